Context: an optimization exercise on an open-source flow, tuned for small area. The choices shown serve that exercise and are no tape-out recipe. Function was checked by simulation only, so behaviour that the tests miss may differ from the original. Order is by start time. A run may have started before the one above it ended, and the first run may already hold edits. The series may have gaps, and a smaller design here may also do less where the tests do not look. Power and IR drop assume default switching activity.

### flow/run.sh
#!/bin/bash
# synth_recipe.tcl (not shown) runs the flow's synth.tcl, then flattens the netlist and writes it again
# the make line also repeats each setting of config.mk as NAME=value (left out here)
make -C /OpenROAD-flow-scripts/flow DESIGN_CONFIG=/design/flow/config.mk WORK_HOME=/design/flow/orfs CLKGATE_MAP_FILE= SYNTH_SCRIPT=/design/flow/synth_recipe.tcl finish
### flow/config.mk
export PLATFORM = sky130hd
export DESIGN_NAME = mc6809i
export DESIGN_NICKNAME = mc6809i
export VERILOG_FILES = /design/flow/design.v
export SDC_FILE = /design/flow/constraint.sdc
export NUM_CORES = 8
export LEC_CHECK = 0
export CAP_MARGIN = 20
export CORE_MARGIN = 2
export CORE_UTILIZATION = 25
export SLEW_MARGIN = 20
### flow/constraint.sdc
create_clock -name core_clock -period 10.0 [get_ports {CLK_ROOT}]
set_input_delay 2.0000 -clock core_clock [delete_from_list [all_inputs] [get_ports {CLK_ROOT}]]
set_output_delay 2.0000 -clock core_clock [all_outputs]
set_load 0.01 [all_outputs]
### flow/design.v
`timescale 1ns / 1ns
module mc6809i
#(
    parameter ILLEGAL_INSTRUCTIONS="GHOST"
) 
(
    input   [7:0]  D,
    output  [7:0]  DOut,
    output  [15:0] ADDR,
    output  RnW,
    input   CLK_ROOT,
    input   CE_E_FALL,
    input   CE_Q_FALL,
    output  BS,
    output  BA,
    input   nIRQ,
    input   nFIRQ,
    input   nNMI,
    output  AVMA,
    output  BUSY,
    output  LIC,
    input   nHALT,
    input   nRESET,
    input   nDMABREQ,
    output  [111:0] RegData
);
reg     [7:0]  DOutput;
assign DOut = DOutput;
reg     RnWOut;          
reg     rLIC;
assign LIC = rLIC;
reg     rAVMA;
assign AVMA = rAVMA;
reg     rBUSY;
assign BUSY = rBUSY;
assign RnW = RnWOut;
reg     [7:0]           a;
reg     [7:0]           b;
reg     [15:0]          x;
reg     [15:0]          y;
reg     [15:0]          u;
reg     [15:0]          s;
reg     [15:0]          pc;
reg     [7:0]           dp;
reg     [7:0]           cc;
reg     [15:0]          tmp;
reg     [15:0]          addr;
reg     [15:0]          ea;
assign  RegData[7:0] = a;
assign  RegData[15:8] = b;
assign  RegData[31:16] = x;
assign  RegData[47:32] = y;
assign  RegData[63:48] = s;
assign  RegData[79:64] = u;
assign  RegData[87:80] = cc;
assign  RegData[95:88] = dp;
assign  RegData[111:96] = pc;
reg     [7:0]           a_nxt;
reg     [7:0]           b_nxt;
reg     [15:0]          x_nxt;
reg     [15:0]          y_nxt;
reg     [15:0]          u_nxt;
reg     [15:0]          s_nxt;
reg     [15:0]          pc_nxt;
reg     [7:0]           dp_nxt;
reg     [7:0]           cc_nxt;
reg     [15:0]          addr_nxt;
reg     [15:0]          ea_nxt;
reg     [15:0]          tmp_nxt;
reg                     BS_nxt;
reg                     BA_nxt;
assign BS = BS_nxt;
assign BA = BA_nxt;
assign ADDR=addr_nxt;
localparam CC_E=  8'H80;
localparam CC_F=  8'H40;
localparam CC_H=  8'H20;
localparam CC_I=  8'H10;
localparam CC_N=  8'H08;
localparam CC_Z=  8'H04;
localparam CC_V=  8'H02;
localparam CC_C=  8'H01;
localparam CC_E_BIT=  3'd7;
localparam CC_F_BIT=  3'd6;
localparam CC_H_BIT=  3'd5;
localparam CC_I_BIT=  3'd4;
localparam CC_N_BIT=  3'd3;
localparam CC_Z_BIT=  3'd2;
localparam CC_V_BIT=  3'd1;
localparam CC_C_BIT=  3'd0;
reg     [15:0] pc_p1;
reg     [15:0] pc_p2;
reg     [15:0] pc_p3;
reg     [15:0] s_p1;
reg     [15:0] s_m1;
reg     [15:0] u_p1;
reg     [15:0] u_m1;
reg     [15:0] addr_p1;
reg     [15:0] ea_p1;
reg     NMIMask;
reg     NMILatched;
reg     NMISample;
reg     NMISample2;
reg     NMIClear;
reg     NMIClear_nxt;
reg     IRQLatched;
reg     IRQSample;
reg     IRQSample2;
reg     FIRQLatched;
reg     FIRQSample;
reg     FIRQSample2;
reg     HALTLatched;
reg     HALTSample;
reg     HALTSample2;
reg     DMABREQLatched;
reg     DMABREQSample;
reg     DMABREQSample2;
localparam INTTYPE_NMI      = 3'H0 ;
localparam INTTYPE_IRQ      = 3'H1 ;
localparam INTTYPE_FIRQ     = 3'H2 ;
localparam INTTYPE_SWI      = 3'H3 ;
localparam INTTYPE_SWI2     = 3'H4 ;
localparam INTTYPE_SWI3     = 3'H5 ;
reg [2:0] IntType;
reg [2:0] IntType_nxt;
reg     InstPage2;
reg     InstPage3;
reg     InstPage2_nxt;
reg     InstPage3_nxt;
reg     [7:0]        Inst1;
reg     [7:0]        Inst2;
reg     [7:0]        Inst3;
reg     [7:0]        Inst1_nxt;
reg     [7:0]        Inst2_nxt;
reg     [7:0]        Inst3_nxt;
localparam CPUSTATE_RESET      =  7'd0;
localparam CPUSTATE_RESET0     =  7'd1;
localparam CPUSTATE_RESET2     =  7'd3;
localparam CPUSTATE_FETCH_I1   =  7'd4;
localparam CPUSTATE_FETCH_I1V2 =  7'd5;     
localparam CPUSTATE_FETCH_I2   =  7'd8;
localparam CPUSTATE_LBRA_OFFSETLOW =  7'd17;
localparam CPUSTATE_LBRA_DONTCARE  =  7'd18;
localparam CPUSTATE_LBRA_DONTCARE2 =  7'd19;
localparam CPUSTATE_BRA_DONTCARE   =  7'd20;
localparam CPUSTATE_BSR_DONTCARE1  =  7'd21;
localparam CPUSTATE_BSR_DONTCARE2  =  7'd22;
localparam CPUSTATE_BSR_RETURNLOW  =  7'd23;
localparam CPUSTATE_BSR_RETURNHIGH =  7'd24;
localparam CPUSTATE_TFR_DONTCARE1  =  7'd26;
localparam CPUSTATE_TFR_DONTCARE2  =  7'd27;
localparam CPUSTATE_TFR_DONTCARE3  =  7'd28;
localparam CPUSTATE_TFR_DONTCARE4  =  7'd29;
localparam CPUSTATE_EXG_DONTCARE1      =    7'd30;
localparam CPUSTATE_EXG_DONTCARE2      =    7'd31;
localparam CPUSTATE_EXG_DONTCARE3      =    7'd32;
localparam CPUSTATE_EXG_DONTCARE4      =    7'd33;
localparam CPUSTATE_EXG_DONTCARE5      =    7'd34;
localparam CPUSTATE_EXG_DONTCARE6      =    7'd35;
localparam CPUSTATE_ABX_DONTCARE       =    7'd36;
localparam  CPUSTATE_RTS_HI            =    7'd38;
localparam  CPUSTATE_RTS_LO            =    7'd39;     
localparam  CPUSTATE_RTS_DONTCARE2     =    7'd40;          
localparam  CPUSTATE_16IMM_LO          =    7'd41;
localparam CPUSTATE_ALU16_DONTCARE     =    7'd42;
localparam CPUSTATE_DIRECT_DONTCARE    =    7'd43;
localparam CPUSTATE_ALU_EA             =    7'd44;
localparam CPUSTATE_ALU_DONTCARE       =    7'd46;
localparam CPUSTATE_ALU_WRITEBACK      =    7'd47;
localparam CPUSTATE_LD16_LO            =    7'd48;
localparam CPUSTATE_ST16_LO            =    7'd49;
localparam CPUSTATE_ALU16_LO           =    7'd50;
localparam CPUSTATE_JSR_DONTCARE       =    7'd53;
localparam CPUSTATE_JSR_RETLO          =    7'd54;
localparam CPUSTATE_JSR_RETHI          =    7'd55;      
localparam CPUSTATE_EXTENDED_ADDRLO    =    7'd56;
localparam CPUSTATE_EXTENDED_DONTCARE  =    7'd57;      
localparam CPUSTATE_INDEXED_BASE       =    7'd58;                
localparam CPUSTATE_IDX_DONTCARE3      =    7'd60;
localparam CPUSTATE_IDX_OFFSET_LO      =    7'd61;
localparam CPUSTATE_IDX_16OFFSET_LO    =    7'd62;
localparam CPUSTATE_IDX_16OFF_DONTCARE0=    7'd63;
localparam CPUSTATE_IDX_16OFF_DONTCARE1=    7'd64;
localparam CPUSTATE_IDX_16OFF_DONTCARE2=    7'd65;
localparam CPUSTATE_IDX_16OFF_DONTCARE3=    7'd66;
localparam CPUSTATE_IDX_DOFF_DONTCARE1 =    7'd68;
localparam CPUSTATE_IDX_DOFF_DONTCARE2 =    7'd69;
localparam CPUSTATE_IDX_DOFF_DONTCARE3 =    7'd70;
localparam CPUSTATE_IDX_PC16OFF_DONTCARE =  7'd71;
localparam CPUSTATE_IDX_EXTIND_LO =         7'd72;
localparam CPUSTATE_IDX_EXTIND_DONTCARE =   7'd73;
localparam CPUSTATE_INDIRECT_HI         =   7'd74;
localparam CPUSTATE_INDIRECT_LO         =   7'd75;
localparam CPUSTATE_INDIRECT_DONTCARE   =   7'd76;
localparam CPUSTATE_MUL_ACTION          =   7'd77;
localparam CPUSTATE_PSH_DONTCARE1       =   7'd80;
localparam CPUSTATE_PSH_DONTCARE2       =   7'd81;
localparam CPUSTATE_PSH_DONTCARE3       =   7'd82;
localparam CPUSTATE_PSH_ACTION          =   7'd83;
localparam CPUSTATE_PUL_DONTCARE1       =   7'd84;
localparam CPUSTATE_PUL_DONTCARE2       =   7'd85;
localparam CPUSTATE_PUL_ACTION          =   7'd86;
localparam CPUSTATE_NMI_START           =   7'd87;
localparam CPUSTATE_IRQ_DONTCARE        =   7'd88;
localparam CPUSTATE_IRQ_START           =   7'd89;
localparam CPUSTATE_IRQ_DONTCARE2       =   7'd90;
localparam CPUSTATE_IRQ_VECTOR_HI       =   7'd91;
localparam CPUSTATE_IRQ_VECTOR_LO       =   7'd92;
localparam CPUSTATE_FIRQ_START          =   7'd93;
localparam CPUSTATE_CC_DONTCARE         =   7'd94;
localparam CPUSTATE_SWI_START           =   7'd95;
localparam CPUSTATE_TST_DONTCARE1       =   7'd96;
localparam CPUSTATE_TST_DONTCARE2       =   7'd97;
localparam CPUSTATE_DEBUG               =   7'd98;
localparam CPUSTATE_16IMM_DONTCARE      =   7'd99;
localparam CPUSTATE_HALTED              =  7'd100;
localparam CPUSTATE_HALT_EXIT2          =  7'd102;
localparam CPUSTATE_STOP                =  7'd105;
localparam CPUSTATE_STOP2               =  7'd106;
localparam CPUSTATE_STOP3               =  7'd107;
localparam CPUSTATE_CWAI                =  7'd108;
localparam CPUSTATE_CWAI_DONTCARE1      =  7'd109;
localparam CPUSTATE_CWAI_POST           =  7'd110;
localparam CPUSTATE_DMABREQ             =  7'd111;
localparam CPUSTATE_DMABREQ_EXIT        =  7'd112;
localparam CPUSTATE_SYNC                =  7'd113;
localparam CPUSTATE_SYNC_EXIT           =  7'd114;
localparam CPUSTATE_INT_DONTCARE        =  7'd115;
reg     [6:0]    CpuState;
reg     [6:0]    CpuState_nxt;
reg     [6:0]    NextState;
reg     [6:0]    NextState_nxt;
wire    [6:0]    PostIllegalState;
generate
if (ILLEGAL_INSTRUCTIONS=="STOP")
begin : postillegal
    assign PostIllegalState = CPUSTATE_STOP; 
end
else
begin
    assign PostIllegalState = CPUSTATE_FETCH_I1;
end
endgenerate
function [7:0] MapInstruction(input [7:0] i);
reg [3:0] topnyb;
reg [3:0] btmnyb;
reg [7:0] newinst;
begin
    newinst = i;
    topnyb = i[7:4];
    btmnyb = i[3:0];
    if ( (topnyb == 4'H0) || 
         (topnyb == 4'H4) || 
         (topnyb == 4'H5) || 
         (topnyb == 4'H6) ||
         (topnyb == 4'H7) 
        )
    begin
        if (btmnyb == 4'H1)
            newinst = {topnyb, 4'H0};
        if (btmnyb == 4'H2)
            newinst = {topnyb, 4'H3};
        if (btmnyb == 4'H5)
            newinst = {topnyb, 4'H4};
        if (btmnyb == 4'HB)
            newinst = {topnyb, 4'HA};
    end
    MapInstruction = newinst;
end
endfunction
wire [7:0] MappedInstruction;
generate
if (ILLEGAL_INSTRUCTIONS=="GHOST")
begin : ghost
    assign MappedInstruction = MapInstruction(D);  
end
else
begin
    assign MappedInstruction = D;
end
endgenerate
function IllegalInstruction(input [7:0] i);
reg [3:0] hi;
reg [3:0] lo;
reg       illegal;
begin
    illegal = 1'b0;
    hi = i[7:4];
    lo = i[3:0];
    if ( (hi == 4'H0) || (hi == 4'H4) || (hi == 4'H5) || (hi == 4'H6) || (hi == 4'H7) )
    begin
        if ( (lo == 4'H1) || (lo == 4'H2) || (lo == 4'H5) || (lo == 4'HB) )
            illegal = 1'b1;
        if (lo == 4'HE)
            if ( (hi == 4'H4) || (hi == 4'H5) )
                illegal = 1'b1;
    end
    if (hi == 4'H3)
    begin
        if ( (lo == 4'H8) || (lo == 4'HE) )
            illegal = 1'b1;
    end
    if (hi == 4'H1)
    begin
        if ( (lo == 4'H4) || (lo == 4'H5) || (lo == 4'H8) || (lo == 4'HB) )
            illegal = 1'b1;
    end
    if ( (hi == 4'H8) || (hi == 4'HC) )
    begin
        if ( (lo == 4'H7) || (lo == 4'HF) )
            illegal = 1'b1;
        if ( lo == 4'HD )
            if (hi == 4'HC)
                illegal = 1'b1;
    end
    IllegalInstruction = illegal;
end
endfunction
wire IsIllegalInstruction;
generate
if (ILLEGAL_INSTRUCTIONS=="GHOST")
begin : never_illegal
    assign IsIllegalInstruction = 1'b0; 
end
else
begin
    assign IsIllegalInstruction = IllegalInstruction(Inst1);
end
endgenerate
wire [6:0] IllegalInstructionState;
generate
if (ILLEGAL_INSTRUCTIONS=="IGNORE")
begin : illegal_state
    assign IllegalInstructionState = CPUSTATE_FETCH_I1;
end
else if (ILLEGAL_INSTRUCTIONS=="STOP")
begin
    assign IllegalInstructionState = CPUSTATE_STOP;
end
else
begin
    assign IllegalInstructionState = 7'd0;
end
endgenerate
always @(posedge CLK_ROOT)
begin
    if (CE_E_FALL) begin
        if ((rnRESET == 1'b0) || ((rnRESET == 1'b1) && (NMIClear_nxt == 1'b1)))
            NMILatched <= 1'b1;
        else if ((NMISample2 == 1'b1) && (NMISample == 1'b0))
            NMILatched <= NMIMask;
    end
end
always @(posedge CLK_ROOT)
begin
    if (CE_Q_FALL) begin
        NMISample <= nNMI;
        IRQSample <= nIRQ;
        FIRQSample <= nFIRQ;
        HALTSample <= nHALT;
        DMABREQSample <= nDMABREQ;
    end
end
reg rnRESET;  
always @(posedge CLK_ROOT)
begin
    if (CE_E_FALL) begin
        rnRESET <= nRESET;
        NMISample2 <= NMISample;
        IRQSample2 <= IRQSample;
        IRQLatched <= IRQSample2;
        FIRQSample2 <= FIRQSample;
        FIRQLatched <= FIRQSample2;
        HALTSample2 <= HALTSample;
        HALTLatched <= HALTSample2;
        DMABREQSample2 <= DMABREQSample;
        DMABREQLatched <= DMABREQSample2;
        if (rnRESET == 1)
        begin
            CpuState <= CpuState_nxt;
            NextState <= NextState_nxt;
            a <= a_nxt;
            b <= b_nxt;
            x <= x_nxt;
            y <= y_nxt;
            s <= s_nxt;
            u <= u_nxt;
            cc <= cc_nxt;
            dp <= dp_nxt;
            pc <= pc_nxt;
            tmp <= tmp_nxt;
            addr <= addr_nxt;
            ea <= ea_nxt;
            InstPage2 <= InstPage2_nxt;
            InstPage3 <= InstPage3_nxt;
            Inst1 <= Inst1_nxt;
            Inst2 <= Inst2_nxt;
            Inst3 <= Inst3_nxt;
            NMIClear <= NMIClear_nxt;
            IntType <= IntType_nxt;
            if ((s != s_nxt) && (CpuState != CPUSTATE_RESET))   
                NMIMask <= 1'b0;
        end
        else
        begin
            CpuState <= CPUSTATE_RESET; 
            NMIMask <= 1'b1;  
            NMIClear <= 1'b0;  
        end
    end
end
localparam IDX_REG_X   =  3'd0;
localparam IDX_REG_Y   =  3'd1;
localparam IDX_REG_U   =  3'd2;
localparam IDX_REG_S   =  3'd3;
localparam IDX_REG_PC  =  3'd4;
localparam IDX_MODE_POSTINC1   =  4'd0;
localparam IDX_MODE_POSTINC2   =  4'd1;
localparam IDX_MODE_PREDEC1    =  4'd2;
localparam IDX_MODE_PREDEC2    =  4'd3;
localparam IDX_MODE_NOOFFSET   =  4'd4;
localparam IDX_MODE_B_OFFSET   =  4'd5;
localparam IDX_MODE_A_OFFSET   =  4'd6;
localparam IDX_MODE_5BIT_OFFSET=  4'd7;     
localparam IDX_MODE_8BIT_OFFSET=  4'd8;
localparam IDX_MODE_16BIT_OFFSET   =  4'd9;
localparam IDX_MODE_D_OFFSET       =  4'd11;
localparam IDX_MODE_8BIT_OFFSET_PC =  4'd12;
localparam IDX_MODE_16BIT_OFFSET_PC=  4'd13;
localparam IDX_MODE_EXTENDED_INDIRECT  =  4'd15;
function [7:0] IndexDecode(input   [7:0] postbyte);
reg     [2:0]  regnum;
reg     indirect;
reg     [3:0]  mode;
begin
    indirect   =  0;
    mode       =  0;
    if (postbyte[7] == 0)            
    begin
        mode   =  IDX_MODE_5BIT_OFFSET;
    end
    else
    begin
        mode   =  postbyte[3:0];
        indirect   =  postbyte[4];
    end            
    if ((mode != IDX_MODE_8BIT_OFFSET_PC) && (mode != IDX_MODE_16BIT_OFFSET_PC))
        regnum[2:0]    =  postbyte[6:5];
    else
        regnum[2:0]    =  IDX_REG_PC;
    IndexDecode    =  {indirect, mode, regnum};
end
endfunction
wire    [3:0]  IndexedMode;
wire    IndexedIndirect;
wire    [2:0]  IndexedRegister;
assign  {IndexedIndirect, IndexedMode, IndexedRegister}    =  IndexDecode(Inst2);
function IsJMP(input   [7:0] inst);
reg     [3:0] hi;
reg     [3:0] lo;
begin
    hi =  inst[7:4];
    lo =  inst[3:0];
    IsJMP  =  0;
    if ((hi == 4'H0) || (hi == 4'H6) || (hi == 4'H7))
        if (lo == 4'HE)
            IsJMP  =  1;
end
endfunction
localparam ST8_REG_A   =  1'b0;
localparam ST8_REG_B   =  1'b1;
function [1:0] IsST8(input   [7:0] inst);
reg     regnum;
reg     IsStore;
begin
    IsStore        =  1'b0;
    regnum =  1'b1;
    if ( (Inst1 == 8'H97) || (Inst1 == 8'HA7) || (Inst1 == 8'HB7) )
    begin
        IsStore    =  1'b1;
        regnum     =  1'b0;
    end
    else if ( (Inst1 == 8'HD7) || (Inst1 == 8'HE7) || (Inst1 == 8'HF7) )
    begin
        IsStore    =  1'b1;
        regnum     =  1'b1;
    end
    IsST8  =  {IsStore, regnum};
end
endfunction
wire    IsStore8;
wire    Store8RegisterNum;
assign  {IsStore8, Store8RegisterNum}  =  IsST8(Inst1);        
localparam ST16_REG_X  =  3'd0;
localparam ST16_REG_Y  =  3'd1;
localparam ST16_REG_U  =  3'd2;
localparam ST16_REG_S  =  3'd3;
localparam ST16_REG_D  =  3'd4;
function [3:0] IsST16(input   [7:0] inst);
reg     [3:0] hi;
reg     [3:0] lo;
reg     [2:0] regnum;
reg     IsStore;
begin
    hi =  inst[7:4];
    lo =  inst[3:0];
    IsStore    =  1'b0;
    regnum     =  3'b111;
    if ((inst == 8'H9F) || (inst == 8'HAF) || (inst == 8'HBF))
    begin
        IsStore    =  1;
        if (~InstPage2)
            regnum =  ST16_REG_X;
        else
            regnum =  ST16_REG_Y;
    end
    else if ((inst == 8'HDF) || (inst == 8'HEF) || (inst == 8'HFF))
    begin
        IsStore        =  1;
        if (~InstPage2)
            regnum =  ST16_REG_U;
        else
            regnum =  ST16_REG_S;
    end
    else if ((inst == 8'HDD) || (inst == 8'HED) || (inst == 8'HFD))
    begin
        IsStore        =  1;
        regnum =  ST16_REG_D;
    end
    IsST16 =  {IsStore, regnum};
end
endfunction
wire    IsStore16;
wire    [2:0] StoreRegisterNum;
assign  {IsStore16, StoreRegisterNum}  =  IsST16(Inst1);
function IsSpecialImm(input   [7:0] inst);
reg     is;
reg     [3:0] hi;
reg     [3:0] lo;
begin
    hi =  inst[7:4];
    lo =  inst[3:0];
    is =  0;
    if (hi == 4'H1)
    begin
        if ( (lo == 4'HA) || (lo == 4'HC) || (lo == 4'HE) || (lo == 4'HF) )      
            is =  1;
    end
    else if (hi == 4'H3)
    begin
        if ( (lo >= 4'H3) && (lo <= 4'H7) )      
            is =  1;
    end
    else
        is =  0;
    IsSpecialImm   =  is;
end
endfunction
wire    IsSpecialImmediate =  IsSpecialImm(Inst1);
function IsOneByteInstruction(input   [7:0] inst);
reg     is;
reg     [3:0] hi;
reg     [3:0] lo;
begin
    hi =  inst[7:4];
    lo =  inst[3:0];
    is = 1'b0;
    if ( (hi == 4'H4) || (hi == 4'H5) )
        is =  1'b1;
    else if ( hi == 4'H1)
    begin
        if ( (lo == 4'H2) || (lo == 4'H3) || (lo == 4'H9) || (lo == 4'HD) )
            is =  1'b1;
    end
    else if (hi == 4'H3)
    begin
        if ( (lo >= 4'H9) && (lo != 4'HC) )
            is =  1'b1;
    end
    else
        is =  1'b0;
    IsOneByteInstruction   =  is;           
end
endfunction 
localparam ALU16_REG_X =  3'd0;
localparam ALU16_REG_Y =  3'd1;
localparam ALU16_REG_U =  3'd2;
localparam ALU16_REG_S =  3'd3;
localparam ALU16_REG_D =  3'd4;
function [2:0] ALU16RegFromInst(input   Page2, input   Page3, input   [7:0] inst);
reg     [2:0] srcreg;
begin
    srcreg =  3'b111;        
    casex ({Page2, Page3, inst})  
        10'b1010xx0011:          
            srcreg =  ALU16_REG_D;
        10'b1010xx1100:          
            srcreg =  ALU16_REG_Y;
        10'b0110xx0011:          
            srcreg =  ALU16_REG_U;
        10'b0110xx1100:          
            srcreg =  ALU16_REG_S;
        10'b0010xx1100:          
            srcreg =  ALU16_REG_X;
        10'b0011xx0011:          
            srcreg =  ALU16_REG_D;
        10'b0011xx1100:          
            srcreg =  ALU16_REG_D;            
        10'b0010xx1110:          
            srcreg =  ALU16_REG_X;
        10'b0011xx1110:          
            srcreg =  ALU16_REG_U;        
        10'b1010xx1110:          
            srcreg =  ALU16_REG_Y;
        10'b1011xx1110:          
            srcreg =  ALU16_REG_S;               
        10'b0010xx0011:          
            srcreg =  ALU16_REG_D;
        10'H03A:                 
            srcreg =  ALU16_REG_X;
        10'H030:                 
            srcreg =  ALU16_REG_X;
        10'H031:                 
            srcreg =  ALU16_REG_Y;
        10'H032:                 
            srcreg =  ALU16_REG_S;
        10'H033:                 
            srcreg =  ALU16_REG_U;
        default:
            srcreg =  3'b111;
    endcase
    ALU16RegFromInst   =  srcreg;
end
endfunction
wire    [2:0] ALU16Reg     =  ALU16RegFromInst(InstPage2, InstPage3, Inst1);
localparam  ALUOP16_SUB        =  3'H0;
localparam  ALUOP16_ADD        =  3'H1;
localparam  ALUOP16_LD         =  3'H2;
localparam  ALUOP16_CMP        =  3'H3;
localparam  ALUOP16_LEA        =  3'H4;
localparam  ALUOP16_INVALID    =  3'H7;
function [3:0] ALU16OpFromInst(input   Page2, input   Page3, input   [7:0] inst);
reg     [2:0] aluop;
reg     writeback;
begin
    aluop  =  3'b111;
    writeback  =  1'b1;
    casex ({Page2, Page3, inst})
        10'b1010xx0011:          
        begin 
            aluop  =  ALUOP16_CMP;
            writeback  =  1'b0;
        end                
        10'b1010xx1100:          
        begin 
            aluop      =  ALUOP16_CMP;
            writeback  =  1'b0;
        end                
        10'b0110xx0011:          
        begin 
            aluop      =  ALUOP16_CMP;
            writeback  =  1'b0;
        end                
        10'b0110xx1100:          
        begin 
            aluop      =  ALUOP16_CMP;
            writeback  =  1'b0;
        end                
        10'b0010xx1100:          
        begin 
            aluop      =  ALUOP16_CMP;
            writeback  =  1'b0;
        end                
        10'b0011xx0011:          
            aluop  =  ALUOP16_ADD;
        10'b0011xx1100:          
            aluop  =  ALUOP16_LD;                
        10'b001xxx1110:          
            aluop  =  ALUOP16_LD;
        10'b101xxx1110:          
            aluop  =  ALUOP16_LD;
        10'b0010xx0011:          
            aluop  =  ALUOP16_SUB;
        10'H03A:                 
            aluop  =  ALUOP16_ADD;
        10'b00001100xx:          
            aluop  =  ALUOP16_LEA;
        default:
            aluop  =  ALUOP16_INVALID;
    endcase
    ALU16OpFromInst    =  {writeback, aluop};
end
endfunction
wire    ALU16OpWriteback;
wire    [2:0]  ALU16Opcode;
assign  {ALU16OpWriteback, ALU16Opcode}    =  ALU16OpFromInst(InstPage2, InstPage3, Inst1);  
wire    IsALU16Opcode  =  (ALU16Opcode != 3'b111);          
function [23:0] ALU16Inst(input   [2:0] operation16, input   [15:0] a_arg, input   [15:0] b_arg, input   [7:0] cc_arg);
reg     [7:0]    cc_out;
reg     [15:0]   ALUFn;
reg     carry;
reg     borrow;
begin
    cc_out =  cc_arg;
    case (operation16)
        ALUOP16_ADD:
        begin
            {cc_out[CC_C_BIT], ALUFn} =  {1'b0, a_arg} + b_arg;
            cc_out[CC_V_BIT]   =  (a_arg[15] & b_arg[15] & ~ALUFn[15]) | (~a_arg[15] & ~b_arg[15] & ALUFn[15]);
        end
        ALUOP16_SUB:
        begin
            {cc_out[CC_C_BIT], ALUFn} =  {1'b0, a_arg} - {1'b0, b_arg};
            cc_out[CC_V_BIT]   =  (a_arg[15] & ~b_arg[15] & ~ALUFn[15]) | (~a_arg[15] & b_arg[15] & ALUFn[15]);
        end
        ALUOP16_LD:
        begin
            ALUFn  =  b_arg;
            cc_out[CC_V_BIT]   =  1'b0;
        end
        ALUOP16_CMP:
        begin
            {cc_out[CC_C_BIT], ALUFn} =  {1'b0, a_arg} - {1'b0, b_arg};
            cc_out[CC_V_BIT]   =  (a_arg[15] & ~b_arg[15] & ~ALUFn[15]) | (~a_arg[15] & b_arg[15] & ALUFn[15]);
        end
        ALUOP16_LEA:
        begin
            ALUFn  =  a_arg;
        end
        default:
            ALUFn = 16'H0000;
    endcase
    cc_out[CC_Z_BIT]   =  (ALUFn[15:0] == 16'H0000);
    if (operation16 != ALUOP16_LEA)
        cc_out[CC_N_BIT]   =  ALUFn[15];
    ALU16Inst  =  {cc_out, ALUFn};
end
endfunction
reg     [2:0]   ALU16_OP;
reg     [15:0]  ALU16_A;
reg     [15:0]  ALU16_B;
reg     [7:0]   ALU16_CC;     
wire    [23:0] ALU16   =  ALU16Inst(ALU16_OP, ALU16_A, ALU16_B, ALU16_CC);
localparam        ALUOP_NEG  =  5'd0;
localparam        ALUOP_COM  =  5'd3;
localparam        ALUOP_LSR  =  5'd4;
localparam        ALUOP_ROR  =  5'd6;
localparam        ALUOP_ASR  =  5'd7;
localparam        ALUOP_ASL  =  5'd8;
localparam        ALUOP_LSL  =  5'd8;
localparam        ALUOP_ROL  =  5'd9;
localparam        ALUOP_DEC  =  5'd10;
localparam        ALUOP_INC  =  5'd12;
localparam        ALUOP_TST  =  5'd13;
localparam        ALUOP_CLR  =  5'd15;
localparam        ALUOP_SUB  =  5'd16;
localparam        ALUOP_CMP  =  5'd17;
localparam        ALUOP_SBC  =  5'd18;
localparam        ALUOP_AND  =  5'd20;
localparam        ALUOP_BIT  =  5'd21;
localparam        ALUOP_LD   =  5'd22;
localparam        ALUOP_EOR  =  5'd24;
localparam        ALUOP_ADC  =  5'd25;
localparam        ALUOP_OR   =  5'd26;
localparam        ALUOP_ADD  =  5'd27;
function [5:0] ALUOpFromInst(input   [7:0] inst);
reg     [4:0] op;
reg     writeback;
begin
    op =  {inst[7], inst[3:0]};
    case (op)
        ALUOP_CMP:
            writeback  =  0;
        ALUOP_TST:
            writeback  =  0;
        ALUOP_BIT:
            writeback  =  0;
        default:
            writeback  =  1;
    endcase
    ALUOpFromInst  =  {writeback, op};                        
end
endfunction
wire    [4:0] ALU8Op;
wire    ALU8Writeback;
assign  {ALU8Writeback, ALU8Op}    =  ALUOpFromInst(Inst1);
reg     [7:0] ALU_A;
reg     [7:0] ALU_B;
reg     [7:0] ALU_CC;
reg     [4:0] ALU_OP;
function [15:0] ALUInst(input   [4:0] operation, input   [7:0] a_arg, input   [7:0] b_arg, input   [7:0] cc_arg);
reg     [7:0]    cc_out;
reg     [7:0]    ALUFn;
reg     carry;
reg     borrow;
begin
    cc_out =  cc_arg;
    case (operation)
        ALUOP_NEG:
        begin
            ALUFn[7:0]             =  ~a_arg + 1'b1;
            cc_out[CC_C_BIT]       =  (ALUFn[7:0] != 8'H00);
            cc_out[CC_V_BIT]       =  (a_arg == 8'H80);
        end
        ALUOP_LSL:
        begin
            {cc_out[CC_C_BIT], ALUFn}  =  {a_arg, 1'b0};
            cc_out[CC_V_BIT]   =  a_arg[7] ^ a_arg[6];
        end
        ALUOP_LSR:
        begin
            {ALUFn, cc_out[CC_C_BIT]}  =  {1'b0, a_arg}; 
        end
        ALUOP_ASR:
        begin
            {ALUFn, cc_out[CC_C_BIT]}  =  {a_arg[7], a_arg}; 
        end    
        ALUOP_ROL:
        begin
            {cc_out[CC_C_BIT], ALUFn}  =  {a_arg, cc_arg[CC_C_BIT]};
            cc_out[CC_V_BIT]   =  a_arg[7] ^ a_arg[6];
        end
        ALUOP_ROR:
        begin
            {ALUFn, cc_out[CC_C_BIT]}  =  {cc_arg[CC_C_BIT], a_arg}; 
        end
        ALUOP_OR:
        begin
            ALUFn[7:0] =  (a_arg | b_arg);
            cc_out[CC_V_BIT]   =  1'b0;
        end
        ALUOP_ADD:
        begin
            {cc_out[CC_C_BIT], ALUFn[7:0]} =  {1'b0, a_arg} + {1'b0, b_arg};
            cc_out[CC_V_BIT]   =  (a_arg[7] & b_arg[7] & ~ALUFn[7]) | (~a_arg[7] & ~b_arg[7] & ALUFn[7]);
            cc_out[CC_H_BIT]   =  a_arg[4] ^ b_arg[4] ^ ALUFn[4];
        end
        ALUOP_SUB:
        begin
            {cc_out[CC_C_BIT], ALUFn[7:0]} = {1'b0, a_arg} - {1'b0, b_arg};
            cc_out[CC_V_BIT]   =   (a_arg[7] & ~b_arg[7] & ~ALUFn[7]) | (~a_arg[7] & b_arg[7] & ALUFn[7]);
        end
        ALUOP_AND:
        begin
            ALUFn[7:0] =  (a_arg & b_arg);
            cc_out[CC_V_BIT]   =  1'b0;
        end
        ALUOP_BIT:
        begin
            ALUFn[7:0] =  (a_arg & b_arg);
            cc_out[CC_V_BIT]   =  1'b0;
        end
        ALUOP_EOR:
        begin
            ALUFn[7:0] =  (a_arg ^ b_arg);
            cc_out[CC_V_BIT]   =  1'b0;                
        end
        ALUOP_CMP:
        begin
            {cc_out[CC_C_BIT], ALUFn[7:0]} = {1'b0, a_arg} - {1'b0, b_arg};
            cc_out[CC_V_BIT]   =   (a_arg[7] & ~b_arg[7] & ~ALUFn[7]) | (~a_arg[7] & b_arg[7] & ALUFn[7]);
        end
        ALUOP_COM:
        begin
            ALUFn[7:0] =  ~a_arg;
            cc_out[CC_V_BIT]   =  1'b0;
            cc_out[CC_C_BIT]   =  1'b1;
        end
        ALUOP_ADC:
        begin
            {cc_out[CC_C_BIT], ALUFn[7:0]} =  {1'b0, a_arg} + {1'b0, b_arg} + cc_arg[CC_C_BIT];
            cc_out[CC_V_BIT]   =  (a_arg[7] & b_arg[7] & ~ALUFn[7]) | (~a_arg[7] & ~b_arg[7] & ALUFn[7]);
            cc_out[CC_H_BIT]   =  a_arg[4] ^ b_arg[4] ^ ALUFn[4];
        end
        ALUOP_LD:
        begin
            ALUFn[7:0] =  b_arg;
            cc_out[CC_V_BIT] = 1'b0;
        end
        ALUOP_INC:
        begin
            {carry, ALUFn} =  {1'b0, a_arg} + 1'b1;
            cc_out[CC_V_BIT]   =  (~a_arg[7] & ALUFn[7]);             
        end
        ALUOP_DEC:
        begin
            {carry, ALUFn[7:0]}    =  {1'b0, a_arg} - 1'b1;
            cc_out[CC_V_BIT]       =   (a_arg[7] & ~ALUFn[7]);
        end
        ALUOP_CLR:
        begin
            ALUFn[7:0] =  8'H00;
            cc_out[CC_V_BIT]   =  1'b0;
            cc_out[CC_C_BIT]   =  1'b0;
        end
        ALUOP_TST:
        begin
            ALUFn[7:0] =  a_arg;
            cc_out[CC_V_BIT]   =  1'b0;
        end
        ALUOP_SBC:
        begin
            {cc_out[CC_C_BIT], ALUFn[7:0]} = {1'b0, a_arg} - {1'b0, b_arg} - cc_arg[CC_C_BIT];
            cc_out[CC_V_BIT]   =   (a_arg[7] & ~b_arg[7] & ~ALUFn[7]) | (~a_arg[7] & b_arg[7] & ALUFn[7]);
        end
        default:
            ALUFn = 8'H00;
    endcase
    cc_out[CC_N_BIT]   =  ALUFn[7];
    cc_out[CC_Z_BIT]   =  (ALUFn == 8'H00);
    ALUInst    =  {cc_out[7:0], ALUFn[7:0]};
end
endfunction
wire    [15:0] ALU =  ALUInst(ALU_OP, ALU_A, ALU_B, ALU_CC);
localparam TYPE_INHERENT   =  3'd0;
localparam TYPE_IMMEDIATE  =  3'd1;
localparam TYPE_DIRECT     =  3'd2;
localparam TYPE_RELATIVE   =  3'd3;
localparam TYPE_INDEXED    =  3'd4;
localparam TYPE_EXTENDED   =  3'd5;
localparam TYPE_INVALID    =  3'd7;
function [2:0] addressing_mode_type(input   [7:0] inst);
begin
    casex (inst)
    8'b0000???? :                 addressing_mode_type   =  TYPE_DIRECT;
    8'b0001???? :
    begin
        casex (inst[3:0])
        4'b0010:
            addressing_mode_type   =  TYPE_INHERENT;
        4'b0011:
            addressing_mode_type   =  TYPE_INHERENT;
        4'b1001:
            addressing_mode_type   =  TYPE_INHERENT;
        4'b1101:
            addressing_mode_type   =  TYPE_INHERENT;
        4'b0110:
            addressing_mode_type   =  TYPE_RELATIVE;
        4'b0111:
            addressing_mode_type   =  TYPE_RELATIVE;
        4'b1010:
            addressing_mode_type   =  TYPE_IMMEDIATE;
        4'b1100:
            addressing_mode_type   =  TYPE_IMMEDIATE;
        4'b1110:
            addressing_mode_type   =  TYPE_IMMEDIATE;
        4'b1111:
            addressing_mode_type   =  TYPE_IMMEDIATE;
        default:
            addressing_mode_type   =  TYPE_INVALID;
        endcase
    end
    8'b0010????:                     addressing_mode_type   =  TYPE_RELATIVE;
    8'b0011????:
    begin
        casex(inst[3:0])
        4'b00??:
            addressing_mode_type   =  TYPE_INDEXED;
        4'b01??:
            addressing_mode_type   =  TYPE_IMMEDIATE;
        4'b1001:
            addressing_mode_type   =  TYPE_INHERENT;
        4'b101?:
            addressing_mode_type   =  TYPE_INHERENT;
        4'b1100:
            addressing_mode_type   =  TYPE_INHERENT;
        4'b1101:
            addressing_mode_type   =  TYPE_INHERENT;
        4'b1111:
            addressing_mode_type   =  TYPE_INHERENT;
        default:
            addressing_mode_type   =  TYPE_INVALID;
        endcase
    end
    8'b010?????:                addressing_mode_type   =  TYPE_INHERENT;
    8'b0110????:                addressing_mode_type   =  TYPE_INDEXED;
    8'b0111????:                addressing_mode_type   =  TYPE_EXTENDED;
    8'b1000????:
    begin
        casex (inst[3:0])
        4'b0111:                addressing_mode_type   =  TYPE_INVALID;
        4'b1111:                addressing_mode_type   =  TYPE_INVALID;
        4'b1101:                addressing_mode_type   =  TYPE_RELATIVE;
        default:                addressing_mode_type   =  TYPE_IMMEDIATE;
        endcase
    end
    8'b1001????:                addressing_mode_type   =  TYPE_DIRECT;
    8'b1010????:                addressing_mode_type   =  TYPE_INDEXED;
    8'b1011????:                addressing_mode_type   =  TYPE_EXTENDED;
    8'b1100????:                addressing_mode_type   =  TYPE_IMMEDIATE;
    8'b1101????:                addressing_mode_type   =  TYPE_DIRECT;
    8'b1110????:                addressing_mode_type   =  TYPE_INDEXED;
    8'b1111????:                addressing_mode_type   =  TYPE_EXTENDED;
    endcase
end
endfunction
wire    [2:0]    AddrModeType   =  addressing_mode_type(Inst1);
localparam OPCODE_INH_ABX           =  8'H3A;
localparam OPCODE_INH_RTS           =  8'H39;
localparam OPCODE_INH_RTI           =  8'H3B;
localparam OPCODE_INH_CWAI          =  8'H3C;
localparam OPCODE_INH_MUL           =  8'H3D;
localparam OPCODE_INH_SWI           =  8'H3F;
localparam OPCODE_INH_SEX           =  8'H1D;
localparam OPCODE_INH_NOP           =  8'H12;
localparam OPCODE_INH_SYNC          =  8'H13;
localparam OPCODE_INH_DAA           =  8'H19;
localparam OPCODE_IMM_ORCC          =  8'H1A;
localparam OPCODE_IMM_ANDCC         =  8'H1C;
localparam OPCODE_IMM_EXG           =  8'H1E;
localparam OPCODE_IMM_TFR           =  8'H1F;
localparam OPCODE_IMM_PSHS          =  8'H34;
localparam OPCODE_IMM_PULS          =  8'H35;
localparam OPCODE_IMM_PSHU          =  8'H36;
localparam OPCODE_IMM_PULU          =  8'H37;
localparam OPCODE_IMM_SUBD          =  8'H83;
localparam OPCODE_IMM_CMPX          =  8'H8C;
localparam OPCODE_IMM_LDX           =  8'H8E;
localparam OPCODE_IMM_ADDD          =  8'HC3;
localparam OPCODE_IMM_LDD           =  8'HCC;
localparam OPCODE_IMM_LDU           =  8'HCE;
localparam OPCODE_IMM_CMPD          =  8'H83;     
localparam OPCODE_IMM_CMPY          =  8'H8C;     
localparam OPCODE_IMM_LDY           =  8'H8E;     
localparam OPCODE_IMM_LDS           =  8'HCE;     
localparam OPCODE_IMM_CMPU          =  8'H83;     
localparam OPCODE_IMM_CMPS          =  8'H8C;     
localparam EXGTFR_REG_D             =  4'H0;
localparam EXGTFR_REG_X             =  4'H1;
localparam EXGTFR_REG_Y             =  4'H2;
localparam EXGTFR_REG_U             =  4'H3;
localparam EXGTFR_REG_S             =  4'H4;
localparam EXGTFR_REG_PC            =  4'H5;
localparam EXGTFR_REG_A             =  4'H8;
localparam EXGTFR_REG_B             =  4'H9;
localparam EXGTFR_REG_CC            =  4'HA;
localparam EXGTFR_REG_DP            =  4'HB;
function IsALU8Set0(input   [7:0] instr);
reg     result;
reg     [3:0] hi;
reg     [3:0] lo;
begin
    hi =  instr[7:4];
    lo =  instr[3:0];
    if ( (hi == 4'H0) || (hi == 4'H4) || (hi == 4'H5) || (hi == 4'H6) || (hi == 4'H7) )
    begin
        if ( (lo != 4'H1) && (lo != 4'H2) && (lo != 4'H5) && (lo != 4'HB) && (lo != 4'HE) )      
            result =  1;
        else
            result =  0;
    end
    else
        result =  0;
    IsALU8Set0     =  result;            
end
endfunction    
function IsALU8Set1(input   [7:0] instr);
reg     result;
reg     [3:0] hi;
reg     [3:0] lo;
begin
    hi =  instr[7:4];
    lo =  instr[3:0];
    if ( (hi >= 4'H8) )
    begin
        if ( (lo <= 4'HB) && (lo != 4'H3) && (lo != 4'H7) )      
            result =  1;
        else
            result =  0;
    end
    else
        result =  0;
    IsALU8Set1     =  result;                
end
endfunction
function ALU8BitOp(input   [7:0] instr);
begin
    ALU8BitOp      =  IsALU8Set0(instr) | IsALU8Set1(instr);
end
endfunction
wire    Is8BitInst     =  ALU8BitOp(Inst1);
function IsRegA(input   [7:0] instr);
reg     result;
reg     [3:0]    hi;
begin
    hi =  instr[7:4];
    if ((hi == 4'H4) || (hi == 4'H8) || (hi == 4'H9) || (hi == 4'HA) || (hi == 4'HB) )
        result =  1;
    else
        result =  0;
    IsRegA =  result;
end
endfunction
wire    IsTargetRegA   =  IsRegA(Inst1);
localparam INST_LBRA   =  8'H16;                 
localparam INST_LBSR   =  8'H17;                
localparam INST_BRA    =  8'H20;            
localparam INST_BRN    =  8'H21;            
localparam INST_BHI    =  8'H22;            
localparam INST_BLS    =  8'H23;            
localparam INST_BCC    =  8'H24;            
localparam INST_BHS    =  8'H24;            
localparam INST_BCS    =  8'H25;            
localparam INST_BLO    =  8'H25;            
localparam INST_BNE    =  8'H26;            
localparam INST_BEQ    =  8'H27;            
localparam INST_BVC    =  8'H28;            
localparam INST_BVS    =  8'H29;            
localparam INST_BPL    =  8'H2A;            
localparam INST_BMI    =  8'H2B;            
localparam INST_BGE    =  8'H2C;            
localparam INST_BLT    =  8'H2D;            
localparam INST_BGT    =  8'H2E;            
localparam INST_BLE    =  8'H2F;            
localparam INST_BSR    =  8'H8D;            
localparam NYB_BRA     =  4'H0;             
localparam NYB_BRN     =  4'H1;             
localparam NYB_BHI     =  4'H2;             
localparam NYB_BLS     =  4'H3;             
localparam NYB_BCC     =  4'H4;             
localparam NYB_BHS     =  4'H4;             
localparam NYB_BCS     =  4'H5;             
localparam NYB_BLO     =  4'H5;             
localparam NYB_BNE     =  4'H6;             
localparam NYB_BEQ     =  4'H7;             
localparam NYB_BVC     =  4'H8;             
localparam NYB_BVS     =  4'H9;             
localparam NYB_BPL     =  4'HA;             
localparam NYB_BMI     =  4'HB;             
localparam NYB_BGE     =  4'HC;             
localparam NYB_BLT     =  4'HD;             
localparam NYB_BGT     =  4'HE;             
localparam NYB_BLE     =  4'HF;             
function take_branch(input   [7:0] Inst1, input   [7:0] cc);
begin
    take_branch    =  0;     
    if ( (Inst1 == INST_BSR) || (Inst1 == INST_LBSR) || (Inst1 == INST_LBRA) )
        take_branch    =  1;
    else
        case (Inst1[3:0])
            NYB_BRA:
                take_branch    =  1;
            NYB_BRN:
                take_branch    =  0;
            NYB_BHI:
                if ( ( cc[CC_Z_BIT] | cc[CC_C_BIT] ) == 0)
                    take_branch    =  1;
            NYB_BLS:
                if ( cc[CC_Z_BIT] | cc[CC_C_BIT] )
                    take_branch    =  1;
            NYB_BCC:
                if ( cc[CC_C_BIT] == 0 )
                    take_branch    =  1;
            NYB_BCS:
                if ( cc[CC_C_BIT] == 1 )
                    take_branch    =  1;
            NYB_BNE:
                if ( cc[CC_Z_BIT] == 0 )
                    take_branch    =  1;
            NYB_BEQ:
                if ( cc[CC_Z_BIT] == 1 )
                    take_branch    =  1;
            NYB_BVC:
                if ( cc[CC_V_BIT] == 0)
                    take_branch    =  1;
            NYB_BVS:
                if ( cc[CC_V_BIT] == 1)
                    take_branch    =  1;
            NYB_BPL:
                if ( cc[CC_N_BIT] == 0 )
                    take_branch    =  1;
            NYB_BMI:
                if (cc[CC_N_BIT] == 1)
                    take_branch    =  1;
            NYB_BGE:
                if ((cc[CC_N_BIT] ^ cc[CC_V_BIT]) == 0)
                    take_branch    =  1;
            NYB_BLT:
                if ((cc[CC_N_BIT] ^ cc[CC_V_BIT]) == 1)
                    take_branch    =  1;
            NYB_BGT:
                if ( ((cc[CC_N_BIT] ^ cc[CC_V_BIT]) == 0) & (cc[CC_Z_BIT] == 0) )
                    take_branch    =  1;
            NYB_BLE:
                if ( ((cc[CC_N_BIT] ^ cc[CC_V_BIT]) == 1) | (cc[CC_Z_BIT] == 1) )
                    take_branch    =  1;
    endcase
end
endfunction
wire    TakeBranch =  take_branch(Inst1, cc);
function [15:0] EXGTFRRegister(input [3:0] regid);
begin
        case (regid)
            EXGTFR_REG_D:
                EXGTFRRegister   =  {a, b};
            EXGTFR_REG_X:
                EXGTFRRegister   =  x;
            EXGTFR_REG_Y:
                EXGTFRRegister   =  y;
            EXGTFR_REG_U:
                EXGTFRRegister   =  u;
            EXGTFR_REG_S:
                EXGTFRRegister   =  s;
            EXGTFR_REG_PC:
                EXGTFRRegister   =  pc_p1;  
            EXGTFR_REG_DP:
                EXGTFRRegister   =  {8'HFF, dp};
            EXGTFR_REG_A:
                EXGTFRRegister   =  {8'HFF, a};
            EXGTFR_REG_B:
                EXGTFRRegister   =  {8'HFF, b};
            EXGTFR_REG_CC:
                EXGTFRRegister   =  {8'HFF, cc};
            default:
                EXGTFRRegister   =  16'H0;                                       
        endcase
end
endfunction
wire [15:0] EXGTFRRegA = EXGTFRRegister(D[7:4]);
wire [15:0] EXGTFRRegB = EXGTFRRegister(D[3:0]);
always @(*)
begin
    rLIC       =  1'b0;
    rAVMA      =  1'b1;
    rBUSY      =  1'b0;
    addr_nxt   =  16'HFFFF;
    pc_p1      =  (pc+16'H1);
    pc_p2      =  (pc+16'H2);
    pc_p3      =  (pc+16'H3);
    s_p1       =  (s+16'H1);
    s_m1       =  (s-16'H1);
    u_p1       =  (u+16'H1);
    u_m1       =  (u-16'H1);
    addr_p1    =  (addr+16'H1);
    ea_p1      =  (ea+16'H1);
    BS_nxt     =  1'b0;
    BA_nxt     =  1'b0;
    IntType_nxt = IntType;
    NMIClear_nxt = NMIClear;
    NextState_nxt = NextState;
    a_nxt      =  a;
    b_nxt      =  b;
    x_nxt      =  x;
    y_nxt      =  y;
    s_nxt      =  s;
    u_nxt      =  u;
    cc_nxt     =  cc;
    dp_nxt     =  dp;
    pc_nxt     =  pc;
    tmp_nxt    =  tmp;
    ea_nxt     =  ea;
    ALU_A      =  8'H00;
    ALU_B      =  8'H00;
    ALU_CC     =  8'H00;
    ALU_OP     =  5'H00;
    ALU16_OP   =  3'H0;
    ALU16_A    =  16'H0000;
    ALU16_B    =  16'H0000;
    ALU16_CC   =  8'H00;
    DOutput       =  8'H00;
    RnWOut     =  1'b1;      
    Inst1_nxt  =  Inst1;
    Inst2_nxt  =  Inst2;
    Inst3_nxt  =  Inst3;
    InstPage2_nxt  =  InstPage2;
    InstPage3_nxt  =  InstPage3;
    CpuState_nxt   =  CpuState;
    case (CpuState)
    CPUSTATE_RESET:
    begin
        addr_nxt   =  16'HFFFF;
        a_nxt      =  0;
        b_nxt      =  0;
        x_nxt      =  0;
        y_nxt      =  0;
        s_nxt      =  16'HFFFD;     
        u_nxt      =  0;
        cc_nxt     =  CC_F | CC_I;  
        dp_nxt     =  0;
        ea_nxt     =  16'HFFFF;
        RnWOut     =  1;         
        rLIC       =  1'b0;      
        NMIClear_nxt= 1'b0;
        IntType_nxt = 3'b111;
        rAVMA = 1'b1;
        CpuState_nxt   =  CPUSTATE_RESET0;
    end
    CPUSTATE_RESET0:
    begin
        addr_nxt       =  16'HFFFE;
        rBUSY          =  1'b1;
        pc_nxt[15:8]   =  D[7:0];
        BS_nxt         =  1'b1;  
        rAVMA = 1'b1;
        rLIC = 1'b1;
        CpuState_nxt   =  CPUSTATE_RESET2;
    end
    CPUSTATE_RESET2:
    begin
        addr_nxt       =  addr_p1;
        BS_nxt         =  1'b1;  
        pc_nxt[7:0]    =  D[7:0];
        rAVMA = 1'b1;
        rLIC = 1'b1;
        CpuState_nxt   =  CPUSTATE_FETCH_I1;
    end
    CPUSTATE_FETCH_I1:
    begin
        if (~DMABREQLatched)
        begin
            addr_nxt      = pc;
            RnWOut        = 1'b1;
            rAVMA         = 1'b0;
            tmp_nxt       = {tmp[15:4], 4'b1111};
            BS_nxt         = 1'b1;
            BA_nxt         = 1'b1;
            rLIC           = 1'b1;
            CpuState_nxt  = CPUSTATE_DMABREQ;
        end
        else if (~HALTLatched)
        begin
            addr_nxt       = pc;
            RnWOut         = 1'b1;
            rAVMA          = 1'b0;
            BS_nxt         = 1'b1;
            BA_nxt         = 1'b1;
            rLIC           = 1'b1;            
            CpuState_nxt = CPUSTATE_HALTED;
        end
        else  
        begin
            addr_nxt       =  pc;    
            pc_nxt =  pc_p1;
            RnWOut =  1;             
            Inst1_nxt  =  MappedInstruction;
            InstPage2_nxt  =  0;
            InstPage3_nxt  =  0;
            if (NMILatched == 0)
            begin
                pc_nxt = pc;        
                rAVMA = 1'b1;
                CpuState_nxt = CPUSTATE_NMI_START;
            end
            else if ((FIRQLatched == 0) && (cc[CC_F_BIT] == 0))
            begin
                pc_nxt = pc;
                rAVMA = 1'b1;
                CpuState_nxt = CPUSTATE_FIRQ_START;
            end
            else if ((IRQLatched == 0) && (cc[CC_I_BIT] == 0))
            begin
                pc_nxt = pc; 
                rAVMA = 1'b1;                
                CpuState_nxt = CPUSTATE_IRQ_START;
            end
            else if (Inst1_nxt == 8'H10)  
            begin
                InstPage2_nxt  =  1;
                rAVMA = 1'b1;
                CpuState_nxt   =  CPUSTATE_FETCH_I1V2;
            end
            else if (Inst1_nxt == 8'H11)     
            begin
                InstPage3_nxt  =  1;
                rAVMA = 1'b1;
                CpuState_nxt   =  CPUSTATE_FETCH_I1V2;
            end
            else
            begin
                rAVMA = 1'b1;
                CpuState_nxt   =  CPUSTATE_FETCH_I2;
            end
        end  
    end
    CPUSTATE_FETCH_I1V2:
    begin
        addr_nxt   =  pc;             
        pc_nxt     =  pc_p1;
        RnWOut     =  1;             
        Inst1_nxt  =  MappedInstruction;
        if (Inst1_nxt == 8'H10)          
        begin
            if (InstPage3 == 0)              
                InstPage2_nxt  =  1;
            rAVMA = 1'b1;
            CpuState_nxt   =  CPUSTATE_FETCH_I1V2;
        end
        else if (Inst1_nxt == 8'H11)     
        begin
            if (InstPage2 == 0)              
                InstPage3_nxt  =  1;
            rAVMA = 1'b1;
            CpuState_nxt   =  CPUSTATE_FETCH_I1V2;
        end
        else
        begin
            rAVMA = 1'b1;
            CpuState_nxt   =  CPUSTATE_FETCH_I2;
        end
    end
    CPUSTATE_FETCH_I2:       
    begin
        addr_nxt   =  addr_p1;     
        pc_nxt     =  pc_p1;
        Inst2_nxt  =  D[7:0];
        rAVMA = 1'b1;
        CpuState_nxt   =  CPUSTATE_FETCH_I1;
        if (IsIllegalInstruction)            
        begin
            rAVMA = 1'b1;
            CpuState_nxt = IllegalInstructionState;
            rLIC = 1'b1;
        end
        else
        begin
            case (AddrModeType)
                TYPE_INDEXED:
                begin
                    rAVMA = 1'b1;
                    CpuState_nxt   =  CPUSTATE_INDEXED_BASE;
                end
                TYPE_EXTENDED:
                begin
                    ea_nxt[15:8]   =  Inst2_nxt;
                    rAVMA = 1'b1;
                    CpuState_nxt   =  CPUSTATE_EXTENDED_ADDRLO;
                end
                TYPE_DIRECT:
                begin
                    ea_nxt =  {dp, Inst2_nxt};
                    rAVMA = 1'b0;
                    CpuState_nxt   =  CPUSTATE_DIRECT_DONTCARE;
                end
                TYPE_INHERENT:
                begin
                    if (Inst1 == OPCODE_INH_NOP)
                    begin
                        rLIC = 1'b1;  
                        rAVMA = 1'b1;
                        CpuState_nxt = CPUSTATE_FETCH_I1;    
                    end
                    else if (Inst1 == OPCODE_INH_DAA)        
                    begin
                        if ( ((cc[CC_C_BIT]) || (a[7:4] > 4'H9)) ||
                             ((a[7:4] > 4'H8) && (a[3:0] > 4'H9)) )
                            tmp_nxt[7:4] = 4'H6;
                        else
                            tmp_nxt[7:4] = 4'H0;
                        if ((cc[CC_H_BIT]) || (a[3:0] > 4'H9))
                            tmp_nxt[3:0] = 4'H6;
                        else
                            tmp_nxt[3:0] = 4'H0;
                        {tmp_nxt[8], a_nxt} = {1'b0, a} + tmp_nxt[7:0];
                        cc_nxt[CC_C_BIT] = cc_nxt[CC_C_BIT] | tmp_nxt[8];
                        cc_nxt[CC_N_BIT] = a_nxt[7];
                        cc_nxt[CC_Z_BIT] = (a_nxt == 8'H00);
                        rLIC = 1'b1;  
                        rAVMA = 1'b1;
                        CpuState_nxt = CPUSTATE_FETCH_I1;    
                    end
                    else if (Inst1 == OPCODE_INH_SYNC)
                    begin
                        CpuState_nxt = CPUSTATE_SYNC;
                        rLIC = 1'b1;
                        rAVMA = 1'b0;
                    end
                    else if (Inst1 == OPCODE_INH_MUL)
                    begin
                        tmp_nxt = 16'H0000;
                        ea_nxt[15:8] = 8'H00;
                        ea_nxt[7:0] = a;
                        a_nxt = 8;
                        rAVMA = 1'b0;
                        CpuState_nxt = CPUSTATE_MUL_ACTION;
                    end
                    else if (Inst1 == OPCODE_INH_RTS)
                    begin
                        rAVMA = 1'b1;
                        CpuState_nxt   =  CPUSTATE_RTS_HI;
                    end
                    else if (Inst1 == OPCODE_INH_RTI)
                    begin
                        rAVMA = 1'b1;
                        tmp_nxt = 16'H1001;  
                        CpuState_nxt = CPUSTATE_PUL_ACTION;
                        NextState_nxt = CPUSTATE_FETCH_I1;
                    end
                    else if (Inst1 == OPCODE_INH_SWI)
                    begin
                        rAVMA = 1'b1;
                        CpuState_nxt = CPUSTATE_SWI_START;
                    end
                    else if (Inst1 == OPCODE_INH_CWAI)
                    begin
                        rAVMA = 1'b1;
                        CpuState_nxt = CPUSTATE_CWAI;
                    end
                    else if (Inst1 == OPCODE_INH_SEX)
                    begin
                        a_nxt = {8{b[7]}};
                        rLIC = 1'b1;  
                        rAVMA = 1'b1;
                        CpuState_nxt = CPUSTATE_FETCH_I1;
                        end
                    else if (Inst1 == OPCODE_INH_ABX)
                    begin
                        x_nxt  =  x + b;
                        rAVMA = 1'b0;
                        CpuState_nxt   =  CPUSTATE_ABX_DONTCARE;
                    end                                                                        
                    else
                    begin
                        ALU_OP =  ALU8Op; 
                        if (IsTargetRegA)
                            ALU_A  =  a;
                        else
                            ALU_A  =  b;
                        ALU_B  =  0;
                        ALU_CC =  cc;
                        cc_nxt =  ALU[15:8];
                        if (ALU8Writeback)
                        begin
                            if (IsTargetRegA)
                                a_nxt  =  ALU[7:0];
                            else
                                b_nxt  =  ALU[7:0];
                        end
                        rLIC = 1'b1;  
                        rAVMA = 1'b1;
                        CpuState_nxt = CPUSTATE_FETCH_I1;  
                    end
                    if (IsOneByteInstruction(Inst1))         
                        pc_nxt =  pc;                        
                 end
                TYPE_IMMEDIATE:
                begin
                    if (IsSpecialImmediate)
                    begin
                        if (Inst1 == OPCODE_IMM_ANDCC)
                        begin
                            pc_nxt = pc_p1;
                            cc_nxt = cc & D;  
                            rAVMA = 1'b1;
                            CpuState_nxt = CPUSTATE_CC_DONTCARE;
                        end
                        else if (Inst1 == OPCODE_IMM_ORCC)
                        begin
                            pc_nxt = pc_p1;
                            cc_nxt = cc | D;  
                            rAVMA = 1'b1;
                            CpuState_nxt = CPUSTATE_CC_DONTCARE;
                        end
                        else if ( (Inst1 == OPCODE_IMM_PSHS) | (Inst1 == OPCODE_IMM_PSHU) )
                        begin
                            pc_nxt = pc_p1;
                            tmp_nxt[15] = 1'b0;
                            tmp_nxt[14] = Inst1[1];  
                            tmp_nxt[13] = 1'b0;  
                            tmp_nxt[13:8] = 6'H00;
                            tmp_nxt[7:0] = Inst2_nxt;
                            rAVMA = 1'b0;
                            CpuState_nxt = CPUSTATE_PSH_DONTCARE1;
                            NextState_nxt = CPUSTATE_FETCH_I1;
                        end
                        else if ( (Inst1 == OPCODE_IMM_PULS) | (Inst1 == OPCODE_IMM_PULU) )
                        begin
                            pc_nxt = pc_p1;
                            tmp_nxt[15] = 1'b0;
                            tmp_nxt[14] = Inst1[1];  
                            tmp_nxt[13:8] = 6'H00;
                            tmp_nxt[7:0] = Inst2_nxt;
                            rAVMA = 1'b0;
                            CpuState_nxt = CPUSTATE_PUL_DONTCARE1;
                            NextState_nxt = CPUSTATE_FETCH_I1;
                        end
                        else if (Inst1 == OPCODE_IMM_TFR)
                        begin
                            case (Inst2_nxt[3:0])
                                EXGTFR_REG_D:
                                    {a_nxt,b_nxt}  =  EXGTFRRegA;
                                EXGTFR_REG_X:
                                    x_nxt  =  EXGTFRRegA;
                                EXGTFR_REG_Y:
                                    y_nxt  =  EXGTFRRegA;
                                EXGTFR_REG_U:
                                    u_nxt  =  EXGTFRRegA;
                                EXGTFR_REG_S:
                                    s_nxt  =  EXGTFRRegA;
                                EXGTFR_REG_PC:
                                    pc_nxt =  EXGTFRRegA;
                                EXGTFR_REG_DP:
                                    dp_nxt =  EXGTFRRegA[7:0];
                                EXGTFR_REG_A:
                                    a_nxt  =  EXGTFRRegA[7:0];
                                EXGTFR_REG_B:
                                    b_nxt  =  EXGTFRRegA[7:0];
                                EXGTFR_REG_CC:
                                    cc_nxt =  EXGTFRRegA[7:0];
                                default:
                                begin
                                end
                            endcase                          
                            rAVMA = 1'b0;
                            CpuState_nxt   =  CPUSTATE_TFR_DONTCARE1;
                        end
                        else if (Inst1 == OPCODE_IMM_EXG)
                        begin
                            case (Inst2_nxt[7:4])
                                EXGTFR_REG_D:
                                    {a_nxt,b_nxt}  =  EXGTFRRegB;
                                EXGTFR_REG_X:
                                    x_nxt  =  EXGTFRRegB;
                                EXGTFR_REG_Y:
                                    y_nxt  =  EXGTFRRegB;
                                EXGTFR_REG_U:
                                    u_nxt  =  EXGTFRRegB;
                                EXGTFR_REG_S:
                                    s_nxt  =  EXGTFRRegB;
                                EXGTFR_REG_PC:
                                    pc_nxt =  EXGTFRRegB;
                                EXGTFR_REG_DP:
                                    dp_nxt =  EXGTFRRegB[7:0];
                                EXGTFR_REG_A:
                                    a_nxt  =  EXGTFRRegB[7:0];
                                EXGTFR_REG_B:
                                    b_nxt  =  EXGTFRRegB[7:0];
                                EXGTFR_REG_CC:
                                    cc_nxt =  EXGTFRRegB[7:0];
                                default:
                                begin
                                end
                            endcase
                            case (Inst2_nxt[3:0])
                                EXGTFR_REG_D:
                                    {a_nxt,b_nxt}  =  EXGTFRRegA;
                                EXGTFR_REG_X:
                                    x_nxt  =  EXGTFRRegA;
                                EXGTFR_REG_Y:
                                    y_nxt  =  EXGTFRRegA;
                                EXGTFR_REG_U:
                                    u_nxt  =  EXGTFRRegA;
                                EXGTFR_REG_S:
                                    s_nxt  =  EXGTFRRegA;
                                EXGTFR_REG_PC:
                                    pc_nxt =  EXGTFRRegA;
                                EXGTFR_REG_DP:
                                    dp_nxt =  EXGTFRRegA[7:0];
                                EXGTFR_REG_A:
                                    a_nxt  =  EXGTFRRegA[7:0];
                                EXGTFR_REG_B:
                                    b_nxt  =  EXGTFRRegA[7:0];
                                EXGTFR_REG_CC:
                                    cc_nxt =  EXGTFRRegA[7:0];
                                default:
                                begin
                                end
                            endcase                               
                            rAVMA = 1'b0;
                            CpuState_nxt   =  CPUSTATE_EXG_DONTCARE1;  
                        end
                    end
                    else if (Is8BitInst)
                    begin
                        ALU_OP =  ALU8Op;     
                        if (IsTargetRegA)
                            ALU_A  =  a;
                        else
                            ALU_A  =  b;
                        ALU_B  =  Inst2_nxt;
                        ALU_CC =  cc;
                        cc_nxt =  ALU[15:8];
                        if (ALU8Writeback)
                        begin
                            if (IsTargetRegA)
                                a_nxt  =  ALU[7:0];
                            else
                                b_nxt  =  ALU[7:0];
                        end
                        rLIC = 1'b1;  
                        rAVMA = 1'b1;
                        CpuState_nxt   =  CPUSTATE_FETCH_I1;
                    end
                    else             
                    begin
                        if (IsALU16Opcode)
                        begin
                            rAVMA = 1'b1;
                            CpuState_nxt   =  CPUSTATE_16IMM_LO;
                        end
                    end
                end
                TYPE_RELATIVE:
                begin
                    if ( (InstPage2) || (Inst1 == INST_LBRA) || (Inst1 == INST_LBSR) )
                    begin
                        rAVMA = 1'b1;
                        CpuState_nxt   =  CPUSTATE_LBRA_OFFSETLOW;
                    end
                    else
                    begin
                        rAVMA = 1'b0;
                        CpuState_nxt   =  CPUSTATE_BRA_DONTCARE;
                    end
                end
                default:
                begin
                    CpuState_nxt = CPUSTATE_FETCH_I1;
                end
            endcase
        end
    end
    CPUSTATE_LBRA_OFFSETLOW:
    begin
        addr_nxt   =  pc;
        pc_nxt     =  pc_p1;
        Inst3_nxt  =  D[7:0];
        rAVMA = 1'b0;
        CpuState_nxt   =  CPUSTATE_LBRA_DONTCARE;
    end
    CPUSTATE_LBRA_DONTCARE:
    begin
        addr_nxt       =  16'HFFFF;
        if ( TakeBranch )
        begin
            rAVMA = 1'b0;
            CpuState_nxt   =  CPUSTATE_LBRA_DONTCARE2;
        end
        else
        begin
            rLIC = 1'b1;  
            rAVMA = 1'b1;            
            CpuState_nxt   =  CPUSTATE_FETCH_I1;
        end            
    end
    CPUSTATE_BRA_DONTCARE:
    begin
        addr_nxt   =  16'HFFFF;
        tmp_nxt    =  pc;
        if (TakeBranch)
        begin
            pc_nxt =  pc + { {8{Inst2[7]}}, Inst2[7:0]};  
            if (Inst1 == INST_BSR)
            begin
                rAVMA = 1'b1;
                CpuState_nxt   =  CPUSTATE_BSR_DONTCARE1;
            end
            else
            begin
                rLIC = 1'b1;  
                rAVMA = 1'b1;                
                CpuState_nxt   =  CPUSTATE_FETCH_I1;
            end
        end
        else
        begin
            rLIC = 1'b1;
            rAVMA = 1'b1;
            CpuState_nxt   =  CPUSTATE_FETCH_I1;
        end
    end
    CPUSTATE_LBRA_DONTCARE2:
    begin
        tmp_nxt=  pc;
        addr_nxt   =  16'HFFFF;
        pc_nxt     =  pc + {Inst2[7:0], Inst3[7:0]};
        if (Inst1 == INST_LBSR)
        begin
            rAVMA = 1'b1;
            CpuState_nxt   =  CPUSTATE_BSR_DONTCARE1;
        end
        else
        begin
            rLIC = 1'b1;  
            rAVMA = 1'b1;
            CpuState_nxt   =  CPUSTATE_FETCH_I1;
        end
    end
    CPUSTATE_BSR_DONTCARE1:
    begin
        addr_nxt   =  pc;
        rAVMA = 1'b0;
        CpuState_nxt   =  CPUSTATE_BSR_DONTCARE2;
    end
    CPUSTATE_BSR_DONTCARE2:
    begin
        addr_nxt       =  16'HFFFF;
        rAVMA = 1'b1;
        CpuState_nxt   =  CPUSTATE_BSR_RETURNLOW;
    end
    CPUSTATE_BSR_RETURNLOW:
    begin
        addr_nxt       =  s_m1;
        s_nxt  =  s_m1;
        DOutput[7:0]  =  tmp[7:0];
        RnWOut     =  0;
        rAVMA = 1'b1;
        CpuState_nxt   =  CPUSTATE_BSR_RETURNHIGH;
    end
    CPUSTATE_BSR_RETURNHIGH:
    begin
        addr_nxt       =  s_m1;
        s_nxt  =  s_m1;
        DOutput[7:0]  =  tmp[15:8];
        RnWOut     =  0;
        rLIC = 1'b1;  
        rAVMA = 1'b1;
        CpuState_nxt   =  CPUSTATE_FETCH_I1;     
    end
    CPUSTATE_TFR_DONTCARE1:
    begin
        addr_nxt       =  16'HFFFF;
        rAVMA = 1'b0;
        CpuState_nxt   =  CPUSTATE_TFR_DONTCARE2;
    end            
    CPUSTATE_TFR_DONTCARE2:
    begin
        addr_nxt       =  16'HFFFF;
        rAVMA = 1'b0;
        CpuState_nxt   =  CPUSTATE_TFR_DONTCARE3;
    end            
    CPUSTATE_TFR_DONTCARE3:
    begin
        addr_nxt       =  16'HFFFF;
        rAVMA = 1'b0;
        CpuState_nxt   =  CPUSTATE_TFR_DONTCARE4;
    end            
    CPUSTATE_TFR_DONTCARE4:
    begin
        addr_nxt       =  16'HFFFF;
        rAVMA = 1'b1;
        rLIC = 1'b1;  
        CpuState_nxt   =  CPUSTATE_FETCH_I1;
    end            
    CPUSTATE_EXG_DONTCARE1:
    begin
        addr_nxt       =  16'HFFFF;
        rAVMA = 1'b0;
        CpuState_nxt   =  CPUSTATE_EXG_DONTCARE2;
    end            
    CPUSTATE_EXG_DONTCARE2:
    begin
        addr_nxt       =  16'HFFFF;
        rAVMA = 1'b0;
        CpuState_nxt   =  CPUSTATE_EXG_DONTCARE3;
    end            
    CPUSTATE_EXG_DONTCARE3:
    begin
        addr_nxt       =  16'HFFFF;
        rAVMA = 1'b0;
        CpuState_nxt   =  CPUSTATE_EXG_DONTCARE4;
    end            
    CPUSTATE_EXG_DONTCARE4:
    begin
        addr_nxt       =  16'HFFFF;
        rAVMA = 1'b0;
        CpuState_nxt   =  CPUSTATE_EXG_DONTCARE5;
    end    
    CPUSTATE_EXG_DONTCARE5:
    begin
        rAVMA = 1'b0;
        addr_nxt       =  16'HFFFF;
        CpuState_nxt   =  CPUSTATE_EXG_DONTCARE6;
    end    
    CPUSTATE_EXG_DONTCARE6:
    begin
        addr_nxt       =  16'HFFFF;
        rAVMA = 1'b1;
        rLIC = 1'b1;  
        CpuState_nxt   =  CPUSTATE_FETCH_I1;
    end            
    CPUSTATE_ABX_DONTCARE:
    begin
        addr_nxt       =  16'HFFFF;
        rAVMA = 1'b1;
        rLIC = 1'b1;  
        CpuState_nxt   =  CPUSTATE_FETCH_I1;
    end            
    CPUSTATE_RTS_HI:
    begin
        addr_nxt       =  s;
        s_nxt  =  s_p1;
        pc_nxt[15:8]   =  D[7:0];
        rAVMA = 1'b1;
        CpuState_nxt   =  CPUSTATE_RTS_LO;
    end
    CPUSTATE_RTS_LO:
    begin
        addr_nxt       =  s;
        s_nxt  =  s_p1;
        pc_nxt[7:0]    =  D[7:0];
        rAVMA = 1'b0;
        CpuState_nxt   =  CPUSTATE_RTS_DONTCARE2;
    end
    CPUSTATE_RTS_DONTCARE2:
    begin
        addr_nxt       =  16'HFFFF;
        rLIC = 1'b1;  
        rAVMA = 1'b1;
        CpuState_nxt   =  CPUSTATE_FETCH_I1;
    end
    CPUSTATE_16IMM_LO:
    begin
        addr_nxt       =  pc;
        pc_nxt =  pc_p1;
        ALU16_OP   =  ALU16Opcode;
        ALU16_CC   =  cc;
        ALU16_B    =  {Inst2, D[7:0]};
        case (ALU16Reg)
            ALU16_REG_X:
                ALU16_A    =  x;
            ALU16_REG_D:
                ALU16_A    =  {a, b};
            ALU16_REG_Y:
                ALU16_A    =  y;
            ALU16_REG_U:
                ALU16_A    =  u;
            ALU16_REG_S:
                ALU16_A    =  s;
            default:
                ALU16_A    =  16'H0;
        endcase
        if (ALU16OpWriteback)
        begin
            case (ALU16Reg)
                ALU16_REG_X:
                    {cc_nxt, x_nxt}        =  ALU16; 
                ALU16_REG_D:
                    {cc_nxt, a_nxt, b_nxt} =  ALU16;
                ALU16_REG_Y:
                    {cc_nxt, y_nxt}        =  ALU16;
                ALU16_REG_U:
                    {cc_nxt, u_nxt}        =  ALU16;
                ALU16_REG_S:
                    {cc_nxt, s_nxt}        =  ALU16;
                default:
                begin
                end
            endcase
        end
        else
            cc_nxt = ALU16[23:16];
        if (ALU16_OP == ALUOP16_LD)
        begin
            rLIC = 1'b1;  
            rAVMA = 1'b1;
            CpuState_nxt   =  CPUSTATE_FETCH_I1;
        end
        else
        begin
            rAVMA = 1'b0;
            CpuState_nxt   =  CPUSTATE_16IMM_DONTCARE;
        end
    end   
    CPUSTATE_DIRECT_DONTCARE:
    begin
        addr_nxt       =  16'HFFFF;
        if (IsJMP(Inst1))
        begin
            pc_nxt =  ea;
            rLIC = 1'b1;  
            rAVMA = 1'b1;
            CpuState_nxt   =  CPUSTATE_FETCH_I1;
        end
        else
        begin
            rAVMA = 1'b1;
            CpuState_nxt   =  CPUSTATE_ALU_EA;
        end
    end
    CPUSTATE_ALU_EA:
    begin
        if (IsALU8Set1(Inst1))
        begin
            addr_nxt   =  ea;
            ALU_OP     =  ALU8Op;
            ALU_B      =  D[7:0];
            ALU_CC     =  cc;
            if (IsTargetRegA)
                ALU_A  =  a;
            else
                ALU_A  =  b;
            cc_nxt =  ALU[15:8];
            if ( (ALU8Writeback) )
            begin
                if (IsTargetRegA)
                    a_nxt  =  ALU[7:0];
                else
                    b_nxt  =  ALU[7:0];
            end
            rLIC = 1'b1;  
            rAVMA = 1'b1;
            CpuState_nxt   =  CPUSTATE_FETCH_I1;
        end
        else if (IsStore8)
        begin
            addr_nxt       =  ea;
            RnWOut =  0;     
            ALU_OP     =  ALUOP_LD;   
            ALU_A      =  8'H00;
            ALU_CC     =  cc;
            case (Store8RegisterNum)
                ST8_REG_A:
                begin
                    DOutput   =  a;
                    ALU_B  =  a;
                end
                ST8_REG_B:
                begin
                    DOutput   =  b;                                                
                    ALU_B  =  b;
                end
            endcase
            cc_nxt =  ALU[15:8];
            rLIC = 1'b1;  
            rAVMA = 1'b1;
            CpuState_nxt   =  CPUSTATE_FETCH_I1;
        end
        else if (IsALU16Opcode & (ALU16Opcode == ALUOP16_LD))
        begin
            addr_nxt   =  ea;
            ea_nxt     =  ea_p1;
            case (ALU16Reg)
                ALU16_REG_X:
                    x_nxt[15:8]    =  D[7:0];
                ALU16_REG_D:
                    a_nxt          =  D[7:0];
                ALU16_REG_Y:
                    y_nxt[15:8]    =  D[7:0];
                ALU16_REG_S:
                    s_nxt[15:8]    =  D[7:0];                                
                ALU16_REG_U:
                    u_nxt[15:8]    =  D[7:0];
                default:
                begin
                end
            endcase
            rAVMA = 1'b1;
            rBUSY = 1'b1;
            CpuState_nxt   =  CPUSTATE_LD16_LO;
        end
        else if (IsStore16)
        begin
            addr_nxt       =  ea;
            ea_nxt         =  ea_p1;
            ALU16_OP       =  ALUOP16_LD;    
            ALU16_CC       =  cc;
            ALU16_A        =  8'H00;
            case (StoreRegisterNum)
                ST16_REG_X:
                begin
                    DOutput[7:0]  =  x[15:8];
                    ALU16_B    =  x;
                end
                ST16_REG_Y:
                begin
                    DOutput[7:0]  =  y[15:8];
                    ALU16_B    =  y;
                end
                ST16_REG_U:
                begin
                    DOutput[7:0]  =  u[15:8];
                    ALU16_B    =  u;                    
                end
                ST16_REG_S:
                begin
                    DOutput[7:0]  =  s[15:8];
                    ALU16_B    =  s;                    
                end
                ST16_REG_D:
                begin
                    DOutput[7:0]  =  a[7:0];
                    ALU16_B    =  {a,b};
                end
                default:
                begin
                end
            endcase
            cc_nxt = ALU16[23:16];
            RnWOut         =  0;         
            rAVMA          =  1'b1;
            rBUSY          =  1'b1;
            CpuState_nxt   =  CPUSTATE_ST16_LO;
        end
        else if (IsALU8Set0(Inst1))
        begin
            addr_nxt       =  ea;
            ALU_OP =  ALU8Op;       
            ALU_A  =  D[7:0];
            ALU_CC =  cc;
            tmp_nxt[15:8] = cc;   
            tmp_nxt[7:0]   =  ALU[7:0];
            cc_nxt =  ALU[15:8];
            if (ALU8Op == ALUOP_TST)
            begin
                rAVMA = 1'b0;
                CpuState_nxt = CPUSTATE_TST_DONTCARE1;
            end
            else
            begin
                rAVMA = 1'b0;
                rBUSY = 1'b1;
                CpuState_nxt   =  CPUSTATE_ALU_DONTCARE;
            end
        end
        else if (IsALU16Opcode && (ALU16Opcode != ALUOP16_LD) && ((Inst1 < 8'H30) || (Inst1 > 8'H33)) )  
        begin
            addr_nxt       =  ea;
            ea_nxt =  ea_p1;
            tmp_nxt[15:8]  =  D[7:0];
            rAVMA = 1'b1;
            rBUSY = 1'b1;
            CpuState_nxt   =  CPUSTATE_ALU16_LO;
        end
        else if ((Inst1 == 8'H9D) || (Inst1 == 8'HAD) || (Inst1 == 8'HBD))       
        begin
            pc_nxt =  ea;
            addr_nxt   =  ea;
            tmp_nxt    =  pc;
            rAVMA = 1'b0;
            CpuState_nxt   =  CPUSTATE_JSR_DONTCARE;
        end
        else if ((Inst1 >= 8'H30) && (Inst1<= 8'H33))
        begin
            addr_nxt = 16'HFFFF;  
            ALU16_OP       =  ALU16Opcode;
            ALU16_CC       =  cc;
            ALU16_A        =  ea;
            case (ALU16Reg)
                ALU16_REG_X:
                    {cc_nxt, x_nxt}    =  ALU16; 
                ALU16_REG_Y:
                    {cc_nxt, y_nxt}    =  ALU16;
                ALU16_REG_U:
                    u_nxt = ALU16[15:0];
                ALU16_REG_S:
                    s_nxt = ALU16[15:0];
                default:
                begin
                end
            endcase
            rLIC = 1'b1;  
            rAVMA = 1'b1;
            CpuState_nxt   =  CPUSTATE_FETCH_I1;
        end
    end         
    CPUSTATE_ALU_DONTCARE:
    begin
        addr_nxt       =  16'HFFFF;
        rAVMA = 1'b1;
        rBUSY = 1'b1;  
        CpuState_nxt   =  CPUSTATE_ALU_WRITEBACK;
    end
    CPUSTATE_ALU_WRITEBACK:
    begin
        addr_nxt       =  ea;
        RnWOut =  0;     
        DOutput   =  tmp[7:0];
        rLIC = 1'b1;  
        rAVMA = 1'b1;
        CpuState_nxt   =  CPUSTATE_FETCH_I1;
    end
    CPUSTATE_LD16_LO:
    begin
        addr_nxt       =  ea;
        case (ALU16Reg)
            ALU16_REG_X:
            begin
                x_nxt[7:0] =  D[7:0];
                ALU16_B[15:8] = x[15:8];
            end
            ALU16_REG_D:
            begin
                b_nxt      =  D[7:0];
                ALU16_B[15:8] = a;
            end
            ALU16_REG_Y:
            begin
                y_nxt[7:0] =  D[7:0];
                ALU16_B[15:8] = y[15:8];                
            end
            ALU16_REG_S:
            begin
                s_nxt[7:0] =  D[7:0];                                
                ALU16_B[15:8] = s[15:8];                
            end
            ALU16_REG_U:
            begin
                u_nxt[7:0] =  D[7:0];                                
                ALU16_B[15:8] = u[15:8];                
            end
            default:
            begin
            end
        endcase
        ALU16_OP       =    ALU16Opcode;
        ALU16_CC       =    cc;
        ALU16_A        =    8'H00;        
        ALU16_B[7:0]   =    D[7:0];
        cc_nxt         =    ALU16[23:16];
        rLIC = 1'b1;  
        rAVMA = 1'b1;
        CpuState_nxt   =  CPUSTATE_FETCH_I1;
    end
    CPUSTATE_ST16_LO:
    begin
        addr_nxt       =  ea;
        ea_nxt =  ea_p1;
        case (StoreRegisterNum)
            ST16_REG_X:
                DOutput[7:0]  =  x[7:0];
            ST16_REG_Y:
                DOutput[7:0]  =  y[7:0];
            ST16_REG_U:
                DOutput[7:0]  =  u[7:0];
            ST16_REG_S:
                DOutput[7:0]  =  s[7:0];
            ST16_REG_D:
                DOutput[7:0]  =  b[7:0];
            default:
            begin
            end
        endcase
        RnWOut     =  0;         
        rLIC = 1'b1;  
        rAVMA = 1'b1;
        CpuState_nxt   =  CPUSTATE_FETCH_I1;                
    end
    CPUSTATE_ALU16_LO:
    begin
        addr_nxt       =  ea;
        ALU16_OP       =  ALU16Opcode;
        ALU16_CC       =  cc;
        ALU16_B        =  {tmp[15:8], D[7:0]};
        case (ALU16Reg)
            ALU16_REG_X:
                ALU16_A        =  x;
            ALU16_REG_D:
                ALU16_A        =  {a, b};
            ALU16_REG_Y:
                ALU16_A        =  y;
            ALU16_REG_S:
                ALU16_A        =  s;                                
            ALU16_REG_U:
                ALU16_A        =  u;      
            default:
                ALU16_A        =  16'H0;
        endcase
        if (ALU16OpWriteback)
        begin
            case (ALU16Reg)
                ALU16_REG_X:
                    {cc_nxt, x_nxt}        =  ALU16; 
                ALU16_REG_D:
                    {cc_nxt, a_nxt, b_nxt} =  ALU16;
                ALU16_REG_Y:
                    {cc_nxt, y_nxt}        =  ALU16;
                ALU16_REG_U:
                    {cc_nxt, u_nxt}        =  ALU16;
                ALU16_REG_S:
                    {cc_nxt, s_nxt}        =  ALU16;
                default:
                begin
                end
            endcase
        end
        else
            cc_nxt = ALU16[23:16];
        rAVMA = 1'b0;
        CpuState_nxt   =  CPUSTATE_ALU16_DONTCARE;
    end
    CPUSTATE_ALU16_DONTCARE:
    begin
        addr_nxt = 16'HFFFF;
        rLIC = 1'b1;  
        rAVMA = 1'b1;
        CpuState_nxt   =  CPUSTATE_FETCH_I1;
    end
    CPUSTATE_JSR_DONTCARE:
    begin
        addr_nxt       =  16'HFFFF;
        rAVMA = 1'b1;
        CpuState_nxt   =  CPUSTATE_JSR_RETLO;
    end
    CPUSTATE_JSR_RETLO:
    begin
        addr_nxt       =  s_m1;
        s_nxt  =  s_m1;
        RnWOut =  0;
        DOutput   =  tmp[7:0];
        rAVMA = 1'b1;
        CpuState_nxt   =  CPUSTATE_JSR_RETHI;
    end
    CPUSTATE_JSR_RETHI:
    begin
        addr_nxt       =  s_m1;
        s_nxt  =  s_m1;
        RnWOut =  0;
        DOutput   =  tmp[15:8];
        rLIC = 1'b1;  
        rAVMA = 1'b1;
        CpuState_nxt   =  CPUSTATE_FETCH_I1;
    end
    CPUSTATE_EXTENDED_ADDRLO:
    begin
        addr_nxt       =  pc;
        pc_nxt =  pc_p1;
        ea_nxt[7:0]    =  D[7:0];
        rAVMA = 1'b0;
        CpuState_nxt   =  CPUSTATE_EXTENDED_DONTCARE;
    end
    CPUSTATE_EXTENDED_DONTCARE:
    begin
        addr_nxt       =  16'HFFFF;
        if (IsJMP(Inst1))
        begin
            pc_nxt =  ea;
            rLIC = 1'b1;  
            rAVMA = 1'b1;
            CpuState_nxt   =  CPUSTATE_FETCH_I1;
        end
        else
        begin
            rAVMA = 1'b1;
            CpuState_nxt   =  CPUSTATE_ALU_EA;
        end
    end
    CPUSTATE_INDEXED_BASE:
    begin
        addr_nxt       =  pc;
        Inst3_nxt      =  D[7:0];
        case (IndexedRegister)
            IDX_REG_X:
                ALU16_A        =  x;
            IDX_REG_Y:
                ALU16_A        =  y;
            IDX_REG_U:
                ALU16_A        =  u;
            IDX_REG_S:
                ALU16_A        =  s;
            IDX_REG_PC:
                ALU16_A        =  pc_p1;
            default:
                ALU16_A        =  16'H0;
        endcase
        ALU16_OP       =  ALUOP16_ADD;                    
        case (IndexedMode)
            IDX_MODE_NOOFFSET:
            begin
                case (IndexedRegister)
                    IDX_REG_X:
                        ea_nxt =  x;
                    IDX_REG_Y:
                        ea_nxt =  y;
                    IDX_REG_U:
                        ea_nxt =  u;
                    IDX_REG_S:
                        ea_nxt =  s;
                    default:
                        ea_nxt =  16'H0;
                endcase
                if (IndexedIndirect)
                begin
                    rAVMA = 1'b1;
                    CpuState_nxt   =  CPUSTATE_INDIRECT_HI;
                end
                else
                begin
                    if (IsJMP(Inst1))
                    begin
                        pc_nxt =  ea_nxt;
                        rLIC = 1'b1;  
                        rAVMA = 1'b1;
                        CpuState_nxt   =  CPUSTATE_FETCH_I1;
                    end
                    else
                    begin
                        rAVMA = 1'b1;
                        CpuState_nxt   =  CPUSTATE_ALU_EA;
                    end
                end
            end
            IDX_MODE_5BIT_OFFSET:
            begin
                ALU16_B    =  { {11{Inst2[4]}}, Inst2[4:0] };
                ea_nxt     =  ALU16[15:0]; 
                rAVMA = 1'b0;
                CpuState_nxt   =  CPUSTATE_IDX_DONTCARE3;
            end
            IDX_MODE_8BIT_OFFSET_PC:
            begin
                ALU16_B        =  { {8{D[7]}}, D[7:0] };
                pc_nxt =  pc_p1;
                ea_nxt =  ALU16[15:0];
                rAVMA = 1'b0;
                CpuState_nxt   =  CPUSTATE_IDX_DONTCARE3;
            end
            IDX_MODE_8BIT_OFFSET:
            begin
                ALU16_B        =  { {8{D[7]}}, D[7:0] };
                pc_nxt =  pc_p1;
                ea_nxt =  ALU16[15:0];
                rAVMA = 1'b0;
                CpuState_nxt   =  CPUSTATE_IDX_DONTCARE3;
            end
            IDX_MODE_A_OFFSET:
            begin
                ALU16_B        =  { {8{a[7]}}, a[7:0] };
                rAVMA = 1'b0;
                CpuState_nxt   =  CPUSTATE_IDX_DONTCARE3;
                ea_nxt =  ALU16[15:0];
            end
            IDX_MODE_B_OFFSET:
            begin
                ALU16_B    =  { {8{b[7]}}, b[7:0] };
                rAVMA = 1'b0;
                CpuState_nxt   =  CPUSTATE_IDX_DONTCARE3;
                ea_nxt =  ALU16[15:0];
            end
            IDX_MODE_D_OFFSET:
            begin
                ALU16_B    =  {a, b};
                ea_nxt     =  ALU16[15:0];
                rAVMA = 1'b1;
                CpuState_nxt = CPUSTATE_IDX_DOFF_DONTCARE1;
            end
            IDX_MODE_POSTINC1:
            begin
                ALU16_B    =  16'H1;
                ea_nxt     =  ALU16_A;
                case (IndexedRegister)
                IDX_REG_X:
                    x_nxt      =  ALU16[15:0];
                IDX_REG_Y:
                    y_nxt      =  ALU16[15:0];
                IDX_REG_U:
                    u_nxt      =  ALU16[15:0];
                IDX_REG_S:
                    s_nxt      =  ALU16[15:0];
                default:
                begin
                end
                endcase
                rAVMA = 1'b0;
                CpuState_nxt   =  CPUSTATE_IDX_16OFF_DONTCARE2;  
            end
            IDX_MODE_POSTINC2:
            begin
                ALU16_B        =  16'H2;
                ea_nxt =  ALU16_A;
                case (IndexedRegister)
                    IDX_REG_X:
                        x_nxt  =  ALU16[15:0];
                    IDX_REG_Y:
                        y_nxt  =  ALU16[15:0];
                    IDX_REG_U:
                        u_nxt  =  ALU16[15:0];
                    IDX_REG_S:
                        s_nxt  =  ALU16[15:0];
                    default:
                    begin
                    end
                endcase
                rAVMA = 1'b0;
                CpuState_nxt   =  CPUSTATE_IDX_16OFF_DONTCARE0;
            end
            IDX_MODE_PREDEC1:
            begin
                ALU16_B        =  16'HFFFF;      
                case (IndexedRegister)
                    IDX_REG_X:
                        x_nxt  =  ALU16[15:0];
                    IDX_REG_Y:
                        y_nxt  =  ALU16[15:0];
                    IDX_REG_U:
                        u_nxt  =  ALU16[15:0];
                    IDX_REG_S:
                        s_nxt  =  ALU16[15:0];
                    default:
                    begin
                    end
                endcase
                ea_nxt =  ALU16[15:0];
                rAVMA = 1'b0;
                CpuState_nxt   =  CPUSTATE_IDX_16OFF_DONTCARE2;                              
            end
            IDX_MODE_PREDEC2:
            begin
                ALU16_B        =  16'HFFFE;      
                case (IndexedRegister)
                    IDX_REG_X:
                        x_nxt  =  ALU16[15:0];
                    IDX_REG_Y:
                        y_nxt  =  ALU16[15:0];
                    IDX_REG_U:
                        u_nxt  =  ALU16[15:0];
                    IDX_REG_S:
                        s_nxt  =  ALU16[15:0];
                    default:
                    begin
                    end
                endcase
                ea_nxt =  ALU16[15:0];
                rAVMA = 1'b1;
                CpuState_nxt   =  CPUSTATE_IDX_16OFF_DONTCARE0;                            
            end
            IDX_MODE_16BIT_OFFSET_PC:            
            begin
                tmp_nxt[15:8]  =  D[7:0];
                pc_nxt =  pc_p1;
                rAVMA = 1'b1;
                CpuState_nxt   =  CPUSTATE_IDX_16OFFSET_LO;
            end
            IDX_MODE_16BIT_OFFSET:
            begin
                tmp_nxt[15:8]  =  D[7:0];
                pc_nxt =  pc_p1;
                rAVMA = 1'b1;
                CpuState_nxt   =  CPUSTATE_IDX_16OFFSET_LO;
            end
            IDX_MODE_EXTENDED_INDIRECT:
            begin
                ea_nxt[15:8] = D[7:0];
                pc_nxt =  pc_p1;
                rAVMA = 1'b1;
                CpuState_nxt   =  CPUSTATE_IDX_EXTIND_LO;
            end
            default:
            begin
                rLIC = 1'b1;
                CpuState_nxt = PostIllegalState;
            end
        endcase
    end
    CPUSTATE_IDX_OFFSET_LO:
    begin
        tmp_nxt[7:0]   =  D[7:0];
        addr_nxt       =  pc;
        pc_nxt =  pc_p1;
        ALU16_B    =  tmp_nxt;
        case (IndexedRegister)
            IDX_REG_X:
                ALU16_A    =  x;
            IDX_REG_Y:
                ALU16_A    =  y;
            IDX_REG_U:
                ALU16_A    =  u;
            IDX_REG_S:
                ALU16_A    =  s;
            IDX_REG_PC:
                ALU16_A    =  pc;
            default:
                ALU16_A    =  16'H0;
        endcase
        ALU16_OP   =  ALUOP16_ADD;                    
        ea_nxt     =  ALU16[15:0];
        rAVMA = 1'b1;
        CpuState_nxt   =  CPUSTATE_IDX_16OFF_DONTCARE1;
    end
    CPUSTATE_IDX_DONTCARE3:
    begin
        addr_nxt   =  16'HFFFF;
        if (IndexedIndirect)
        begin
            rAVMA = 1'b1;
            CpuState_nxt = CPUSTATE_INDIRECT_HI;
        end
        else
        begin
            if (IsJMP(Inst1))
            begin
                pc_nxt =  ea;
                rLIC = 1'b1;  
                rAVMA = 1'b1;
                CpuState_nxt   =  CPUSTATE_FETCH_I1;
            end
            else
            begin
                rAVMA = 1'b1;
                CpuState_nxt   =  CPUSTATE_ALU_EA;
            end
        end
    end                
    CPUSTATE_IDX_16OFFSET_LO:
    begin
        addr_nxt       =  pc;
        pc_nxt =  pc_p1;
        case (IndexedRegister)
            IDX_REG_X:
                ALU16_A    =  x;
            IDX_REG_Y:
                ALU16_A    =  y;
            IDX_REG_U:
                ALU16_A    =  u;
            IDX_REG_S:
                ALU16_A    =  s;
            IDX_REG_PC:
                ALU16_A    =  pc_nxt;   
            default:
                ALU16_A    =  x;  
        endcase
        ALU16_OP   =  ALUOP16_ADD;                    
        ALU16_B    =  {tmp[15:8], D[7:0]};
        ea_nxt     =  ALU16[15:0];
        rAVMA = 1'b1;
        CpuState_nxt   =  CPUSTATE_IDX_16OFF_DONTCARE1;
    end
    CPUSTATE_IDX_16OFF_DONTCARE1:
    begin
        addr_nxt       =  pc;
        rAVMA = 1'b0;
        CpuState_nxt   =  CPUSTATE_IDX_16OFF_DONTCARE2;
    end
    CPUSTATE_IDX_16OFF_DONTCARE0:
    begin
        addr_nxt       =  16'HFFFF;
        rAVMA = 1'b0;
        CpuState_nxt   =  CPUSTATE_IDX_16OFF_DONTCARE2;
    end
    CPUSTATE_IDX_16OFF_DONTCARE2:
    begin
        addr_nxt       =  16'HFFFF;
        if (IndexedRegister == IDX_REG_PC)
        begin
            rAVMA = 1'b0;
            CpuState_nxt = CPUSTATE_IDX_PC16OFF_DONTCARE;
        end
        else        
        begin
            rAVMA = 1'b0;
            CpuState_nxt   =  CPUSTATE_IDX_16OFF_DONTCARE3;
        end
    end
    CPUSTATE_IDX_PC16OFF_DONTCARE:
    begin
        addr_nxt       =  16'HFFFF;
        rAVMA = 1'b0;
        CpuState_nxt   =  CPUSTATE_IDX_16OFF_DONTCARE3;
    end
    CPUSTATE_IDX_16OFF_DONTCARE3:
    begin
        addr_nxt       =  16'HFFFF;
        if (IndexedIndirect)
        begin
            rAVMA = 1'b1;
            CpuState_nxt = CPUSTATE_INDIRECT_HI;
        end
        else
        begin
            if (IsJMP(Inst1))
            begin
                pc_nxt =  ea;
                rLIC = 1'b1;  
                rAVMA = 1'b1;
                CpuState_nxt   =  CPUSTATE_FETCH_I1;
            end
            else
            begin
                rAVMA = 1'b1;
                CpuState_nxt   =  CPUSTATE_ALU_EA;        
            end
        end
    end
    CPUSTATE_IDX_DOFF_DONTCARE1:
    begin
        addr_nxt = pc_p1;
        rAVMA = 1'b1;
        CpuState_nxt = CPUSTATE_IDX_DOFF_DONTCARE2;
    end
    CPUSTATE_IDX_DOFF_DONTCARE2:
    begin
        addr_nxt = pc_p2;
        rAVMA = 1'b0;
        CpuState_nxt = CPUSTATE_IDX_16OFF_DONTCARE2;
    end
    CPUSTATE_IDX_DOFF_DONTCARE3:
    begin
        addr_nxt = pc_p3;
        rAVMA = 1'b1;
        CpuState_nxt = CPUSTATE_IDX_DOFF_DONTCARE2;
    end
    CPUSTATE_IDX_EXTIND_LO:
    begin
        ea_nxt[7:0]   =  D[7:0];
        addr_nxt       =  pc;
        pc_nxt =  pc_p1;
        rAVMA = 1'b1;
        CpuState_nxt = CPUSTATE_IDX_EXTIND_DONTCARE;        
    end
    CPUSTATE_IDX_EXTIND_DONTCARE:
    begin
        addr_nxt = pc;
        if (IndexedIndirect)
        begin
            rAVMA = 1'b1;
            CpuState_nxt = CPUSTATE_INDIRECT_HI;
        end
        else
        begin
            if (IsJMP(Inst1))
            begin
                pc_nxt =  ea;
                rLIC = 1'b1;  
                rAVMA = 1'b1;
                CpuState_nxt   =  CPUSTATE_FETCH_I1;
            end
            else
            begin
                rAVMA = 1'b1;
                CpuState_nxt   =  CPUSTATE_ALU_EA;        
            end
        end
    end
    CPUSTATE_INDIRECT_HI:
    begin
        addr_nxt = ea;
        tmp_nxt[15:8] = D[7:0];
        rAVMA = 1'b1;
        rBUSY = 1'b1;
        CpuState_nxt = CPUSTATE_INDIRECT_LO;
    end                        
    CPUSTATE_INDIRECT_LO:
    begin
        addr_nxt = ea_p1;
        ea_nxt[15:8] = tmp_nxt[15:8];
        ea_nxt[7:0] = D[7:0];
        rAVMA = 1'b0;
        CpuState_nxt = CPUSTATE_INDIRECT_DONTCARE;
    end
    CPUSTATE_INDIRECT_DONTCARE:
    begin
        addr_nxt = 16'HFFFF;
        if (IsJMP(Inst1))
        begin
            pc_nxt =  ea;
            rLIC = 1'b1;  
            rAVMA = 1'b1;
            CpuState_nxt   =  CPUSTATE_FETCH_I1;
        end
        else
        begin
            rAVMA = 1'b1;
            CpuState_nxt   =  CPUSTATE_ALU_EA;
        end
    end
    CPUSTATE_MUL_ACTION:
    begin
        addr_nxt = 16'HFFFF;
        rAVMA = 1'b0;
        if (a != 8'H00)
        begin
            if (b[0])
            begin
                tmp_nxt = tmp + ea;
            end
            ea_nxt = {ea[14:0], 1'b0};
            b_nxt = {1'b0, b[7:1]};
            a_nxt = a - 8'H1;
        end
        else
        begin
            {a_nxt, b_nxt} = tmp;
            cc_nxt[CC_Z_BIT] = (tmp == 0);
            cc_nxt[CC_C_BIT] = tmp[7];
            rLIC = 1'b1;  
            rAVMA = 1'b1;
            CpuState_nxt = CPUSTATE_FETCH_I1;
        end
    end
    CPUSTATE_PSH_DONTCARE1:
    begin
        addr_nxt = 16'HFFFF;
        rAVMA = 1'b0;
        CpuState_nxt = CPUSTATE_PSH_DONTCARE2;
    end
    CPUSTATE_PSH_DONTCARE2:
    begin
        addr_nxt = 16'HFFFF;
        rAVMA = 1'b1;
        CpuState_nxt = CPUSTATE_PSH_DONTCARE3;
    end
    CPUSTATE_PSH_DONTCARE3:
    begin
        addr_nxt = (Inst1[1]) ? u : s;
        CpuState_nxt = CPUSTATE_PSH_ACTION;
    end    
    CPUSTATE_PSH_ACTION:
    begin
        rAVMA = 1'b1;
        if (tmp[7] & ~(tmp[15]))                     
        begin
            addr_nxt = (tmp[14]) ? u_m1 : s_m1;
            if (tmp[14])
                u_nxt = u_m1;
            else
                s_nxt = s_m1;
            DOutput = pc[7:0];
            RnWOut = 1'b0;  
            tmp_nxt[15] = 1'b1;            
        end
        else if (tmp[7] & (tmp[15]))                     
        begin
            addr_nxt = (tmp[14]) ? u_m1 : s_m1;
            if (tmp[14])
                u_nxt = u_m1;
            else
                s_nxt = s_m1;
            DOutput = pc[15:8];
            RnWOut = 1'b0;  
            tmp_nxt[7] = 1'b0;
            tmp_nxt[15] = 1'b0;            
        end
        else if (tmp[6] & ~(tmp[15]))                     
        begin
            addr_nxt = (tmp[14]) ? u_m1 : s_m1;
            if (tmp[14])
                u_nxt = u_m1;
            else
                s_nxt = s_m1;
            DOutput = (tmp[14]) ? s[7:0] : u[7:0]; 
            RnWOut = 1'b0;  
            tmp_nxt[15] = 1'b1;            
        end
        else if (tmp[6] & (tmp[15]))                     
        begin
            addr_nxt = (tmp[14]) ? u_m1 : s_m1;
            if (tmp[14])
                u_nxt = u_m1;
            else
                s_nxt = s_m1;
            DOutput = (tmp[14]) ? s[15:8] : u[15:8]; 
            RnWOut = 1'b0;  
            tmp_nxt[6] = 1'b0;
            tmp_nxt[15] = 1'b0;            
        end
        else if (tmp[5] & ~(tmp[15]))                     
        begin
            addr_nxt = (tmp[14]) ? u_m1 : s_m1;
            if (tmp[14])
                u_nxt = u_m1;
            else
                s_nxt = s_m1;
            DOutput = y[7:0];
            RnWOut = 1'b0;  
            tmp_nxt[15] = 1'b1;            
        end
        else if (tmp[5] & (tmp[15]))                     
        begin
            addr_nxt = (tmp[14]) ? u_m1 : s_m1;
            if (tmp[14])
                u_nxt = u_m1;
            else
                s_nxt = s_m1;
            DOutput = y[15:8];
            RnWOut = 1'b0;  
            tmp_nxt[5] = 1'b0;
            tmp_nxt[15] = 1'b0;            
        end        
        else if (tmp[4] & ~(tmp[15]))                     
        begin
            addr_nxt = (tmp[14]) ? u_m1 : s_m1;
            if (tmp[14])
                u_nxt = u_m1;
            else
                s_nxt = s_m1;
            DOutput = x[7:0];
            RnWOut = 1'b0;  
            tmp_nxt[15] = 1'b1;            
        end
        else if (tmp[4] & (tmp[15]))                     
        begin
            addr_nxt = (tmp[14]) ? u_m1 : s_m1;
            if (tmp[14])
                u_nxt = u_m1;
            else
                s_nxt = s_m1;
            DOutput = x[15:8];
            RnWOut = 1'b0;  
            tmp_nxt[4] = 1'b0;
            tmp_nxt[15] = 1'b0;            
        end
        else if (tmp[3])                     
        begin
            addr_nxt = (tmp[14]) ? u_m1 : s_m1;
            if (tmp[14])
                u_nxt = u_m1;
            else
                s_nxt = s_m1;
            DOutput = dp;
            RnWOut = 1'b0;  
            tmp_nxt[3] = 1'b0;        
        end
        else if (tmp[2])                     
        begin
            addr_nxt = (tmp[14]) ? u_m1 : s_m1;
            if (tmp[14])
                u_nxt = u_m1;
            else
                s_nxt = s_m1;
            DOutput = b;
            RnWOut = 1'b0;  
            tmp_nxt[2] = 1'b0;        
        end
        else if (tmp[1])                     
        begin
            addr_nxt = (tmp[14]) ? u_m1 : s_m1;
            if (tmp[14])
                u_nxt = u_m1;
            else
                s_nxt = s_m1;
            DOutput = a;
            RnWOut = 1'b0;  
            tmp_nxt[1] = 1'b0;        
        end
        else if (tmp[0])                     
        begin
            addr_nxt = (tmp[14]) ? u_m1 : s_m1;
            if (tmp[14])
                u_nxt = u_m1;
            else
                s_nxt = s_m1;
            DOutput = cc;
            RnWOut = 1'b0;  
            tmp_nxt[0] = 1'b0;        
        end
        if (tmp[13])  
            rLIC = 1'b1;
        if (tmp_nxt[7:0] == 8'H00)
        begin
            if (NextState == CPUSTATE_FETCH_I1)
            begin
                rAVMA = 1'b1;
                rLIC = 1'b1;
            end
            else if (RnWOut)
                rAVMA = 1'b0;
            else
                rAVMA = 1'b1;
            CpuState_nxt  = NextState;
        end                                           
    end
    CPUSTATE_PUL_DONTCARE1:
    begin
        addr_nxt = 16'HFFFF;
        rAVMA = 1'b0;
        CpuState_nxt = CPUSTATE_PUL_DONTCARE2;
    end
    CPUSTATE_PUL_DONTCARE2:
    begin
        addr_nxt = 16'HFFFF;
        rAVMA = 1'b1;
        CpuState_nxt = CPUSTATE_PUL_ACTION;
    end
    CPUSTATE_PUL_ACTION:
    begin
        rAVMA = 1'b1;
        if (tmp[0])                     
        begin
            addr_nxt = (tmp[14]) ? u : s;
            if (tmp[14])
                u_nxt = u_p1;
            else
                s_nxt = s_p1;
            cc_nxt = D[7:0];
            if (tmp[12] == 1'b1)  
            begin
                if (D[CC_E_BIT])
                    tmp_nxt[7:0] = 8'HFE;      
                else
                    tmp_nxt[7:0] = 8'H80;      
            end
            else
                tmp_nxt[0] = 1'b0;
        end 
        else if (tmp[1])                     
        begin
            addr_nxt = (tmp[14]) ? u : s;
            if (tmp[14])
                u_nxt = u_p1;
            else
                s_nxt = s_p1;
            a_nxt = D[7:0];
            tmp_nxt[1] = 1'b0;
        end         
        else if (tmp[2])                     
        begin
            addr_nxt = (tmp[14]) ? u : s;
            if (tmp[14])
                u_nxt = u_p1;
            else
                s_nxt = s_p1;
            b_nxt = D[7:0];
            tmp_nxt[2] = 1'b0;
        end 
        else if (tmp[3])                     
        begin
            addr_nxt = (tmp[14]) ? u : s;
            if (tmp[14])
                u_nxt = u_p1;
            else
                s_nxt = s_p1;
            dp_nxt = D[7:0];
            tmp_nxt[3] = 1'b0;
        end        
        else if (tmp[4] & (~tmp[15]))                     
        begin
            addr_nxt = (tmp[14]) ? u : s;
            if (tmp[14])
                u_nxt = u_p1;
            else
                s_nxt = s_p1;
            x_nxt[15:8] = D[7:0];
            tmp_nxt[15] = 1'b1;            
        end
        else if (tmp[4] & tmp[15])                     
        begin
            addr_nxt = (tmp[14]) ? u : s;
            if (tmp[14])
                u_nxt = u_p1;
            else
                s_nxt = s_p1;
            x_nxt[7:0] = D[7:0];
            tmp_nxt[4] = 1'b0;
            tmp_nxt[15] = 1'b0;            
        end
        else if (tmp[5] & (~tmp[15]))                     
        begin
            addr_nxt = (tmp[14]) ? u : s;
            if (tmp[14])
                u_nxt = u_p1;
            else
                s_nxt = s_p1;
            y_nxt[15:8] = D[7:0];
            tmp_nxt[15] = 1'b1;            
        end
        else if (tmp[5] & tmp[15])                     
        begin
            addr_nxt = (tmp[14]) ? u : s;
            if (tmp[14])
                u_nxt = u_p1;
            else
                s_nxt = s_p1;
            y_nxt[7:0] = D[7:0];
            tmp_nxt[5] = 1'b0;
            tmp_nxt[15] = 1'b0;            
        end
        else if (tmp[6] & (~tmp[15]))                     
        begin
            addr_nxt = (tmp[14]) ? u : s;
            if (tmp[14])
                u_nxt = u_p1;
            else
                s_nxt = s_p1;
            if (tmp[14])
                s_nxt[15:8] = D[7:0];
            else
                u_nxt[15:8] = D[7:0];
            tmp_nxt[15] = 1'b1;            
        end
        else if (tmp[6] & tmp[15])                     
        begin
            addr_nxt = (tmp[14]) ? u : s;
            if (tmp[14])
                u_nxt = u_p1;
            else
                s_nxt = s_p1;
            if (tmp[14])
                s_nxt[7:0] = D[7:0];
            else
                u_nxt[7:0] = D[7:0];
            tmp_nxt[6] = 1'b0;
            tmp_nxt[15] = 1'b0;            
        end
        else if (tmp[7] & (~tmp[15]))                     
        begin
            addr_nxt = (tmp[14]) ? u : s;
            if (tmp[14])
                u_nxt = u_p1;
            else
                s_nxt = s_p1;
            pc_nxt[15:8] = D[7:0];
            tmp_nxt[15] = 1'b1;            
        end
        else if (tmp[7] & tmp[15])                     
        begin
            addr_nxt = (tmp[14]) ? u : s;
            if (tmp[14])
                u_nxt = u_p1;
            else
                s_nxt = s_p1;
            pc_nxt[7:0] = D[7:0];
            tmp_nxt[7] = 1'b0;
            tmp_nxt[15] = 1'b0;            
        end
        else
        begin
            addr_nxt = (tmp[14]) ? u : s;
            if (NextState == CPUSTATE_FETCH_I1)
            begin
                rAVMA = 1'b1;
                rLIC = 1'b1;
            end
            else
                rAVMA = 1'b0;
            CpuState_nxt  = NextState;
        end  
    end
    CPUSTATE_NMI_START:
    begin
        NMIClear_nxt = 1'b1;
        addr_nxt = pc;
        tmp_nxt = 16'H20FF;  
        NextState_nxt = CPUSTATE_IRQ_DONTCARE2;
        rAVMA = 1'b0;
        CpuState_nxt = CPUSTATE_IRQ_DONTCARE;
        IntType_nxt = INTTYPE_NMI;
        cc_nxt[CC_E_BIT] = 1'b1;
    end
    CPUSTATE_IRQ_START:
    begin
        addr_nxt = pc;
        tmp_nxt = 16'H20FF;  
        NextState_nxt = CPUSTATE_IRQ_DONTCARE2;
        rAVMA = 1'b1;
        CpuState_nxt = CPUSTATE_IRQ_DONTCARE;
        IntType_nxt = INTTYPE_IRQ;        
        cc_nxt[CC_E_BIT] = 1'b1;
    end
    CPUSTATE_FIRQ_START:
    begin
        addr_nxt = pc;
        tmp_nxt = 16'H2081;  
        NextState_nxt = CPUSTATE_IRQ_DONTCARE2;
        rAVMA = 1'b1;
        CpuState_nxt = CPUSTATE_IRQ_DONTCARE;
        IntType_nxt = INTTYPE_FIRQ;        
        cc_nxt[CC_E_BIT] = 1'b0;
    end
    CPUSTATE_SWI_START:
    begin
        addr_nxt = pc;
        tmp_nxt = 16'H00FF;  
        NextState_nxt = CPUSTATE_IRQ_DONTCARE2;
        rAVMA = 1'b1;
        CpuState_nxt = CPUSTATE_IRQ_DONTCARE;
        if (InstPage3)
            IntType_nxt = INTTYPE_SWI3;
        if (InstPage2)
            IntType_nxt = INTTYPE_SWI2;
        else
            IntType_nxt = INTTYPE_SWI;        
        cc_nxt[CC_E_BIT] = 1'b1;
    end
    CPUSTATE_IRQ_DONTCARE:
    begin
        NMIClear_nxt = 1'b0;    
        addr_nxt = 16'HFFFF;
        rAVMA = 1'b1;
        CpuState_nxt = CPUSTATE_PSH_ACTION;
    end
    CPUSTATE_IRQ_DONTCARE2:
    begin
        addr_nxt = 16'HFFFF;
        rAVMA = 1'b1;
        CpuState_nxt = CPUSTATE_IRQ_VECTOR_HI;
        rLIC = 1'b1;
    end
    CPUSTATE_IRQ_VECTOR_HI:
    begin
        case (IntType)
            INTTYPE_NMI:
            begin
                addr_nxt = 16'HFFFC;
                BS_nxt         =  1'b1;  
            end
            INTTYPE_IRQ:
            begin
                addr_nxt = 16'HFFF8;
                BS_nxt         =  1'b1;  
            end
            INTTYPE_SWI:
            begin
                addr_nxt = 16'HFFFA;
            end
            INTTYPE_FIRQ:
            begin
                addr_nxt = 16'HFFF6;
                BS_nxt         =  1'b1;  
            end
            INTTYPE_SWI2:
            begin
                addr_nxt = 16'HFFF4;
            end
            INTTYPE_SWI3:
            begin
                addr_nxt = 16'HFFF2;
            end
            default:  
            begin
                addr_nxt = 16'HFFF8;
                BS_nxt         =  1'b1;  
            end
        endcase
        pc_nxt[15:8] = D[7:0];
        rAVMA = 1'b1;
        rBUSY = 1'b1;
        rLIC = 1'b1;
        CpuState_nxt = CPUSTATE_IRQ_VECTOR_LO;
    end
    CPUSTATE_IRQ_VECTOR_LO:
    begin
        case (IntType)
            INTTYPE_NMI:
            begin
                addr_nxt = 16'HFFFC+16'H1;
                cc_nxt[CC_I_BIT] = 1'b1;
                cc_nxt[CC_F_BIT] = 1'b1;
                BS_nxt         =  1'b1;  
            end                
            INTTYPE_IRQ:
            begin
                addr_nxt = 16'HFFF8+16'H1;
                cc_nxt[CC_I_BIT] = 1'b1;                
                BS_nxt         =  1'b1;  
            end  
            INTTYPE_SWI:
            begin
                addr_nxt = 16'HFFFA+16'H1;
                cc_nxt[CC_F_BIT] = 1'b1;
                cc_nxt[CC_I_BIT] = 1'b1;
                rLIC = 1'b1;
            end                  
            INTTYPE_FIRQ:
            begin
                addr_nxt = 16'HFFF6+16'H1;
                cc_nxt[CC_F_BIT] = 1'b1;                                
                cc_nxt[CC_I_BIT] = 1'b1;
                BS_nxt         =  1'b1;  
            end                  
            INTTYPE_SWI2:
            begin
                addr_nxt = 16'HFFF4+16'H1;
                rLIC = 1'b1;                
            end                  
            INTTYPE_SWI3:
            begin
                addr_nxt = 16'HFFF2+16'H1;
                rLIC = 1'b1;
            end                
            default:
            begin
            end
        endcase
        pc_nxt[7:0] = D[7:0];
        rAVMA = 1'b1;
        rLIC = 1'b1;
        CpuState_nxt = CPUSTATE_INT_DONTCARE;
    end
    CPUSTATE_INT_DONTCARE:
    begin
        addr_nxt = 16'HFFFF;
        rAVMA = 1'b1;
        rLIC = 1'b1;
        CpuState_nxt = CPUSTATE_FETCH_I1;
    end
    CPUSTATE_CC_DONTCARE:
    begin
        addr_nxt = pc;
        rLIC = 1'b1;
        rAVMA = 1'b1;
        CpuState_nxt = CPUSTATE_FETCH_I1;
    end
    CPUSTATE_TST_DONTCARE1:
    begin
        addr_nxt = 16'HFFFF;
        rAVMA = 1'b0;
        CpuState_nxt = CPUSTATE_TST_DONTCARE2;
    end
    CPUSTATE_TST_DONTCARE2:
    begin
        addr_nxt = 16'HFFFF;
        rLIC = 1'b1;
        rAVMA = 1'b1;
        CpuState_nxt = CPUSTATE_FETCH_I1;
    end
    CPUSTATE_DEBUG:
    begin
        addr_nxt = tmp;
        rLIC = 1'b1;
        rAVMA = 1'b1;
        CpuState_nxt = CPUSTATE_FETCH_I1;
    end
    CPUSTATE_16IMM_DONTCARE:
    begin
        addr_nxt = 16'HFFFF;
        rLIC = 1'b1;
        rAVMA = 1'b1;
        CpuState_nxt = CPUSTATE_FETCH_I1;
    end
    CPUSTATE_SYNC:
    begin
        addr_nxt = 16'HFFFF;
        BA_nxt = 1'b1;
        rLIC   = 1'b1;
        rAVMA  = 1'b0;
        if (~(NMILatched & FIRQLatched & IRQLatched))
        begin
            CpuState_nxt = CPUSTATE_SYNC_EXIT;
        end
    end
    CPUSTATE_SYNC_EXIT:
    begin
        addr_nxt = 16'HFFFF;
        BA_nxt = 1'b1;
        rLIC   = 1'b1;
        rAVMA = 1'b1;
        CpuState_nxt = CPUSTATE_FETCH_I1;
    end
    CPUSTATE_DMABREQ:
    begin
        rAVMA = 1'b0;
        addr_nxt = 16'HFFFF;
        BS_nxt = 1'b1;
        BA_nxt = 1'b1;
        rLIC   = 1'b1;
        tmp_nxt[3:0] = tmp[3:0] - 1'b1;
        if ( (tmp[3:0] == 4'H0) | (DMABREQSample2) )
        begin
            CpuState_nxt = CPUSTATE_DMABREQ_EXIT;
        end
    end
    CPUSTATE_DMABREQ_EXIT:
    begin
        addr_nxt = 16'HFFFF;
        rAVMA = 1'b1;
        CpuState_nxt = CPUSTATE_FETCH_I1;
    end
    CPUSTATE_HALTED:
    begin
        rAVMA = 1'b0;
        addr_nxt = 16'HFFFF;
        BS_nxt = 1'b1;
        BA_nxt = 1'b1;
        rLIC   = 1'b1;
        if (HALTSample2)
        begin
            CpuState_nxt = CPUSTATE_HALT_EXIT2;
        end
    end
    CPUSTATE_HALT_EXIT2:
    begin
        addr_nxt = 16'HFFFF;
        rAVMA = 1'b1;
        CpuState_nxt = CPUSTATE_FETCH_I1;
    end
    CPUSTATE_STOP:
    begin
        addr_nxt = 16'HDEAD;
        rAVMA = 1'b1;
        CpuState_nxt = CPUSTATE_STOP2;
    end
    CPUSTATE_STOP2:
    begin
        addr_nxt = pc;
        rAVMA = 1'b1;
        CpuState_nxt = CPUSTATE_STOP3;
    end
    CPUSTATE_STOP3:
    begin
        addr_nxt = 16'H0000;  
        rAVMA = 1'b1;
        CpuState_nxt = CPUSTATE_STOP;
    end
    CPUSTATE_CWAI:
    begin
        addr_nxt = pc;
        cc_nxt = {1'b1, (cc[6:0] & Inst2[6:0])};  
        tmp_nxt = 16'H00FF;  
        NextState_nxt = CPUSTATE_CWAI_POST;
        rAVMA = 1'b0;
        CpuState_nxt = CPUSTATE_CWAI_DONTCARE1;
    end
    CPUSTATE_CWAI_DONTCARE1:
    begin
        addr_nxt = 16'HFFFF;
        rAVMA = 1'b1;
        CpuState_nxt = CPUSTATE_PSH_ACTION;
    end
    CPUSTATE_CWAI_POST:
    begin
        addr_nxt = 16'HFFFF;
        rAVMA = 1'b0;
        CpuState_nxt = CPUSTATE_CWAI_POST;
        if (NMILatched == 0)
        begin
            rAVMA = 1'b1;
            IntType_nxt = INTTYPE_NMI;
            cc_nxt[CC_F_BIT] = 1'b1;
            cc_nxt[CC_I_BIT] = 1'b1;
            CpuState_nxt = CPUSTATE_IRQ_VECTOR_HI;
        end
        else if ((FIRQLatched == 0) && (cc[CC_F_BIT] == 0))
        begin
            rAVMA = 1'b1;
            cc_nxt[CC_F_BIT] = 1'b1;
            cc_nxt[CC_I_BIT] = 1'b1;
            IntType_nxt = INTTYPE_FIRQ;
            CpuState_nxt = CPUSTATE_IRQ_VECTOR_HI;
        end
        else if ((IRQLatched == 0) && (cc[CC_I_BIT] == 0))
        begin
            rAVMA = 1'b1;
            cc_nxt[CC_I_BIT] = 1'b1;
            IntType_nxt = INTTYPE_IRQ;
            CpuState_nxt = CPUSTATE_IRQ_VECTOR_HI;
        end
    end
    default:  
    begin
        CpuState_nxt = PostIllegalState;
    end
    endcase
end
endmodule
==> flow_summary.toml, run 1 <==
[status]
status = "no timing/DRC/antenna violations"

[routing]
route.met3.wl_mm = 70.0
met1_length_mm = 163
routed.top_layer = "met5"
via_per_inst = 7.53
postRouteAntennaNets = 0
wl_per_cell_um = 52.5
met2_length_mm = 167
vias = 64000
drtIter0Drc = 13500
totalWireLength_mm = 446
drt_pass1_iterations = 12
drc = 0

[flow_run]
cap_violations = 0

[final_layout]
area_growth_pct = 18.7
fin_cells = 8497
mostFrequentLayoutCells = "659 x nand2_1, 622 x nor2_1, 597 x a21oi_1, 490 x buf_4, 488 x o21ai_0"
final_nets = 6366
drive_above_1_share_pct = 13.2
final_common_cell = "nand2_1"

[yosys]
synthSimpleGateAreaFrac_pct = 25.8
async_flop_share_pct = 0
synth_xor_area_share_pct = 4.58
synth_seq_cells = 221
yosysSeqAreaShare_pct = 15.7
synth_edf_count = 218
ys.flop_type = "edfxtp_1"
ys_types = 126
synth_mux_area_share_pct = 4.82
yosysWarnings = 1
syn_area_um2 = 42000
synthCells = 6071
syn_nets = 6239
synth_compound_area_share_pct = 37.5
synth_top_family_by_area = "compound AO/OA/AOI/OAI gates"
syn_area_per_cell_um2 = 6.92
synth_fa_ha_area_share_pct = 4.71

[worst_setup_path]
r2r_setup_slack_ps = 1140
path_class = "reg -> reg"
cp_max_fo = 26
cp-start-kind = "register"
r2r-end = "NMIMask"
cp.required_ps = 10360
worstRegToRegCells = 25
arrival_ps = 9220
rr_startpoint = "Inst1[3]"
endpoint_kind = "register"

[sta]
final_max_slew_viol_count = 0
tightest_slew_ps = 1410
slew_headroom_pct = 5.01
fin_ws_ps = 1140
fin_skew_ps = 58.7
final_hold_viol_count = 0
fmax_mhz = 113
whs_ps = 418
timing.final.crit_share_pct = 88.6
setup_viol = 0
rsz0062_at_grt = "false"
min_period_ps = 8860
finalSetupTns_ps = 0

[cts]
clockBufferDepth = 3
cts_hold_buf = 0
cts_made_buffers = 37
htree_levels = 2
clkLatencyLatePin_ps = 680
cts.sinks = 221
cts_tree = "done"
cts_post_setup_buffers_inserted = 0
cts.clk_slew.worst_paths_ps = 60
cts-root-buf = "clkbuf_16"
post_cts_resized = 0

[power_and_ir_drop]
power.total_mw = 5.05
ir_drop_mv = 0.116
power_density_nw_per_um2 = 101
leakagePower_nw = 17.5

[global_routing]
antenna_found_initial = 91
track_usage_pct = 49.9
grt-ovfl-total = 0
grt_max_degree = 76
grt_pass1_vias = 56400
grt_pass1_wl_mm = 570

[hold_path]
hold_depth = 0
hold_end = "IRQLatched"
hp-start = "IRQSample2"
hp-class = "reg -> reg"

[floorplan]
initial_core_util_pct = 25.1
rows = 150
core_area_um2 = 167000
ioPinCount = 159
die_w_um = 414
die_h_um = 414
dieArea_um2 = 171000

[placement]
dp_hpwl_mm = 340
place.gp.congestion = 1.16
place_ws_ps = 1450
numPortBuffers = 158
place_inst = 8362
==> layout make-up <==
class	instances	area (um2)
fillers	18500	117000
repair buffers	652	5340
multi-input cells	5135	33100
clock inverters	28	363
diodes	67	168
flip-flops and latches	221	6610
clock buffers	39	933
well taps	2204	2760
inverters	151	567
==> critical path: stages, from the launching register on <==
cell and delay (ps):
edfxtp_1 800, buf_4 370, nor4_1 800, nand3_1 740, nor2_1 320, a2111oi_0 120, a21o_1 230, and2_1 200
inv_1 80, ha_1 260, inv_1 100, fa_1 480, or3_1 360, and3_1 200, o311ai_0 360, xnor2_1 120
a221o_1 360, a221oi_2 490, nor3_1 110, a221o_1 280, or3_1 370, or4_1 430, nor4_1 360, nand3_1 150
a2111oi_2 240, a41oi_1 180
==> synthesized netlist by cell type, types with 22 or more instances <==
library cell / number / share of area (%)
nand2_1: 661 / 5.9
nor2_1: 644 / 5.8
a21oi_1: 609 / 7.3
o21ai_0: 494 / 5.9
clkbuf_1: 425 / 3.8
edfxtp_1: 218 / 16
nand3_1: 201 / 2.4
nor3_1: 158 / 1.9
ha_1: 142 / 4.2
inv_1: 139 / 1.2
xnor2_1: 132 / 2.8
a221oi_1: 116 / 2.4
a211oi_1: 114 / 2.0
mux2i_1: 111 / 2.6
o22ai_1: 91 / 1.4
o211ai_1: 90 / 1.6
xor2_1: 86 / 1.8
a31oi_1: 85 / 1.3
a22oi_1: 82 / 1.5
o221ai_1: 78 / 1.6
and3_1: 71 / 1.1
nand4_1: 66 / 0.98
buf_1: 62 / 0.55
nor4_1: 62 / 0.92
nor2b_1: 61 / 0.91
buf_2: 51 / 0.61
nand2b_1: 47 / 0.70
a21o_1: 46 / 0.82
a222oi_1: 45 / 1.1
a2111oi_0: 41 / 0.85
and2_1: 40 / 0.60
a221o_1: 39 / 0.93
o21a_1: 37 / 0.66
o21bai_1: 34 / 0.61
or3_1: 33 / 0.49
o2111ai_1: 30 / 0.63
mux2_2: 29 / 0.78
o31ai_1: 28 / 0.50
or2_2: 28 / 0.42
a211o_1: 27 / 0.56
mux4_2: 26 / 1.4
nand3b_1: 26 / 0.46
a32oi_1: 23 / 0.48
or4_1: 22 / 0.39
==> per-layer routing <==
metal	GRT usage (%)	vias to the layer above
met5	1.39	-
met4	39.9	51
met3	26.0	2071
met2	66.1	6786
met1	59.1	31500
li1	-	23600
==> worst max-delay path by stage <==
stage / startpoint / endpoint / slack, ps / cells after the start
global route: Inst1[3] / NMIMask / 790 / 25
floorplan: D[2] / NMIMask / 2440 / 23
detailed placement: D[2] / NMIMask / 1450 / 20
CTS: CpuState[3] / ADDR[15] / 1480 / 13
global placement: D[2] / NMIMask / 1380 / 20
finish: Inst1[3] / NMIMask / 1140 / 25
==> flip-flops by register name, indices dropped and copies added, names as in the netlist, 7 cells and up, named ones only <==
register / count
addr: 16
ea: 16
pc: 16
s: 16
tmp: 16
u: 16
x: 16
y: 16
Inst1: 8
Inst2: 8
Inst3: 8
a: 8
b: 8
cc: 8
dp: 8
CpuState: 7
==> stage by stage <==
stage	cell area, um2	util (%)
6_report	49800	29.8
4_1_cts	49600	29.7
2_1_floorplan	42000	-
3_3_place_gp	48200	28.9
3_5_place_dp	48300	28.9
5_1_grt	49700	29.8
==> power breakdown <==
part	switching, mW	internal [mW]	leakage, nW	total, mW
registers	0.0848	1.08	2.01	1.17
logic	1.73	0.608	14.9	2.34
clock network	0.673	0.868	0.618	1.54
total	2.48	2.56	17.5	5.05
==> kinds of logic (layout without fill, tap and decap cells) <==
logic type | count (synthesis) | after routing
compound gates | 2350 | 2350
xor+xnor | 219 | 219
fa+ha+maj | 153 | 153
buf+inv | 715 | 870
flops | 221 | 221
mux | 166 | 166
other cells | 0 | 67
simple gates | 2247 | 2247
==> run 2, diff against run 1 <==
==> flow/design.v (replaced) <==
`timescale 1ns / 1ns
module mc6809i
#(
    parameter ILLEGAL_INSTRUCTIONS="GHOST"
)
(
    input   [7:0]  D,
    output  [7:0]  DOut,
    output  [15:0] ADDR,
    output  RnW,
    input   CLK_ROOT,
    input   CE_E_FALL,
    input   CE_Q_FALL,
    output  BS,
    output  BA,
    input   nIRQ,
    input   nFIRQ,
    input   nNMI,
    output  AVMA,
    output  BUSY,
    output  LIC,
    input   nHALT,
    input   nRESET,
    input   nDMABREQ,
    output  [111:0] RegData
);
reg     [7:0]   a;
reg     [7:0]   b;
reg     [15:0]  x;
reg     [15:0]  y;
reg     [15:0]  u;
reg     [15:0]  s;
reg     [15:0]  pc;
reg     [7:0]   dp;
reg     [7:0]   cc;
reg     [15:0]  tmp;
reg     [15:0]  ea;
reg     [7:0]   Inst1;
reg     [7:0]   Inst2;
reg             InstPage2;
reg             InstPage3;
reg     [5:0]   CpuState;
reg     [1:0]   NextState;       
reg     [2:0]   IntType;         
reg     NMIMask;
reg     NMILatched;
reg     NMISample;
reg     NMISample2;
reg     IRQLatched;
reg     IRQSample;
reg     IRQSample2;
reg     FIRQLatched;
reg     FIRQSample;
reg     FIRQSample2;
reg     HALTLatched;
reg     HALTSample;
reg     HALTSample2;
reg     DMABREQLatched;
reg     DMABREQSample;
reg     DMABREQSample2;
reg     rnRESET;
assign  RegData[7:0]    = a;
assign  RegData[15:8]   = b;
assign  RegData[31:16]  = x;
assign  RegData[47:32]  = y;
assign  RegData[63:48]  = s;
assign  RegData[79:64]  = u;
assign  RegData[87:80]  = cc;
assign  RegData[95:88]  = dp;
assign  RegData[111:96] = pc;
localparam CC_E_BIT=  3'd7;
localparam CC_F_BIT=  3'd6;
localparam CC_H_BIT=  3'd5;
localparam CC_I_BIT=  3'd4;
localparam CC_N_BIT=  3'd3;
localparam CC_Z_BIT=  3'd2;
localparam CC_V_BIT=  3'd1;
localparam CC_C_BIT=  3'd0;
localparam INT_NMI  = 3'b110;
localparam INT_SWI  = 3'b101;
localparam INT_IRQ  = 3'b100;
localparam INT_FIRQ = 3'b011;
localparam INT_SWI2 = 3'b010;
localparam INT_RST  = 3'b111;
localparam NS_FETCH = 2'd0;
localparam NS_IRQ   = 2'd1;
localparam NS_CWAI  = 2'd2;
localparam S_RESET              = 6'd0;
localparam S_FETCH_I1           = 6'd1;
localparam S_FETCH_I1V2         = 6'd2;
localparam S_FETCH_I2           = 6'd3;
localparam S_LBRA_OFFSETLOW     = 6'd4;
localparam S_LBRA_DONTCARE      = 6'd5;
localparam S_LBRA_DONTCARE2     = 6'd6;
localparam S_BRA_DONTCARE       = 6'd7;
localparam S_BSR_DONTCARE1      = 6'd8;
localparam S_RET_DC             = 6'd9;
localparam S_RET_LO             = 6'd10;
localparam S_RET_HI             = 6'd11;
localparam S_TFR_DC1            = 6'd12;
localparam S_TFR_DC2            = 6'd13;
localparam S_TFR_DC3            = 6'd14;
localparam S_EXG_DC1            = 6'd15;
localparam S_EXG_DC2            = 6'd16;
localparam S_DONE               = 6'd17;
localparam S_RTS_HI             = 6'd18;
localparam S_RTS_LO             = 6'd19;
localparam S_IMM16_LO           = 6'd20;
localparam S_JMPCHK             = 6'd21;
localparam S_IDXCHK             = 6'd22;
localparam S_ALU_EA             = 6'd23;
localparam S_ALU_DONTCARE       = 6'd24;
localparam S_ALU_WRITEBACK      = 6'd25;
localparam S_LD16_LO            = 6'd26;
localparam S_ST16_LO            = 6'd27;
localparam S_ALU16_LO           = 6'd28;
localparam S_EXTENDED_ADDRLO    = 6'd29;
localparam S_INDEXED_BASE       = 6'd30;
localparam S_IDX_16OFFSET_LO    = 6'd31;
localparam S_IDX_16OFF_DC0      = 6'd32;
localparam S_IDX_16OFF_DC1      = 6'd33;
localparam S_IDX_16OFF_DC2      = 6'd34;
localparam S_IDX_PC16OFF_DC     = 6'd35;
localparam S_IDX_DOFF_DC1       = 6'd36;
localparam S_IDX_DOFF_DC2       = 6'd37;
localparam S_IDX_EXTIND_LO      = 6'd38;
localparam S_IDX_EXTIND_DC      = 6'd39;
localparam S_INDIRECT_HI        = 6'd40;
localparam S_INDIRECT_LO        = 6'd41;
localparam S_MUL_ACTION         = 6'd42;
localparam S_PP_DC1             = 6'd43;
localparam S_PP_DC2             = 6'd44;
localparam S_PSH_DC3            = 6'd45;
localparam S_PSH_ACTION         = 6'd46;
localparam S_PUL_ACTION         = 6'd47;
localparam S_INT_START          = 6'd48;
localparam S_PSHI               = 6'd49;
localparam S_IRQ_DONTCARE2      = 6'd50;
localparam S_VEC_HI             = 6'd51;
localparam S_VEC_LO             = 6'd52;
localparam S_CC_DONTCARE        = 6'd53;
localparam S_SYNC               = 6'd54;
localparam S_SYNC_EXIT          = 6'd55;
localparam S_DMABREQ            = 6'd56;
localparam S_HALTED             = 6'd57;
localparam S_BUS_EXIT           = 6'd58;
localparam S_CWAI               = 6'd59;
localparam S_CWAI_POST          = 6'd60;
wire [3:0] hi = Inst1[7:4];
wire [3:0] lo = Inst1[3:0];
wire hi0 = (hi == 4'h0);
wire hi1 = (hi == 4'h1);
wire hi2 = (hi == 4'h2);
wire hi3 = (hi == 4'h3);
wire hi4 = (hi == 4'h4);
wire hi5 = (hi == 4'h5);
wire hi6 = (hi == 4'h6);
wire hi7 = (hi == 4'h7);
wire hi8 = (hi == 4'h8);
wire hiC = (hi == 4'hC);
wire        d_ghost_hi = (D[7:4] == 4'h0) | (D[7:4] == 4'h4) | (D[7:4] == 4'h5) |
                         (D[7:4] == 4'h6) | (D[7:4] == 4'h7);
reg  [7:0]  MappedInstruction;
always @(*)
begin
    MappedInstruction = D;
    if (d_ghost_hi)
    begin
        if (D[3:0] == 4'h1) MappedInstruction[3:0] = 4'h0;
        if (D[3:0] == 4'h2) MappedInstruction[3:0] = 4'h3;
        if (D[3:0] == 4'h5) MappedInstruction[3:0] = 4'h4;
        if (D[3:0] == 4'hB) MappedInstruction[3:0] = 4'hA;
    end
end
wire mapped_is10 = (D == 8'h10);
wire mapped_is11 = (D == 8'h11);
localparam TYPE_INHERENT   =  3'd0;
localparam TYPE_IMMEDIATE  =  3'd1;
localparam TYPE_DIRECT     =  3'd2;
localparam TYPE_RELATIVE   =  3'd3;
localparam TYPE_INDEXED    =  3'd4;
localparam TYPE_EXTENDED   =  3'd5;
localparam TYPE_INVALID    =  3'd7;
reg [2:0] AddrModeType;
always @(*)
begin
    casez (Inst1)
    8'b0000????: AddrModeType = TYPE_DIRECT;
    8'b0001????:
        casez (lo)
        4'b0010, 4'b0011, 4'b1001, 4'b1101: AddrModeType = TYPE_INHERENT;
        4'b0110, 4'b0111:                   AddrModeType = TYPE_RELATIVE;
        4'b1010, 4'b1100, 4'b1110, 4'b1111: AddrModeType = TYPE_IMMEDIATE;
        default:                            AddrModeType = TYPE_INVALID;
        endcase
    8'b0010????: AddrModeType = TYPE_RELATIVE;
    8'b0011????:
        casez (lo)
        4'b00??:                            AddrModeType = TYPE_INDEXED;
        4'b01??:                            AddrModeType = TYPE_IMMEDIATE;
        4'b1001, 4'b101?, 4'b1100, 4'b1101, 4'b1111: AddrModeType = TYPE_INHERENT;
        default:                            AddrModeType = TYPE_INVALID;
        endcase
    8'b010?????: AddrModeType = TYPE_INHERENT;
    8'b0110????: AddrModeType = TYPE_INDEXED;
    8'b0111????: AddrModeType = TYPE_EXTENDED;
    8'b1000????:
        casez (lo)
        4'b0111, 4'b1111:                   AddrModeType = TYPE_INVALID;
        4'b1101:                            AddrModeType = TYPE_RELATIVE;
        default:                            AddrModeType = TYPE_IMMEDIATE;
        endcase
    8'b1001????: AddrModeType = TYPE_DIRECT;
    8'b1010????: AddrModeType = TYPE_INDEXED;
    8'b1011????: AddrModeType = TYPE_EXTENDED;
    8'b1100????: AddrModeType = TYPE_IMMEDIATE;
    8'b1101????: AddrModeType = TYPE_DIRECT;
    8'b1110????: AddrModeType = TYPE_INDEXED;
    default:     AddrModeType = TYPE_EXTENDED;
    endcase
end
wire IsJMP = (hi0 | hi6 | hi7) & (lo == 4'hE);
wire IsStore8 = Inst1[7] & (Inst1[5:4] != 2'b00) & (lo == 4'h7);
wire Store8B  = Inst1[6];
wire st16_hiok = Inst1[7] & (Inst1[5:4] != 2'b00);
wire IsStore16 = st16_hiok & ((lo == 4'hF) | (Inst1[6] & (lo == 4'hD)));
reg [3:0] st16_code;
always @(*)
begin
    if (lo == 4'hD)             st16_code = 4'd0;
    else if (~Inst1[6])         st16_code = InstPage2 ? 4'd2 : 4'd1;
    else                        st16_code = InstPage2 ? 4'd4 : 4'd3;
end
wire IsSpecialImmediate = (hi1 & ((lo == 4'hA) | (lo == 4'hC) | (lo == 4'hE) | (lo == 4'hF))) |
                          (hi3 & ((lo == 4'h3) | (lo[3:2] == 2'b01)));
wire IsOneByteInstruction = hi4 | hi5 |
                            (hi1 & ((lo == 4'h2) | (lo == 4'h3) | (lo == 4'h9) | (lo == 4'hD))) |
                            (hi3 & lo[3] & (lo[2:0] != 3'b000) & (lo != 4'hC));
localparam ALUOP16_SUB        =  3'H0;
localparam ALUOP16_ADD        =  3'H1;
localparam ALUOP16_LD         =  3'H2;
localparam ALUOP16_CMP        =  3'H3;
localparam ALUOP16_LEA        =  3'H4;
localparam ALUOP16_INVALID    =  3'H7;
reg [3:0] ALU16Reg;
reg [2:0] ALU16Opcode;
reg       ALU16OpWriteback;
always @(*)
begin
    ALU16Reg = 4'd15;
    ALU16Opcode = ALUOP16_INVALID;
    ALU16OpWriteback = 1'b1;
    casez ({InstPage2, InstPage3, Inst1})
        10'b1010??0011: begin ALU16Reg = 4'd0; ALU16Opcode = ALUOP16_CMP; ALU16OpWriteback = 1'b0; end  
        10'b1010??1100: begin ALU16Reg = 4'd2; ALU16Opcode = ALUOP16_CMP; ALU16OpWriteback = 1'b0; end  
        10'b0110??0011: begin ALU16Reg = 4'd3; ALU16Opcode = ALUOP16_CMP; ALU16OpWriteback = 1'b0; end  
        10'b0110??1100: begin ALU16Reg = 4'd4; ALU16Opcode = ALUOP16_CMP; ALU16OpWriteback = 1'b0; end  
        10'b0010??1100: begin ALU16Reg = 4'd1; ALU16Opcode = ALUOP16_CMP; ALU16OpWriteback = 1'b0; end  
        10'b0011??0011: begin ALU16Reg = 4'd0; ALU16Opcode = ALUOP16_ADD; end  
        10'b0011??1100: begin ALU16Reg = 4'd0; ALU16Opcode = ALUOP16_LD;  end  
        10'b0010??1110: begin ALU16Reg = 4'd1; ALU16Opcode = ALUOP16_LD;  end  
        10'b0011??1110: begin ALU16Reg = 4'd3; ALU16Opcode = ALUOP16_LD;  end  
        10'b1010??1110: begin ALU16Reg = 4'd2; ALU16Opcode = ALUOP16_LD;  end  
        10'b1011??1110: begin ALU16Reg = 4'd4; ALU16Opcode = ALUOP16_LD;  end  
        10'b0010??0011: begin ALU16Reg = 4'd0; ALU16Opcode = ALUOP16_SUB; end  
        10'h03A:        begin ALU16Reg = 4'd1; ALU16Opcode = ALUOP16_ADD; end  
        10'h030:        begin ALU16Reg = 4'd1; ALU16Opcode = ALUOP16_LEA; end  
        10'h031:        begin ALU16Reg = 4'd2; ALU16Opcode = ALUOP16_LEA; end  
        10'h032:        begin ALU16Reg = 4'd4; ALU16Opcode = ALUOP16_LEA; end  
        10'h033:        begin ALU16Reg = 4'd3; ALU16Opcode = ALUOP16_LEA; end  
        default: ;
    endcase
end
wire IsALU16Opcode = (ALU16Opcode != ALUOP16_INVALID);
localparam ALUOP_NEG  =  5'd0;
localparam ALUOP_COM  =  5'd3;
localparam ALUOP_LSR  =  5'd4;
localparam ALUOP_ROR  =  5'd6;
localparam ALUOP_ASR  =  5'd7;
localparam ALUOP_ASL  =  5'd8;
localparam ALUOP_ROL  =  5'd9;
localparam ALUOP_DEC  =  5'd10;
localparam ALUOP_INC  =  5'd12;
localparam ALUOP_TST  =  5'd13;
localparam ALUOP_CLR  =  5'd15;
localparam ALUOP_SUB  =  5'd16;
localparam ALUOP_CMP  =  5'd17;
localparam ALUOP_SBC  =  5'd18;
localparam ALUOP_AND  =  5'd20;
localparam ALUOP_BIT  =  5'd21;
localparam ALUOP_LD   =  5'd22;
localparam ALUOP_EOR  =  5'd24;
localparam ALUOP_ADC  =  5'd25;
localparam ALUOP_OR   =  5'd26;
localparam ALUOP_ADD  =  5'd27;
wire [4:0] ALU8Op = {Inst1[7], lo};
wire ALU8Writeback = ~((ALU8Op == ALUOP_CMP) | (ALU8Op == ALUOP_TST) | (ALU8Op == ALUOP_BIT));
wire IsALU8Set0 = (hi0 | hi4 | hi5 | hi6 | hi7) &
                  ~((lo == 4'h1) | (lo == 4'h2) | (lo == 4'h5) | (lo == 4'hB) | (lo == 4'hE));
wire IsALU8Set1 = Inst1[7] & ~(lo[3] & lo[2]) & (lo != 4'h3) & (lo != 4'h7);
wire Is8BitInst = IsALU8Set0 | IsALU8Set1;
wire IsTargetRegA = hi4 | hi8 | (hi == 4'h9) | (hi == 4'hA) | (hi == 4'hB);
wire IsLEA  = hi3 & (lo[3:2] == 2'b00);
wire IsJSR  = (Inst1 == 8'h9D) | (Inst1 == 8'hAD) | (Inst1 == 8'hBD);
reg TakeBranch;
always @(*)
begin
    if ((Inst1 == 8'h8D) || (Inst1 == 8'h17) || (Inst1 == 8'h16))
        TakeBranch = 1'b1;
    else
        case (lo[3:1])
            3'd0: TakeBranch = 1'b1;
            3'd1: TakeBranch = ~(cc[CC_Z_BIT] | cc[CC_C_BIT]);
            3'd2: TakeBranch = ~cc[CC_C_BIT];
            3'd3: TakeBranch = ~cc[CC_Z_BIT];
            3'd4: TakeBranch = ~cc[CC_V_BIT];
            3'd5: TakeBranch = ~cc[CC_N_BIT];
            3'd6: TakeBranch = ~(cc[CC_N_BIT] ^ cc[CC_V_BIT]);
            default: TakeBranch = ~((cc[CC_N_BIT] ^ cc[CC_V_BIT]) | cc[CC_Z_BIT]);
        endcase
    if (!((Inst1 == 8'h8D) || (Inst1 == 8'h17) || (Inst1 == 8'h16)) && lo[0])
        TakeBranch = ~TakeBranch;
end
wire [3:0] IndexedMode     = Inst2[7] ? Inst2[3:0] : 4'd7;
wire       IndexedIndirect = Inst2[7] & Inst2[4];
wire       IndexedPC       = Inst2[7] & (Inst2[3:1] == 3'b110);    
reg  [3:0] idx_code;
always @(*)
begin
    if (IndexedPC)
        idx_code = 4'd5;
    else
        case (Inst2[6:5])
            2'b00:   idx_code = 4'd1;
            2'b01:   idx_code = 4'd2;
            2'b10:   idx_code = 4'd3;
            default: idx_code = 4'd4;
        endcase
end
function [16:0] radd16(input [15:0] p, input [15:0] q, input ci);
    integer i, k;
    reg [15:0] pp, gg;
    reg [3:0] bp, bg;
    reg [4:0] bc;
    reg c;
    begin
        pp = p ^ q;
        gg = p & q;
        for (k = 0; k < 4; k = k + 1)
        begin
            bp[k] = pp[4*k] & pp[4*k+1] & pp[4*k+2] & pp[4*k+3];
            bg[k] = gg[4*k+3] | (pp[4*k+3] & gg[4*k+2]) | (pp[4*k+3] & pp[4*k+2] & gg[4*k+1]) |
                    (pp[4*k+3] & pp[4*k+2] & pp[4*k+1] & gg[4*k]);
        end
        bc[0] = ci;
        for (k = 0; k < 4; k = k + 1)
            bc[k+1] = bg[k] | (bp[k] & bc[k]);
        for (k = 0; k < 4; k = k + 1)
        begin
            c = bc[k];
            for (i = 4*k; i < 4*k+4; i = i + 1)
            begin
                radd16[i] = pp[i] ^ c;
                c = gg[i] | (pp[i] & c);
            end
        end
        radd16[16] = bc[4];
    end
endfunction
function [15:0] rinc16(input [15:0] p);
    integer i;
    reg c;
    begin
        c = 1'b1;
        for (i = 0; i < 16; i = i + 1)
        begin
            rinc16[i] = p[i] ^ c;
            c = p[i] & c;
        end
    end
endfunction
function [8:0] radd8(input [7:0] p, input [7:0] q, input ci);
    integer i, k;
    reg [7:0] pp, gg;
    reg [1:0] bp, bg;
    reg [2:0] bc;
    reg c;
    begin
        pp = p ^ q;
        gg = p & q;
        for (k = 0; k < 2; k = k + 1)
        begin
            bp[k] = pp[4*k] & pp[4*k+1] & pp[4*k+2] & pp[4*k+3];
            bg[k] = gg[4*k+3] | (pp[4*k+3] & gg[4*k+2]) | (pp[4*k+3] & pp[4*k+2] & gg[4*k+1]) |
                    (pp[4*k+3] & pp[4*k+2] & pp[4*k+1] & gg[4*k]);
        end
        bc[0] = ci;
        for (k = 0; k < 2; k = k + 1)
            bc[k+1] = bg[k] | (bp[k] & bc[k]);
        for (k = 0; k < 2; k = k + 1)
        begin
            c = bc[k];
            for (i = 4*k; i < 4*k+4; i = i + 1)
            begin
                radd8[i] = pp[i] ^ c;
                c = gg[i] | (pp[i] & c);
            end
        end
        radd8[8] = bc[2];
    end
endfunction
wire [15:0] pc_inc = rinc16(pc);
reg  [3:0]  xsel;        
reg  [3:0]  ysel;        
reg         yinv;
reg         cin;
reg  [3:0]  rsel;        
reg         dout_hi;
localparam Y_ZERO = 4'd0;
localparam Y_TD   = 4'd1;    
localparam Y_TMP  = 4'd2;
localparam Y_SI2  = 4'd3;    
localparam Y_SD   = 4'd4;    
localparam Y_SA   = 4'd5;    
localparam Y_SB   = 4'd6;    
localparam Y_S5   = 4'd7;    
localparam Y_AB   = 4'd8;    
localparam Y_B    = 4'd9;    
localparam Y_ONE  = 4'd10;
reg  [15:0] xop;
always @(*)
begin
    case (xsel)
        4'd0:    xop = {a, b};
        4'd1:    xop = x;
        4'd2:    xop = y;
        4'd3:    xop = u;
        4'd4:    xop = s;
        4'd5:    xop = pc;
        4'd6:    xop = ea;
        4'd8:    xop = {8'hFF, a};
        4'd9:    xop = {8'hFF, b};
        4'd10:   xop = {8'hFF, cc};
        4'd11:   xop = {8'hFF, dp};
        default: xop = 16'h0000;
    endcase
end
reg  [15:0] yraw;
always @(*)
begin
    case (ysel)
        Y_TD:    yraw = {tmp[15:8], D};
        Y_TMP:   yraw = tmp;
        Y_SI2:   yraw = {{8{Inst2[7]}}, Inst2};
        Y_SD:    yraw = {{8{D[7]}}, D};
        Y_SA:    yraw = {{8{a[7]}}, a};
        Y_SB:    yraw = {{8{b[7]}}, b};
        Y_S5:    yraw = {{11{Inst2[4]}}, Inst2[4:0]};
        Y_AB:    yraw = {a, b};
        Y_B:     yraw = {8'h00, b};
        Y_ONE:   yraw = 16'h0001;
        default: yraw = 16'h0000;
    endcase
end
wire [15:0] yop = yraw ^ {16{yinv}};
wire [16:0] add16 = radd16(xop, yop, cin);
wire [15:0] r16 = add16[15:0];
wire        c16 = add16[16];
wire        v16 = (xop[15] & yop[15] & ~r16[15]) | (~xop[15] & ~yop[15] & r16[15]);
wire        z16 = (r16 == 16'h0000);
reg  [15:0] rdp;
always @(*)
begin
    case (rsel)
        4'd0:    rdp = {a, b};
        4'd1:    rdp = x;
        4'd2:    rdp = y;
        4'd3:    rdp = u;
        4'd4:    rdp = s;
        4'd5:    rdp = pc_inc;
        4'd6:    rdp = tmp;
        4'd7:    rdp = pc;
        4'd8:    rdp = {8'hFF, a};
        4'd9:    rdp = {8'hFF, b};
        4'd10:   rdp = {8'hFF, cc};
        4'd11:   rdp = {8'hFF, dp};
        default: rdp = 16'h0000;
    endcase
end
assign DOut = dout_hi ? rdp[15:8] : rdp[7:0];
reg  [4:0]  alu_op;
reg  [1:0]  alu_asel;    
reg  [1:0]  alu_bsel;    
reg         alu_daa;
reg         alu_mul;
wire [7:0] alu_a = (alu_asel == 2'd0) ? a : (alu_asel == 2'd1) ? b : D;
wire daa_hi = cc[CC_C_BIT] | (a[7] & (a[6] | a[5])) | (a[7] & (a[6] | a[5] | a[4]) & a[3] & (a[2] | a[1]));
wire daa_lo = cc[CC_H_BIT] | (a[3] & (a[2] | a[1]));
wire [7:0] daa_corr = {1'b0, daa_hi, daa_hi, 1'b0, 1'b0, daa_lo, daa_lo, 1'b0};
wire [7:0] alu_b = (alu_bsel == 2'd0) ? D : (alu_bsel == 2'd1) ? daa_corr : (ea[7:0] & {8{tmp[0]}});
wire op_add = (alu_op == ALUOP_ADD) | (alu_op == ALUOP_ADC);
wire op_sub = (alu_op == ALUOP_SUB) | (alu_op == ALUOP_CMP) | (alu_op == ALUOP_SBC);
wire op_neg = (alu_op == ALUOP_NEG);
wire op_inc = (alu_op == ALUOP_INC);
wire op_dec = (alu_op == ALUOP_DEC);
reg  [7:0] ax8, ay8;
reg        aci;
always @(*)
begin
    ax8 = alu_a;
    ay8 = alu_b;
    aci = 1'b0;
    if (alu_daa)
    begin
        ax8 = a;
    end
    else if (alu_mul)
    begin
        ax8 = tmp[15:8];
    end
    else if (op_neg)
    begin
        ax8 = 8'h00; ay8 = ~alu_a; aci = 1'b1;
    end
    else if (op_sub)
    begin
        ay8 = ~alu_b;
        aci = (alu_op == ALUOP_SBC) ? ~cc[CC_C_BIT] : 1'b1;
    end
    else if (op_inc)
    begin
        ay8 = 8'h00; aci = 1'b1;
    end
    else if (op_dec)
    begin
        ay8 = 8'hFF;
    end
    else
    begin
        aci = (alu_op == ALUOP_ADC) ? cc[CC_C_BIT] : 1'b0;
    end
end
wire [8:0] add8 = radd8(ax8, ay8, aci);
wire [7:0] s8 = add8[7:0];
wire       c8 = add8[8];
wire       v8 = (ax8[7] & ay8[7] & ~s8[7]) | (~ax8[7] & ~ay8[7] & s8[7]);
wire       h8 = ax8[4] ^ ay8[4] ^ s8[4];
reg  [7:0] r8;
reg  [7:0] cc8;
always @(*)
begin
    cc8 = cc;
    case (alu_op)
        ALUOP_NEG, ALUOP_SUB, ALUOP_CMP, ALUOP_SBC:
        begin
            r8 = s8; cc8[CC_C_BIT] = ~c8; cc8[CC_V_BIT] = v8;
        end
        ALUOP_ADD, ALUOP_ADC:
        begin
            r8 = s8; cc8[CC_C_BIT] = c8; cc8[CC_V_BIT] = v8; cc8[CC_H_BIT] = h8;
        end
        ALUOP_INC, ALUOP_DEC:
        begin
            r8 = s8; cc8[CC_V_BIT] = v8;
        end
        ALUOP_COM:
        begin
            r8 = ~alu_a; cc8[CC_V_BIT] = 1'b0; cc8[CC_C_BIT] = 1'b1;
        end
        ALUOP_LSR:
        begin
            r8 = {1'b0, alu_a[7:1]}; cc8[CC_C_BIT] = alu_a[0];
        end
        ALUOP_ROR:
        begin
            r8 = {cc[CC_C_BIT], alu_a[7:1]}; cc8[CC_C_BIT] = alu_a[0];
        end
        ALUOP_ASR:
        begin
            r8 = {alu_a[7], alu_a[7:1]}; cc8[CC_C_BIT] = alu_a[0];
        end
        ALUOP_ASL:
        begin
            r8 = {alu_a[6:0], 1'b0}; cc8[CC_C_BIT] = alu_a[7]; cc8[CC_V_BIT] = alu_a[7] ^ alu_a[6];
        end
        ALUOP_ROL:
        begin
            r8 = {alu_a[6:0], cc[CC_C_BIT]}; cc8[CC_C_BIT] = alu_a[7]; cc8[CC_V_BIT] = alu_a[7] ^ alu_a[6];
        end
        ALUOP_AND, ALUOP_BIT:
        begin
            r8 = alu_a & alu_b; cc8[CC_V_BIT] = 1'b0;
        end
        ALUOP_EOR:
        begin
            r8 = alu_a ^ alu_b; cc8[CC_V_BIT] = 1'b0;
        end
        ALUOP_OR:
        begin
            r8 = alu_a | alu_b; cc8[CC_V_BIT] = 1'b0;
        end
        ALUOP_LD:
        begin
            r8 = alu_b; cc8[CC_V_BIT] = 1'b0;
        end
        ALUOP_TST:
        begin
            r8 = alu_a; cc8[CC_V_BIT] = 1'b0;
        end
        ALUOP_CLR:
        begin
            r8 = 8'h00; cc8[CC_V_BIT] = 1'b0; cc8[CC_C_BIT] = 1'b0;
        end
        default:
            r8 = 8'h00;
    endcase
    if (alu_daa)
    begin
        r8 = s8;
        cc8 = cc;
        cc8[CC_C_BIT] = cc[CC_C_BIT] | c8;
    end
    cc8[CC_N_BIT] = r8[7];
    cc8[CC_Z_BIT] = (r8 == 8'h00);
end
reg  [5:0]  CpuState_nxt;
reg         rLIC, rAVMA, rBUSY, rBS, rBA, rRnW;
reg  [1:0]  addr_sel;        
reg  [3:0]  addr_lo4;
reg  [1:0]  au_sel;          
reg  [1:0]  au_mode;         
localparam AS_CONST = 2'd0;
localparam AS_BASE  = 2'd1;
localparam AS_AU    = 2'd2;
localparam AU_PC    = 2'd0;
localparam AU_EA    = 2'd1;
localparam AU_S     = 2'd2;
localparam AU_U     = 2'd3;
localparam AU_INC   = 2'd0;
localparam AU_DEC   = 2'd1;
localparam AU_INC2  = 2'd2;
reg         rst_regs;        
reg         pc_inc_we;       
reg         pc_r16_we;       
reg         pc_hi_d, pc_lo_d;
reg         ea_r16_we, ea_xop_we, ea_dir_we, ea_hi_d, ea_lo_d;
reg  [3:0]  wr16_code;       
reg  [3:0]  wrhd_code;       
reg  [3:0]  wrld_code;       
reg         tfr_we;          
reg  [3:0]  tdest;
reg  [3:0]  tkeep;           
reg         tmp_rdp;         
reg         a_alu, b_alu, a_sex, a_zero, b_zero, a_d, b_d, dp_d;
reg         ea_mul_init, ea_mul_shift;
reg         cc_alu8, cc_alu16, cc_d, cc_andd, cc_ord, cc_cwai, cc_mulf;
reg  [1:0]  f16_mode;        
reg         cc_set_e, cc_clr_e, cc_set_i, cc_set_f;
reg  [15:0] tmp_nxt;
reg  [1:0]  NextState_nxt;
reg  [2:0]  IntType_nxt;
reg         inst1_we, inst2_we;
reg         InstPage2_nxt, InstPage3_nxt;
wire        stk_u  = tmp[14];
wire [3:0]  stk_code = stk_u ? 4'd3 : 4'd4;
function [3:0] tcode(input [3:0] c);
    tcode = ((c[2:0] == 3'd6) | (c[2:0] == 3'd7) | (c[3] & c[2])) ? 4'd15 : c;
endfunction
wire        exg_swap_d  = (D[7:4] == 4'd4);
wire [3:0]  exg_p_d     = exg_swap_d ? D[3:0] : D[7:4];
wire [3:0]  exg_q_d     = exg_swap_d ? D[7:4] : D[3:0];
wire        exg_swap_i  = (Inst2[7:4] == 4'd4);
wire [3:0]  exg_p_i     = exg_swap_i ? Inst2[3:0] : Inst2[7:4];
wire [3:0]  exg_q_i     = exg_swap_i ? Inst2[7:4] : Inst2[3:0];
wire        int_bs = (IntType == INT_NMI) | (IntType == INT_IRQ) | (IntType == INT_FIRQ) | (IntType == INT_RST);
wire [5:0]  ns_state = (NextState == NS_FETCH) ? S_FETCH_I1 :
                       (NextState == NS_IRQ)   ? S_IRQ_DONTCARE2 : S_CWAI_POST;
always @(*)
begin
    CpuState_nxt = CpuState;
    rLIC  = 1'b0;
    rAVMA = 1'b1;
    rBUSY = 1'b0;
    rBS   = 1'b0;
    rBA   = 1'b0;
    rRnW  = 1'b1;
    addr_sel = AS_CONST;
    addr_lo4 = 4'hF;
    au_sel = AU_PC;
    au_mode = AU_INC;
    xsel = 4'd15;
    ysel = Y_ZERO;
    yinv = 1'b0;
    cin  = 1'b0;
    rsel = 4'd6;
    dout_hi = 1'b0;
    alu_op = ALU8Op;
    alu_asel = IsTargetRegA ? 2'd0 : 2'd1;
    alu_bsel = 2'd0;
    alu_daa = 1'b0;
    alu_mul = 1'b0;
    rst_regs = 1'b0;
    pc_inc_we = 1'b0; pc_r16_we = 1'b0; pc_hi_d = 1'b0; pc_lo_d = 1'b0;
    ea_r16_we = 1'b0; ea_xop_we = 1'b0; ea_dir_we = 1'b0; ea_hi_d = 1'b0; ea_lo_d = 1'b0;
    wr16_code = 4'd15; wrhd_code = 4'd15; wrld_code = 4'd15;
    tfr_we = 1'b0; tdest = 4'd15; tkeep = 4'd15; tmp_rdp = 1'b0;
    a_alu = 1'b0; b_alu = 1'b0; a_sex = 1'b0; a_zero = 1'b0; b_zero = 1'b0; a_d = 1'b0; b_d = 1'b0; dp_d = 1'b0;
    ea_mul_init = 1'b0; ea_mul_shift = 1'b0;
    cc_alu8 = 1'b0; cc_alu16 = 1'b0; cc_d = 1'b0; cc_andd = 1'b0; cc_ord = 1'b0; cc_cwai = 1'b0; cc_mulf = 1'b0;
    f16_mode = 2'd2;
    cc_set_e = 1'b0; cc_clr_e = 1'b0; cc_set_i = 1'b0; cc_set_f = 1'b0;
    tmp_nxt = tmp;
    NextState_nxt = NextState;
    IntType_nxt = IntType;
    inst1_we = 1'b0; inst2_we = 1'b0;
    InstPage2_nxt = InstPage2;
    InstPage3_nxt = InstPage3;
    case (CpuState)
    S_RESET:
    begin
        rst_regs = 1'b1;
        IntType_nxt = INT_RST;
        CpuState_nxt = S_VEC_HI;
    end
    S_FETCH_I1:
    begin
        addr_sel = AS_BASE; au_sel = AU_PC;
        if (~DMABREQLatched)
        begin
            rAVMA = 1'b0;
            tmp_nxt[3:0] = 4'b1111;
            rBS = 1'b1;
            rBA = 1'b1;
            rLIC = 1'b1;
            CpuState_nxt = S_DMABREQ;
        end
        else if (~HALTLatched)
        begin
            rAVMA = 1'b0;
            rBS = 1'b1;
            rBA = 1'b1;
            rLIC = 1'b1;
            CpuState_nxt = S_HALTED;
        end
        else
        begin
            inst1_we = 1'b1;
            InstPage2_nxt = 1'b0;
            InstPage3_nxt = 1'b0;
            if (NMILatched == 1'b0)
            begin
                IntType_nxt = INT_NMI;
                CpuState_nxt = S_INT_START;
            end
            else if ((FIRQLatched == 1'b0) && (cc[CC_F_BIT] == 1'b0))
            begin
                IntType_nxt = INT_FIRQ;
                CpuState_nxt = S_INT_START;
            end
            else if ((IRQLatched == 1'b0) && (cc[CC_I_BIT] == 1'b0))
            begin
                IntType_nxt = INT_IRQ;
                CpuState_nxt = S_INT_START;
            end
            else
            begin
                pc_inc_we = 1'b1;
                if (mapped_is10)
                begin
                    InstPage2_nxt = 1'b1;
                    CpuState_nxt = S_FETCH_I1V2;
                end
                else if (mapped_is11)
                begin
                    InstPage3_nxt = 1'b1;
                    CpuState_nxt = S_FETCH_I1V2;
                end
                else
                    CpuState_nxt = S_FETCH_I2;
            end
        end
    end
    S_FETCH_I1V2:
    begin
        addr_sel = AS_BASE; au_sel = AU_PC;
        pc_inc_we = 1'b1;
        inst1_we = 1'b1;
        if (mapped_is10)
        begin
            if (InstPage3 == 1'b0)
                InstPage2_nxt = 1'b1;
            CpuState_nxt = S_FETCH_I1V2;
        end
        else if (mapped_is11)
        begin
            if (InstPage2 == 1'b0)
                InstPage3_nxt = 1'b1;
            CpuState_nxt = S_FETCH_I1V2;
        end
        else
            CpuState_nxt = S_FETCH_I2;
    end
    S_FETCH_I2:
    begin
        addr_sel = AS_BASE; au_sel = AU_PC;    
        pc_inc_we = 1'b1;
        inst2_we = 1'b1;
        tmp_nxt[15:8] = D;
        CpuState_nxt = S_FETCH_I1;
        case (AddrModeType)
            TYPE_INDEXED:
                CpuState_nxt = S_INDEXED_BASE;
            TYPE_EXTENDED:
            begin
                ea_hi_d = 1'b1;
                CpuState_nxt = S_EXTENDED_ADDRLO;
            end
            TYPE_DIRECT:
            begin
                ea_dir_we = 1'b1;
                rAVMA = 1'b0;
                CpuState_nxt = S_JMPCHK;
            end
            TYPE_INHERENT:
            begin
                if (IsOneByteInstruction)
                    pc_inc_we = 1'b0;
                if (Inst1 == 8'h12)          
                begin
                    rLIC = 1'b1;
                end
                else if (Inst1 == 8'h19)     
                begin
                    alu_daa = 1'b1;
                    alu_bsel = 2'd1;
                    a_alu = 1'b1;
                    cc_alu8 = 1'b1;
                    rLIC = 1'b1;
                end
                else if (Inst1 == 8'h13)     
                begin
                    CpuState_nxt = S_SYNC;
                    rLIC = 1'b1;
                    rAVMA = 1'b0;
                end
                else if (Inst1 == 8'h3D)     
                begin
                    tmp_nxt = {8'h00, b};
                    ea_mul_init = 1'b1;
                    a_zero = 1'b1;
                    b_zero = 1'b1;
                    rAVMA = 1'b0;
                    CpuState_nxt = S_MUL_ACTION;
                end
                else if (Inst1 == 8'h39)     
                begin
                    CpuState_nxt = S_RTS_HI;
                end
                else if (Inst1 == 8'h3B)     
                begin
                    tmp_nxt = 16'h1001;
                    CpuState_nxt = S_PUL_ACTION;
                    NextState_nxt = NS_FETCH;
                end
                else if (Inst1 == 8'h3F)     
                begin
                    IntType_nxt = InstPage2 ? INT_SWI2 : INT_SWI;
                    CpuState_nxt = S_INT_START;
                end
                else if (Inst1 == 8'h3C)     
                begin
                    CpuState_nxt = S_CWAI;
                end
                else if (Inst1 == 8'h1D)     
                begin
                    a_sex = 1'b1;
                    rLIC = 1'b1;
                end
                else if (Inst1 == 8'h3A)     
                begin
                    xsel = 4'd1;
                    ysel = Y_B;
                    wr16_code = 4'd1;
                    rAVMA = 1'b0;
                    CpuState_nxt = S_DONE;
                end
                else
                begin
                    a_alu = IsTargetRegA & ALU8Writeback;
                    b_alu = ~IsTargetRegA & ALU8Writeback;
                    cc_alu8 = 1'b1;
                    rLIC = 1'b1;
                end
            end
            TYPE_IMMEDIATE:
            begin
                if (IsSpecialImmediate)
                begin
                    if (Inst1 == 8'h1C)          
                    begin
                        cc_andd = 1'b1;
                        CpuState_nxt = S_CC_DONTCARE;
                    end
                    else if (Inst1 == 8'h1A)     
                    begin
                        cc_ord = 1'b1;
                        CpuState_nxt = S_CC_DONTCARE;
                    end
                    else if (hi3)                
                    begin
                        tmp_nxt = {1'b0, Inst1[1], 6'b000000, D};
                        rAVMA = 1'b0;
                        NextState_nxt = NS_FETCH;
                        CpuState_nxt = S_PP_DC1;
                    end
                    else if (Inst1[0])           
                    begin
                        tfr_we = 1'b1;
                        tdest = D[3:0];
                        xsel = tcode(D[7:4]);
                        cin = (D[7:4] == 4'd5);
                        rAVMA = 1'b0;
                        CpuState_nxt = S_TFR_DC1;
                    end
                    else                         
                    begin
                        tfr_we = 1'b1;
                        tdest = exg_q_d;
                        xsel = tcode(exg_p_d);
                        cin = (exg_p_d == 4'd5);
                        rsel = tcode(exg_q_d);
                        tmp_rdp = 1'b1;
                        rAVMA = 1'b0;
                        CpuState_nxt = S_EXG_DC1;
                    end
                end
                else if (Is8BitInst)
                begin
                    a_alu = IsTargetRegA & ALU8Writeback;
                    b_alu = ~IsTargetRegA & ALU8Writeback;
                    cc_alu8 = 1'b1;
                    rLIC = 1'b1;
                end
                else if (IsALU16Opcode)
                begin
                    CpuState_nxt = S_IMM16_LO;
                end
            end
            TYPE_RELATIVE:
            begin
                if (InstPage2 || (Inst1 == 8'h16) || (Inst1 == 8'h17))
                    CpuState_nxt = S_LBRA_OFFSETLOW;
                else
                begin
                    rAVMA = 1'b0;
                    CpuState_nxt = S_BRA_DONTCARE;
                end
            end
            default: ;
        endcase
    end
    S_LBRA_OFFSETLOW:
    begin
        addr_sel = AS_BASE; au_sel = AU_PC;
        pc_inc_we = 1'b1;
        tmp_nxt[7:0] = D;
        rAVMA = 1'b0;
        CpuState_nxt = S_LBRA_DONTCARE;
    end
    S_LBRA_DONTCARE:
    begin
        if (TakeBranch)
        begin
            rAVMA = 1'b0;
            CpuState_nxt = S_LBRA_DONTCARE2;
        end
        else
        begin
            rLIC = 1'b1;
            CpuState_nxt = S_FETCH_I1;
        end
    end
    S_BRA_DONTCARE:
    begin
        tmp_nxt = pc;
        xsel = 4'd5;
        ysel = Y_SI2;
        if (TakeBranch)
        begin
            pc_r16_we = 1'b1;
            if (Inst1 == 8'h8D)
                CpuState_nxt = S_BSR_DONTCARE1;
            else
            begin
                rLIC = 1'b1;
                CpuState_nxt = S_FETCH_I1;
            end
        end
        else
        begin
            rLIC = 1'b1;
            CpuState_nxt = S_FETCH_I1;
        end
    end
    S_LBRA_DONTCARE2:
    begin
        tmp_nxt = pc;
        xsel = 4'd5;
        ysel = Y_TMP;
        pc_r16_we = 1'b1;
        if (Inst1 == 8'h17)
            CpuState_nxt = S_BSR_DONTCARE1;
        else
        begin
            rLIC = 1'b1;
            CpuState_nxt = S_FETCH_I1;
        end
    end
    S_BSR_DONTCARE1:
    begin
        addr_sel = AS_BASE; au_sel = AU_PC;
        rAVMA = 1'b0;
        CpuState_nxt = S_RET_DC;
    end
    S_RET_DC:
        CpuState_nxt = S_RET_LO;
    S_RET_LO, S_RET_HI:
    begin
        xsel = 4'd4;
        yinv = 1'b1;
        addr_sel = AS_AU; au_sel = AU_S; au_mode = AU_DEC;
        wr16_code = 4'd4;
        rsel = 4'd6;
        rRnW = 1'b0;
        if (CpuState == S_RET_LO)
            CpuState_nxt = S_RET_HI;
        else
        begin
            dout_hi = 1'b1;
            rLIC = 1'b1;
            CpuState_nxt = S_FETCH_I1;
        end
    end
    S_TFR_DC1:
    begin
        rAVMA = 1'b0;
        CpuState_nxt = S_TFR_DC2;
    end
    S_TFR_DC2:
    begin
        rAVMA = 1'b0;
        CpuState_nxt = S_TFR_DC3;
    end
    S_TFR_DC3:
    begin
        rAVMA = 1'b0;
        CpuState_nxt = S_DONE;
    end
    S_EXG_DC1:       
    begin
        rAVMA = 1'b0;
        xsel = 4'd15;
        ysel = Y_TMP;
        tfr_we = 1'b1;
        tdest = exg_p_i;
        tkeep = exg_q_i;
        CpuState_nxt = S_EXG_DC2;
    end
    S_EXG_DC2:
    begin
        rAVMA = 1'b0;
        CpuState_nxt = S_TFR_DC1;
    end
    S_DONE:
    begin
        rLIC = 1'b1;
        CpuState_nxt = S_FETCH_I1;
    end
    S_RTS_HI, S_RTS_LO:
    begin
        xsel = 4'd4;
        cin = 1'b1;
        addr_sel = AS_BASE; au_sel = AU_S;
        wr16_code = 4'd4;
        if (CpuState == S_RTS_HI)
        begin
            pc_hi_d = 1'b1;
            CpuState_nxt = S_RTS_LO;
        end
        else
        begin
            pc_lo_d = 1'b1;
            rAVMA = 1'b0;
            CpuState_nxt = S_DONE;
        end
    end
    S_IMM16_LO, S_ALU16_LO:
    begin
        ysel = Y_TD;
        cc_alu16 = 1'b1;
        case (ALU16Opcode)
            ALUOP16_LD:  begin xsel = 4'd15;   f16_mode = 2'd2; end
            ALUOP16_ADD: begin xsel = ALU16Reg; f16_mode = 2'd1; end
            default:     begin xsel = ALU16Reg; f16_mode = 2'd0; yinv = 1'b1; cin = 1'b1; end
        endcase
        if (ALU16OpWriteback)
            wr16_code = ALU16Reg;
        if (CpuState == S_IMM16_LO)
        begin
            addr_sel = AS_BASE; au_sel = AU_PC;
            pc_inc_we = 1'b1;
            if (ALU16Opcode == ALUOP16_LD)
            begin
                rLIC = 1'b1;
                CpuState_nxt = S_FETCH_I1;
            end
            else
            begin
                rAVMA = 1'b0;
                CpuState_nxt = S_DONE;
            end
        end
        else
        begin
            addr_sel = AS_BASE; au_sel = AU_EA;
            rAVMA = 1'b0;
            CpuState_nxt = S_DONE;
        end
    end
    S_JMPCHK, S_IDXCHK:
    begin
        xsel = 4'd6;
        if ((CpuState == S_IDXCHK) && IndexedIndirect)
            CpuState_nxt = S_INDIRECT_HI;
        else if (IsJMP)
        begin
            pc_r16_we = 1'b1;
            rLIC = 1'b1;
            CpuState_nxt = S_FETCH_I1;
        end
        else
            CpuState_nxt = S_ALU_EA;
    end
    S_ALU_EA:
    begin
        if (IsALU8Set1)
        begin
            addr_sel = AS_BASE; au_sel = AU_EA;
            a_alu = IsTargetRegA & ALU8Writeback;
            b_alu = ~IsTargetRegA & ALU8Writeback;
            cc_alu8 = 1'b1;
            rLIC = 1'b1;
            CpuState_nxt = S_FETCH_I1;
        end
        else if (IsStore8)
        begin
            addr_sel = AS_BASE; au_sel = AU_EA;
            rRnW = 1'b0;
            alu_op = ALUOP_TST;
            alu_asel = Store8B ? 2'd1 : 2'd0;
            rsel = Store8B ? 4'd9 : 4'd8;
            cc_alu8 = 1'b1;
            rLIC = 1'b1;
            CpuState_nxt = S_FETCH_I1;
        end
        else if (IsALU16Opcode & (ALU16Opcode == ALUOP16_LD))
        begin
            addr_sel = AS_BASE; au_sel = AU_EA;
            xsel = 4'd6;
            cin = 1'b1;
            ea_r16_we = 1'b1;
            wrhd_code = ALU16Reg;
            tmp_nxt[15:8] = D;
            rBUSY = 1'b1;
            CpuState_nxt = S_LD16_LO;
        end
        else if (IsStore16)
        begin
            addr_sel = AS_BASE; au_sel = AU_EA;
            xsel = st16_code;
            cc_alu16 = 1'b1;
            f16_mode = 2'd2;
            rsel = st16_code;
            dout_hi = 1'b1;
            rRnW = 1'b0;
            rBUSY = 1'b1;
            CpuState_nxt = S_ST16_LO;
        end
        else if (IsALU8Set0)
        begin
            addr_sel = AS_BASE; au_sel = AU_EA;
            alu_asel = 2'd2;
            tmp_nxt[7:0] = r8;
            cc_alu8 = 1'b1;
            rAVMA = 1'b0;
            if (ALU8Op == ALUOP_TST)
                CpuState_nxt = S_TFR_DC3;
            else
            begin
                rBUSY = 1'b1;
                CpuState_nxt = S_ALU_DONTCARE;
            end
        end
        else if (IsALU16Opcode && (ALU16Opcode != ALUOP16_LD) && !IsLEA)
        begin
            addr_sel = AS_BASE; au_sel = AU_EA;
            xsel = 4'd6;
            cin = 1'b1;
            ea_r16_we = 1'b1;
            tmp_nxt[15:8] = D;
            rBUSY = 1'b1;
            CpuState_nxt = S_ALU16_LO;
        end
        else if (IsJSR)
        begin
            addr_sel = AS_BASE; au_sel = AU_EA;
            xsel = 4'd6;
            pc_r16_we = 1'b1;
            tmp_nxt = pc;
            rAVMA = 1'b0;
            CpuState_nxt = S_RET_DC;
        end
        else if (IsLEA)
        begin
            xsel = 4'd6;
            if (~InstPage2 & ~InstPage3)
            begin
                wr16_code = ALU16Reg;
                cc_alu16 = ~Inst1[1];
                f16_mode = 2'd3;
            end
            rLIC = 1'b1;
            CpuState_nxt = S_FETCH_I1;
        end
    end
    S_ALU_DONTCARE:
    begin
        rBUSY = 1'b1;
        CpuState_nxt = S_ALU_WRITEBACK;
    end
    S_ALU_WRITEBACK:
    begin
        addr_sel = AS_BASE; au_sel = AU_EA;
        rRnW = 1'b0;
        rsel = 4'd6;
        rLIC = 1'b1;
        CpuState_nxt = S_FETCH_I1;
    end
    S_LD16_LO:
    begin
        addr_sel = AS_BASE; au_sel = AU_EA;
        xsel = 4'd15;
        ysel = Y_TD;
        wr16_code = ALU16Reg;
        cc_alu16 = 1'b1;
        f16_mode = 2'd2;
        rLIC = 1'b1;
        CpuState_nxt = S_FETCH_I1;
    end
    S_ST16_LO:
    begin
        addr_sel = AS_AU; au_sel = AU_EA; au_mode = AU_INC;
        rsel = st16_code;
        rRnW = 1'b0;
        rLIC = 1'b1;
        CpuState_nxt = S_FETCH_I1;
    end
    S_EXTENDED_ADDRLO:
    begin
        addr_sel = AS_BASE; au_sel = AU_PC;
        pc_inc_we = 1'b1;
        ea_lo_d = 1'b1;
        rAVMA = 1'b0;
        CpuState_nxt = S_JMPCHK;
    end
    S_INDEXED_BASE:
    begin
        addr_sel = AS_BASE; au_sel = AU_PC;
        xsel = idx_code;
        case (IndexedMode)
            4'd4:    
            begin
                ea_r16_we = 1'b1;
                if (IndexedIndirect)
                    CpuState_nxt = S_INDIRECT_HI;
                else if (IsJMP)
                begin
                    pc_r16_we = 1'b1;
                    rLIC = 1'b1;
                    CpuState_nxt = S_FETCH_I1;
                end
                else
                    CpuState_nxt = S_ALU_EA;
            end
            4'd7:    
            begin
                ysel = Y_S5;
                ea_r16_we = 1'b1;
                rAVMA = 1'b0;
                CpuState_nxt = S_IDXCHK;
            end
            4'd8, 4'd12:     
            begin
                ysel = Y_SD;
                cin = IndexedPC;
                pc_inc_we = 1'b1;
                ea_r16_we = 1'b1;
                rAVMA = 1'b0;
                CpuState_nxt = S_IDXCHK;
            end
            4'd6, 4'd5:      
            begin
                ysel = IndexedMode[0] ? Y_SB : Y_SA;
                ea_r16_we = 1'b1;
                rAVMA = 1'b0;
                CpuState_nxt = S_IDXCHK;
            end
            4'd11:           
            begin
                ysel = Y_AB;
                ea_r16_we = 1'b1;
                CpuState_nxt = S_IDX_DOFF_DC1;
            end
            4'd0:            
            begin
                cin = 1'b1;
                ea_xop_we = 1'b1;
                wr16_code = idx_code;
                rAVMA = 1'b0;
                CpuState_nxt = S_IDX_16OFF_DC2;
            end
            4'd1:            
            begin
                ysel = Y_ONE;
                cin = 1'b1;
                ea_xop_we = 1'b1;
                wr16_code = idx_code;
                rAVMA = 1'b0;
                CpuState_nxt = S_IDX_16OFF_DC0;
            end
            4'd2:            
            begin
                yinv = 1'b1;
                ea_r16_we = 1'b1;
                wr16_code = idx_code;
                rAVMA = 1'b0;
                CpuState_nxt = S_IDX_16OFF_DC2;
            end
            4'd3:            
            begin
                ysel = Y_ONE;
                yinv = 1'b1;
                ea_r16_we = 1'b1;
                wr16_code = idx_code;
                CpuState_nxt = S_IDX_16OFF_DC0;
            end
            4'd9, 4'd13:     
            begin
                tmp_nxt[15:8] = D;
                pc_inc_we = 1'b1;
                CpuState_nxt = S_IDX_16OFFSET_LO;
            end
            4'd15:           
            begin
                ea_hi_d = 1'b1;
                pc_inc_we = 1'b1;
                CpuState_nxt = S_IDX_EXTIND_LO;
            end
            default:
            begin
                rLIC = 1'b1;
                CpuState_nxt = S_FETCH_I1;
            end
        endcase
    end
    S_IDX_EXTIND_DC:
    begin
        xsel = 4'd6;
        addr_sel = AS_BASE; au_sel = AU_PC;
        if (IndexedIndirect)
            CpuState_nxt = S_INDIRECT_HI;
        else if (IsJMP)
        begin
            pc_r16_we = 1'b1;
            rLIC = 1'b1;
            CpuState_nxt = S_FETCH_I1;
        end
        else
            CpuState_nxt = S_ALU_EA;
    end
    S_IDX_16OFFSET_LO:
    begin
        addr_sel = AS_BASE; au_sel = AU_PC;
        pc_inc_we = 1'b1;
        xsel = idx_code;
        cin = IndexedPC;
        ysel = Y_TD;
        ea_r16_we = 1'b1;
        CpuState_nxt = S_IDX_16OFF_DC1;
    end
    S_IDX_16OFF_DC1:
    begin
        addr_sel = AS_BASE; au_sel = AU_PC;
        rAVMA = 1'b0;
        CpuState_nxt = S_IDX_16OFF_DC2;
    end
    S_IDX_16OFF_DC0:
    begin
        rAVMA = 1'b0;
        CpuState_nxt = S_IDX_16OFF_DC2;
    end
    S_IDX_16OFF_DC2:
    begin
        rAVMA = 1'b0;
        CpuState_nxt = IndexedPC ? S_IDX_PC16OFF_DC : S_IDXCHK;
    end
    S_IDX_PC16OFF_DC:
    begin
        rAVMA = 1'b0;
        CpuState_nxt = S_IDXCHK;
    end
    S_IDX_DOFF_DC1:
    begin
        addr_sel = AS_AU; au_sel = AU_PC; au_mode = AU_INC;
        CpuState_nxt = S_IDX_DOFF_DC2;
    end
    S_IDX_DOFF_DC2:
    begin
        addr_sel = AS_AU; au_sel = AU_PC; au_mode = AU_INC2;
        rAVMA = 1'b0;
        CpuState_nxt = S_IDX_16OFF_DC2;
    end
    S_IDX_EXTIND_LO:
    begin
        addr_sel = AS_BASE; au_sel = AU_PC;
        pc_inc_we = 1'b1;
        ea_lo_d = 1'b1;
        CpuState_nxt = S_IDX_EXTIND_DC;
    end
    S_INDIRECT_HI:
    begin
        addr_sel = AS_BASE; au_sel = AU_EA;
        tmp_nxt[15:8] = D;
        xsel = 4'd6;
        cin = 1'b1;
        ea_r16_we = 1'b1;
        rBUSY = 1'b1;
        CpuState_nxt = S_INDIRECT_LO;
    end
    S_INDIRECT_LO:
    begin
        addr_sel = AS_BASE; au_sel = AU_EA;
        xsel = 4'd15;
        ysel = Y_TD;
        ea_r16_we = 1'b1;
        rAVMA = 1'b0;
        CpuState_nxt = S_JMPCHK;
    end
    S_MUL_ACTION:
    begin
        rAVMA = 1'b0;
        if (ea[15:8] != 8'h00)
        begin
            alu_mul = 1'b1;
            alu_bsel = 2'd2;
            tmp_nxt = {c8, s8, tmp[7:1]};
            ea_mul_shift = 1'b1;
        end
        else
        begin
            xsel = 4'd15;
            ysel = Y_TMP;
            wr16_code = 4'd0;
            cc_mulf = 1'b1;
            rLIC = 1'b1;
            rAVMA = 1'b1;
            CpuState_nxt = S_FETCH_I1;
        end
    end
    S_PP_DC1:
    begin
        rAVMA = 1'b0;
        CpuState_nxt = S_PP_DC2;
    end
    S_PP_DC2:
        CpuState_nxt = Inst1[0] ? S_PUL_ACTION : S_PSH_DC3;
    S_PSH_DC3:
    begin
        addr_sel = AS_BASE; au_sel = Inst1[1] ? AU_U : AU_S;
        CpuState_nxt = S_PSH_ACTION;
    end
    S_PSH_ACTION:
    begin
        xsel = stk_code;
        yinv = 1'b1;
        if (tmp[7:0] != 8'h00)
        begin
            addr_sel = AS_AU; au_sel = stk_u ? AU_U : AU_S; au_mode = AU_DEC;
            wr16_code = stk_code;
            rRnW = 1'b0;
        end
        if (tmp[7])
        begin
            rsel = 4'd7;
            dout_hi = tmp[15];
            tmp_nxt[15] = ~tmp[15];
            if (tmp[15]) tmp_nxt[7] = 1'b0;
        end
        else if (tmp[6])
        begin
            rsel = stk_u ? 4'd4 : 4'd3;
            dout_hi = tmp[15];
            tmp_nxt[15] = ~tmp[15];
            if (tmp[15]) tmp_nxt[6] = 1'b0;
        end
        else if (tmp[5])
        begin
            rsel = 4'd2;
            dout_hi = tmp[15];
            tmp_nxt[15] = ~tmp[15];
            if (tmp[15]) tmp_nxt[5] = 1'b0;
        end
        else if (tmp[4])
        begin
            rsel = 4'd1;
            dout_hi = tmp[15];
            tmp_nxt[15] = ~tmp[15];
            if (tmp[15]) tmp_nxt[4] = 1'b0;
        end
        else if (tmp[3])
        begin
            rsel = 4'd11;
            tmp_nxt[3] = 1'b0;
        end
        else if (tmp[2])
        begin
            rsel = 4'd9;
            tmp_nxt[2] = 1'b0;
        end
        else if (tmp[1])
        begin
            rsel = 4'd8;
            tmp_nxt[1] = 1'b0;
        end
        else if (tmp[0])
        begin
            rsel = 4'd10;
            tmp_nxt[0] = 1'b0;
        end
        if (tmp[13])
            rLIC = 1'b1;
        if (tmp_nxt[7:0] == 8'h00)
        begin
            if (NextState == NS_FETCH)
                rLIC = 1'b1;
            else if (tmp[7:0] == 8'h00)
                rAVMA = 1'b0;
            CpuState_nxt = ns_state;
        end
    end
    S_PUL_ACTION:
    begin
        xsel = stk_code;
        cin = 1'b1;
        addr_sel = AS_BASE; au_sel = stk_u ? AU_U : AU_S;
        if (tmp[7:0] != 8'h00)
            wr16_code = stk_code;
        if (tmp[0])
        begin
            cc_d = 1'b1;
            if (tmp[12])
                tmp_nxt[7:0] = D[CC_E_BIT] ? 8'hFE : 8'h80;
            else
                tmp_nxt[0] = 1'b0;
        end
        else if (tmp[1])
        begin
            a_d = 1'b1;
            tmp_nxt[1] = 1'b0;
        end
        else if (tmp[2])
        begin
            b_d = 1'b1;
            tmp_nxt[2] = 1'b0;
        end
        else if (tmp[3])
        begin
            dp_d = 1'b1;
            tmp_nxt[3] = 1'b0;
        end
        else if (tmp[4])
        begin
            if (tmp[15]) wrld_code = 4'd1; else wrhd_code = 4'd1;
            tmp_nxt[15] = ~tmp[15];
            if (tmp[15]) tmp_nxt[4] = 1'b0;
        end
        else if (tmp[5])
        begin
            if (tmp[15]) wrld_code = 4'd2; else wrhd_code = 4'd2;
            tmp_nxt[15] = ~tmp[15];
            if (tmp[15]) tmp_nxt[5] = 1'b0;
        end
        else if (tmp[6])
        begin
            if (tmp[15]) wrld_code = stk_u ? 4'd4 : 4'd3; else wrhd_code = stk_u ? 4'd4 : 4'd3;
            tmp_nxt[15] = ~tmp[15];
            if (tmp[15]) tmp_nxt[6] = 1'b0;
        end
        else if (tmp[7])
        begin
            if (tmp[15]) wrld_code = 4'd5; else wrhd_code = 4'd5;
            tmp_nxt[15] = ~tmp[15];
            if (tmp[15]) tmp_nxt[7] = 1'b0;
        end
        else
        begin
            if (NextState == NS_FETCH)
                rLIC = 1'b1;
            else
                rAVMA = 1'b0;
            CpuState_nxt = ns_state;
        end
    end
    S_INT_START:
    begin
        addr_sel = AS_BASE; au_sel = AU_PC;
        NextState_nxt = NS_IRQ;
        CpuState_nxt = S_PSHI;
        if (IntType == INT_FIRQ)
        begin
            tmp_nxt = 16'h2081;
            cc_clr_e = 1'b1;
        end
        else
        begin
            tmp_nxt = ((IntType == INT_NMI) | (IntType == INT_IRQ)) ? 16'h20FF : 16'h00FF;
            cc_set_e = 1'b1;
        end
        if (IntType == INT_NMI)
            rAVMA = 1'b0;
    end
    S_PSHI:
        CpuState_nxt = S_PSH_ACTION;
    S_IRQ_DONTCARE2:
    begin
        rLIC = 1'b1;
        CpuState_nxt = S_VEC_HI;
    end
    S_VEC_HI:
    begin
        addr_lo4 = {IntType, 1'b0};
        rBS = int_bs;
        pc_hi_d = 1'b1;
        rBUSY = 1'b1;
        rLIC = 1'b1;
        CpuState_nxt = S_VEC_LO;
    end
    S_VEC_LO:
    begin
        addr_lo4 = {IntType, 1'b1};
        rBS = int_bs;
        cc_set_i = (IntType == INT_NMI) | (IntType == INT_IRQ) | (IntType == INT_SWI) | (IntType == INT_FIRQ);
        cc_set_f = (IntType == INT_NMI) | (IntType == INT_SWI) | (IntType == INT_FIRQ);
        pc_lo_d = 1'b1;
        rLIC = 1'b1;
        CpuState_nxt = (IntType == INT_RST) ? S_FETCH_I1 : S_DONE;
    end
    S_CC_DONTCARE:
    begin
        addr_sel = AS_BASE; au_sel = AU_PC;
        rLIC = 1'b1;
        CpuState_nxt = S_FETCH_I1;
    end
    S_SYNC:
    begin
        rBA = 1'b1;
        rLIC = 1'b1;
        rAVMA = 1'b0;
        if (~(NMILatched & FIRQLatched & IRQLatched))
            CpuState_nxt = S_SYNC_EXIT;
    end
    S_SYNC_EXIT:
    begin
        rBA = 1'b1;
        rLIC = 1'b1;
        CpuState_nxt = S_FETCH_I1;
    end
    S_DMABREQ:
    begin
        rAVMA = 1'b0;
        rBS = 1'b1;
        rBA = 1'b1;
        rLIC = 1'b1;
        tmp_nxt[3:0] = tmp[3:0] - 4'd1;
        if ((tmp[3:0] == 4'h0) | DMABREQSample2)
            CpuState_nxt = S_BUS_EXIT;
    end
    S_BUS_EXIT:
        CpuState_nxt = S_FETCH_I1;
    S_HALTED:
    begin
        rAVMA = 1'b0;
        rBS = 1'b1;
        rBA = 1'b1;
        rLIC = 1'b1;
        if (HALTSample2)
            CpuState_nxt = S_BUS_EXIT;
    end
    S_CWAI:
    begin
        addr_sel = AS_BASE; au_sel = AU_PC;
        cc_cwai = 1'b1;
        tmp_nxt = 16'h00FF;
        NextState_nxt = NS_CWAI;
        rAVMA = 1'b0;
        CpuState_nxt = S_PSHI;
    end
    S_CWAI_POST:
    begin
        rAVMA = 1'b0;
        if (NMILatched == 1'b0)
        begin
            rAVMA = 1'b1;
            IntType_nxt = INT_NMI;
            cc_set_f = 1'b1;
            cc_set_i = 1'b1;
            CpuState_nxt = S_VEC_HI;
        end
        else if ((FIRQLatched == 1'b0) && (cc[CC_F_BIT] == 1'b0))
        begin
            rAVMA = 1'b1;
            cc_set_f = 1'b1;
            cc_set_i = 1'b1;
            IntType_nxt = INT_FIRQ;
            CpuState_nxt = S_VEC_HI;
        end
        else if ((IRQLatched == 1'b0) && (cc[CC_I_BIT] == 1'b0))
        begin
            rAVMA = 1'b1;
            cc_set_i = 1'b1;
            IntType_nxt = INT_IRQ;
            CpuState_nxt = S_VEC_HI;
        end
    end
    default:
        CpuState_nxt = S_FETCH_I1;
    endcase
end
reg [15:0] au_base;
always @(*)
begin
    case (au_sel)
        AU_PC:   au_base = pc;
        AU_EA:   au_base = ea;
        AU_S:    au_base = s;
        default: au_base = u;
    endcase
end
reg [15:0] au_r;
always @(*)
begin : au_incdec
    integer i;
    reg c;
    if (au_mode == AU_INC2)
    begin
        au_r[0] = au_base[0];
        c = 1'b1;
    end
    else
    begin
        au_r[0] = ~au_base[0];
        c = au_base[0] ^ au_mode[0];
    end
    for (i = 1; i < 16; i = i + 1)
    begin
        au_r[i] = au_base[i] ^ c;
        c = c & (au_base[i] ^ au_mode[0]);
    end
end
reg [15:0] addr_out;
always @(*)
begin
    case (addr_sel)
        AS_BASE:  addr_out = au_base;
        AS_AU:    addr_out = au_r;
        default:  addr_out = {12'hFFF, addr_lo4};
    endcase
end
assign ADDR = addr_out;
assign RnW  = rRnW;
assign BS   = rBS;
assign BA   = rBA;
assign LIC  = rLIC;
assign AVMA = rAVMA;
assign BUSY = rBUSY;
wire t_d  = tfr_we & (tdest == 4'd0);
wire t_a  = tfr_we & ((tdest == 4'd8) | t_d) & ~((tkeep == 4'd8) | (tkeep == 4'd0));
wire t_b  = tfr_we & ((tdest == 4'd9) | t_d) & ~((tkeep == 4'd9) | (tkeep == 4'd0));
wire t_x  = tfr_we & (tdest == 4'd1)  & (tkeep != 4'd1);
wire t_y  = tfr_we & (tdest == 4'd2)  & (tkeep != 4'd2);
wire t_u  = tfr_we & (tdest == 4'd3)  & (tkeep != 4'd3);
wire t_s  = tfr_we & (tdest == 4'd4)  & (tkeep != 4'd4);
wire t_pc = tfr_we & (tdest == 4'd5)  & (tkeep != 4'd5);
wire t_cc = tfr_we & (tdest == 4'd10) & (tkeep != 4'd10);
wire t_dp = tfr_we & (tdest == 4'd11) & (tkeep != 4'd11);
reg [7:0] a_n, b_n, dp_n, cc_n;
always @(*)
begin
    if (rst_regs | a_zero)              a_n = 8'h00;
    else if (t_a)                       a_n = t_d ? r16[15:8] : r16[7:0];
    else if (wr16_code == 4'd0)         a_n = r16[15:8];
    else if (a_alu)                     a_n = r8;
    else if (a_sex)                     a_n = {8{b[7]}};
    else if (a_d | (wrhd_code == 4'd0)) a_n = D;
    else                                a_n = a;
    if (rst_regs | b_zero)              b_n = 8'h00;
    else if (t_b)                       b_n = r16[7:0];
    else if (wr16_code == 4'd0)         b_n = r16[7:0];
    else if (b_alu)                     b_n = r8;
    else if (b_d | (wrld_code == 4'd0)) b_n = D;
    else                                b_n = b;
    if (rst_regs)                       dp_n = 8'h00;
    else if (t_dp)                      dp_n = r16[7:0];
    else if (dp_d)                      dp_n = D;
    else                                dp_n = dp;
    cc_n = cc;
    if (rst_regs)                       cc_n = 8'h50;
    else if (t_cc)                      cc_n = r16[7:0];
    else if (cc_alu8)                   cc_n = cc8;
    else if (cc_alu16)
    begin
        cc_n[CC_Z_BIT] = z16;
        if (f16_mode != 2'd3)
        begin
            cc_n[CC_N_BIT] = r16[15];
            cc_n[CC_V_BIT] = (f16_mode[1]) ? 1'b0 : v16;
            if (f16_mode == 2'd0) cc_n[CC_C_BIT] = ~c16;
            if (f16_mode == 2'd1) cc_n[CC_C_BIT] = c16;
        end
    end
    else if (cc_d)                      cc_n = D;
    else if (cc_andd)                   cc_n = cc & D;
    else if (cc_ord)                    cc_n = cc | D;
    else if (cc_cwai)                   cc_n = {1'b1, cc[6:0] & Inst2[6:0]};
    else if (cc_mulf)
    begin
        cc_n[CC_Z_BIT] = z16;
        cc_n[CC_C_BIT] = tmp[7];
    end
    if (cc_set_e) cc_n[CC_E_BIT] = 1'b1;
    if (cc_clr_e) cc_n[CC_E_BIT] = 1'b0;
    if (cc_set_i) cc_n[CC_I_BIT] = 1'b1;
    if (cc_set_f) cc_n[CC_F_BIT] = 1'b1;
end
function [16:0] nxt16(input [15:0] cur, input [3:0] code, input rst, input [15:0] rstval,
                      input t, input [3:0] w16, input [3:0] whd, input [3:0] wld,
                      input [15:0] r16v, input [7:0] dv);
    begin
        nxt16 = {1'b1, cur};
        if (rst)                  nxt16[15:0] = rstval;
        else if (t)               nxt16[15:0] = r16v;
        else if (w16 == code)     nxt16[15:0] = r16v;
        else if (whd == code)     nxt16[15:8] = dv;
        else if (wld == code)     nxt16[7:0]  = dv;
        else                      nxt16[16]   = 1'b0;
    end
endfunction
wire [16:0] x_n = nxt16(x, 4'd1, rst_regs, 16'h0000, t_x, wr16_code, wrhd_code, wrld_code, r16, D);
wire [16:0] y_n = nxt16(y, 4'd2, rst_regs, 16'h0000, t_y, wr16_code, wrhd_code, wrld_code, r16, D);
wire [16:0] u_n = nxt16(u, 4'd3, rst_regs, 16'h0000, t_u, wr16_code, wrhd_code, wrld_code, r16, D);
wire [16:0] s_n = nxt16(s, 4'd4, rst_regs, 16'hFFFD, t_s, wr16_code, wrhd_code, wrld_code, r16, D);
reg [15:0] pc_n;
always @(*)
begin
    pc_n = pc;
    if (t_pc | pc_r16_we)       pc_n = r16;
    else if (pc_hi_d | (wrhd_code == 4'd5)) pc_n[15:8] = D;
    else if (pc_lo_d | (wrld_code == 4'd5)) pc_n[7:0] = D;
    else if (pc_inc_we)         pc_n = pc_inc;
end
reg [15:0] ea_n;
always @(*)
begin
    ea_n = ea;
    if (ea_r16_we)         ea_n = r16;
    else if (ea_xop_we)    ea_n = xop;
    else if (ea_dir_we)    ea_n = {dp, D};
    else if (ea_hi_d)      ea_n[15:8] = D;
    else if (ea_lo_d)      ea_n[7:0] = D;
    else if (ea_mul_init)  ea_n = {8'h80, a};
    else if (ea_mul_shift) ea_n[15:8] = {1'b0, ea[15:9]};
end
wire [15:0] tmp_n = tmp_rdp ? rdp : tmp_nxt;
wire s_changes = s_n[16] & (s_n[15:0] != s);
always @(posedge CLK_ROOT)
begin
    if (CE_Q_FALL) begin
        NMISample <= nNMI;
        IRQSample <= nIRQ;
        FIRQSample <= nFIRQ;
        HALTSample <= nHALT;
        DMABREQSample <= nDMABREQ;
    end
end
always @(posedge CLK_ROOT)
begin
    if (CE_E_FALL) begin
        if ((rnRESET == 1'b0) || ((CpuState == S_INT_START) && (IntType == INT_NMI)))
            NMILatched <= 1'b1;
        else if ((NMISample2 == 1'b1) && (NMISample == 1'b0))
            NMILatched <= NMIMask;
        rnRESET <= nRESET;
        NMISample2 <= NMISample;
        IRQSample2 <= IRQSample;
        IRQLatched <= IRQSample2;
        FIRQSample2 <= FIRQSample;
        FIRQLatched <= FIRQSample2;
        HALTSample2 <= HALTSample;
        HALTLatched <= HALTSample2;
        DMABREQSample2 <= DMABREQSample;
        DMABREQLatched <= DMABREQSample2;
        if (rnRESET == 1'b1)
        begin
            CpuState <= CpuState_nxt;
            NextState <= NextState_nxt;
            a <= a_n;
            b <= b_n;
            x <= x_n[15:0];
            y <= y_n[15:0];
            s <= s_n[15:0];
            u <= u_n[15:0];
            cc <= cc_n;
            dp <= dp_n;
            pc <= pc_n;
            tmp <= tmp_n;
            ea <= ea_n;
            if (inst1_we) Inst1 <= MappedInstruction;
            if (inst2_we) Inst2 <= D;
            InstPage2 <= InstPage2_nxt;
            InstPage3 <= InstPage3_nxt;
            IntType <= IntType_nxt;
            if (s_changes && (CpuState != S_RESET))
                NMIMask <= 1'b0;
        end
        else
        begin
            CpuState <= S_RESET;
            NMIMask <= 1'b1;
        end
    end
end
endmodule
==> flow_summary.toml, run 2 <==
[worst_setup_path]
r2r-end = "NMIMask"
worstRegToRegCells = 27
arrival_ps = 9740
cp-start-kind = "input port"
path_class = "in -> reg"
r2r_setup_slack_ps = 820
cp.required_ps = 10300
endpoint_kind = "register"
rr_startpoint = "Inst1[0]"
cp_max_fo = 12

[yosys]
ys_top_cells_by_area = "edfxtp_1 22%, nand2_1 5.5%, nor2_1 5.1%, a21oi_1 5.0%, mux2i_1 4.8%"
ys_types = 120
syn_area_per_cell_um2 = 7.60
syn_nets = 3452
synthCells = 3349
yosysTopAreaCell = "edfxtp_1"
synth_seq_cells = 193
yosysSeqAreaShare_pct = 22.6
syn_area_um2 = 25500
ys.flop_type = "edfxtp_1"
yosysWarnings = 1
yosysMostFrequentCell = "nand2_1"
synth_commonest_cells = "374 x nand2_1, 349 x nor2_1, 255 x a21oi_1"
async_flop_share_pct = 0
synth_edf_count = 190
synth_top_area_share_pct = 22.4

[hold_path]
hold_end = "FIRQLatched"
hold_depth = 0
hp-class = "reg -> reg"
hp-start = "FIRQSample2"

[sta]
setup_viol = 0
rsz0062_at_grt = "false"
fmax_mhz = 106
fin_skew_ps = 30.0
slew_headroom_pct = 16.4
final_max_slew_viol_count = 0
timing.final.crit_share_pct = 94.4
final_hold_viol_count = 0
tightest_slew_ps = 1250
finalSetupTns_ps = 0
min_period_ps = 9440

[routing]
postRouteAntennaNets = 0
drtIter0Drc = 6114
vias = 32700
totalWireLength_mm = 191
drt_pass1_iterations = 8
via_per_inst = 6.68
wl_per_cell_um = 39.0
drc = 0

[cts]
post_cts_resized = 0
cts-root-buf = "clkbuf_16"
clkLatencyLatePin_ps = 560
cts_hold_buf = 0
cts.sinks = 193
htree_levels = 4
cts_post_setup_buffers_inserted = 0
cts.clk_slew.worst_paths_ps = 90
cts_made_buffers = 17
clockBufferDepth = 2
cts_tree = "done"

[power_and_ir_drop]
clkPwrFrac_pct = 16.3
p_comb_share_pct = 60.9
power.total_mw = 4.69
power.internal_mw = 2.17
ir_drop_mv = 0.150
pwr-share-seq_pct = 22.7
p_sw_share_pct = 53.6
power_switching_mw = 2.51
leakagePower_nw = 10.9
power_density_nw_per_um2 = 155

[floorplan]
die_h_um = 323
core_area_um2 = 101000
rows = 117
die_w_um = 323
dieArea_um2 = 104000
initial_core_util_pct = 25.1
ioPinCount = 159

[final_layout]
drive_above_1_share_pct = 12.9
area_growth_pct = 18.9
mostFrequentLayoutCells = "374 x nand2_1, 348 x nor2_1, 263 x buf_4, 255 x a21oi_1, 222 x o21ai_0"
final_common_cell = "nand2_1"
fill_cells = 10900
final_nets = 3609

[global_routing]
grt_max_degree = 54
grt_pass1_vias = 29700
grt_pass1_wl_mm = 257
antenna_found_initial = 15
track_usage_pct = 35.6
grt-ovfl-total = 0

[placement]
numPortBuffers = 158
dp_hpwl_mm = 148
place.gp.congestion = 1.08

[status]
status = "no timing/DRC/antenna violations"

[flow_run]
cap_violations = 0
run 2: cell types whose count changed in the layout (fill, tap and decap cells not counted), sizes merged, moves of 74 or more:
cell / delta
a21oi: -351
ha: -74
xnor2: -87
nand2: -288
o21ai: -273
buf: -230
nor2: -291
run 2: worst max-delay path, stage by stage:
cell,delay (ps)
clkdlybuf4s50_1,720
nand2b_1,120
o21a_1,190
o21ai_0,170
a211oi_1,120
nor3_1,740
a2111o_1,390
nor4b_2,140
buf_4,220
a222oi_1,410
nand3_1,310
ha_1,400
and4_1,200
o31a_1,190
o211ai_1,170
nand2_1,100
nand2_1,60
fa_1,380
fa_1,420
fa_1,450
xor2_1,180
a222oi_1,250
o221ai_1,150
a21oi_1,170
o211ai_1,300
a21oi_1,260
nor4b_1,360
a31oi_1,150
run 2: power by group through the flow:
stage,registers (mW),clock network [mW],logic [mW]
floorplan,1.01,0,1.38
global placement,1.08,0,2.69
detailed placement,1.07,0,2.68
CTS,1.06,0.764,2.69
global route,1.06,0.787,2.90
finish,1.07,0.765,2.86
run 2: through the flow:
step           setup WS, ps  cells  util, %  instance area, um2  hold WS, ps
2_1_floorplan          1810   3349        -               25500          400
3_3_place_gp            370   4853     29.2               29600          405
3_5_place_dp            324   4854     29.2               29600          405
4_1_cts                 872   4886     29.8               30200          433
5_1_grt                 275   4887     29.8               30300          448
6_report                559   4894     29.8               30300          436
run 2: logic make-up after synthesis:
kind of cell | Yosys count | synth area share (%)
AO/OA/AOI/OAI | 1192 | 33.0
AND/OR/NAND/NOR | 1280 | 24.5
flip-flops | 193 | 22.6
adder cells (fa/ha/maj) | 87 | 4.80
multiplexers | 157 | 6.61
buffers and inverters | 374 | 6.15
XOR/XNOR | 66 | 2.27
run 2: how the worst max path moves through the flow:
stage                     startpoint  cells after the start       to
after floorplan                 D[2]                     29    cc[2]
after global placement          D[6]                     32  NMIMask
after detailed placement        D[6]                     29  NMIMask
after CTS                       D[6]                     29  NMIMask
after global routing            D[7]                     30  NMIMask
final                           D[6]                     28  NMIMask
run 2: area by class of cell:
class	instances	area [um2]	share of cell area [%]
Inverter	87	327	1.08
Sequential cell	193	5770	19.0
Timing Repair Buffer	425	3590	11.8
Antenna cell	7	17.5	0.0579
Multi-Input combinational cell	2782	18300	60.4
Clock buffer	17	425	1.41
Clock inverter	15	169	0.558
Tap cell	1368	1710	5.65
run 2: per-layer routing:
layer  global-route usage, %  vias to the layer above  share of wire (%)
li1                        -                    13200                  -
met1                    47.3                    16000                 39
met2                    49.6                     2858                 39
met3                    11.7                      622                 14
met4                    21.4                        8                7.3
met5                       0                        -              0.029
==> run 3, diff against run 2 <==
--- a/flow/design.v
+++ b/flow/design.v
@@ -42,6 +42,7 @@
 reg     [5:0]   CpuState;
 reg     [1:0]   NextState;       
 reg     [2:0]   IntType;         
+reg             PcPending;       
 reg     NMIMask;
 reg     NMILatched;
 reg     NMISample;
@@ -100,8 +101,8 @@
 localparam S_TFR_DC1            = 6'd12;
 localparam S_TFR_DC2            = 6'd13;
 localparam S_TFR_DC3            = 6'd14;
-localparam S_EXG_DC1            = 6'd15;
-localparam S_EXG_DC2            = 6'd16;
+localparam S_EXG_DC0            = 6'd15;
+localparam S_EXG_DC1            = 6'd16;
 localparam S_DONE               = 6'd17;
 localparam S_RTS_HI             = 6'd18;
 localparam S_RTS_LO             = 6'd19;
@@ -409,12 +410,10 @@
         radd8[8] = bc[2];
     end
 endfunction
-wire [15:0] pc_inc = rinc16(pc);
 reg  [3:0]  xsel;        
 reg  [3:0]  ysel;        
 reg         yinv;
 reg         cin;
-reg  [3:0]  rsel;        
 reg         dout_hi;
 localparam Y_ZERO = 4'd0;
 localparam Y_TD   = 4'd1;    
@@ -438,6 +437,7 @@
         4'd4:    xop = s;
         4'd5:    xop = pc;
         4'd6:    xop = ea;
+        4'd7:    xop = tmp;
         4'd8:    xop = {8'hFF, a};
         4'd9:    xop = {8'hFF, b};
         4'd10:   xop = {8'hFF, cc};
@@ -468,36 +468,16 @@
 wire        c16 = add16[16];
 wire        v16 = (xop[15] & yop[15] & ~r16[15]) | (~xop[15] & ~yop[15] & r16[15]);
 wire        z16 = (r16 == 16'h0000);
-reg  [15:0] rdp;
-always @(*)
-begin
-    case (rsel)
-        4'd0:    rdp = {a, b};
-        4'd1:    rdp = x;
-        4'd2:    rdp = y;
-        4'd3:    rdp = u;
-        4'd4:    rdp = s;
-        4'd5:    rdp = pc_inc;
-        4'd6:    rdp = tmp;
-        4'd7:    rdp = pc;
-        4'd8:    rdp = {8'hFF, a};
-        4'd9:    rdp = {8'hFF, b};
-        4'd10:   rdp = {8'hFF, cc};
-        4'd11:   rdp = {8'hFF, dp};
-        default: rdp = 16'h0000;
-    endcase
-end
-assign DOut = dout_hi ? rdp[15:8] : rdp[7:0];
+assign DOut = dout_hi ? xop[15:8] : xop[7:0];
 reg  [4:0]  alu_op;
 reg  [1:0]  alu_asel;    
 reg  [1:0]  alu_bsel;    
 reg         alu_daa;
-reg         alu_mul;
 wire [7:0] alu_a = (alu_asel == 2'd0) ? a : (alu_asel == 2'd1) ? b : D;
 wire daa_hi = cc[CC_C_BIT] | (a[7] & (a[6] | a[5])) | (a[7] & (a[6] | a[5] | a[4]) & a[3] & (a[2] | a[1]));
 wire daa_lo = cc[CC_H_BIT] | (a[3] & (a[2] | a[1]));
 wire [7:0] daa_corr = {1'b0, daa_hi, daa_hi, 1'b0, 1'b0, daa_lo, daa_lo, 1'b0};
-wire [7:0] alu_b = (alu_bsel == 2'd0) ? D : (alu_bsel == 2'd1) ? daa_corr : (ea[7:0] & {8{tmp[0]}});
+wire [7:0] alu_b = alu_bsel[0] ? daa_corr : D;
 wire op_add = (alu_op == ALUOP_ADD) | (alu_op == ALUOP_ADC);
 wire op_sub = (alu_op == ALUOP_SUB) | (alu_op == ALUOP_CMP) | (alu_op == ALUOP_SBC);
 wire op_neg = (alu_op == ALUOP_NEG);
@@ -514,10 +494,6 @@
     begin
         ax8 = a;
     end
-    else if (alu_mul)
-    begin
-        ax8 = tmp[15:8];
-    end
     else if (op_neg)
     begin
         ax8 = 8'h00; ay8 = ~alu_a; aci = 1'b1;
@@ -649,9 +625,10 @@
 reg  [3:0]  wrld_code;       
 reg         tfr_we;          
 reg  [3:0]  tdest;
-reg  [3:0]  tkeep;           
-reg         tmp_rdp;         
-reg         a_alu, b_alu, a_sex, a_zero, b_zero, a_d, b_d, dp_d;
+reg         tmp_r16;         
+reg  [1:0]  au_we;           
+reg         exg_scmp;        
+reg         a_alu, b_alu, a_sex, a_eight, b_shr, a_d, b_d, dp_d;
 reg         ea_mul_init, ea_mul_shift;
 reg         cc_alu8, cc_alu16, cc_d, cc_andd, cc_ord, cc_cwai, cc_mulf;
 reg  [1:0]  f16_mode;        
@@ -662,14 +639,10 @@
 reg         inst1_we, inst2_we;
 reg         InstPage2_nxt, InstPage3_nxt;
 wire        stk_u  = tmp[14];
-wire [3:0]  stk_code = stk_u ? 4'd3 : 4'd4;
 function [3:0] tcode(input [3:0] c);
     tcode = ((c[2:0] == 3'd6) | (c[2:0] == 3'd7) | (c[3] & c[2])) ? 4'd15 : c;
 endfunction
-wire        exg_swap_d  = (D[7:4] == 4'd4);
-wire [3:0]  exg_p_d     = exg_swap_d ? D[3:0] : D[7:4];
-wire [3:0]  exg_q_d     = exg_swap_d ? D[7:4] : D[3:0];
-wire        exg_swap_i  = (Inst2[7:4] == 4'd4);
+wire        exg_swap_i  = (Inst2[7:4] == 4'd4) | (Inst2[3:0] == 4'd5);
 wire [3:0]  exg_p_i     = exg_swap_i ? Inst2[3:0] : Inst2[7:4];
 wire [3:0]  exg_q_i     = exg_swap_i ? Inst2[7:4] : Inst2[3:0];
 wire        int_bs = (IntType == INT_NMI) | (IntType == INT_IRQ) | (IntType == INT_FIRQ) | (IntType == INT_RST);
@@ -692,19 +665,17 @@
     ysel = Y_ZERO;
     yinv = 1'b0;
     cin  = 1'b0;
-    rsel = 4'd6;
     dout_hi = 1'b0;
     alu_op = ALU8Op;
     alu_asel = IsTargetRegA ? 2'd0 : 2'd1;
     alu_bsel = 2'd0;
     alu_daa = 1'b0;
-    alu_mul = 1'b0;
     rst_regs = 1'b0;
     pc_inc_we = 1'b0; pc_r16_we = 1'b0; pc_hi_d = 1'b0; pc_lo_d = 1'b0;
     ea_r16_we = 1'b0; ea_xop_we = 1'b0; ea_dir_we = 1'b0; ea_hi_d = 1'b0; ea_lo_d = 1'b0;
     wr16_code = 4'd15; wrhd_code = 4'd15; wrld_code = 4'd15;
-    tfr_we = 1'b0; tdest = 4'd15; tkeep = 4'd15; tmp_rdp = 1'b0;
-    a_alu = 1'b0; b_alu = 1'b0; a_sex = 1'b0; a_zero = 1'b0; b_zero = 1'b0; a_d = 1'b0; b_d = 1'b0; dp_d = 1'b0;
+    tfr_we = 1'b0; tdest = 4'd15; tmp_r16 = 1'b0; au_we = 2'd0; exg_scmp = 1'b0;
+    a_alu = 1'b0; b_alu = 1'b0; a_sex = 1'b0; a_eight = 1'b0; b_shr = 1'b0; a_d = 1'b0; b_d = 1'b0; dp_d = 1'b0;
     ea_mul_init = 1'b0; ea_mul_shift = 1'b0;
     cc_alu8 = 1'b0; cc_alu16 = 1'b0; cc_d = 1'b0; cc_andd = 1'b0; cc_ord = 1'b0; cc_cwai = 1'b0; cc_mulf = 1'b0;
     f16_mode = 2'd2;
@@ -719,6 +690,9 @@
     S_RESET:
     begin
         rst_regs = 1'b1;
+        tfr_we = PcPending;
+        tdest = 4'd5;
+        xsel = Inst1[0] ? tcode(Inst2[7:4]) : tcode(exg_q_i);
         IntType_nxt = INT_RST;
         CpuState_nxt = S_VEC_HI;
     end
@@ -845,10 +819,9 @@
                 end
                 else if (Inst1 == 8'h3D)     
                 begin
-                    tmp_nxt = {8'h00, b};
+                    tmp_nxt = 16'h0000;
                     ea_mul_init = 1'b1;
-                    a_zero = 1'b1;
-                    b_zero = 1'b1;
+                    a_eight = 1'b1;
                     rAVMA = 1'b0;
                     CpuState_nxt = S_MUL_ACTION;
                 end
@@ -913,25 +886,10 @@
                         NextState_nxt = NS_FETCH;
                         CpuState_nxt = S_PP_DC1;
                     end
-                    else if (Inst1[0])           
-                    begin
-                        tfr_we = 1'b1;
-                        tdest = D[3:0];
-                        xsel = tcode(D[7:4]);
-                        cin = (D[7:4] == 4'd5);
-                        rAVMA = 1'b0;
-                        CpuState_nxt = S_TFR_DC1;
-                    end
                     else                         
                     begin
-                        tfr_we = 1'b1;
-                        tdest = exg_q_d;
-                        xsel = tcode(exg_p_d);
-                        cin = (exg_p_d == 4'd5);
-                        rsel = tcode(exg_q_d);
-                        tmp_rdp = 1'b1;
                         rAVMA = 1'b0;
-                        CpuState_nxt = S_EXG_DC1;
+                        CpuState_nxt = Inst1[0] ? S_TFR_DC1 : S_EXG_DC0;
                     end
                 end
                 else if (Is8BitInst)
@@ -1026,11 +984,9 @@
         CpuState_nxt = S_RET_LO;
     S_RET_LO, S_RET_HI:
     begin
-        xsel = 4'd4;
-        yinv = 1'b1;
+        xsel = 4'd7;
         addr_sel = AS_AU; au_sel = AU_S; au_mode = AU_DEC;
-        wr16_code = 4'd4;
-        rsel = 4'd6;
+        au_we = 2'd2;
         rRnW = 1'b0;
         if (CpuState == S_RET_LO)
             CpuState_nxt = S_RET_HI;
@@ -1041,9 +997,21 @@
             CpuState_nxt = S_FETCH_I1;
         end
     end
-    S_TFR_DC1:
+    S_TFR_DC1:       
     begin
         rAVMA = 1'b0;
+        tfr_we = 1'b1;
+        if (Inst1[0])
+        begin
+            tdest = Inst2[3:0];
+            xsel = tcode(Inst2[7:4]);
+        end
+        else
+        begin
+            tdest = exg_q_i;
+            xsel = 4'd15;
+            ysel = Y_TMP;
+        end
         CpuState_nxt = S_TFR_DC2;
     end
     S_TFR_DC2:
@@ -1056,19 +1024,20 @@
         rAVMA = 1'b0;
         CpuState_nxt = S_DONE;
     end
-    S_EXG_DC1:       
+    S_EXG_DC0:       
     begin
         rAVMA = 1'b0;
-        xsel = 4'd15;
-        ysel = Y_TMP;
-        tfr_we = 1'b1;
-        tdest = exg_p_i;
-        tkeep = exg_q_i;
-        CpuState_nxt = S_EXG_DC2;
+        xsel = tcode(exg_p_i);
+        tmp_r16 = 1'b1;
+        exg_scmp = (exg_q_i == 4'd4);
+        CpuState_nxt = S_EXG_DC1;
     end
-    S_EXG_DC2:
+    S_EXG_DC1:       
     begin
         rAVMA = 1'b0;
+        xsel = tcode(exg_q_i);
+        tfr_we = 1'b1;
+        tdest = exg_p_i;
         CpuState_nxt = S_TFR_DC1;
     end
     S_DONE:
@@ -1078,10 +1047,8 @@
     end
     S_RTS_HI, S_RTS_LO:
     begin
-        xsel = 4'd4;
-        cin = 1'b1;
         addr_sel = AS_BASE; au_sel = AU_S;
-        wr16_code = 4'd4;
+        au_we = 2'd2;
         if (CpuState == S_RTS_HI)
         begin
             pc_hi_d = 1'b1;
@@ -1158,7 +1125,7 @@
             rRnW = 1'b0;
             alu_op = ALUOP_TST;
             alu_asel = Store8B ? 2'd1 : 2'd0;
-            rsel = Store8B ? 4'd9 : 4'd8;
+            xsel = Store8B ? 4'd9 : 4'd8;
             cc_alu8 = 1'b1;
             rLIC = 1'b1;
             CpuState_nxt = S_FETCH_I1;
@@ -1180,7 +1147,6 @@
             xsel = st16_code;
             cc_alu16 = 1'b1;
             f16_mode = 2'd2;
-            rsel = st16_code;
             dout_hi = 1'b1;
             rRnW = 1'b0;
             rBUSY = 1'b1;
@@ -1242,7 +1208,7 @@
     begin
         addr_sel = AS_BASE; au_sel = AU_EA;
         rRnW = 1'b0;
-        rsel = 4'd6;
+        xsel = 4'd7;
         rLIC = 1'b1;
         CpuState_nxt = S_FETCH_I1;
     end
@@ -1260,7 +1226,7 @@
     S_ST16_LO:
     begin
         addr_sel = AS_AU; au_sel = AU_EA; au_mode = AU_INC;
-        rsel = st16_code;
+        xsel = st16_code;
         rRnW = 1'b0;
         rLIC = 1'b1;
         CpuState_nxt = S_FETCH_I1;
@@ -1459,12 +1425,16 @@
     S_MUL_ACTION:
     begin
         rAVMA = 1'b0;
-        if (ea[15:8] != 8'h00)
+        if (a != 8'h00)      
         begin
-            alu_mul = 1'b1;
-            alu_bsel = 2'd2;
-            tmp_nxt = {c8, s8, tmp[7:1]};
+            xsel = 4'd6;
+            ysel = Y_TMP;
+            tmp_r16 = b[0];
             ea_mul_shift = 1'b1;
+            b_shr = 1'b1;
+            alu_op = ALUOP_DEC;
+            alu_asel = 2'd0;
+            a_alu = 1'b1;
         end
         else
         begin
@@ -1491,60 +1461,58 @@
     end
     S_PSH_ACTION:
     begin
-        xsel = stk_code;
-        yinv = 1'b1;
         if (tmp[7:0] != 8'h00)
         begin
             addr_sel = AS_AU; au_sel = stk_u ? AU_U : AU_S; au_mode = AU_DEC;
-            wr16_code = stk_code;
+            au_we = stk_u ? 2'd1 : 2'd2;
             rRnW = 1'b0;
         end
         if (tmp[7])
         begin
-            rsel = 4'd7;
+            xsel = 4'd5;
             dout_hi = tmp[15];
             tmp_nxt[15] = ~tmp[15];
             if (tmp[15]) tmp_nxt[7] = 1'b0;
         end
         else if (tmp[6])
         begin
-            rsel = stk_u ? 4'd4 : 4'd3;
+            xsel = stk_u ? 4'd4 : 4'd3;
             dout_hi = tmp[15];
             tmp_nxt[15] = ~tmp[15];
             if (tmp[15]) tmp_nxt[6] = 1'b0;
         end
         else if (tmp[5])
         begin
-            rsel = 4'd2;
+            xsel = 4'd2;
             dout_hi = tmp[15];
             tmp_nxt[15] = ~tmp[15];
             if (tmp[15]) tmp_nxt[5] = 1'b0;
         end
         else if (tmp[4])
         begin
-            rsel = 4'd1;
+            xsel = 4'd1;
             dout_hi = tmp[15];
             tmp_nxt[15] = ~tmp[15];
             if (tmp[15]) tmp_nxt[4] = 1'b0;
         end
         else if (tmp[3])
         begin
-            rsel = 4'd11;
+            xsel = 4'd11;
             tmp_nxt[3] = 1'b0;
         end
         else if (tmp[2])
         begin
-            rsel = 4'd9;
+            xsel = 4'd9;
             tmp_nxt[2] = 1'b0;
         end
         else if (tmp[1])
         begin
-            rsel = 4'd8;
+            xsel = 4'd8;
             tmp_nxt[1] = 1'b0;
         end
         else if (tmp[0])
         begin
-            rsel = 4'd10;
+            xsel = 4'd10;
             tmp_nxt[0] = 1'b0;
         end
         if (tmp[13])
@@ -1560,11 +1528,9 @@
     end
     S_PUL_ACTION:
     begin
-        xsel = stk_code;
-        cin = 1'b1;
         addr_sel = AS_BASE; au_sel = stk_u ? AU_U : AU_S;
         if (tmp[7:0] != 8'h00)
-            wr16_code = stk_code;
+            au_we = stk_u ? 2'd1 : 2'd2;
         if (tmp[0])
         begin
             cc_d = 1'b1;
@@ -1794,26 +1760,28 @@
 assign AVMA = rAVMA;
 assign BUSY = rBUSY;
 wire t_d  = tfr_we & (tdest == 4'd0);
-wire t_a  = tfr_we & ((tdest == 4'd8) | t_d) & ~((tkeep == 4'd8) | (tkeep == 4'd0));
-wire t_b  = tfr_we & ((tdest == 4'd9) | t_d) & ~((tkeep == 4'd9) | (tkeep == 4'd0));
-wire t_x  = tfr_we & (tdest == 4'd1)  & (tkeep != 4'd1);
-wire t_y  = tfr_we & (tdest == 4'd2)  & (tkeep != 4'd2);
-wire t_u  = tfr_we & (tdest == 4'd3)  & (tkeep != 4'd3);
-wire t_s  = tfr_we & (tdest == 4'd4)  & (tkeep != 4'd4);
-wire t_pc = tfr_we & (tdest == 4'd5)  & (tkeep != 4'd5);
-wire t_cc = tfr_we & (tdest == 4'd10) & (tkeep != 4'd10);
-wire t_dp = tfr_we & (tdest == 4'd11) & (tkeep != 4'd11);
+wire t_a  = tfr_we & ((tdest == 4'd8) | t_d);
+wire t_b  = tfr_we & ((tdest == 4'd9) | t_d);
+wire t_x  = tfr_we & (tdest == 4'd1);
+wire t_y  = tfr_we & (tdest == 4'd2);
+wire t_u  = tfr_we & (tdest == 4'd3);
+wire t_s  = tfr_we & (tdest == 4'd4);
+wire t_pc = tfr_we & (tdest == 4'd5);
+wire t_cc = tfr_we & (tdest == 4'd10);
+wire t_dp = tfr_we & (tdest == 4'd11);
 reg [7:0] a_n, b_n, dp_n, cc_n;
 always @(*)
 begin
-    if (rst_regs | a_zero)              a_n = 8'h00;
+    if (rst_regs)                       a_n = 8'h00;
+    else if (a_eight)                   a_n = 8'h08;
     else if (t_a)                       a_n = t_d ? r16[15:8] : r16[7:0];
     else if (wr16_code == 4'd0)         a_n = r16[15:8];
     else if (a_alu)                     a_n = r8;
     else if (a_sex)                     a_n = {8{b[7]}};
     else if (a_d | (wrhd_code == 4'd0)) a_n = D;
     else                                a_n = a;
-    if (rst_regs | b_zero)              b_n = 8'h00;
+    if (rst_regs)                       b_n = 8'h00;
+    else if (b_shr)                     b_n = {1'b0, b[7:1]};
     else if (t_b)                       b_n = r16[7:0];
     else if (wr16_code == 4'd0)         b_n = r16[7:0];
     else if (b_alu)                     b_n = r8;
@@ -1854,21 +1822,22 @@
 end
 function [16:0] nxt16(input [15:0] cur, input [3:0] code, input rst, input [15:0] rstval,
                       input t, input [3:0] w16, input [3:0] whd, input [3:0] wld,
-                      input [15:0] r16v, input [7:0] dv);
+                      input [15:0] r16v, input [7:0] dv, input auw, input [15:0] auv);
     begin
         nxt16 = {1'b1, cur};
         if (rst)                  nxt16[15:0] = rstval;
         else if (t)               nxt16[15:0] = r16v;
+        else if (auw)             nxt16[15:0] = auv;
         else if (w16 == code)     nxt16[15:0] = r16v;
         else if (whd == code)     nxt16[15:8] = dv;
         else if (wld == code)     nxt16[7:0]  = dv;
         else                      nxt16[16]   = 1'b0;
     end
 endfunction
-wire [16:0] x_n = nxt16(x, 4'd1, rst_regs, 16'h0000, t_x, wr16_code, wrhd_code, wrld_code, r16, D);
-wire [16:0] y_n = nxt16(y, 4'd2, rst_regs, 16'h0000, t_y, wr16_code, wrhd_code, wrld_code, r16, D);
-wire [16:0] u_n = nxt16(u, 4'd3, rst_regs, 16'h0000, t_u, wr16_code, wrhd_code, wrld_code, r16, D);
-wire [16:0] s_n = nxt16(s, 4'd4, rst_regs, 16'hFFFD, t_s, wr16_code, wrhd_code, wrld_code, r16, D);
+wire [16:0] x_n = nxt16(x, 4'd1, rst_regs, 16'h0000, t_x, wr16_code, wrhd_code, wrld_code, r16, D, 1'b0, au_r);
+wire [16:0] y_n = nxt16(y, 4'd2, rst_regs, 16'h0000, t_y, wr16_code, wrhd_code, wrld_code, r16, D, 1'b0, au_r);
+wire [16:0] u_n = nxt16(u, 4'd3, rst_regs, 16'h0000, t_u, wr16_code, wrhd_code, wrld_code, r16, D, au_we[0], au_r);
+wire [16:0] s_n = nxt16(s, 4'd4, rst_regs, 16'hFFFD, t_s, wr16_code, wrhd_code, wrld_code, r16, D, au_we[1], au_r);
 reg [15:0] pc_n;
 always @(*)
 begin
@@ -1876,7 +1845,7 @@
     if (t_pc | pc_r16_we)       pc_n = r16;
     else if (pc_hi_d | (wrhd_code == 4'd5)) pc_n[15:8] = D;
     else if (pc_lo_d | (wrld_code == 4'd5)) pc_n[7:0] = D;
-    else if (pc_inc_we)         pc_n = pc_inc;
+    else if (pc_inc_we)         pc_n = au_r;       
 end
 reg [15:0] ea_n;
 always @(*)
@@ -1887,11 +1856,21 @@
     else if (ea_dir_we)    ea_n = {dp, D};
     else if (ea_hi_d)      ea_n[15:8] = D;
     else if (ea_lo_d)      ea_n[7:0] = D;
-    else if (ea_mul_init)  ea_n = {8'h80, a};
-    else if (ea_mul_shift) ea_n[15:8] = {1'b0, ea[15:9]};
+    else if (ea_mul_init)  ea_n = {8'h00, a};
+    else if (ea_mul_shift) ea_n = {ea[14:0], 1'b0};
 end
-wire [15:0] tmp_n = tmp_rdp ? rdp : tmp_nxt;
-wire s_changes = s_n[16] & (s_n[15:0] != s);
+wire [15:0] tmp_n = tmp_r16 ? r16 : tmp_nxt;
+wire tfrexg_pc_d = IsSpecialImmediate & hi1 & Inst1[2] & Inst1[1] &
+                   ((D[3:0] == 4'd5) | (~Inst1[0] & (D[7:4] == 4'd5)));
+wire PcPending_nxt = (CpuState == S_FETCH_I2) ? tfrexg_pc_d :
+                     ((CpuState == S_RESET) | (CpuState == S_TFR_DC1) | (CpuState == S_EXG_DC1)) ? 1'b0 :
+                     PcPending;
+wire s_r16 = t_s | (wr16_code == 4'd4) | exg_scmp;
+wire s_deferred = (CpuState == S_TFR_DC1) | (CpuState == S_EXG_DC0);
+wire s_changes = (s_r16 & (r16 != s)) |
+                 au_we[1] |
+                 ((wrhd_code == 4'd4) & (D != s[15:8])) |
+                 ((wrld_code == 4'd4) & (D != s[7:0]));
 always @(posedge CLK_ROOT)
 begin
     if (CE_Q_FALL) begin
@@ -1908,7 +1887,7 @@
         if ((rnRESET == 1'b0) || ((CpuState == S_INT_START) && (IntType == INT_NMI)))
             NMILatched <= 1'b1;
         else if ((NMISample2 == 1'b1) && (NMISample == 1'b0))
-            NMILatched <= NMIMask;
+            NMILatched <= NMIMask & ~(s_changes & s_deferred);
         rnRESET <= nRESET;
         NMISample2 <= NMISample;
         IRQSample2 <= IRQSample;
@@ -1939,6 +1918,7 @@
             InstPage2 <= InstPage2_nxt;
             InstPage3 <= InstPage3_nxt;
             IntType <= IntType_nxt;
+            PcPending <= PcPending_nxt;
             if (s_changes && (CpuState != S_RESET))
                 NMIMask <= 1'b0;
         end
--- a/flow/config.mk
+++ b/flow/config.mk
@@ -5,7 +5,8 @@
 export SDC_FILE = /design/flow/constraint.sdc
 export NUM_CORES = 8
 export LEC_CHECK = 0
+export ABC_AREA = 1
 export CAP_MARGIN = 20
 export CORE_MARGIN = 2
-export CORE_UTILIZATION = 25
+export CORE_UTILIZATION = 40
 export SLEW_MARGIN = 20
==> flow_summary.toml, run 3 <==
[cts]
cts_made_buffers = 17
cts_tree = "done"
post_cts_resized = 0
clockBufferDepth = 2
htree_levels = 4
cts_hold_buf = 0
cts-root-buf = "clkbuf_16"
cts_post_setup_buffers_inserted = 0
cts.sinks = 194
cts.clk_slew.worst_paths_ps = 80
clkLatencyLatePin_ps = 540

[hold_path]
hp-class = "reg -> reg"

[final_layout]
final_nets = 3733
mostFrequentLayoutCells = "679 x nand2_1, 495 x inv_1, 427 x nor2_1, 301 x o21ai_0, 243 x a21oi_1"
utilization_pct = 46.0
final_common_cell = "nand2_1"
area_growth_pct = 14.0
drive_above_1_share_pct = 6.64

[sta]
fin_ws_ps = 622
final_hold_viol_count = 0
slew_headroom_pct = 18.5
final_max_slew_viol_count = 0
timing.final.crit_share_pct = 93.8
finalSetupTns_ps = 0
tightest_slew_ps = 1210
rsz0062_at_grt = "false"
min_period_ps = 9380
setup_viol = 0
fin_skew_ps = 25.2
fmax_mhz = 107

[yosys]
syn_area_per_cell_um2 = 6.45
yosysSeqAreaShare_pct = 25.5
ys_types = 74
yosysTopAreaCell = "edfxtp_1"
ys_top_cells_by_area = "edfxtp_1 25%, nand2_1 11%, inv_1 8.2%, nor2_1 7.1%, o21ai_0 6.6%"
async_flop_share_pct = 0
synth_edf_count = 191
synth_seq_cells = 194
synth_top_area_share_pct = 25.3
syn_nets = 3607
synth_commonest_cells = "679 x nand2_1, 495 x inv_1, 428 x nor2_1"
ys.flop_type = "edfxtp_1"
yosysWarnings = 1
syn_area_um2 = 22700
synthCells = 3518
yosysMostFrequentCell = "nand2_1"

[global_routing]
grt-ovfl-total = 0
track_usage_pct = 47.6
grt_pass1_vias = 27100
grt_pass1_wl_mm = 200
antenna_found_initial = 7
grt_max_degree = 48

[floorplan]
ioPinCount = 159
core_area_um2 = 56300
die_w_um = 242
die_h_um = 242
rows = 87
dieArea_um2 = 58700
initial_core_util_pct = 40.3

[status]
status = "no timing/DRC/antenna violations"

[flow_run]
cap_violations = 0

[power_and_ir_drop]
power_density_nw_per_um2 = 331
ir_drop_mv = 0.419
leakagePower_nw = 11.2

[worst_setup_path]
path_class = "reg -> reg"
arrival_ps = 9640
cp_max_fo = 13
crit_top_cell = "nor2_1"
cpPeakStageDelay_ps = 610
cp.required_ps = 10260
cp-start-kind = "register"
endpoint_kind = "register"
worst_path_max_delay_cell = "nor2_1"

[routing]
postRouteAntennaNets = 0
wl_per_cell_um = 32.6
via_per_inst = 6.67
drtIter0Drc = 5653
drc = 0
drt_pass1_iterations = 9
totalWireLength_mm = 144
vias = 29500

[placement]
place.gp.congestion = 1.13
place_ws_ps = 995
dp_hpwl_mm = 112
numPortBuffers = 158
[run 3: power by group]
group / internal (mW) / total (mW) / switching (mW)
logic: 1.68 / 6.64 / 4.96
registers: 1.05 / 1.17 / 0.120
clock network: 0.356 / 0.764 / 0.409
[run 3: layout make-up]
cell class / count / area [um2]
Sequential cell: 194 / 5800
Fill cell: 6080 / 30400
Inverter: 546 / 2050
Clock inverter: 15 / 168
Tap cell: 756 / 946
Antenna cell: 6 / 15.0
Timing Repair Buffer: 236 / 2170
Clock buffer: 17 / 425
Multi-Input combinational cell: 2649 / 14300
[run 3: per-layer routing]
metal,routed length [um],share of wire [%],up-vias,GRT usage [%]
met3,22500,16,657,20.7
met1,54100,38,13800,60.2
li1,-,-,12400,-
met2,56100,39,2580,66.0
met5,44,0.031,-,0
met4,11300,7.8,6,29.8
[run 3: path summary, 6_finish.rpt]
path               startpoint          to  slack [ps]  cells after the start
hold reg to reg    IRQSample2  IRQLatched         430                      0
setup reg to reg  CpuState[5]       cc[2]         620                     40
setup / recovery  CpuState[5]       cc[2]         620                     40
hold / removal     IRQSample2  IRQLatched         430                      0
[run 3: logic make-up after synthesis]
kind of cell | after synthesis | share of synthesized area [%]
buffers and inverters | 675 | 11.5
multiplexers | 1 | 0.0496
AO/OA/AOI/OAI | 971 | 26.2
adder cells (fa/ha/maj) | 72 | 4.56
XOR/XNOR | 60 | 2.35
AND/OR/NAND/NOR | 1545 | 29.8
flip-flops | 194 | 25.5
[run 3: worst max-delay path, delay by kind of cell, from the launching register on]
| family | cells | cell delay [ps] |
|---|---|---|
| buffers and inverters | 8 | 1520 |
| adders and majority gates | 4 | 1340 |
| DFF | 1 | 520 |
| AOI/OAI and AO/OA | 12 | 2340 |
| and+or+nand+nor | 16 | 3350 |
[run 3: stage by stage]
step,hold WS (ps),std cells,power (mW),area (um2)
6_report,428,4419,8.57,25900
3_3_place_gp,404,4381,7.31,25300
4_1_cts,424,4413,8.06,25900
2_1_floorplan,400,3518,4.19,22700
5_1_grt,427,4413,8.65,25900
3_5_place_dp,407,4381,7.29,25300
==> run 4, diff against run 3 <==
--- a/flow/design.v
+++ b/flow/design.v
@@ -40,8 +40,8 @@
 reg             InstPage2;
 reg             InstPage3;
 reg     [5:0]   CpuState;
-reg     [1:0]   NextState;       
-reg     [2:0]   IntType;         
+wire    [1:0]   NextState = tmp[12:11];      
+wire    [2:0]   IntType   = tmp[10:8];       
 reg             PcPending;       
 reg     NMIMask;
 reg     NMILatched;
@@ -187,13 +187,15 @@
 begin
     casez (Inst1)
     8'b0000????: AddrModeType = TYPE_DIRECT;
-    8'b0001????:
-        casez (lo)
-        4'b0010, 4'b0011, 4'b1001, 4'b1101: AddrModeType = TYPE_INHERENT;
-        4'b0110, 4'b0111:                   AddrModeType = TYPE_RELATIVE;
-        4'b1010, 4'b1100, 4'b1110, 4'b1111: AddrModeType = TYPE_IMMEDIATE;
-        default:                            AddrModeType = TYPE_INVALID;
-        endcase
+    8'b0001????:     
+        if ((lo == 4'h2) || (lo == 4'h3) || (lo == 4'h9) || (lo == 4'hD))
+            AddrModeType = TYPE_INHERENT;
+        else if ((lo == 4'h6) || (lo == 4'h7))
+            AddrModeType = TYPE_RELATIVE;
+        else if ((lo == 4'hA) || (lo == 4'hC) || (lo == 4'hE) || (lo == 4'hF))
+            AddrModeType = TYPE_IMMEDIATE;
+        else
+            AddrModeType = TYPE_INVALID;
     8'b0010????: AddrModeType = TYPE_RELATIVE;
     8'b0011????:
         casez (lo)
@@ -325,19 +327,8 @@
 wire [3:0] IndexedMode     = Inst2[7] ? Inst2[3:0] : 4'd7;
 wire       IndexedIndirect = Inst2[7] & Inst2[4];
 wire       IndexedPC       = Inst2[7] & (Inst2[3:1] == 3'b110);    
-reg  [3:0] idx_code;
-always @(*)
-begin
-    if (IndexedPC)
-        idx_code = 4'd5;
-    else
-        case (Inst2[6:5])
-            2'b00:   idx_code = 4'd1;
-            2'b01:   idx_code = 4'd2;
-            2'b10:   idx_code = 4'd3;
-            default: idx_code = 4'd4;
-        endcase
-end
+wire [3:0] idx_code = IndexedPC ? 4'd5 :
+                      {1'b0, Inst2[6] & Inst2[5], Inst2[6] ^ Inst2[5], ~Inst2[5]};
 function [16:0] radd16(input [15:0] p, input [15:0] q, input ci);
     integer i, k;
     reg [15:0] pp, gg;
@@ -621,6 +612,7 @@
 reg         pc_hi_d, pc_lo_d;
 reg         ea_r16_we, ea_xop_we, ea_dir_we, ea_hi_d, ea_lo_d;
 reg  [3:0]  wr16_code;       
+reg         wr16_step;       
 reg  [3:0]  wrhd_code;       
 reg  [3:0]  wrld_code;       
 reg         tfr_we;          
@@ -628,14 +620,15 @@
 reg         tmp_r16;         
 reg  [1:0]  au_we;           
 reg         exg_scmp;        
-reg         a_alu, b_alu, a_sex, a_eight, b_shr, a_d, b_d, dp_d;
-reg         ea_mul_init, ea_mul_shift;
+reg         a_alu, b_alu, b_eight, a_shr, a_d, b_d, dp_d;
+reg         ea_mul_shift;
 reg         cc_alu8, cc_alu16, cc_d, cc_andd, cc_ord, cc_cwai, cc_mulf;
 reg  [1:0]  f16_mode;        
 reg         cc_set_e, cc_clr_e, cc_set_i, cc_set_f;
 reg  [15:0] tmp_nxt;
 reg  [1:0]  NextState_nxt;
 reg  [2:0]  IntType_nxt;
+reg         ns_we, it_we;
 reg         inst1_we, inst2_we;
 reg         InstPage2_nxt, InstPage3_nxt;
 wire        stk_u  = tmp[14];
@@ -673,16 +666,18 @@
     rst_regs = 1'b0;
     pc_inc_we = 1'b0; pc_r16_we = 1'b0; pc_hi_d = 1'b0; pc_lo_d = 1'b0;
     ea_r16_we = 1'b0; ea_xop_we = 1'b0; ea_dir_we = 1'b0; ea_hi_d = 1'b0; ea_lo_d = 1'b0;
-    wr16_code = 4'd15; wrhd_code = 4'd15; wrld_code = 4'd15;
+    wr16_code = 4'd15; wrhd_code = 4'd15; wrld_code = 4'd15; wr16_step = 1'b0;
     tfr_we = 1'b0; tdest = 4'd15; tmp_r16 = 1'b0; au_we = 2'd0; exg_scmp = 1'b0;
-    a_alu = 1'b0; b_alu = 1'b0; a_sex = 1'b0; a_eight = 1'b0; b_shr = 1'b0; a_d = 1'b0; b_d = 1'b0; dp_d = 1'b0;
-    ea_mul_init = 1'b0; ea_mul_shift = 1'b0;
+    a_alu = 1'b0; b_alu = 1'b0; b_eight = 1'b0; a_shr = 1'b0; a_d = 1'b0; b_d = 1'b0; dp_d = 1'b0;
+    ea_mul_shift = 1'b0;
     cc_alu8 = 1'b0; cc_alu16 = 1'b0; cc_d = 1'b0; cc_andd = 1'b0; cc_ord = 1'b0; cc_cwai = 1'b0; cc_mulf = 1'b0;
     f16_mode = 2'd2;
     cc_set_e = 1'b0; cc_clr_e = 1'b0; cc_set_i = 1'b0; cc_set_f = 1'b0;
     tmp_nxt = tmp;
     NextState_nxt = NextState;
     IntType_nxt = IntType;
+    ns_we = 1'b0;
+    it_we = 1'b0;
     inst1_we = 1'b0; inst2_we = 1'b0;
     InstPage2_nxt = InstPage2;
     InstPage3_nxt = InstPage3;
@@ -693,7 +688,7 @@
         tfr_we = PcPending;
         tdest = 4'd5;
         xsel = Inst1[0] ? tcode(Inst2[7:4]) : tcode(exg_q_i);
-        IntType_nxt = INT_RST;
+        IntType_nxt = INT_RST; it_we = 1'b1;
         CpuState_nxt = S_VEC_HI;
     end
     S_FETCH_I1:
@@ -723,17 +718,17 @@
             InstPage3_nxt = 1'b0;
             if (NMILatched == 1'b0)
             begin
-                IntType_nxt = INT_NMI;
+                IntType_nxt = INT_NMI; it_we = 1'b1;
                 CpuState_nxt = S_INT_START;
             end
             else if ((FIRQLatched == 1'b0) && (cc[CC_F_BIT] == 1'b0))
             begin
-                IntType_nxt = INT_FIRQ;
+                IntType_nxt = INT_FIRQ; it_we = 1'b1;
                 CpuState_nxt = S_INT_START;
             end
             else if ((IRQLatched == 1'b0) && (cc[CC_I_BIT] == 1'b0))
             begin
-                IntType_nxt = INT_IRQ;
+                IntType_nxt = INT_IRQ; it_we = 1'b1;
                 CpuState_nxt = S_INT_START;
             end
             else
@@ -819,9 +814,11 @@
                 end
                 else if (Inst1 == 8'h3D)     
                 begin
-                    tmp_nxt = 16'h0000;
-                    ea_mul_init = 1'b1;
-                    a_eight = 1'b1;
+                    tmp_nxt = 16'h0000;      
+                    xsel = 4'd15;            
+                    ysel = Y_B;              
+                    ea_r16_we = 1'b1;        
+                    b_eight = 1'b1;
                     rAVMA = 1'b0;
                     CpuState_nxt = S_MUL_ACTION;
                 end
@@ -833,20 +830,23 @@
                 begin
                     tmp_nxt = 16'h1001;
                     CpuState_nxt = S_PUL_ACTION;
-                    NextState_nxt = NS_FETCH;
                 end
                 else if (Inst1 == 8'h3F)     
                 begin
-                    IntType_nxt = InstPage2 ? INT_SWI2 : INT_SWI;
+                    IntType_nxt = InstPage2 ? INT_SWI2 : INT_SWI; it_we = 1'b1;
                     CpuState_nxt = S_INT_START;
                 end
                 else if (Inst1 == 8'h3C)     
-                begin
+                begin                        
+                    cc_andd = 1'b1;
+                    cc_set_e = 1'b1;
                     CpuState_nxt = S_CWAI;
                 end
                 else if (Inst1 == 8'h1D)     
                 begin
-                    a_sex = 1'b1;
+                    xsel = 4'd15;
+                    ysel = Y_SB;
+                    wr16_code = 4'd0;
                     rLIC = 1'b1;
                 end
                 else if (Inst1 == 8'h3A)     
@@ -883,7 +883,7 @@
                     begin
                         tmp_nxt = {1'b0, Inst1[1], 6'b000000, D};
                         rAVMA = 1'b0;
-                        NextState_nxt = NS_FETCH;
+                        NextState_nxt = NS_FETCH; ns_we = 1'b1;
                         CpuState_nxt = S_PP_DC1;
                     end
                     else                         
@@ -1289,6 +1289,7 @@
             end
             4'd0:            
             begin
+                wr16_step = 1'b1;
                 cin = 1'b1;
                 ea_xop_we = 1'b1;
                 wr16_code = idx_code;
@@ -1297,6 +1298,7 @@
             end
             4'd1:            
             begin
+                wr16_step = 1'b1;
                 ysel = Y_ONE;
                 cin = 1'b1;
                 ea_xop_we = 1'b1;
@@ -1306,6 +1308,7 @@
             end
             4'd2:            
             begin
+                wr16_step = 1'b1;
                 yinv = 1'b1;
                 ea_r16_we = 1'b1;
                 wr16_code = idx_code;
@@ -1314,6 +1317,7 @@
             end
             4'd3:            
             begin
+                wr16_step = 1'b1;
                 ysel = Y_ONE;
                 yinv = 1'b1;
                 ea_r16_we = 1'b1;
@@ -1425,16 +1429,16 @@
     S_MUL_ACTION:
     begin
         rAVMA = 1'b0;
-        if (a != 8'h00)      
+        if (b != 8'h00)      
         begin
             xsel = 4'd6;
             ysel = Y_TMP;
-            tmp_r16 = b[0];
+            tmp_r16 = a[0];
             ea_mul_shift = 1'b1;
-            b_shr = 1'b1;
+            a_shr = 1'b1;
             alu_op = ALUOP_DEC;
-            alu_asel = 2'd0;
-            a_alu = 1'b1;
+            alu_asel = 2'd1;
+            b_alu = 1'b1;
         end
         else
         begin
@@ -1578,28 +1582,26 @@
             tmp_nxt[15] = ~tmp[15];
             if (tmp[15]) tmp_nxt[7] = 1'b0;
         end
-        else
+        else                 
         begin
-            if (NextState == NS_FETCH)
-                rLIC = 1'b1;
-            else
-                rAVMA = 1'b0;
-            CpuState_nxt = ns_state;
+            rLIC = 1'b1;
+            CpuState_nxt = S_FETCH_I1;
         end
     end
     S_INT_START:
     begin
         addr_sel = AS_BASE; au_sel = AU_PC;
-        NextState_nxt = NS_IRQ;
+        NextState_nxt = NS_IRQ; ns_we = 1'b1;
         CpuState_nxt = S_PSHI;
+        tmp_nxt[15:13] = {2'b00, (IntType != INT_SWI) & (IntType != INT_SWI2)};
         if (IntType == INT_FIRQ)
         begin
-            tmp_nxt = 16'h2081;
+            tmp_nxt[7:0] = 8'h81;
             cc_clr_e = 1'b1;
         end
         else
         begin
-            tmp_nxt = ((IntType == INT_NMI) | (IntType == INT_IRQ)) ? 16'h20FF : 16'h00FF;
+            tmp_nxt[7:0] = 8'hFF;
             cc_set_e = 1'b1;
         end
         if (IntType == INT_NMI)
@@ -1675,9 +1677,8 @@
     S_CWAI:
     begin
         addr_sel = AS_BASE; au_sel = AU_PC;
-        cc_cwai = 1'b1;
         tmp_nxt = 16'h00FF;
-        NextState_nxt = NS_CWAI;
+        NextState_nxt = NS_CWAI; ns_we = 1'b1;
         rAVMA = 1'b0;
         CpuState_nxt = S_PSHI;
     end
@@ -1687,7 +1688,7 @@
         if (NMILatched == 1'b0)
         begin
             rAVMA = 1'b1;
-            IntType_nxt = INT_NMI;
+            IntType_nxt = INT_NMI; it_we = 1'b1;
             cc_set_f = 1'b1;
             cc_set_i = 1'b1;
             CpuState_nxt = S_VEC_HI;
@@ -1697,20 +1698,22 @@
             rAVMA = 1'b1;
             cc_set_f = 1'b1;
             cc_set_i = 1'b1;
-            IntType_nxt = INT_FIRQ;
+            IntType_nxt = INT_FIRQ; it_we = 1'b1;
             CpuState_nxt = S_VEC_HI;
         end
         else if ((IRQLatched == 1'b0) && (cc[CC_I_BIT] == 1'b0))
         begin
             rAVMA = 1'b1;
             cc_set_i = 1'b1;
-            IntType_nxt = INT_IRQ;
+            IntType_nxt = INT_IRQ; it_we = 1'b1;
             CpuState_nxt = S_VEC_HI;
         end
     end
     default:
         CpuState_nxt = S_FETCH_I1;
     endcase
+    if (ns_we) tmp_nxt[12:11] = NextState_nxt;
+    if (it_we) tmp_nxt[10:8]  = IntType_nxt;
 end
 reg [15:0] au_base;
 always @(*)
@@ -1727,6 +1730,8 @@
 begin : au_incdec
     integer i;
     reg c;
+    reg [15:0] t;
+    reg [3:0] bc;
     if (au_mode == AU_INC2)
     begin
         au_r[0] = au_base[0];
@@ -1737,10 +1742,17 @@
         au_r[0] = ~au_base[0];
         c = au_base[0] ^ au_mode[0];
     end
+    t = au_base ^ {16{au_mode[0]}};
+    bc[0] = c;
+    bc[1] = c & t[1] & t[2] & t[3];
+    bc[2] = bc[1] & t[4] & t[5] & t[6] & t[7];
+    bc[3] = bc[2] & t[8] & t[9] & t[10] & t[11];
     for (i = 1; i < 16; i = i + 1)
     begin
+        if (i == 4 || i == 8 || i == 12)
+            c = bc[i / 4];
         au_r[i] = au_base[i] ^ c;
-        c = c & (au_base[i] ^ au_mode[0]);
+        c = c & t[i];
     end
 end
 reg [15:0] addr_out;
@@ -1773,15 +1785,14 @@
 always @(*)
 begin
     if (rst_regs)                       a_n = 8'h00;
-    else if (a_eight)                   a_n = 8'h08;
+    else if (a_shr)                     a_n = {1'b0, a[7:1]};
     else if (t_a)                       a_n = t_d ? r16[15:8] : r16[7:0];
     else if (wr16_code == 4'd0)         a_n = r16[15:8];
     else if (a_alu)                     a_n = r8;
-    else if (a_sex)                     a_n = {8{b[7]}};
     else if (a_d | (wrhd_code == 4'd0)) a_n = D;
     else                                a_n = a;
     if (rst_regs)                       b_n = 8'h00;
-    else if (b_shr)                     b_n = {1'b0, b[7:1]};
+    else if (b_eight)                   b_n = 8'h08;
     else if (t_b)                       b_n = r16[7:0];
     else if (wr16_code == 4'd0)         b_n = r16[7:0];
     else if (b_alu)                     b_n = r8;
@@ -1809,7 +1820,6 @@
     else if (cc_d)                      cc_n = D;
     else if (cc_andd)                   cc_n = cc & D;
     else if (cc_ord)                    cc_n = cc | D;
-    else if (cc_cwai)                   cc_n = {1'b1, cc[6:0] & Inst2[6:0]};
     else if (cc_mulf)
     begin
         cc_n[CC_Z_BIT] = z16;
@@ -1856,7 +1866,6 @@
     else if (ea_dir_we)    ea_n = {dp, D};
     else if (ea_hi_d)      ea_n[15:8] = D;
     else if (ea_lo_d)      ea_n[7:0] = D;
-    else if (ea_mul_init)  ea_n = {8'h00, a};
     else if (ea_mul_shift) ea_n = {ea[14:0], 1'b0};
 end
 wire [15:0] tmp_n = tmp_r16 ? r16 : tmp_nxt;
@@ -1865,9 +1874,11 @@
 wire PcPending_nxt = (CpuState == S_FETCH_I2) ? tfrexg_pc_d :
                      ((CpuState == S_RESET) | (CpuState == S_TFR_DC1) | (CpuState == S_EXG_DC1)) ? 1'b0 :
                      PcPending;
-wire s_r16 = t_s | (wr16_code == 4'd4) | exg_scmp;
+wire s_r16 = t_s | ((wr16_code == 4'd4) & ~wr16_step) | exg_scmp;
+wire [15:0] s_load = xop | yop;
 wire s_deferred = (CpuState == S_TFR_DC1) | (CpuState == S_EXG_DC0);
-wire s_changes = (s_r16 & (r16 != s)) |
+wire s_changes = (s_r16 & (s_load != s)) |
+                 ((wr16_code == 4'd4) & wr16_step) |
                  au_we[1] |
                  ((wrhd_code == 4'd4) & (D != s[15:8])) |
                  ((wrld_code == 4'd4) & (D != s[7:0]));
@@ -1901,7 +1912,6 @@
         if (rnRESET == 1'b1)
         begin
             CpuState <= CpuState_nxt;
-            NextState <= NextState_nxt;
             a <= a_n;
             b <= b_n;
             x <= x_n[15:0];
@@ -1917,7 +1927,6 @@
             if (inst2_we) Inst2 <= D;
             InstPage2 <= InstPage2_nxt;
             InstPage3 <= InstPage3_nxt;
-            IntType <= IntType_nxt;
             PcPending <= PcPending_nxt;
             if (s_changes && (CpuState != S_RESET))
                 NMIMask <= 1'b0;
==> flow/flow/run.sh (new file) <==
#!/bin/bash
set -euo pipefail
WORK=$(cd "$(dirname "$0")/.." && pwd)
rm -rf "$WORK/orfs_scripts"
cp -r "$FLOW_HOME/scripts" "$WORK/orfs_scripts"
cp "$WORK/flow/abc_area.script" "$WORK/orfs_scripts/abc_area.script"
bash "$WORK/standard.sh" SCRIPTS_DIR="$WORK/orfs_scripts" finish > "$WORK/standard.log" 2>&1
==> flow/flow/abc_area.script (new file) <==
strash
&get -n
&deepsyn -T 120
&put
dch -f
amap -m
topo
==> flow/standard.sh (new file) <==
#!/bin/bash
# synth_recipe.tcl (not shown) runs the flow's synth.tcl, then flattens the netlist and writes it again
# the make line also repeats each setting of config.mk as NAME=value (left out here)
make -C /OpenROAD-flow-scripts/flow DESIGN_CONFIG=/design/flow/config.mk WORK_HOME=/design/flow/orfs CLKGATE_MAP_FILE= SYNTH_SCRIPT=/design/flow/synth_recipe.tcl "${@:-finish}"
--- a/flow/config.mk
+++ b/flow/config.mk
@@ -9,4 +9,6 @@
 export CAP_MARGIN = 20
 export CORE_MARGIN = 2
 export CORE_UTILIZATION = 40
+export GPL_TIMING_DRIVEN = 0
+export SETUP_SLACK_MARGIN = 0.7
 export SLEW_MARGIN = 20
removed: flow/run.sh
==> flow_summary.toml, run 4 <==
[status]
status = "no timing/DRC/antenna violations"

[sta]
final_max_slew_viol_count = 0
finalSetupTns_ps = 0
final_hold_viol_count = 0
whs_ps = 423
fin_skew_ps = 20.4
rsz0062_at_grt = "true"
setup_viol = 0
min_period_ps = 9540
tightest_slew_ps = 1280
slew_headroom_pct = 14.1
fmax_mhz = 105
timing.final.crit_share_pct = 95.4

[yosys]
async_flop_share_pct = 0
syn_nets = 2548
synth_edf_count = 186
ys_types = 51
synthCells = 2446
yosysTopAreaCell = "edfxtp_1"
ys.flop_type = "edfxtp_1"
synth_commonest_cells = "469 x nor2_1, 400 x clkinv_1, 205 x o22ai_1"
synth_top_area_share_pct = 30.9
syn_area_um2 = 18100
synth_seq_cells = 186
yosysWarnings = 1
ys_top_cells_by_area = "edfxtp_1 31%, nor2_1 9.8%, clkinv_1 8.3%, o22ai_1 7.1%, o21ai_0 5.1%"
yosysSeqAreaShare_pct = 30.9
yosysMostFrequentCell = "nor2_1"
syn_area_per_cell_um2 = 7.38

[final_layout]
fin_area_um2 = 22600
drive_above_1_share_pct = 10.7
utilization_pct = 50.8
multiInputGateArea_um2 = 11800
fill_cells = 4421
mostFrequentLayoutCells = "435 x nor2_1, 349 x clkinv_1, 197 x o22ai_1, 186 x edfxtp_1, 170 x a21oi_1"
final_common_cell = "nor2_1"
regArea_um2 = 5590
area_growth_pct = 24.9
final_nets = 2803

[placement]
numPortBuffers = 158
place.gp.congestion = 1.12
placed_area_um2 = 20600
dp_hpwl_mm = 91.8

[routing]
totalWireLength_mm = 122
wl_per_cell_um = 37.0
postRouteAntennaNets = 0
drt_pass1_iterations = 12
vias = 24900
drc = 0
drtIter0Drc = 5050
via_per_inst = 7.51

[floorplan]
initial_core_util_pct = 40.6
rows = 77
die_w_um = 216
ioPinCount = 159
core_area_um2 = 44400
die_h_um = 216
dieArea_um2 = 46800

[cts]
cts-root-buf = "clkbuf_16"
cts_made_buffers = 17
cts.clk_slew.worst_paths_ps = 80
htree_levels = 4
cts.sinks = 186
clkLatencyLatePin_ps = 530
cts_tree = "done"
clockBufferDepth = 2

[global_routing]
grt-ovfl-total = 0
antenna_found_initial = 5
grt_pass1_vias = 22600
grt_pass1_wl_mm = 167
grt_max_degree = 24
track_usage_pct = 50.6

[worst_setup_path]
endpoint_kind = "register"
worst_path_max_delay_cell = "fa_1"
path_class = "reg -> reg"
cp-start-kind = "register"
cp_max_fo = 23
arrival_ps = 9880
cpPeakStageDelay_ps = 560
cp.required_ps = 10340
crit_top_cell = "clkinv_1"

[power_and_ir_drop]
power_density_nw_per_um2 = 265
ir_drop_mv = 0.198
leakagePower_nw = 7.46

[flow_run]
cap_violations = 0

[hold_path]
hp-class = "reg -> reg"
## run 4: changes by cell type after synthesis, sizes merged, moves of 47 or more
cell / previous run / this run
inv: 535 / 0
clkinv: 11 / 400
o211ai: 60 / 13
o21ai: 340 / 185
nand2: 705 / 127
clkbuf: 95 / 0
nand3: 174 / 52
a21oi: 246 / 181
o22ai: 58 / 205
## run 4: cell type report
type                    count  area share, %
well taps                 592           3.28
clock inverters            12          0.838
inverters                 400           7.24
plain buffers               4         0.0666
repair buffers            235           9.47
flip-flops and latches    186           24.8
multi-input cells        1857           52.4
diodes                      5         0.0555
clock buffers              18           1.90
## run 4: final timing paths
kind	slack (ps)	cells past startpoint	end	startpoint
max	460	38	cc[2]	CpuState[5]
min	420	0	DMABREQSample2	DMABREQSample
max reg2reg	460	38	cc[2]	CpuState[5]
min reg2reg	420	0	DMABREQSample2	DMABREQSample
## run 4: layer usage
layer | track usage [%] | part of all wire [%] | routed length (um)
met5 | 0.833 | 0.17 | 202
met2 | 68.8 | 38 | 46800
met4 | 30.8 | 8.0 | 9760
met3 | 24.8 | 18 | 21700
met1 | 63.6 | 36 | 43900
## run 4: what timing repair did
| action | 4_1_cts | 5_1_grt |
|---|---|---|
| setup buffers | 36 | 22 |
| hold buffers | 0 | 0 |
| cloned | 1 | 0 |
| resized for setup | 157 | 75 |
| pin swaps | 12 | 15 |
| endpoints found under the setup margin | 158 | 36 |
## run 4: where the power goes
part	switching [mW]	leakage, nW	internal [mW]
Clock	0.366	0.303	0.419
Sequential	0.0703	1.70	0.973
Combinational	2.95	5.45	1.19
## run 4: cell families after synthesis
family,synth area share (%)
compound gates,34.1
flops,30.9
buf+inv,8.40
simple gates,19.9
fa+ha+maj,6.64
## run 4: metrics by stage
| step | power (mW) | worst slack (ps) | std cells |
|---|---|---|---|
| 6_report | 5.97 | 462 | 3309 |
| 5_1_grt | 5.97 | 423 | 3304 |
| 4_1_cts | 5.47 | 593 | 3281 |
| 3_5_place_dp | 4.51 | -3030 | 3214 |
| 3_3_place_gp | 4.47 | -5920 | 3196 |
| 2_1_floorplan | 2.81 | 768 | 2446 |
## run 4: critical path: cells and delay by family, from the launching register on
| family | cells | cell delay [ps] |
|---|---|---|
| adder cells (fa/ha/maj) | 4 | 1670 |
| buffers and inverters | 11 | 2370 |
| flip-flops | 1 | 450 |
| AND/OR/NAND/NOR | 13 | 3400 |
| AO/OA/AOI/OAI | 10 | 1410 |
==> run 5, diff against run 4 <==
--- a/flow/config.mk
+++ b/flow/config.mk
@@ -10,5 +10,5 @@
 export CORE_MARGIN = 2
 export CORE_UTILIZATION = 40
 export GPL_TIMING_DRIVEN = 0
-export SETUP_SLACK_MARGIN = 0.7
+export SETUP_SLACK_MARGIN = 0.45
 export SLEW_MARGIN = 20
==> flow_summary.toml, run 5 <==
[yosys]
ys_types = 51
synth_seq_cells = 186
syn_area_per_cell_um2 = 7.38
synth_top_family_by_area = "compound AO/OA/AOI/OAI gates"
yosysSeqAreaShare_pct = 30.9
synth_mux_area_share_pct = 0
yosysMostFrequentCell = "nor2_1"
synth_top_area_share_pct = 30.9
synth_xor_area_share_pct = 0
ys_top_cells_by_area = "edfxtp_1 31%, nor2_1 9.8%, clkinv_1 8.3%, o22ai_1 7.1%, o21ai_0 5.1%"
yosysWarnings = 1
synth_edf_count = 186
syn_area_um2 = 18100
synthSimpleGateAreaFrac_pct = 19.9
synth_fa_ha_area_share_pct = 6.64
synthCells = 2446
synth_compound_area_share_pct = 34.1
syn_nets = 2548
ys.flop_type = "edfxtp_1"
synth_commonest_cells = "469 x nor2_1, 400 x clkinv_1, 205 x o22ai_1"
yosysTopAreaCell = "edfxtp_1"
async_flop_share_pct = 0

[routing]
wl_per_cell_um = 36.5
totalWireLength_mm = 121
vias = 24900
drc = 0
drtIter0Drc = 5059
drt_pass1_iterations = 12
via_per_inst = 7.53
postRouteAntennaNets = 0

[placement]
place_inst = 3216
placed_area_um2 = 20600
numPortBuffers = 158
dp_hpwl_mm = 91.3
place.gp.congestion = 1.16

[sta]
timing.final.crit_share_pct = 95.1
fmax_mhz = 105
rsz0062_at_grt = "true"
whs_ps = 425
fin_skew_ps = 13.3
final_max_slew_viol_count = 0
slew_headroom_pct = 15.1
setup_viol = 0
final_hold_viol_count = 0
min_period_ps = 9510
tightest_slew_ps = 1270

[final_layout]
final_common_cell = "nor2_1"
area_growth_pct = 23.9
utilization_pct = 50.4
regArea_um2 = 5590
final_nets = 2804
fill_cells = 4461
mostFrequentLayoutCells = "442 x nor2_1, 359 x clkinv_1, 199 x o22ai_1, 186 x edfxtp_1, 171 x a21oi_1"
drive_above_1_share_pct = 9.69
fin_area_um2 = 22400
fin_cells = 3312
multiInputGateArea_um2 = 11700

[worst_setup_path]
cp-start-kind = "register"
arrival_ps = 9840
path_buf_inv = 8
cp.required_ps = 10330
worst_path_max_delay_cell = "fa_1"
cpPeakStageDelay_ps = 1270
path_class = "reg -> reg"
endpoint_kind = "register"
cp_max_fo = 10
critPathTopFamily = "simple AND/OR/NAND/NOR gates"

[power_and_ir_drop]
power.internal_mw = 2.44
power_density_nw_per_um2 = 259
power_switching_mw = 3.36
ir_drop_mv = 0.176
p_comb_share_pct = 70.0
leakagePower_nw = 7.38
pwr-share-seq_pct = 18.0
p_sw_share_pct = 57.9
clkPwrFrac_pct = 12.0
power.total_mw = 5.80

[global_routing]
grt_pass1_vias = 22600
track_usage_pct = 50.1
grt_max_degree = 24
antenna_found_initial = 10
grt-ovfl-total = 0
grt_pass1_wl_mm = 167

[cts]
cts.clk_slew.worst_paths_ps = 80
htree_levels = 4
cts-root-buf = "clkbuf_16"
clkLatencyLatePin_ps = 520
clockBufferDepth = 2
cts_tree = "done"
cts_hold_buf = 0
cts.sinks = 186
cts_made_buffers = 17

[floorplan]
dieArea_um2 = 46800
die_w_um = 216
die_h_um = 216
initial_core_util_pct = 40.6
core_area_um2 = 44400
ioPinCount = 159
rows = 77

[flow_run]
cap_violations = 0

[hold_path]
hp-class = "reg -> reg"

[status]
status = "no timing/DRC/antenna violations"
==> run 5: cell types whose count changed in the layout (fill, tap and decap cells not counted), moves of 4 or more <==
cell,change
bufinv_16,-4
clkinv_1,+10
clkinv_2,-9
nor2_1,+7
nor2_2,-8
==> run 5: cell type report <==
class	count	share of cell area, %
Clock buffer	18	1.92
Buffer	4	0.0671
Inverter	400	7.12
Multi-Input combinational cell	1857	52.2
Timing Repair Buffer	236	9.78
Sequential cell	186	25.0
Tap cell	592	3.31
Antenna cell	5	0.0559
Clock inverter	14	0.570
==> run 5: routing by layer <==
metal	vias up	part of all wire [%]	GRT usage, %
li1	9866	-	-
met1	11800	36	63.5
met2	2576	38	67.4
met3	684	18	22.8
met4	19	8.9	33.1
met5	-	0.22	2.40
==> run 5: kinds of logic after synthesis <==
kind of cell | Yosys count
DFF | 186
and+or+nand+nor | 840
AOI/OAI and AO/OA | 931
adders and majority gates | 85
buffers and inverters | 404
==> run 5: worst register-to-register path: cells and delay by family, from the launching register on <==
| family | cells | cell delay, ps |
|---|---|---|
| adders and majority gates | 2 | 1560 |
| buffers and inverters | 8 | 1190 |
| and+or+nand+nor | 14 | 3840 |
| DFF | 1 | 460 |
| AOI/OAI and AO/OA | 12 | 2270 |
==> run 5: final timing paths <==
path,from,end,slack [ps],cells past startpoint
worst max register to register,CpuState[4],cc[2],490,36
worst min-delay path,DMABREQSample,DMABREQSample2,430,0
worst min register to register,DMABREQSample,DMABREQSample2,430,0
worst max-delay path,CpuState[4],cc[2],490,36
==> run 5: metrics by stage <==
| step | setup WS, ps | TNS (ps) |
|---|---|---|
| floorplan | 495 | 0 |
| global placement | -6060 | -525780 |
| detailed placement | -2890 | -127780 |
| CTS | 442 | 0 |
| global route | 238 | 0 |
| finish | 495 | 0 |
==> run 5: timing repair <==
action                                  CTS  global route
endpoints found under the setup margin  154            41
gates resized for setup                 112            80
pin swaps                                12             9
gates cloned                              1             0
buffers inserted                         41            16
endpoints found under the hold margin     0             0
==> run 5: power groups by stage <==
| stage | clock network (mW) | logic (mW) | registers, mW |
|---|---|---|---|
| floorplan | 0 | 1.77 | 1.05 |
| detailed placement | 0 | 3.41 | 1.08 |
| CTS | 0.685 | 3.64 | 1.04 |
| finish | 0.696 | 4.06 | 1.04 |
| global route | 0.714 | 4.06 | 1.04 |
| global placement | 0 | 3.34 | 1.08 |

[what the ideal ports hide]
The flow's constraints put no driver on any port. The routed layouts listed below were extracted and timed again, unchanged, in two steps. Step 1 assumes that a clkbuf_16 drives the clock port and a buf_2 every other input. Step 2 moves the port delays by t, midway between the first and last clock arrival at a register: inputs arrive t later, outputs are due t later. That takes back most of the time a late clock gives input paths. Slacks: ideal ports / drivers / drivers and shift; pairs: ideal ports / drivers.
run	t, ns	slack for setup (ns)	clock arrival spread, ns
run 1	0.741	1.140 / 1.081 / 1.140	0.058 / 0.058
run 2	0.608	0.559 / 0.598 / -0.010	0.030 / 0.030
run 3	0.591	0.622 / 0.622 / 0.622	0.026 / 0.025
run 4	0.577	0.462 / 0.462 / 0.178	0.021 / 0.022
run 5	0.565	0.495 / 0.476 / 0.209	0.013 / 0.013
With both steps, setup timing fails in run 2, where it was met with ideal ports. The setup slack of run 2, which loses most, moves by +0.039 ns with the drivers and by -0.569 ns with both steps.
